This design comes from an exercise in tuning for small area, a short achievable clock period and few clock cycles on the open sky130 flow, not from production work. Where RTL was checked, it was by simulation tests only, not by an equivalence proof against the original. The runs stand in the order in which they began. Some may have run side by side, so a run need not build on the results above it, and the first need not be the original design. Not every run is shown, and edits may drop behaviour that the tests do not exercise. The RTL of runs 2, 7, 8, 12 and 13 was laid out without a check of its function. Power and IR drop assume default switching activity.

File: flow/design.v
`timescale 1ns / 1ps
module ALU #(
    parameter BUS_WIDTH = 64,
    parameter SELECT_WIDTH = 2
) (
    output [BUS_WIDTH-1:0]result,
    output overflow_flag,
    input [BUS_WIDTH-1:0]num1,
    input [BUS_WIDTH-1:0]num2,
    input [SELECT_WIDTH-1:0]operation
);
wire inverted_selection[SELECT_WIDTH-1:0];  
genvar i;
generate
    for (i = 0; i < SELECT_WIDTH; i = i+1) begin
        not(inverted_selection[i], operation[i]);
    end
endgenerate  
wire and_enable, xor_enable;
and(and_enable, operation[1], inverted_selection[0]);
and(xor_enable, operation[1], operation[0]);
wire [BUS_WIDTH-1:0]add_sub_result;
wire sum_overflow;
wire [BUS_WIDTH-1:0]bitwise_and_result;
wire [BUS_WIDTH-1:0]bitwise_xor_result;
adder_subtractor ADD_SUB1(
    .result(add_sub_result),
    .overflow_flag(sum_overflow),
    .num1(num1),
    .num2(num2),
    .mode(operation[0])
);
bitwise_and BITWISE_AND1(
    .result(bitwise_and_result),
    .num1(num1),
    .num2(num2)
);
bitwise_xor BITWISE_XOR1(
    .result(bitwise_xor_result),
    .num1(num1),
    .num2(num2)
);
wire addsub_effective_result[BUS_WIDTH-1:0];
wire bitwise_and_effective_result[BUS_WIDTH-1:0];
wire bitwise_xor_effective_result[BUS_WIDTH-1:0];
generate
    for (i = 0; i < BUS_WIDTH ; i = i + 1) begin
        and(addsub_effective_result[i], add_sub_result[i], inverted_selection[1]);
        and(bitwise_and_effective_result[i], bitwise_and_result[i], and_enable);
        and(bitwise_xor_effective_result[i], bitwise_xor_result[i], xor_enable);
        or(result[i], addsub_effective_result[i], bitwise_and_effective_result[i], bitwise_xor_effective_result[i]);
    end
endgenerate
and(overflow_flag, sum_overflow, inverted_selection[1]);
endmodule
module half_adder (
    output S, C,
    input A, B
);
    xor(S, A, B);
    and(C, A, B);
endmodule
module full_adder (
    output S, C,
    input A, B, Cin
);
    wire S0, C0;
    half_adder ha1(
        .A(A),
        .B(B),
        .S(S0),
        .C(C0)
    );
    wire C1;
    half_adder ha2(
        .A(S0),
        .B(Cin),
        .S(S),
        .C(C1)
    );
    or(C, C0, C1);
endmodule
module adder_subtractor #(
    parameter BUS_WIDTH = 64
) (
    output [BUS_WIDTH-1:0]result,
    output overflow_flag,
    input [BUS_WIDTH-1:0]num1,
    input [BUS_WIDTH-1:0]num2,
    input mode
);
    wire [BUS_WIDTH:0]carry;
    wire [BUS_WIDTH-1:0] num2_effective;
    assign carry[0] = mode;
    genvar i;
    generate
        for (i = 0; i < BUS_WIDTH; i = i + 1) begin
            xor(num2_effective[i], num2[i], mode);
        end
    endgenerate
    generate
        for (i = 0; i <  BUS_WIDTH; i = i + 1) begin
            full_adder FA1(result[i], carry[i+1], num1[i], num2_effective[i], carry[i]);
        end
    endgenerate
    xor(overflow_flag, carry[BUS_WIDTH], carry[BUS_WIDTH-1]);
endmodule
module bitwise_and #(
    parameter BUS_WIDTH = 64
) (
    output [BUS_WIDTH-1:0]result,
    input [BUS_WIDTH-1:0]num1,
    input [BUS_WIDTH-1:0]num2
);
genvar i;
generate
    for(i = 0; i < BUS_WIDTH; i = i + 1) begin
        and(result[i], num1[i], num2[i]);
    end
endgenerate
endmodule
module bitwise_xor #(
    parameter BUS_WIDTH = 64
) (
    output [BUS_WIDTH-1:0]result,
    input [BUS_WIDTH-1:0]num1,
    input [BUS_WIDTH-1:0]num2
);
genvar i;
generate
    for(i = 0; i < BUS_WIDTH; i = i + 1) begin
        xor(result[i], num1[i], num2[i]);
    end
endgenerate
endmodule
`timescale 1ns / 1ps
module control(
    input [3:0] d_srcA, d_srcB, D_icode,
    input [3:0] E_dstM, E_icode,
    input e_cnd,
    input [3:0] M_icode,
    input [1:0] W_stat, m_stat,
    output reg F_stall,
    output reg D_bubble, D_stall,
    output reg E_bubble,
    output reg set_cc,
    output reg M_bubble,
    output reg W_stall
);
reg load_use, ret_in_pipe, mispredict;
always @(*) begin
    load_use = (E_icode == 4'h5 || E_icode == 4'hB) && (E_dstM == d_srcA || E_dstM == d_srcB);
    ret_in_pipe = (D_icode == 4'h9 || E_icode == 4'h9 || M_icode == 4'h9);
    mispredict = (E_icode == 4'h7 && !e_cnd);
    F_stall = load_use || ret_in_pipe;
    D_stall = load_use;
    D_bubble = mispredict || (!load_use && ret_in_pipe);
    E_bubble = mispredict || load_use;
    M_bubble = (m_stat != 0) || (W_stat != 0);
    W_stall = (W_stat != 0);
    set_cc = (E_icode == 4'h6) && (m_stat == 0) && (W_stat == 0);
end
endmodule
`timescale 1ns / 1ps
module pc_update(
    output reg [63:0] f_pc,
    input [3:0] M_icode,
    input [3:0] W_icode,
    input [63:0] M_valA,
    input [63:0] W_valM,
    input [63:0] F_pc_prelim,
    input M_cnd
);
always @(*) begin
    if (M_icode == 4'h7 && !M_cnd) f_pc = M_valA;
    else if (W_icode == 4'h9) f_pc = W_valM;
    else f_pc = F_pc_prelim;
end
endmodule
module fetch #(
    parameter size = 512  
)(
    output reg [3:0] f_icode,
    output reg [3:0] f_ifun,
    output reg [3:0] f_rA,
    output reg [3:0] f_rB,
    output reg [63:0] f_valC,
    output reg [63:0] f_valP,
    input [63:0] f_pc,
    input [79:0] imem_data,
    output reg [63:0] f_predPC,
    output reg [1:0] f_stat
);
    wire [7:0] byte0 = imem_data[7:0];
    wire [7:0] byte1 = imem_data[15:8];
    reg need_regids, need_valC, bad_ifun, bad_regs;
    reg [63:0] len;
    always @(*) begin
        f_icode = byte0[7:4];
        f_ifun = byte0[3:0];
        case (f_icode)
            4'h2, 4'h3, 4'h4, 4'h5, 4'h6, 4'hA, 4'hB: need_regids = 1'b1;
            default: need_regids = 1'b0;
        endcase
        case (f_icode)
            4'h3, 4'h4, 4'h5, 4'h7, 4'h8: need_valC = 1'b1;
            default: need_valC = 1'b0;
        endcase
        case (f_icode)
            4'h2, 4'h7: bad_ifun = (f_ifun > 4'h6);
            4'h6: bad_ifun = (f_ifun > 4'h3);
            4'hC, 4'hD, 4'hE, 4'hF: bad_ifun = 1'b1;
            default: bad_ifun = (f_ifun != 4'h0);
        endcase
        if (need_regids) begin
            f_rA = byte1[7:4];
            f_rB = byte1[3:0];
            f_valC = imem_data[79:16];
        end else begin
            f_rA = 4'hF;
            f_rB = 4'hF;
            f_valC = imem_data[71:8];
        end
        case (f_icode)
            4'h2, 4'h4, 4'h5, 4'h6: bad_regs = (f_rA == 4'hF) || (f_rB == 4'hF);
            4'h3: bad_regs = (f_rA != 4'hF) || (f_rB == 4'hF);
            4'hA, 4'hB: bad_regs = (f_rA == 4'hF) || (f_rB != 4'hF);
            default: bad_regs = 1'b0;
        endcase
        len = 64'd1 + {63'd0, need_regids} + (need_valC ? 64'd8 : 64'd0);
        f_valP = f_pc + len;
        if (f_pc >= size) f_stat = 2'd2;             
        else if (bad_ifun) f_stat = 2'd3;            
        else if (f_valP > size) f_stat = 2'd2;       
        else if (bad_regs) f_stat = 2'd3;
        else if (f_icode == 4'h0) f_stat = 2'd1;     
        else f_stat = 2'd0;
        case (f_icode)
            4'h7, 4'h8: f_predPC = f_valC;
            default: f_predPC = f_valP;
        endcase
    end
endmodule
`timescale 1ns / 1ps
module f_register (
    input clk,
    input rst,
    input F_stall,
    input [63:0] f_predPC,
    output reg [63:0] F_pc_prelim
);
always @(posedge clk) begin
    if (rst) F_pc_prelim <= 64'd0;
    else if (!F_stall) F_pc_prelim <= f_predPC;
end
endmodule
`timescale 1ns / 1ps
module d_register (
    input clk, rst, D_bubble, D_stall,
    input [1:0] f_stat,
    input [3:0] f_icode,
    input [3:0] f_ifun,
    input [3:0] f_rA,
    input [3:0] f_rB,
    input [63:0] f_valC,
    input [63:0] f_valP,
    output reg [1:0] D_stat,
    output reg [3:0] D_icode,
    output reg [3:0] D_ifun,
    output reg [3:0] D_rA,
    output reg [3:0] D_rB,
    output reg [63:0] D_valC,
    output reg [63:0] D_valP
);
    always @(posedge clk) begin
        if (rst || (!D_stall && D_bubble)) begin
            D_stat <= 0;
            D_icode <= 4'h1;
            D_ifun <= 4'h0;
            D_rA <= 4'hF;
            D_rB <= 4'hF;
            D_valC <= 0;
            D_valP <= 0;
        end
        else if (D_stall) begin
        end
        else if (f_stat != 0) begin
            D_stat <= f_stat;
            D_icode <= 4'h0;
            D_ifun <= 4'h0;
            D_rA <= 4'hF;
            D_rB <= 4'hF;
            D_valC <= 0;
            D_valP <= 0;
        end
        else begin
            D_stat <= f_stat;
            D_icode <= f_icode;
            D_ifun <= f_ifun;
            D_rA <= f_rA;
            D_rB <= f_rB;
            D_valC <= f_valC;
            D_valP <= f_valP;
        end
    end
endmodule
`timescale 1ns / 1ps
module e_register(
    input E_bubble,
    input clk,
    input rst,
    input [1:0] d_stat,
    input [3:0] d_icode,
    input [3:0] d_ifun,
    input [63:0] d_valC,
    input [63:0] d_valB,
    input [63:0] d_valA,
    input [3:0] d_dstE,
    input [3:0] d_dstM,
    output reg [1:0] E_stat,
    output reg [3:0] E_icode,
    output reg [3:0] E_ifun,
    output reg [63:0] E_valC,
    output reg [63:0] E_valB,
    output reg [63:0] E_valA,
    output reg [3:0] E_dstE,
    output reg [3:0] E_dstM
);
always @(posedge clk) begin
    if (rst || E_bubble) begin
        E_stat <= 0;
        E_valC <= 0;
        E_valB <= 0;
        E_valA <= 0;
        E_icode <= 4'h1;
        E_ifun <= 4'h0;
        E_dstE <= 4'hF;
        E_dstM <= 4'hF;
    end
    else begin
        E_stat <= d_stat;
        E_valC <= d_valC;
        E_valB <= d_valB;
        E_valA <= d_valA;
        E_icode <= d_icode;
        E_ifun <= d_ifun;
        E_dstE <= d_dstE;
        E_dstM <= d_dstM;
    end
end
endmodule
`timescale 1ns / 1ps
module m_register(
    input clk,
    input rst,
    input M_bubble,
    input [1:0] e_stat,
    input [3:0] e_icode,
    input e_cnd,
    input [63:0] e_valE,
    input [63:0] e_valA,
    input [3:0] e_dstE,
    input [3:0] e_dstM,
    output reg [1:0] M_stat,
    output reg [3:0] M_icode,
    output reg M_cnd,
    output reg [63:0] M_valE,
    output reg [63:0] M_valA,
    output reg [3:0] M_dstE,
    output reg [3:0] M_dstM
);
always @(posedge clk) begin
    if (rst || M_bubble) begin
        M_stat <= 0;
        M_cnd <= 0;
        M_valE <= 0;
        M_valA <= 0;
        M_icode <= 4'h1;
        M_dstE <= 4'hF;
        M_dstM <= 4'hF;
    end
    else begin
        M_stat <= e_stat;
        M_cnd <= e_cnd;
        M_valE <= e_valE;
        M_valA <= e_valA;
        M_icode <= e_icode;
        M_dstE <= e_dstE;
        M_dstM <= e_dstM;
    end
end
endmodule
`timescale 1ns / 1ps
module w_register (
    input clk, rst, W_stall,
    input [1:0] m_stat,
    input [3:0] m_icode,
    input [63:0] m_valE,
    input [63:0] m_valM,
    input [3:0] m_dstE,
    input [3:0] m_dstM,
    output reg [1:0] W_stat,
    output reg [3:0] W_icode,
    output reg [63:0] W_valE,
    output reg [63:0] W_valM,
    output reg [3:0] W_dstE,
    output reg [3:0] W_dstM
);
always @(posedge clk) begin
    if (rst) begin
        W_stat <= 0;
        W_icode <= 4'h1;
        W_valE <= 0;
        W_valM <= 0;
        W_dstE <= 4'hF;
        W_dstM <= 4'hF;
    end
    else if (!W_stall) begin
        W_stat <= m_stat;
        W_icode <= m_icode;
        W_valE <= m_valE;
        W_valM <= m_valM;
        W_dstE <= m_dstE;
        W_dstM <= m_dstM;
    end
end
endmodule
`timescale 1ns / 1ps
module decode_wb(
    input clk,
    input rst,
    input [1:0] D_stat,
    input [3:0] D_icode,
    input [3:0] D_ifun,
    input [3:0] D_rA,
    input [3:0] D_rB,
    input [63:0] D_valC,
    input [63:0] D_valP,
    input [3:0] e_dstE,
    input [63:0] e_valE,
    input [3:0] M_dstE,
    input [63:0] M_valE,
    input [3:0] M_dstM,
    input [63:0] m_valM,
    input [1:0] W_stat,
    input [63:0] W_valE,
    input [63:0] W_valM,
    input [3:0] W_dstE,
    input [3:0] W_dstM,
    input [3:0] dbg_sel,
    output reg [63:0] dbg_val,
    output reg [1:0] d_stat,
    output reg [3:0] d_icode,
    output reg [3:0] d_ifun,
    output reg [63:0] d_valC,
    output reg [63:0] d_valA,
    output reg [63:0] d_valB,
    output reg [3:0] d_dstE,
    output reg [3:0] d_dstM,
    output reg [3:0] d_srcA,
    output reg [3:0] d_srcB
);
    reg [63:0] registers[0:14];
    integer i;
    always @(*) begin
        d_stat = D_stat;
        d_icode = D_icode;
        d_ifun = D_ifun;
        d_valC = D_valC;
        case (d_icode)
            4'h2: begin  
                d_srcA = D_rA;
                d_srcB = 4'hF;
                d_dstE = D_rB;
                d_dstM = 4'hF;
            end
            4'h3: begin  
                d_srcA = 4'hF;
                d_srcB = 4'hF;
                d_dstE = D_rB;
                d_dstM = 4'hF;
            end
            4'h4: begin  
                d_srcA = D_rA;
                d_srcB = D_rB;
                d_dstE = 4'hF;
                d_dstM = 4'hF;
            end
            4'h5: begin  
                d_srcA = 4'hF;
                d_srcB = D_rB;
                d_dstE = 4'hF;
                d_dstM = D_rA;
            end
            4'h6: begin  
                d_srcA = D_rA;
                d_srcB = D_rB;
                d_dstE = D_rB;
                d_dstM = 4'hF;
            end
            4'h8: begin  
                d_srcA = 4'hF;
                d_srcB = 4;
                d_dstE = 4;
                d_dstM = 4'hF;
            end
            4'h9: begin  
                d_srcA = 4;
                d_srcB = 4;
                d_dstE = 4;
                d_dstM = 4'hF;
            end
            4'hA: begin  
                d_srcA = D_rA;
                d_srcB = 4;
                d_dstE = 4;
                d_dstM = 4'hF;
            end
            4'hB: begin  
                d_srcA = 4;
                d_srcB = 4;
                d_dstE = 4;
                d_dstM = D_rA;
            end
            default: begin  
                d_srcA = 4'hF;
                d_srcB = 4'hF;
                d_dstE = 4'hF;
                d_dstM = 4'hF;
            end
        endcase
        d_valA = (d_srcA == 15 ? 64'd0 : registers[d_srcA]);
        d_valB = (d_srcB == 15 ? 64'd0 : registers[d_srcB]);
        if (D_icode == 4'h8 || D_icode == 4'h7) d_valA = D_valP;
        if (d_srcA != 4'hF) begin
            if (e_dstE == d_srcA) d_valA = e_valE;
            else if (M_dstM == d_srcA) d_valA = m_valM;
            else if (M_dstE == d_srcA) d_valA = M_valE;
            else if (W_dstM == d_srcA) d_valA = W_valM;
            else if (W_dstE == d_srcA) d_valA = W_valE;
        end
        if (d_srcB != 4'hF) begin
            if (e_dstE == d_srcB) d_valB = e_valE;
            else if (M_dstM == d_srcB) d_valB = m_valM;
            else if (M_dstE == d_srcB) d_valB = M_valE;
            else if (W_dstM == d_srcB) d_valB = W_valM;
            else if (W_dstE == d_srcB) d_valB = W_valE;
        end
    end
    always @(posedge clk) begin
        if (rst) begin
            for (i = 0; i < 15; i = i + 1) registers[i] <= 64'd0;
        end
        else if (W_stat == 0) begin
            for (i = 0; i < 15; i = i + 1) begin
                if (W_dstM == i) registers[i] <= W_valM;
                else if (W_dstE == i) registers[i] <= W_valE;
            end
        end
    end
    always @(*) begin
        dbg_val = (dbg_sel == 4'hF) ? 64'd0 : registers[dbg_sel];
    end
endmodule
`timescale 1ns / 1ps
module execute (
    output reg [63:0] e_valE,
    output reg e_cnd,
    output reg [63:0] e_valA,
    output reg [3:0] e_dstE, e_dstM, e_icode,
    output reg [1:0] e_stat,
    input clk,
    input rst,
    input [3:0] E_icode,
    input [3:0] E_ifun,
    input [63:0] E_valA,
    input [63:0] E_valB,
    input [63:0] E_valC,
    input [3:0] E_dstE,
    input [3:0] E_dstM,
    input [1:0] E_stat,
    input set_cc
);
    reg zero_flag, sign_flag, overflow_flag;
    wire [63:0] alu_output;
    reg [63:0] num1;
    reg [63:0] num2;
    reg [1:0] operation;
    wire overflow;
    ALU alu1(
        .result(alu_output),
        .overflow_flag(overflow),
        .num1(num1),
        .num2(num2),
        .operation(operation)
    );
    always @(posedge clk) begin
        if (rst) begin
            zero_flag <= 1'b0;
            sign_flag <= 1'b0;
            overflow_flag <= 1'b0;
        end
        else if (E_icode == 4'h6 && set_cc) begin
            zero_flag <= (alu_output == 64'b0);
            sign_flag <= alu_output[63];
            overflow_flag <= overflow;
        end
    end
    always @(*) begin
        num1 = E_valB;
        num2 = E_valC;
        operation = 2'b00;
        case (E_icode)
            4'h2: begin num1 = E_valA; num2 = E_valB; end       
            4'h6: begin num1 = E_valB; num2 = E_valA; operation = E_ifun[1:0]; end  
            4'h8, 4'hA: begin num1 = E_valB; num2 = -64'd8; end  
            4'h9, 4'hB: begin num1 = E_valB; num2 = 64'd8; end   
            default: begin end                                   
        endcase
        e_valE = (E_icode == 4'h3) ? E_valC : alu_output;
        case (E_ifun)
            4'h0: e_cnd = 1'b1;
            4'h1: e_cnd = (sign_flag ^ overflow_flag) | zero_flag;
            4'h2: e_cnd = sign_flag ^ overflow_flag;
            4'h3: e_cnd = zero_flag;
            4'h4: e_cnd = ~zero_flag;
            4'h5: e_cnd = ~(sign_flag ^ overflow_flag);
            4'h6: e_cnd = ~((sign_flag ^ overflow_flag) | zero_flag);
            default: e_cnd = 1'b0;
        endcase
    end
    always @(*) begin
        e_stat = E_stat;
        e_icode = E_icode;
        e_valA = E_valA;
        e_dstM = E_dstM;
        e_dstE = (E_icode == 4'h2 && !e_cnd) ? 4'hF : E_dstE;
    end
endmodule
`timescale 1ns / 1ps
module memory #(
    parameter mem_size = 512
) (
    input [1:0] M_stat,
    input wire [3:0] M_icode,
    input wire [63:0] M_valA,
    input wire [63:0] M_valE,
    input [3:0] M_dstE,
    input [3:0] M_dstM,
    output reg [8:0] dmem_addr,
    output reg dmem_we,
    output reg [63:0] dmem_wdata,
    input [63:0] dmem_rdata,
    output reg [3:0] m_icode,
    output reg [63:0] m_valM,
    output reg [1:0] m_stat,
    output reg [63:0] m_valE,
    output reg [3:0] m_dstE,
    output reg [3:0] m_dstM
);
    reg error, mem_read, mem_write;
    reg [63:0] addr;
    always @(*) begin
        mem_read = (M_icode == 4'h5 || M_icode == 4'h9 || M_icode == 4'hB);
        mem_write = (M_icode == 4'h4 || M_icode == 4'hA || M_icode == 4'h8);
        addr = (M_icode == 4'h9 || M_icode == 4'hB) ? M_valA : M_valE;
        error = (mem_read || mem_write) && (addr > mem_size - 8);
        dmem_addr = addr[8:0];
        dmem_we = mem_write && !error;
        dmem_wdata = M_valA;
        m_valM = dmem_rdata;
        m_stat = error ? 2'd2 : M_stat;
        m_icode = M_icode;
        m_valE = M_valE;
        m_dstE = M_dstE;
        m_dstM = M_dstM;
    end
endmodule
`timescale 1ns / 1ps
module y86_pipe (
    input clk,
    input rst,
    output [8:0] imem_addr,
    input [79:0] imem_data,
    output [8:0] dmem_addr,
    output dmem_we,
    output [63:0] dmem_wdata,
    input [63:0] dmem_rdata,
    output [1:0] stat,
    input [3:0] dbg_sel,
    output [63:0] dbg_val
);
    wire F_stall, D_bubble, D_stall, E_bubble, M_bubble, W_stall, set_cc;
    wire [63:0] F_pc_prelim;
    wire [63:0] f_predPC;
    wire [1:0] f_stat;
    wire [3:0] f_icode, f_ifun, f_rA, f_rB;
    wire [63:0] f_valC, f_valP, f_pc;
    wire [3:0] M_icode, W_icode;
    wire [63:0] M_valA, W_valM;
    wire M_cnd;
    wire [1:0] D_stat;
    wire [3:0] D_icode, D_ifun, D_rA, D_rB;
    wire [63:0] D_valC, D_valP;
    wire [1:0] d_stat;
    wire [3:0] d_icode, d_ifun;
    wire [63:0] d_valC, d_valB, d_valA;
    wire [3:0] d_dstE, d_dstM, d_srcA, d_srcB;
    wire [1:0] E_stat;
    wire [3:0] E_icode, E_ifun;
    wire [63:0] E_valC, E_valB, E_valA;
    wire [3:0] E_dstE, E_dstM;
    wire [1:0] e_stat;
    wire [3:0] e_icode;
    wire e_cnd;
    wire [63:0] e_valE, e_valA;
    wire [3:0] e_dstE, e_dstM;
    wire [1:0] M_stat;
    wire [63:0] M_valE;
    wire [3:0] M_dstE, M_dstM;
    wire [1:0] m_stat;
    wire [3:0] m_icode;
    wire [63:0] m_valE, m_valM;
    wire [3:0] m_dstE, m_dstM;
    wire [1:0] W_stat;
    wire [63:0] W_valE;
    wire [3:0] W_dstE, W_dstM;
    assign imem_addr = f_pc[8:0];
    assign stat = W_stat;
    control control(
        .d_srcA(d_srcA), .d_srcB(d_srcB), .D_icode(D_icode),
        .E_dstM(E_dstM), .E_icode(E_icode),
        .e_cnd(e_cnd),
        .M_icode(M_icode),
        .W_stat(W_stat), .m_stat(m_stat),
        .F_stall(F_stall),
        .D_bubble(D_bubble), .D_stall(D_stall),
        .E_bubble(E_bubble),
        .set_cc(set_cc),
        .M_bubble(M_bubble),
        .W_stall(W_stall)
    );
    f_register f_register(
        .clk(clk), .rst(rst),
        .F_stall(F_stall),
        .f_predPC(f_predPC),
        .F_pc_prelim(F_pc_prelim)
    );
    pc_update pc_update(
        .f_pc(f_pc),
        .M_icode(M_icode),
        .W_icode(W_icode),
        .M_valA(M_valA),
        .W_valM(W_valM),
        .M_cnd(M_cnd),
        .F_pc_prelim(F_pc_prelim)
    );
    fetch fetch(
        .f_icode(f_icode),
        .f_ifun(f_ifun),
        .f_rA(f_rA),
        .f_rB(f_rB),
        .f_valC(f_valC),
        .f_valP(f_valP),
        .f_pc(f_pc),
        .imem_data(imem_data),
        .f_predPC(f_predPC),
        .f_stat(f_stat)
    );
    d_register d_register(
        .clk(clk), .rst(rst), .D_bubble(D_bubble), .D_stall(D_stall),
        .f_stat(f_stat), .f_icode(f_icode), .f_ifun(f_ifun),
        .f_rA(f_rA), .f_rB(f_rB), .f_valC(f_valC), .f_valP(f_valP),
        .D_stat(D_stat), .D_icode(D_icode), .D_ifun(D_ifun),
        .D_rA(D_rA), .D_rB(D_rB), .D_valC(D_valC), .D_valP(D_valP)
    );
    decode_wb decode_wb(
        .clk(clk), .rst(rst),
        .D_stat(D_stat), .D_icode(D_icode), .D_ifun(D_ifun),
        .D_rA(D_rA), .D_rB(D_rB), .D_valC(D_valC), .D_valP(D_valP),
        .e_dstE(e_dstE), .e_valE(e_valE),
        .M_dstE(M_dstE), .M_valE(M_valE),
        .M_dstM(M_dstM), .m_valM(m_valM),
        .W_stat(W_stat), .W_valE(W_valE), .W_valM(W_valM),
        .W_dstE(W_dstE), .W_dstM(W_dstM),
        .dbg_sel(dbg_sel), .dbg_val(dbg_val),
        .d_stat(d_stat), .d_icode(d_icode), .d_ifun(d_ifun),
        .d_valC(d_valC), .d_valA(d_valA), .d_valB(d_valB),
        .d_dstE(d_dstE), .d_dstM(d_dstM),
        .d_srcA(d_srcA), .d_srcB(d_srcB)
    );
    e_register e_register(
        .E_bubble(E_bubble), .clk(clk), .rst(rst),
        .d_stat(d_stat), .d_icode(d_icode), .d_ifun(d_ifun),
        .d_valC(d_valC), .d_valB(d_valB), .d_valA(d_valA),
        .d_dstE(d_dstE), .d_dstM(d_dstM),
        .E_stat(E_stat), .E_icode(E_icode), .E_ifun(E_ifun),
        .E_valC(E_valC), .E_valB(E_valB), .E_valA(E_valA),
        .E_dstE(E_dstE), .E_dstM(E_dstM)
    );
    execute execute(
        .e_valE(e_valE), .e_cnd(e_cnd),
        .e_valA(e_valA),
        .e_dstE(e_dstE), .e_dstM(e_dstM), .e_icode(e_icode),
        .e_stat(e_stat),
        .clk(clk), .rst(rst),
        .E_icode(E_icode), .E_ifun(E_ifun),
        .E_valA(E_valA), .E_valB(E_valB), .E_valC(E_valC),
        .E_dstE(E_dstE), .E_dstM(E_dstM), .E_stat(E_stat),
        .set_cc(set_cc)
    );
    m_register m_register(
        .clk(clk), .rst(rst), .M_bubble(M_bubble),
        .e_stat(e_stat), .e_icode(e_icode), .e_cnd(e_cnd),
        .e_valE(e_valE), .e_valA(e_valA),
        .e_dstE(e_dstE), .e_dstM(e_dstM),
        .M_stat(M_stat), .M_icode(M_icode), .M_cnd(M_cnd),
        .M_valE(M_valE), .M_valA(M_valA),
        .M_dstE(M_dstE), .M_dstM(M_dstM)
    );
    memory memory(
        .M_stat(M_stat), .M_icode(M_icode),
        .M_valA(M_valA), .M_valE(M_valE),
        .M_dstE(M_dstE), .M_dstM(M_dstM),
        .dmem_addr(dmem_addr), .dmem_we(dmem_we),
        .dmem_wdata(dmem_wdata), .dmem_rdata(dmem_rdata),
        .m_icode(m_icode), .m_valM(m_valM), .m_stat(m_stat),
        .m_valE(m_valE), .m_dstE(m_dstE), .m_dstM(m_dstM)
    );
    w_register w_register(
        .clk(clk), .rst(rst), .W_stall(W_stall),
        .m_stat(m_stat), .m_icode(m_icode),
        .m_valE(m_valE), .m_valM(m_valM),
        .m_dstE(m_dstE), .m_dstM(m_dstM),
        .W_stat(W_stat), .W_icode(W_icode),
        .W_valE(W_valE), .W_valM(W_valM),
        .W_dstE(W_dstE), .W_dstM(W_dstM)
    );
endmodule
File: flow/run.sh
#!/bin/bash
# synth_recipe.tcl (not shown) runs the flow's synth.tcl, then flattens the netlist and writes it again
# the make line also repeats each setting of config.mk as NAME=value (left out here)
make -C /OpenROAD-flow-scripts/flow DESIGN_CONFIG=/design/flow/config.mk WORK_HOME=/design/flow/orfs CLKGATE_MAP_FILE= SYNTH_SCRIPT=/design/flow/synth_recipe.tcl finish
File: flow/config.mk
export PLATFORM = sky130hd
export DESIGN_NAME = y86_pipe
export DESIGN_NICKNAME = y86_pipe
export VERILOG_FILES = /design/flow/design.v
export SDC_FILE = /design/flow/constraint.sdc
export NUM_CORES = 8
export LEC_CHECK = 0
export CAP_MARGIN = 20
export CORE_MARGIN = 2
export CORE_UTILIZATION = 40
export SLEW_MARGIN = 20
File: flow/constraint.sdc
create_clock -name core_clock -period 30.0 [get_ports {clk}]
set_input_delay 6.0000 -clock core_clock [delete_from_list [all_inputs] [get_ports {clk}]]
set_output_delay 6.0000 -clock core_clock [all_outputs]
set_load 0.01 [all_outputs]
==> notes.md, run 1 <==
Mapped Cells 12200; post-synthesis sequential element count 1668; dpl cells 14700; maximum level of the CTS H-tree 4; endpoints failing hold 0; die area 254000 um2; maximum clock frequency 34.2 MHz; number of cells on the worst reg-to-reg path 76; via count of the first global-routing pass 103000; global-route wire length before repair 818000 um; transition time at the pin with the least slew margin 1410 ps; buffer cell driving the clock tree root clkbuf_16; I/O Pins 299; area fraction in compound gates after synthesis 0.285; Min Clock Period, post-route 29270 ps; filler-free cell count of the finished design 15100; Crit path arrival time 30060 ps; number of distinct library cells after synthesis 95; min-delay worst type flip-flop to flip-flop; Wirelength per Cell 39.3 um; Mapped Area 100000 um2; launch instance of the worst min-delay path e_register.E_stat[1]; Largest stage delay, worst path 490 ps; CTS buffer count 187; pin count of the biggest net entering global routing 200; Synth Area in Adders 0.0212; kind of start point of the critical path flip-flop; final routed DRC violation total 0; worst rel slew slack 0.0572; sequential area share after synthesis 0.334; fraction of the cycle the final worst path needs 0.976; xor/xnor share of the synthesized area 0.0155; final worst-path setup slack 731 ps; Post-Synth Simple-Gate Area 0.158; main combinational cell family by area after synthesis compound AO/OA/AOI/OAI gates; result of the run no timing/DRC/antenna violations; DP Worst Slack -1270 ps; endpoint class of the critical path flip-flop; overflow left after global routing 0; final cell area excluding filler cells 112000 um2; TritonCTS clock tree yes; detailed-route via count 113000; Worst R2R Start e_register.E_icode[3]; Final Max Slew Viols 0; unrepaired setup endpoints after global routing no; Yosys warning total 13; leakage 35.6 nW; Clock Pin Slew Worst Setup and Hold Paths 70 ps; antenna violations before repair 60; most common library cell in the layout ignoring fill and taps dfxtp_1; HPWL reported at the end of detailed placement 355000 um; hold-fix buffer count after cts 0; Mapped Avg Cell Area 8.21 um2; Endpoint, Worst Hold m_register.M_stat[1]; number of enable flip-flop cells after synthesis 0; fraction of layout instances using a drive strength above 1 0.0943; highest-delay cell along the critical path fa_1; final-layout fill cell count 24300; Core ar. 249000 um2; floorplan die height 504 um; commonest cells after routing, fill and taps aside dfxtp_1 (1664), nor2_1 (1328), mux2i_1 (1174); Max IR drop VDD 0.0634 mV; post-DR vias/cell 7.50; effective utilization at floorplan 0.402; overall global routing resource usage 0.441; Final Util 0.451; primary flip-flop cell chosen by synthesis mapping dfxtp_1; Power Density 46.9 nW/um2; Die W 504 um; initial DRC count 25300; post-synthesis mux area share 0.128; Synth async-reset ratio 0; final setup violating endpoints 0; post-synthesis to final-layout area growth 12.2%; clock skew 48.9 ps; worst flop-to-flop path endpoint execute.zero_flag; maximum buffer depth of the clock tree 3; quantity of I/O buffers inserted on ports 298; largest fanout on the critical path 4; reg-to-reg setup timing slack 730 ps; critical path class flip-flop to flip-flop; total iterations of the first detailed-routing run 22; number of rows created at floorplan 183; final weighted congestion of routability-driven global placement 1.01; max cap viols 0; Final Hold Slack 422 ps; number of nets in the layout 11800; Post-DRT Antenna Nets 0; insertion delay of the later-clocked pin in the worst-skew pair 910 ps; area after detailed placement 105000 um2; CTS Sinks 1668; Data required, critical path 30790 ps; routed wire length 594000 um; most common cell type on the critical path fa_2; Hold Path Cell Cnt 1
## kinds of logic (layout without fill, tap and decap cells)
kind of cell / Yosys count / count (layout)
compound gates: 3889 / 3889
simple gates: 3541 / 3541
flops: 1668 / 1668
buf+inv: 1504 / 1036
mux: 1270 / 1270
xor+xnor: 177 / 177
fa+ha+maj: 131 / 131
other cells: 0 / 62
## power by group
part | internal (mW) | switching [mW] | leakage, nW
clock network | 1.37 | 1.07 | 3.11
logic | 0.143 | 0.378 | 19.1
registers | 2.25 | 0.0514 | 13.5
total | 3.77 | 1.50 | 35.6
## sequential cells by signal, indices dropped and copies added (netlist names), 64 cells and up
signal                  flops
e_register.E_valA          64
e_register.E_valC          64
w_register.W_valM          64
decode_wb.registers       960
d_register.D_valP          64
w_register.W_valE          64
f_register.F_pc_prelim     64
d_register.D_valC          64
m_register.M_valA          64
m_register.M_valE          64
e_register.E_valB          64
## cells in the mapped netlist, drive strengths merged (26+ instances only)
master  instances  area share
o221ai        123       0.011
nand2        1035       0.039
and2          241       0.015
a221oi         75      0.0066
xnor2         135       0.012
fa             64       0.013
nor3          149      0.0075
mux2i        1176        0.12
a22o           62      0.0054
buf           237       0.010
o211ai        149       0.011
clkbuf       1232       0.046
a31oi          58      0.0036
xor2           42      0.0037
a22oi         740       0.056
o31ai         123      0.0099
and3           36      0.0023
dfxtp        1668        0.33
inv            35      0.0013
nand2b         26      0.0016
o221a          69      0.0078
nand3         322       0.016
a222oi        318       0.032
mux2           94       0.011
o21ai         332       0.017
nor4           82      0.0054
ha             67      0.0084
a21oi         586       0.029
a211oi       1062       0.080
nand4         152      0.0096
nor2         1365       0.051
## final cells by class
class | count | area, um2 | area share
Antenna cell | 62 | 155 | 0.00138
Clock inverter | 77 | 885 | 0.00788
Sequential cell | 1668 | 33400 | 0.298
Multi-Input combinational cell | 9008 | 61900 | 0.552
Timing Repair Buffer | 659 | 6150 | 0.0548
Tap cell | 3330 | 4170 | 0.0371
Inverter | 35 | 131 | 0.00117
Clock buffer | 265 | 5420 | 0.0483
## critical path, delay by kind of cell, from the launching register on
| family | cells | cell delay, ps |
|---|---|---|
| simple gates | 7 | 1530 |
| compound gates | 3 | 410 |
| buf+inv | 2 | 240 |
| fa+ha+maj | 63 | 26440 |
| flops | 1 | 360 |
| xor+xnor | 1 | 210 |
## metal layers
layer  wire [um]  GRT usage
met5        1480     0.0282
met4       56600      0.300
met3      100000      0.218
met2      222000      0.587
met1      213000      0.548
## worst max-delay path by stage
stage	start	end	cells past startpoint	slack, ps
2_1_floorplan	e_register.E_icode[1]	execute.zero_flag	78	30
3_3_place_gp	e_register.E_icode[1]	execute.zero_flag	76	-1350
3_5_place_dp	e_register.E_icode[1]	execute.zero_flag	76	-1270
4_1_cts	e_register.E_icode[1]	execute.zero_flag	76	10
5_1_grt	e_register.E_icode[3]	execute.zero_flag	76	40
6_report	e_register.E_icode[3]	execute.zero_flag	76	730
## repair_timing
action                     in CTS  in global routing
setup buffers                   0                  2
resized for setup              21                 15
cloned                          0                  0
setup endpoints to repair      11                  6
pin swaps                       4                  8
## stage by stage
stage	total power [mW]	setup TNS, ps
final	5.27	0
after global routing	5.34	0
after CTS	5.21	0
after detailed placement	2.83	-5730
after global placement	2.83	-6020
after floorplan	2.59	0
Testbench counts, summed over its fixed seeds: cycles 173,496.
==> inputs of run 2 (changes only) <==
==> flow/design.v (replaced) <==
`timescale 1ns / 1ps
module y86_pipe (
    input clk,
    input rst,
    output [8:0] imem_addr,
    input [79:0] imem_data,
    output [8:0] dmem_addr,
    output dmem_we,
    output [63:0] dmem_wdata,
    input [63:0] dmem_rdata,
    output [1:0] stat,
    input [3:0] dbg_sel,
    output [63:0] dbg_val
);
    reg [8:0] pc;           
    reg pc_hi;              
    reg [63:0] R [0:14];    
    reg zf, sf, of;         
    reg [1:0] st;           
    wire [7:0] b0 = imem_data[7:0];
    wire [3:0] icode = b0[7:4];
    wire [3:0] ifun = b0[3:0];
    wire [3:0] rA = imem_data[15:12];
    wire [3:0] rB = imem_data[11:8];
    wire i_halt  = icode == 4'h0;
    wire i_cmov  = icode == 4'h2;
    wire i_irmov = icode == 4'h3;
    wire i_rmmov = icode == 4'h4;
    wire i_mrmov = icode == 4'h5;
    wire i_op    = icode == 4'h6;
    wire i_jxx   = icode == 4'h7;
    wire i_call  = icode == 4'h8;
    wire i_ret   = icode == 4'h9;
    wire i_push  = icode == 4'hA;
    wire i_pop   = icode == 4'hB;
    reg need_regids, need_valC, bad_ifun, bad_regs;
    always @(*) begin
        case (icode)
            4'h2, 4'h3, 4'h4, 4'h5, 4'h6, 4'hA, 4'hB: need_regids = 1'b1;
            default: need_regids = 1'b0;
        endcase
        case (icode)
            4'h3, 4'h4, 4'h5, 4'h7, 4'h8: need_valC = 1'b1;
            default: need_valC = 1'b0;
        endcase
        case (icode)
            4'h2, 4'h7: bad_ifun = (ifun > 4'h6);
            4'h6: bad_ifun = (ifun > 4'h3);
            4'hC, 4'hD, 4'hE, 4'hF: bad_ifun = 1'b1;
            default: bad_ifun = (ifun != 4'h0);
        endcase
        case (icode)
            4'h2, 4'h4, 4'h5, 4'h6: bad_regs = (rA == 4'hF) || (rB == 4'hF);
            4'h3: bad_regs = (rA != 4'hF) || (rB == 4'hF);
            4'hA, 4'hB: bad_regs = (rA == 4'hF) || (rB != 4'hF);
            default: bad_regs = 1'b0;
        endcase
    end
    wire [63:0] valC = need_regids ? imem_data[79:16] : imem_data[71:8];
    wire [3:0] len = 4'd1 + {3'd0, need_regids} + {need_valC, 3'd0};
    wire [9:0] valP = {1'b0, pc} + {6'd0, len};
    reg [1:0] f_stat;
    always @(*) begin
        if (pc_hi) f_stat = 2'd2;
        else if (bad_ifun) f_stat = 2'd3;
        else if (valP > 10'd512) f_stat = 2'd2;
        else if (bad_regs) f_stat = 2'd3;
        else if (i_halt) f_stat = 2'd1;
        else f_stat = 2'd0;
    end
    wire halt_now = !pc_hi && (b0 == 8'h00);
    wire stopped = (st != 2'd0);
    wire [3:0] idxA = (stopped || halt_now) ? dbg_sel : rA;
    wire [63:0] valA = (idxA == 4'hF) ? 64'd0 : R[idxA];
    wire [63:0] valB = (rB == 4'hF) ? 64'd0 : R[rB];
    wire [63:0] rsp = R[4];
    assign dbg_val = valA;
    reg cnd;
    always @(*) begin
        case (ifun)
            4'h0: cnd = 1'b1;
            4'h1: cnd = (sf ^ of) | zf;
            4'h2: cnd = sf ^ of;
            4'h3: cnd = zf;
            4'h4: cnd = ~zf;
            4'h5: cnd = ~(sf ^ of);
            4'h6: cnd = ~((sf ^ of) | zf);
            default: cnd = 1'b0;
        endcase
    end
    wire sub = ifun[0];
    wire [63:0] opB = valA ^ {64{sub}};
    wire [64:0] sum = {1'b0, valB} + {1'b0, opB} + {64'd0, sub};
    wire [63:0] arith = sum[63:0];
    wire arith_of = (valB[63] == opB[63]) && (arith[63] != valB[63]);
    reg [63:0] alu;
    always @(*) begin
        case (ifun[1:0])
            2'd2: alu = valB & valA;
            2'd3: alu = valB ^ valA;
            default: alu = arith;
        endcase
    end
    wire alu_of = ~ifun[1] & arith_of;
    wire [9:0] am = {1'b0, valB[8:0]} + {1'b0, valC[8:0]};
    wire [63:9] ax = valB[63:9] ^ valC[63:9];
    wire [63:9] ao = valB[63:9] | valC[63:9];
    wire am_hi_zero = (ax[9] == am[9]) && ((ax[63:10] ^ ao[62:9]) == 54'd0);
    wire am_ok = am_hi_zero && !(am[8:3] == 6'h3F && am[2:0] != 3'd0);
    wire [63:0] rsp_dec = rsp - 64'd8;
    wire [63:0] rsp_inc = rsp + 64'd8;
    wire dec_ok = (rsp >= 64'd8) && (rsp <= 64'd512);
    wire inc_ok = (rsp <= 64'd504);
    reg mem_err;
    always @(*) begin
        case (icode)
            4'h4, 4'h5: mem_err = !am_ok;
            4'h8, 4'hA: mem_err = !dec_ok;
            4'h9, 4'hB: mem_err = !inc_ok;
            default: mem_err = 1'b0;
        endcase
    end
    wire go = !stopped && (f_stat == 2'd0);    
    wire exec = go && !mem_err;
    assign imem_addr = pc;
    assign dmem_addr = (i_rmmov | i_mrmov) ? am[8:0] : (i_push | i_call) ? rsp_dec[8:0] : rsp[8:0];
    assign dmem_we = exec && (i_rmmov | i_push | i_call);
    assign dmem_wdata = i_call ? {54'd0, valP} : valA;
    assign stat = stopped ? st : {1'b0, halt_now};
    wire [63:0] valE = i_op ? alu : i_irmov ? valC : valA;
    wire wE = (i_cmov & cnd) | i_irmov | i_op;    
    wire wM = i_mrmov | i_pop;                     
    wire [63:0] wdata = wM ? dmem_rdata : valE;
    integer i;
    always @(posedge clk) begin
        for (i = 0; i < 15; i = i + 1) begin
            if (i != 4) begin
                if (rst) R[i] <= 64'd0;
                else if (exec && ((wE && rB == i) || (wM && rA == i))) R[i] <= wdata;
            end
        end
        if (rst) R[4] <= 64'd0;
        else if (exec) begin
            if (wM && rA == 4'd4) R[4] <= dmem_rdata;
            else if (i_push | i_call) R[4] <= rsp_dec;
            else if (i_pop | i_ret) R[4] <= rsp_inc;
            else if (wE && rB == 4'd4) R[4] <= valE;
        end
    end
    always @(posedge clk) begin
        if (rst) begin
            pc <= 9'd0;
            pc_hi <= 1'b0;
            zf <= 1'b0; sf <= 1'b0; of <= 1'b0;
            st <= 2'd0;
        end else begin
            if (!stopped) begin
                if (f_stat != 2'd0) st <= f_stat;
                else if (mem_err) st <= 2'd2;
            end
            if (exec) begin
                if (i_op) begin
                    zf <= (alu == 64'd0);
                    sf <= alu[63];
                    of <= alu_of;
                end
                if ((i_jxx & cnd) | i_call) begin
                    pc <= valC[8:0];
                    pc_hi <= |valC[63:9];
                end else if (i_ret) begin
                    pc <= dmem_rdata[8:0];
                    pc_hi <= |dmem_rdata[63:9];
                end else begin
                    pc <= valP[8:0];
                    pc_hi <= valP[9];
                end
            end
        end
    end
endmodule
==> run 2 against run 1 <==
Against the previous run:
- clock power is 42% lower
- fmax is 43% higher
- routed wire length fell by 36%
- total power is 31% lower
- area after synthesis decreased by 38%
- register-to-register slack improved by 17000 ps
- clock skew grew 27 ps
- sequential power down 43%
- final area down 37%
- setup slack improved by 8800 ps
==> notes.md, run 2 <==
result of the run no timing/DRC/antenna violations; CTS Sinks 975; final total negative setup slack 0 ps; overflow left after global routing 0; number of rows created at floorplan 144; hold-fix buffer count after cts 0; launch instance of the worst min-delay path of; kind of start point of the critical path input pin; Mapped Avg Cell Area 7.43 um2; commonest cells after routing, fill and taps aside nand2_1 (1555), dfxtp_1 (975), a21oi_1 (900); worst rel slew slack 0.136; crit path cell chain clkdlybuf4s50_1, nand2b_1, nor2_4, buf_4, buf_4, a22oi_1, nand4_1, o221a_2, inv_1, ha_1, xor2_1, nand4_1, nor4_1, nand4_1, o21a_1, a211oi_1, buf_4, and2_2, nor3b_1, clkdlybuf4s50_1; die area 157000 um2; top cell types by occurrence after synthesis nand2_1 (1568), dfxtp_1 (975), a21oi_1 (912); post-synthesis cell type with the largest combined area dfxtp_1; initial DRC count 13900; max cap viols 0; I/O Pins 299; most common library cell in the layout ignoring fill and taps nand2_1; final worst-path setup slack 9530 ps; Die W 397 um; top cell type's share of synthesized area 0.317; post-synthesis to final-layout area growth 14.0%; buffer cell driving the clock tree root clkbuf_16; Post-CTS Setup Bufs 0; critical path class input pin to output port; detailed-route via count 72300; TritonCTS clock tree yes; Max IR drop VDD 0.0486 mV; Wirelength per Cell 36.9 um; Crit path arrival time 14470 ps; CTS buffer count 104; reg-to-reg setup timing slack 17330 ps; overall global routing resource usage 0.460; Post-DRT Antenna Nets 0; largest reg by FF count R; post-synthesis sequential element count 975; Clock Pin Slew Worst Setup and Hold Paths 60 ps; largest registers R x960, pc x9, st x2; Data required, critical path 24000 ps; max FFs per register 960; insertion delay of the later-clocked pin in the worst-skew pair 780 ps; min-delay worst type flip-flop to flip-flop; clock skew 76.1 ps; synth top area cells dfxtp_1 (32%), nand2_1 (9.5%), a21oi_1 (7.4%); floorplan die height 397 um; fraction of layout instances using a drive strength above 1 0.0889; global-route wire length before repair 517000 um; Mapped Cells 8301; number of nets in the layout 8515; fraction of the cycle the final worst path needs 0.682; DP Worst Slack 10060 ps; largest fanout on the critical path 37; Final Util 0.458; via count of the first global-routing pass 65400; Power Density 51.4 nW/um2; leakage 24.2 nW; maximum level of the CTS H-tree 3; unrepaired setup endpoints after global routing no; Min Clock Period, post-route 20470 ps; final-layout fill cell count 15500; total iterations of the first detailed-routing run 13; number of distinct library cells after synthesis 101; Mapped Area 61600 um2; antenna violations before repair 21; cell with the most instances after synthesis nand2_1; final routed DRC violation total 0; highest-delay cell along the critical path clkdlybuf4s50_1; post-DR vias/cell 7.01; number of enable flip-flop cells after synthesis 0; Synth async-reset ratio 0; pin count of the biggest net entering global routing 228; sequential area share after synthesis 0.317; Worst setup startpoint imem_data[8]; Largest stage delay, worst path 1120 ps; Worst R2R Start pc_hi; routed wire length 381000 um; quantity of I/O buffers inserted on ports 298; total power after layout 3.61 mW; endpoints failing hold 0; Core ar. 154000 um2; maximum clock frequency 48.8 MHz; cts repair resizes 0; Final Max Slew Viols 0; Yosys warning total 2; maximum buffer depth of the clock tree 3; HPWL reported at the end of detailed placement 252000 um; effective utilization at floorplan 0.402; primary flip-flop cell chosen by synthesis mapping dfxtp_1; final setup violating endpoints 0; endpoint class of the critical path output port; transition time at the pin with the least slew margin 1300 ps; final weighted congestion of routability-driven global placement 1.06
==> run 2: final cells by class <==
class                   instances  area, um2  area share
diodes                          7       17.5    0.000249
clock buffers                 146       2990      0.0426
clock inverters                48        691     0.00983
inverters                     142        536     0.00762
multi-input cells            6387      38900       0.554
flip-flops and latches        975      19500       0.278
well taps                    2044       2560      0.0364
repair buffers                557       5010      0.0714
==> run 2: path summary, 6_finish.rpt <==
kind | to | cells past startpoint
setup / recovery | dmem_we | 20
hold / removal | of | 2
setup reg to reg | zf | 27
hold reg to reg | of | 2
==> run 2: cells by family after synthesis <==
kind of cell | share of synthesized area
AND/OR/NAND/NOR | 0.215
AO/OA/AOI/OAI | 0.301
XOR/XNOR | 0.0331
buffers and inverters | 0.0611
multiplexers | 0.0326
adder cells (fa/ha/maj) | 0.0406
flip-flops | 0.317
==> run 2: report_power, final <==
group | switching, mW | internal (mW)
combinational | 0.646 | 0.251
sequential | 0.000763 | 1.29
clock | 0.611 | 0.811
==> run 2: critical path: cells and delay by family <==
family	cells	cell delay, ps
buffers and inverters	6	3410
adders and majority gates	1	290
and+or+nand+nor	8	3070
AOI/OAI and AO/OA	4	1050
xor gates and xnor gates	1	520
==> run 2: stage by stage <==
stage / area, um2 / cells / hold slack, ps
floorplan: 61600 / 8301 / 444
global placement: 66500 / 10100 / 453
detailed placement: 66500 / 10100 / 457
CTS: 70200 / 10300 / 465
global route: 70300 / 10300 / 483
finish: 70300 / 10300 / 470
==> run 2: per-layer routing <==
metal  vias to the layer above  global-route usage  routed length [um]
li1                      30000                   -                   -
met1                     33900               0.567              137000
met2                      6444               0.639              149000
met3                      1843               0.196               61000
met4                        24               0.324               33600
met5                         -             0.00739                 418
==> inputs of run 3 (changes only) <==
==> flow/design.v (replaced) <==
`timescale 1ns / 1ps
module rf_read (
    input [1023:0] r,
    input [15:0] sel,
    output [63:0] out
);
    reg [63:0] o;
    integer i;
    always @(*) begin
        o = 64'd0;
        for (i = 0; i < 16; i = i + 1) o = o | (r[64*i +: 64] & {64{sel[i]}});
    end
    assign out = o;
endmodule
module y86_pipe (
    input clk,
    input rst,
    output [8:0] imem_addr,
    input [79:0] imem_data,
    output [8:0] dmem_addr,
    output dmem_we,
    output [63:0] dmem_wdata,
    input [63:0] dmem_rdata,
    output [1:0] stat,
    input [3:0] dbg_sel,
    output [63:0] dbg_val
);
    reg [8:0] fpc;           
    reg fpc_hi;              
    reg [63:0] R [0:14];     
    reg zf, sf, of;          
    reg [1:0] st;            
    reg Dv;                  
    reg [1:0] Dst;           
    reg [3:0] Dic, Dfn, DrA, DrB;
    reg [63:0] DvalC;
    reg [9:0] DvalP;
    reg [9:0] Dpred;         
    reg [9:0] ras;           
    wire stopped = (st != 2'd0);
    function cond(input [3:0] fn, input z, input s, input o);
        case (fn)
            4'h0: cond = 1'b1;
            4'h1: cond = (s ^ o) | z;
            4'h2: cond = s ^ o;
            4'h3: cond = z;
            4'h4: cond = ~z;
            4'h5: cond = ~(s ^ o);
            4'h6: cond = ~((s ^ o) | z);
            default: cond = 1'b0;
        endcase
    endfunction
    wire [3:0] icode = imem_data[7:4];
    wire [3:0] ifun = imem_data[3:0];
    wire [3:0] rA = imem_data[15:12];
    wire [3:0] rB = imem_data[11:8];
    reg need_regids, need_valC, bad_ifun, bad_regs;
    always @(*) begin
        case (icode)
            4'h2, 4'h3, 4'h4, 4'h5, 4'h6, 4'hA, 4'hB: need_regids = 1'b1;
            default: need_regids = 1'b0;
        endcase
        case (icode)
            4'h3, 4'h4, 4'h5, 4'h7, 4'h8: need_valC = 1'b1;
            default: need_valC = 1'b0;
        endcase
        case (icode)
            4'h2, 4'h7: bad_ifun = (ifun > 4'h6);
            4'h6: bad_ifun = (ifun > 4'h3);
            4'hC, 4'hD, 4'hE, 4'hF: bad_ifun = 1'b1;
            default: bad_ifun = (ifun != 4'h0);
        endcase
        case (icode)
            4'h2, 4'h4, 4'h5, 4'h6: bad_regs = (rA == 4'hF) || (rB == 4'hF);
            4'h3: bad_regs = (rA != 4'hF) || (rB == 4'hF);
            4'hA, 4'hB: bad_regs = (rA == 4'hF) || (rB != 4'hF);
            default: bad_regs = 1'b0;
        endcase
    end
    wire [63:0] dest = imem_data[71:8];      
    wire [3:0] len = 4'd1 + {3'd0, need_regids} + {need_valC, 3'd0};
    wire [9:0] valP = {1'b0, fpc} + {6'd0, len};
    reg [1:0] f_stat;
    always @(*) begin
        if (fpc_hi) f_stat = 2'd2;
        else if (bad_ifun) f_stat = 2'd3;
        else if (valP > 10'd512) f_stat = 2'd2;
        else if (bad_regs) f_stat = 2'd3;
        else if (icode == 4'h0) f_stat = 2'd1;
        else f_stat = 2'd0;
    end
    wire x_cmov  = Dic == 4'h2;
    wire x_irmov = Dic == 4'h3;
    wire x_rmmov = Dic == 4'h4;
    wire x_mrmov = Dic == 4'h5;
    wire x_op    = Dic == 4'h6;
    wire x_call  = Dic == 4'h8;
    wire x_ret   = Dic == 4'h9;
    wire x_push  = Dic == 4'hA;
    wire x_pop   = Dic == 4'hB;
    wire x_stack = x_push | x_pop | x_call | x_ret;
    wire x_fault = Dv && (Dst != 2'd0);
    wire halted = stopped || x_fault;
    wire go = Dv && (Dst == 2'd0) && !stopped;
    wire [1023:0] rA_in, rB_in;
    genvar g;
    generate
        for (g = 0; g < 15; g = g + 1) begin : flat
            assign rA_in[64*g +: 64] = R[g];
            assign rB_in[64*g +: 64] = R[g];
        end
    endgenerate
    assign rA_in[1023:960] = {54'd0, DvalP};
    assign rB_in[1023:960] = 64'd0;
    reg [15:0] selA, selB;
    integer k;
    always @(*) begin
        for (k = 0; k < 15; k = k + 1) begin
            selA[k] = halted ? (dbg_sel == k) : (DrA == k) && !x_call;
            selB[k] = x_stack ? (k == 4) : (DrB == k) && !x_cmov && !x_irmov;
        end
        selA[15] = !halted && x_call;
        selB[15] = 1'b0;
    end
    wire [63:0] valA, valB;
    rf_read portA (.r(rA_in), .sel(selA), .out(valA));
    rf_read portB (.r(rB_in), .sel(selB), .out(valB));
    wire [63:0] rsp = R[4];
    assign dbg_val = valA;
    assign dmem_wdata = valA;
    wire sub = x_op & Dfn[0];
    wire dec = x_push | x_call;
    reg [63:0] opB;
    always @(*) begin
        if (x_stack) opB = dec ? -64'd8 : 64'd8;
        else if (x_irmov) opB = DvalC;
        else opB = valA ^ {64{sub}};
    end
    wire [64:0] arith_c = {valB, 1'b1} + {opB, sub};
    wire [63:0] arith = arith_c[64:1];
    wire arith_of = (valB[63] == opB[63]) && (arith[63] != valB[63]);
    reg [63:0] alu;
    always @(*) begin
        case ({x_op, Dfn[1:0]})
            3'b110: alu = valB & valA;
            3'b111: alu = valB ^ valA;
            default: alu = arith;
        endcase
    end
    wire alu_zf = (alu == 64'd0);
    wire alu_sf = alu[63];
    wire alu_of = ~Dfn[1] & arith_of;
    wire [9:0] am = {1'b0, valB[8:0]} + {1'b0, DvalC[8:0]};
    wire [63:9] ax = valB[63:9] ^ DvalC[63:9];
    wire [63:9] ao = valB[63:9] | DvalC[63:9];
    wire am_hi_zero = (ax[9] == am[9]) && ((ax[63:10] ^ ao[62:9]) == 54'd0);
    wire am_ok = am_hi_zero && !(am[8:3] == 6'h3F && am[2:0] != 3'd0);
    wire rsp_hi0 = (rsp[63:10] == 54'd0);
    wire dec_ok = rsp_hi0 && (rsp[9] ? (rsp[8:0] == 9'd0) : (rsp[8:3] != 6'd0));
    wire inc_ok = rsp_hi0 && !rsp[9] && !(rsp[8:3] == 6'h3F && rsp[2:0] != 3'd0);
    wire [8:0] rsp_dec = {rsp[8:3] - 6'd1, rsp[2:0]};
    reg mem_err;
    always @(*) begin
        case (Dic)
            4'h4, 4'h5: mem_err = !am_ok;
            4'h8, 4'hA: mem_err = !dec_ok;
            4'h9, 4'hB: mem_err = !inc_ok;
            default: mem_err = 1'b0;
        endcase
    end
    wire exec = go && !mem_err;
    wire ret_miss = (dmem_rdata != {54'd0, Dpred});
    assign dmem_addr = (x_rmmov | x_mrmov) ? am[8:0] : dec ? rsp_dec : rsp[8:0];
    assign dmem_we = exec && (x_rmmov | x_push | x_call);
    assign stat = stopped ? st : x_fault ? Dst : 2'd0;
    wire x_cnd = cond(Dfn, zf, sf, of);
    wire wE = (x_cmov & x_cnd) | x_irmov | x_op;    
    wire wM = x_mrmov | x_pop;                       
    wire [63:0] wdata = wM ? dmem_rdata : alu;
    wire [63:0] wdata4 = (wM && DrA == 4'd4) ? dmem_rdata : alu;
    wire [63:0] wd = rst ? 64'd0 : wdata;
    wire [63:0] wd4 = rst ? 64'd0 : wdata4;
    reg [14:0] we;
    integer i;
    always @(*) begin
        for (i = 0; i < 15; i = i + 1)
            we[i] = rst || (exec && ((wE && DrB == i) || (wM && DrA == i) || (i == 4 && x_stack)));
    end
    always @(posedge clk) begin
        for (i = 0; i < 15; i = i + 1) begin
            if (we[i]) R[i] <= (i == 4) ? wd4 : wd;
        end
    end
    wire fz = (go && x_op) ? alu_zf : zf;
    wire fs = (go && x_op) ? alu_sf : sf;
    wire fo = (go && x_op) ? alu_of : of;
    wire f_cnd = cond(ifun, fz, fs, fo);
    wire take = (icode == 4'h8) || ((icode == 4'h7) && f_cnd);
    wire f_ret = (icode == 4'h9);
    assign imem_addr = fpc;
    always @(posedge clk) begin
        if (rst) begin
            fpc <= 9'd0;
            fpc_hi <= 1'b0;
            zf <= 1'b0; sf <= 1'b0; of <= 1'b0;
            st <= 2'd0;
            Dv <= 1'b0;
        end else if (!stopped) begin
            if (x_fault) st <= Dst;
            else if (go && mem_err) st <= 2'd2;
            if (exec && x_op) begin
                zf <= alu_zf;
                sf <= alu_sf;
                of <= alu_of;
            end
            if (go && x_ret && ret_miss) begin
                fpc <= dmem_rdata[8:0];
                fpc_hi <= |dmem_rdata[63:9];
                Dv <= 1'b0;
            end else begin
                Dv <= 1'b1;
                if (f_ret) begin
                    fpc <= ras[8:0];
                    fpc_hi <= ras[9];
                end else if (take) begin
                    fpc <= dest[8:0];
                    fpc_hi <= |dest[63:9];
                end else begin
                    fpc <= valP[8:0];
                    fpc_hi <= valP[9];
                end
            end
        end
    end
    always @(posedge clk) begin
        Dst <= f_stat;
        Dic <= icode;
        Dfn <= ifun;
        DrA <= rA;
        DrB <= rB;
        DvalC <= imem_data[79:16];
        DvalP <= valP;
        Dpred <= ras;
        if (rst) ras <= 10'd0;
        else if (icode == 4'h8) ras <= valP;
    end
endmodule
--- a/flow/config.mk
+++ b/flow/config.mk
@@ -9,3 +9,4 @@
 export CORE_MARGIN = 2
 export CORE_UTILIZATION = 40
 export SLEW_MARGIN = 20
+export SYNTH_HIERARCHICAL = 1
==> run 3 against run 2 <==
Against the previous run:
- still clean
- final area is 4.8% lower
- clock skew is 30 ps lower
- sequential cell count is 113 higher
- cell count is 30% lower
- fmax is 27% higher
- die area is 5.2% lower
- largest cell class is now flip-flops and latches
- largest power group is now sequential cells
==> notes.md, run 3 <==
post-synthesis cell type with the largest combined area edfxtp_1; top cell type's share of synthesized area 0.493; post-DR vias/cell 6.87; leakage 24.1 nW; worst flop-to-flop path endpoint fpc[7]; number of nets in the layout 5516; Post-CTS Setup Bufs 0; overflow left after global routing 0; post-synthesis to final-layout area growth 14.5%; TritonCTS clock tree yes; Mapped Avg Cell Area 11.8 um2; largest fanout on the critical path 34; multi-input gate area in the final layout 24600 um2; reg-to-reg setup timing slack 18680 ps; commonest cells after routing, fill and taps aside edfxtp_1 (960), a221oi_1 (519), a22o_1 (512); min-delay worst type flip-flop to flip-flop; final setup violating endpoints 0; hold-fix buffer count after cts 0; synth top area cells edfxtp_1 (49%), a221oi_1 (7.8%), a22o_1 (7.7%); Clock Pin Slew Worst Setup and Hold Paths 60 ps; Post-DRT Antenna Nets 0; Worst R2R Start Dic[2]; final-layout fill cell count 13300; CTS buffer count 116; maximum clock frequency 62.3 MHz; max FFs per register 960; I/O Pins 299; quantity of I/O buffers inserted on ports 298; final weighted congestion of routability-driven global placement 1.08; largest registers R x960, DvalC x64; die area 149000 um2; number of cells on the worst reg-to-reg path 27; total iterations of the first detailed-routing run 6; max cap viols 0; area used by sequential logic in the layout 31400 um2; Yosys warning total 9; number of enable flip-flop cells after synthesis 960; effective utilization at floorplan 0.402; Synth async-reset ratio 0; Mapped Cells 4948; Core ar. 145000 um2; post-synthesis sequential element count 1088; Max IR drop VDD 0.0521 mV; cell with the most instances after synthesis edfxtp_1; via count of the first global-routing pass 46500; sequential area share after synthesis 0.537; initial DRC count 7293; top cell types by occurrence after synthesis edfxtp_1 (960), a221oi_1 (519), a22o_1 (512); final routed DRC violation total 0; fraction of the cycle the final worst path needs 0.535; Data required, critical path 24000 ps; HPWL reported at the end of detailed placement 170000 um; Min Clock Period, post-route 16060 ps; antenna violations before repair 5; launch instance of the worst min-delay path ras[3]; Hold Path Cell Cnt 0; endpoint class of the critical path output port; Die W 386 um; routed wire length 262000 um; most common library cell in the layout ignoring fill and taps edfxtp_1; overall global routing resource usage 0.342; fraction of layout instances using a drive strength above 1 0.0830; maximum buffer depth of the clock tree 3; Wirelength per Cell 36.4 um; Crit path arrival time 10060 ps; pin count of the biggest net entering global routing 90; unrepaired setup endpoints after global routing no; global-route wire length before repair 359000 um; kind of start point of the critical path input pin; insertion delay of the later-clocked pin in the worst-skew pair 790 ps; largest reg by FF count R; transition time at the pin with the least slew margin 1260 ps; result of the run no timing/DRC/antenna violations; worst rel slew slack 0.161; maximum level of the CTS H-tree 3; Mapped Area 58400 um2; final total negative setup slack 0 ps; primary flip-flop cell chosen by synthesis mapping edfxtp_1; CTS Sinks 1088; clock skew 46.2 ps; cts repair resizes 0; number of distinct library cells after synthesis 88; endpoints failing hold 0; number of rows created at floorplan 140; Final Max Slew Viols 0; total power after layout 5.86 mW; floorplan die height 386 um; buffer cell driving the clock tree root clkbuf_16; critical path class input pin to output port; detailed-route via count 49400; Endpoint, Worst Hold Dpred[3]; Power Density 87.6 nW/um2
-- run 3: power breakdown --
| part | switching (mW) | total, mW | internal, mW | leakage (nW) |
|---|---|---|---|---|
| Combinational | 1.32 | 1.98 | 0.661 | 11.4 |
| Sequential | 0.219 | 2.42 | 2.20 | 10.8 |
| Clock | 0.640 | 1.46 | 0.820 | 1.88 |
| Total | 2.18 | 5.86 | 3.68 | 24.1 |
-- run 3: through the flow --
stage | hold slack (ps) | area, um2 | setup slack [ps] | util | std cells
floorplan | 346 | 58900 | 16560 | - | 5066
global placement | 358 | 63000 | 13770 | 0.434 | 6966
detailed placement | 358 | 63100 | 14020 | 0.434 | 6966
CTS | 367 | 66900 | 14010 | 0.460 | 7185
global route | 376 | 66900 | 13960 | 0.460 | 7185
finish | 365 | 66900 | 13940 | 0.460 | 7187
-- run 3: how the worst max path moves through the flow --
| stage | depth (start not counted) | startpoint | end | slack (ps) |
|---|---|---|---|---|
| 3_5_place_dp | 9 | dbg_sel[0] | dmem_wdata[45] | 14020 |
| 5_1_grt | 9 | dbg_sel[0] | dmem_wdata[23] | 13960 |
| 2_1_floorplan | 7 | dbg_sel[1] | dmem_wdata[62] | 16560 |
| 4_1_cts | 9 | dbg_sel[0] | dbg_val[45] | 14010 |
| 3_3_place_gp | 25 | dbg_sel[0] | fpc[7] | 13770 |
| 6_report | 9 | dbg_sel[0] | dbg_val[23] | 13940 |
-- run 3: logic make-up (layout without fill, tap and decap cells) --
kind of cell | Yosys count | after routing | share of synthesized area
other cells | 1 | 121 | 0.0000642
buf+inv | 619 | 821 | 0.0590
fa+ha+maj | 199 | 199 | 0.0430
mux | 77 | 77 | 0.0135
xor+xnor | 195 | 195 | 0.0292
flops | 1088 | 1088 | 0.537
compound gates | 1775 | 1775 | 0.234
simple gates | 994 | 994 | 0.0842
-- run 3: final cells by class --
cell class | count | share of cell area
antenna | 2 | 0.0000748
tap | 1917 | 0.0359
clock buffer | 156 | 0.0484
clock inverter | 63 | 0.00861
multi-input combinational | 3359 | 0.368
sequential | 1088 | 0.469
inverter | 155 | 0.00870
timing repair buffer | 447 | 0.0613
-- run 3: metal layers --
metal	part of all wire	wire [um]	vias to the layer above	GRT usage
met2	0.43	113000	3699	0.518
li1	-	-	20300	-
met5	0.00016	41	-	0.00162
met3	0.13	32700	843	0.0916
met4	0.070	18300	6	0.200
met1	0.37	97500	24500	0.438
-- run 3: per-module statistics from Yosys, one instance, submodules excluded --
module	copies in the design	cell area, um2	flops+latches
y86_pipe	1	46900	1088
rf_read	2	5740	0
-- run 3: critical path, cell delays in order --
cell	delay [ps]
clkdlybuf4s50_1	460
nand3b_1	440
o22ai_4	290
buf_4	620
buf_4	620
a22o_1	240
a221oi_1	50
nand4_1	540
clkdlybuf4s50_1	700
Testbench counts for the RTL of run 3, summed over its fixed seeds: cycles 140,205.
==> inputs of run 4 (changes only) <==
==> flow/flow/run.sh (new file) <==
#!/bin/bash
# The standard ORFS layout (standard.sh), with every port buffered
# with buf_4 instead of the default delay buffer.
set -euo pipefail
bash standard.sh "BUFFER_PORTS_ARGS=-buffer_cell sky130_fd_sc_hd__buf_4" finish > standard_flow.log 2>&1
==> flow/standard.sh (new file) <==
#!/bin/bash
# synth_recipe.tcl (not shown) runs the flow's synth.tcl, then flattens the netlist and writes it again
# the make line also repeats each setting of config.mk as NAME=value (left out here)
make -C /OpenROAD-flow-scripts/flow DESIGN_CONFIG=/design/flow/config.mk WORK_HOME=/design/flow/orfs CLKGATE_MAP_FILE= SYNTH_SCRIPT=/design/flow/synth_recipe.tcl "${@:-finish}"
--- a/flow/config.mk
+++ b/flow/config.mk
@@ -7,6 +7,6 @@
 export LEC_CHECK = 0
 export CAP_MARGIN = 20
 export CORE_MARGIN = 2
-export CORE_UTILIZATION = 40
+export CORE_UTILIZATION = 50
 export SLEW_MARGIN = 20
 export SYNTH_HIERARCHICAL = 1
removed: flow/run.sh
==> run 4 against run 3 <==
Against the previous run:
- register-to-register slack lost 660 ps
- highest routed layer unchanged
- sequential power is essentially flat
- largest cell class unchanged
- via count shrank 0.66%
- setup slack gained 19 ps
- total power shrank 0.41%
==> notes.md, run 4 <==
number of rows created at floorplan 125; CTS buffer count 115; Final Max Slew Viols 0; main combinational cell family by area after synthesis compound AO/OA/AOI/OAI gates; final routed DRC violation total 0; Die W 346 um; number of enable flip-flop cells after synthesis 960; die area 120000 um2; min-delay worst type flip-flop to flip-flop; via count of the first global-routing pass 46100; maximum level of the CTS H-tree 3; endpoints failing hold 0; global-route wire length before repair 346000 um; Yosys warning total 9; CTS Sinks 1088; worst rel slew slack 0.136; maximum buffer depth of the clock tree 3; Final Util 0.566; hold-fix buffer count after cts 0; Post-CTS Setup Bufs 0; Min Clock Period, post-route 16040 ps; number of nets in the layout 5518; final total negative setup slack 0 ps; quantity of I/O buffers inserted on ports 298; leakage 24.5 nW; top cell types by occurrence after synthesis edfxtp_1 (960), a221oi_1 (519), a22o_1 (512); post-synthesis mux area share 0.0135; Mapped Area 58400 um2; I/O Pins 299; Post-Synth Simple-Gate Area 0.0842; total iterations of the first detailed-routing run 7; Power Density 88.8 nW/um2; number of distinct library cells after synthesis 88; max FFs per register 960; maximum clock frequency 62.4 MHz; clock skew 37.8 ps; pin count of the biggest net entering global routing 73; cts repair resizes 0; most common library cell in the layout ignoring fill and taps edfxtp_1; sequential area share after synthesis 0.537; detailed-route via count 49100; Data required, critical path 30600 ps; antenna violations before repair 5; max cap viols 0; largest registers R x960, DvalC x64; TritonCTS clock tree yes; Max IR drop VDD 0.0580 mV; kind of start point of the critical path input pin; HPWL reported at the end of detailed placement 168000 um; post-synthesis sequential element count 1088; Post-DRT Antenna Nets 0; synth top area cells edfxtp_1 (49%), a221oi_1 (7.8%), a22o_1 (7.7%); Clock Pin Slew Worst Setup and Hold Paths 60 ps; endpoint class of the critical path flip-flop; buffer cell driving the clock tree root clkbuf_16; CP delay by family, top simple AND/OR/NAND/NOR gates; routed wire length 250000 um; result of the run no timing/DRC/antenna violations; final weighted congestion of routability-driven global placement 1.07; fraction of the cycle the final worst path needs 0.535; Largest stage delay, worst path 1090 ps; primary flip-flop cell chosen by synthesis mapping edfxtp_1; largest reg by FF count R; commonest cells after routing, fill and taps aside edfxtp_1 (960), a221oi_1 (519), a22o_1 (512); effective utilization at floorplan 0.503; fraction of layout instances using a drive strength above 1 0.140; buffering stage count on the worst path with inverters included 2; Mapped Avg Cell Area 11.8 um2; Synth async-reset ratio 0; Crit path arrival time 16640 ps; Core ar. 116000 um2; Synth Area in Adders 0.0430; critical path class input pin to flip-flop; post-synthesis cell type with the largest combined area edfxtp_1; overflow left after global routing 0; largest fanout on the critical path 21; area fraction in compound gates after synthesis 0.234; floorplan die height 346 um; xor/xnor share of the synthesized area 0.0292; highest-delay cell along the critical path nor4b_1; Mapped Cells 4948; overall global routing resource usage 0.406; post-DR vias/cell 7.22; Wirelength per Cell 36.9 um; final setup violating endpoints 0; unrepaired setup endpoints after global routing no; transition time at the pin with the least slew margin 1280 ps; initial DRC count 6903; post-synthesis to final-layout area growth 12.5%; insertion delay of the later-clocked pin in the worst-skew pair 760 ps; top cell type's share of synthesized area 0.493; cell with the most instances after synthesis edfxtp_1
## run 4: changes by cell type in the layout (fill, tap and decap cells not counted), sizes merged
| cell | previous run | this run |
|---|---|---|
| buf | 150 | 449 |
| clkdlybuf4s50 | 297 | 0 |
| clkbuf | 156 | 159 |
| clkinv | 45 | 42 |
| inv | 162 | 159 |
| bufinv | 7 | 9 |
| diode | 2 | 1 |
## run 4: per-module statistics from Yosys (local to each module, per instance)
module    cell area [um2]  cells inside
y86_pipe            46900          3572
rf_read              5740           688
## run 4: layer usage
metal | track usage | routed length (um) | share of wire
met3 | 0.0785 | 28400 | 0.11
met5 | 0 | 23 | 0.000092
met1 | 0.545 | 95500 | 0.38
met2 | 0.621 | 110000 | 0.44
met4 | 0.224 | 16200 | 0.065
## run 4: report_power, final
group          internal [mW]  total (mW)  switching (mW)
combinational          0.627        1.97            1.34
clock                  0.823        1.45           0.630
sequential              2.20        2.41           0.214
total                   3.65        5.83            2.18
## run 4: kinds of logic after synthesis
logic type | Yosys count
buffers and inverters | 619
other | 1
adders and majority gates | 199
AOI/OAI and AO/OA | 1775
and+or+nand+nor | 994
muxes | 77
DFF | 1088
xor gates and xnor gates | 195
## run 4: worst register-to-register path: cells and delay by family (launching register included)
| kind | cells | cell delay, ps |
|---|---|---|
| AOI/OAI and AO/OA | 12 | 4270 |
| xor gates and xnor gates | 2 | 420 |
| adders and majority gates | 1 | 430 |
| buffers and inverters | 1 | 610 |
| DFF | 1 | 560 |
| and+or+nand+nor | 13 | 5560 |
## run 4: worst paths after layout
path                   start  endpoint  slack (ps)  cells after the start
setup / recovery  dbg_sel[0]    fpc[0]       13960                     27
hold / removal        ras[4]  Dpred[4]         370                      0
setup reg to reg      Dic[2]    fpc[0]       18020                     29
hold reg to reg       ras[4]  Dpred[4]         370                      0
## run 4: final cells by class
cell class	count	area (um2)
fillers	9889	50300
flip-flops and latches	1088	31400
multi-input cells	3359	24600
repair buffers	450	3410
clock buffers	158	3190
well taps	1524	1910
clock inverters	59	608
inverters	155	582
diodes	1	2.50
## run 4: metrics by stage
step	cell area (um2)	power (mW)	hold slack [ps]	cells	setup WS, ps
5_1_grt	65700	6.03	376	6793	14040
4_1_cts	65700	5.76	371	6792	14390
3_3_place_gp	61900	4.30	361	6575	13800
2_1_floorplan	58900	3.48	346	5066	16560
3_5_place_dp	61900	4.32	363	6575	13830
6_report	65700	5.83	372	6794	13960
==> inputs of run 5 (changes only) <==
==> flow/flow/run.sh (replaced) <==
#!/bin/bash
# The standard ORFS layout (standard.sh), with:
#  - every port buffered with buf_4 instead of the default delay buffer,
#  - repair_timing asked to keep a large setup margin (the SDC is unchanged).
set -euo pipefail
bash standard.sh "BUFFER_PORTS_ARGS=-buffer_cell sky130_fd_sc_hd__buf_4" SETUP_SLACK_MARGIN=16.5 finish > standard_flow.log 2>&1
==> run 5 against run 4 <==
Against the previous run:
- register-to-register slack improved by 2400 ps
- final area increased by 6.0%
- combinational power increased by about 10%
- via count increased by 3.0%
- first-iteration DRC count increased by 7.9%
- routed wire length increased by 6.8%
- hold slack got worse by 1.1 ps
- critical path type is now input pin to output port
- critical endpoint is now dbg_val[35]
==> notes.md, run 5 <==
most common library cell in the layout ignoring fill and taps edfxtp_1; top cell types by occurrence after synthesis edfxtp_1 (960), a221oi_1 (519), a22o_1 (512); HPWL reported at the end of detailed placement 168000 um; post-synthesis cell type with the largest combined area edfxtp_1; critical path class input pin to output port; Mapped Area 58400 um2; largest reg by FF count R; kind of start point of the critical path input pin; endpoint class of the critical path output port; synth top area cells edfxtp_1 (49%), a221oi_1 (7.8%), a22o_1 (7.7%); highest-delay cell along the critical path a221oi_1; die area 120000 um2; Largest stage delay, worst path 300 ps; fraction of the cycle the final worst path needs 0.466; most common cell type on the critical path buf_12; maximum level of the CTS H-tree 3; routed wire length 267000 um; Crit path arrival time 7990 ps; overflow left after global routing 0; Clock Pin Slew Worst Setup and Hold Paths 60 ps; final worst-path setup slack 16010 ps; commonest cells after routing, fill and taps aside edfxtp_1 (960), a22o_1 (511), buf_4 (483); post-DR vias/cell 7.24; endpoints failing hold 0; pin count of the biggest net entering global routing 73; number of distinct library cells after synthesis 88; effective utilization at floorplan 0.503; top cell type's share of synthesized area 0.493; number of enable flip-flop cells after synthesis 960; initial DRC count 7450; min-delay worst type flip-flop to flip-flop; global-route wire length before repair 361000 um; CP delay by family, top buffers and inverters; max FFs per register 960; detailed-route via count 50600; max cap viols 0; insertion delay of the later-clocked pin in the worst-skew pair 760 ps; I/O Pins 299; post-synthesis to final-layout area growth 19.3%; buffering stage count on the worst path with inverters included 5; CTS Sinks 1088; floorplan die height 346 um; unrepaired setup endpoints after global routing yes; crit path cell chain buf_8, nand3b_1, buf_6, o22ai_4, buf_12, buf_12, a22o_1, a221oi_1, nand4_1, buf_4; multi-input gate area in the final layout 25800 um2; sequential area share after synthesis 0.537; transition time at the pin with the least slew margin 1210 ps; Post-DRT Antenna Nets 0; number of rows created at floorplan 125; final total negative setup slack 0 ps; number of cells on the worst reg-to-reg path 31; Mapped Avg Cell Area 11.8 um2; critical path endpoint dbg_val[35]; largest fanout on the critical path 14; Data required, critical path 24000 ps; area after detailed placement 61900 um2; Mapped Cells 4948; maximum clock frequency 71.5 MHz; cell with the most instances after synthesis edfxtp_1; number of nets in the layout 5703; post-synthesis sequential element count 1088; final weighted congestion of routability-driven global placement 1.07; final routed DRC violation total 0; quantity of I/O buffers inserted on ports 298; result of the run no timing/DRC/antenna violations; Worst R2R Start Dic[2]; leakage 26.3 nW; Yosys warning total 9; DP Worst Slack 13830 ps; antenna violations before repair 13; Final Max Slew Viols 0; Min Clock Period, post-route 13990 ps; Worst setup startpoint dbg_sel[0]; fraction of layout instances using a drive strength above 1 0.202; Wirelength per Cell 38.3 um; Power Density 87.1 nW/um2; maximum buffer depth of the clock tree 3; area used by sequential logic in the layout 31400 um2; buffer cell driving the clock tree root clkbuf_16; reg-to-reg setup timing slack 20450 ps; TritonCTS clock tree yes; final cell area excluding filler cells 69700 um2; worst rel slew slack 0.188; clock skew 44.2 ps; worst flop-to-flop path endpoint fpc[1]; final setup violating endpoints 0; CTS buffer count 115; largest registers R x960, DvalC x64; Synth async-reset ratio 0; overall global routing resource usage 0.427; via count of the first global-routing pass 47300; Critical Path Stages 10; final-layout fill cell count 9478; Max IR drop VDD 0.0588 mV; hold-fix buffer count after cts 0; total iterations of the first detailed-routing run 6; Die W 346 um; Core ar. 116000 um2; primary flip-flop cell chosen by synthesis mapping edfxtp_1
run 5: how the worst min path moves through the flow:
stage	startpoint	end	cells after the start
global route	ras[2]	Dpred[2]	0
floorplan	ras[2]	Dpred[2]	0
global placement	ras[2]	Dpred[2]	0
CTS	ras[2]	Dpred[2]	0
detailed placement	ras[2]	Dpred[2]	0
finish	ras[4]	Dpred[4]	0
run 5: power by group:
part           internal, mW  total, mW  switching [mW]
clock                 0.823       1.46           0.634
sequential             2.20       2.44           0.239
combinational         0.763       2.17            1.41
run 5: kinds of logic (layout without fill, tap and decap cells):
group | after synthesis | in the layout | synth area share
flip-flops | 1088 | 1088 | 0.537
AO/OA/AOI/OAI | 1775 | 1775 | 0.234
buffers and inverters | 619 | 1007 | 0.0590
AND/OR/NAND/NOR | 994 | 994 | 0.0842
other | 1 | 122 | 0.0000642
XOR/XNOR | 195 | 195 | 0.0292
adder cells (fa/ha/maj) | 199 | 199 | 0.0430
multiplexers | 77 | 77 | 0.0135
run 5: per-module statistics from Yosys (local to each module, per instance):
module / copies in the design / flops+latches
rf_read: 2 / 0
y86_pipe: 1 / 1088
run 5: area by class of cell:
type	instances	area share
well taps	1524	0.0274
multi-input cells	3359	0.371
inverters	155	0.00835
diodes	3	0.000108
clock buffers	158	0.0458
clock inverters	59	0.00873
repair buffers	635	0.0885
flip-flops and latches	1088	0.450
run 5: layer usage:
layer / track usage / vias up / routed length, um
li1: - / 20800 / -
met1: 0.557 / 25000 / 98800
met2: 0.639 / 3825 / 114000
met3: 0.0971 / 920 / 32300
met4: 0.282 / 14 / 21900
met5: 0 / - / 80
run 5: what timing repair did:
action / CTS / global route
pin swaps: 86 / 68
gates resized for setup: 244 / 154
buffers inserted: 131 / 26
endpoints found under the hold margin: 0 / 0
setup endpoints to repair: 140 / 139
cloned: 17 / 11
run 5: through the flow:
step	instances	total power, mW	hold slack, ps	util
final	6981	6.07	371	0.600
after global routing	6979	6.25	376	0.600
after CTS	6940	5.91	371	0.590
after detailed placement	6575	4.32	363	0.533
after global placement	6575	4.30	361	0.533
after floorplan	5066	3.48	346	-
==> inputs of run 6 (changes only) <==
==> flow/flow/run.sh (replaced) <==
#!/bin/bash
# The standard ORFS layout (standard.sh), with:
#  - every port buffered with buf_2 instead of the default delay buffer,
#  - repair_timing asked to keep a large setup margin (the SDC is unchanged),
#  - a clock tree of clkbuf_8 with larger sink clusters and no dummy loads.
set -euo pipefail
bash standard.sh "BUFFER_PORTS_ARGS=-buffer_cell sky130_fd_sc_hd__buf_2" SETUP_SLACK_MARGIN=16.5 \
  "CTS_ARGS=-sink_clustering_enable -repair_clock_nets -buf_list sky130_fd_sc_hd__clkbuf_8 -sink_clustering_size 20 -dont_use_dummy_load" \
  finish > standard_flow.log 2>&1
--- a/flow/config.mk
+++ b/flow/config.mk
@@ -7,6 +7,6 @@
 export LEC_CHECK = 0
 export CAP_MARGIN = 20
 export CORE_MARGIN = 2
-export CORE_UTILIZATION = 50
+export CORE_UTILIZATION = 60
 export SLEW_MARGIN = 20
 export SYNTH_HIERARCHICAL = 1
==> run 6 against run 5 <==
Against the previous run:
- clock skew rose by 71 ps
- core utilization rose by 11 points
- count of clock-buffer cells in the layout rose by 17
- routed wire length rose by 1.2%
- total power fell by 6.7%
- critical path depth did not move
- die area fell by 16%
- non-clock buffer count rose by 28
- clock power fell by 27%
- sequential cell count did not move
- setup slack improved by 25 ps
- largest cell class unchanged
==> notes.md, run 6 <==
endpoints failing hold 0; Min Clock Period, post-route 13960 ps; largest registers R x960, DvalC x64; top cell types by occurrence after synthesis edfxtp_1 (960), a221oi_1 (519), a22o_1 (512); total iterations of the first detailed-routing run 7; filler-free cell count of the finished design 6729; effective utilization at floorplan 0.605; cell with the most instances after synthesis edfxtp_1; crit path cell chain buf_6, or2_4, o22ai_4, buf_12, buf_12, buf_16, a22o_1, a221oi_1, nand4_1, buf_2; unrepaired setup endpoints after global routing yes; Post-DRT Antenna Nets 0; Synth async-reset ratio 0; buffer cell driving the clock tree root clkbuf_8; insertion delay of the later-clocked pin in the worst-skew pair 910 ps; die area 99900 um2; CTS buffer count 175; Largest stage delay, worst path 280 ps; critical path class input pin to output port; dpl cells 6306; Hold Path Cell Cnt 0; Power Density 82.8 nW/um2; detailed-route via count 53100; endpoint class of the critical path output port; Crit path arrival time 7960 ps; final weighted congestion of routability-driven global placement 1.11; Worst R2R Start Dic[2]; leakage 25.9 nW; Data required, critical path 24000 ps; largest reg by FF count R; overflow left after global routing 0; Core ar. 96600 um2; Mapped Avg Cell Area 11.8 um2; launch instance of the worst min-delay path ras[0]; transition time at the pin with the least slew margin 1260 ps; primary flip-flop cell chosen by synthesis mapping edfxtp_1; kind of start point of the critical path input pin; final routed DRC violation total 0; Mapped Area 58400 um2; quantity of I/O buffers inserted on ports 298; floorplan die height 316 um; final setup violating endpoints 0; number of distinct library cells after synthesis 88; antenna violations before repair 12; min-delay worst type flip-flop to flip-flop; Final Hold Slack 362 ps; fraction of layout instances using a drive strength above 1 0.215; number of cells on the worst reg-to-reg path 32; maximum level of the CTS H-tree 4; TritonCTS clock tree yes; global-route wire length before repair 358000 um; Die W 316 um; maximum clock frequency 71.6 MHz; Yosys warning total 9; Endpoint, Worst Hold Dpred[0]; most common library cell in the layout ignoring fill and taps edfxtp_1; fraction of the cycle the final worst path needs 0.465; initial DRC count 10300; sequential area share after synthesis 0.537; worst flop-to-flop path endpoint fpc[1]; post-synthesis cell type with the largest combined area edfxtp_1; HPWL reported at the end of detailed placement 159000 um; post-synthesis to final-layout area growth 17.1%; pin count of the biggest net entering global routing 118; synth top area cells edfxtp_1 (49%), a221oi_1 (7.8%), a22o_1 (7.7%); Final Max Slew Viols 0; via count of the first global-routing pass 48700; Mapped Cells 4948; overall global routing resource usage 0.515; worst rel slew slack 0.153; most common cell type on the critical path buf_12; post-synthesis sequential element count 1088; max FFs per register 960; number of rows created at floorplan 114; CTS Sinks 1088; reg-to-reg setup timing slack 20020 ps; number of enable flip-flop cells after synthesis 960; Max IR drop VDD 0.0678 mV; commonest cells after routing, fill and taps aside edfxtp_1 (960), a22o_1 (508), a221oi_1 (332); max cap viols 0; largest fanout on the critical path 8; maximum buffer depth of the clock tree 3; result of the run no timing/DRC/antenna violations; top cell type's share of synthesized area 0.493; final total negative setup slack 0 ps; number of nets in the layout 5791; Clock Pin Slew Worst Setup and Hold Paths 60 ps; post-DR vias/cell 7.90; Wirelength per Cell 40.2 um; clock skew 115 ps; I/O Pins 299; Final Util 0.708; routed wire length 271000 um; highest-delay cell along the critical path a221oi_1
## run 6: cell counts after synthesis
No cell type changed its count.
## run 6: Yosys stat by module, one instance, submodules excluded
module | cells inside | flip-flops and latches | cell area [um2]
y86_pipe | 3572 | 1088 | 46900
rf_read | 688 | 0 | 5740
## run 6: kinds of logic after synthesis
logic type / Yosys count / share of synthesized area
buffers and inverters: 619 / 0.0590
xor gates and xnor gates: 195 / 0.0292
AOI/OAI and AO/OA: 1775 / 0.234
muxes: 77 / 0.0135
and+or+nand+nor: 994 / 0.0842
adders and majority gates: 199 / 0.0430
other: 1 / 0.0000642
DFF: 1088 / 0.537
## run 6: power breakdown
| group | total (mW) | leakage, nW | switching [mW] | internal (mW) |
|---|---|---|---|---|
| clock network | 1.06 | 1.26 | 0.549 | 0.511 |
| logic | 2.14 | 13.8 | 1.41 | 0.732 |
| registers | 2.47 | 10.8 | 0.258 | 2.21 |
## run 6: how the worst max path moves through the flow
stage                     startpoint        endpoint  slack, ps  cells after the start
after floorplan           dbg_sel[1]  dmem_wdata[62]      16560                      7
after global placement    dbg_sel[1]          fpc[7]      14020                     26
after detailed placement  dbg_sel[1]          fpc[1]      14260                     26
after CTS                 dbg_sel[3]  dmem_wdata[62]      16160                     10
after global routing      dbg_sel[3]     dbg_val[62]      16010                     11
final                     dbg_sel[3]     dbg_val[23]      16040                     10
## run 6: repair_timing
action	in CTS	in global routing
hold buffers	0	0
buffers inserted	128	56
gates cloned	34	17
pin swaps	100	93
endpoints found under the setup margin	139	139
gates resized for setup	261	165
## run 6: layout make-up
type	instances	area, um2
clock buffer	175	2410
tap	1276	1600
sequential	1088	31400
multi-input combinational	3359	26200
timing repair buffer	663	6240
inverter	155	582
antenna	13	32.5
fill	6745	28100
## run 6: worst max-delay path, delay by kind of cell
kind                   cells  cell delay, ps
AOI/OAI and AO/OA          3             630
buffers and inverters      5             830
and+or+nand+nor            2             470
## run 6: through the flow
step	cell area, um2	worst slack, ps	total power, mW
floorplan	58900	16560	3.48
global placement	60800	14020	4.21
detailed placement	60800	14260	4.24
CTS	66600	16160	5.43
global route	68400	16010	5.81
finish	68400	16040	5.67
## run 6: per-layer routing
metal	vias up	global-route usage	wire, um
met5	-	0.00521	311
met4	21	0.370	27400
met3	1491	0.200	45800
met2	5499	0.722	108000
met1	25300	0.652	89300
li1	20800	-	-
==> inputs of run 7 (changes only) <==
--- a/flow/design.v
+++ b/flow/design.v
@@ -12,6 +12,329 @@
     end
     assign out = o;
 endmodule
+module add64 (
+    input [63:0] a,
+    input [63:0] b,
+    input cin,
+    output [63:0] sum,
+    output cout,
+    output [63:0] p,         
+    output [63:0] ab         
+);
+    assign p = a ^ b;
+    assign ab = a & b;
+    wire [63:0] g;
+    assign g[0] = ab[0] | (p[0] & cin);
+    assign g[63:1] = ab[63:1];
+    wire n1_g = g[1] | (p[1] & g[0]);
+    wire n1_p = p[1] & p[0];
+    wire n2_g = g[3] | (p[3] & g[2]);
+    wire n2_p = p[3] & p[2];
+    wire n3_g = g[5] | (p[5] & g[4]);
+    wire n3_p = p[5] & p[4];
+    wire n4_g = g[7] | (p[7] & g[6]);
+    wire n4_p = p[7] & p[6];
+    wire n5_g = g[9] | (p[9] & g[8]);
+    wire n5_p = p[9] & p[8];
+    wire n6_g = g[11] | (p[11] & g[10]);
+    wire n6_p = p[11] & p[10];
+    wire n7_g = g[13] | (p[13] & g[12]);
+    wire n7_p = p[13] & p[12];
+    wire n8_g = g[15] | (p[15] & g[14]);
+    wire n8_p = p[15] & p[14];
+    wire n9_g = g[17] | (p[17] & g[16]);
+    wire n9_p = p[17] & p[16];
+    wire n10_g = g[19] | (p[19] & g[18]);
+    wire n10_p = p[19] & p[18];
+    wire n11_g = g[21] | (p[21] & g[20]);
+    wire n11_p = p[21] & p[20];
+    wire n12_g = g[23] | (p[23] & g[22]);
+    wire n12_p = p[23] & p[22];
+    wire n13_g = g[25] | (p[25] & g[24]);
+    wire n13_p = p[25] & p[24];
+    wire n14_g = g[27] | (p[27] & g[26]);
+    wire n14_p = p[27] & p[26];
+    wire n15_g = g[29] | (p[29] & g[28]);
+    wire n15_p = p[29] & p[28];
+    wire n16_g = g[31] | (p[31] & g[30]);
+    wire n16_p = p[31] & p[30];
+    wire n17_g = g[33] | (p[33] & g[32]);
+    wire n17_p = p[33] & p[32];
+    wire n18_g = g[35] | (p[35] & g[34]);
+    wire n18_p = p[35] & p[34];
+    wire n19_g = g[37] | (p[37] & g[36]);
+    wire n19_p = p[37] & p[36];
+    wire n20_g = g[39] | (p[39] & g[38]);
+    wire n20_p = p[39] & p[38];
+    wire n21_g = g[41] | (p[41] & g[40]);
+    wire n21_p = p[41] & p[40];
+    wire n22_g = g[43] | (p[43] & g[42]);
+    wire n22_p = p[43] & p[42];
+    wire n23_g = g[45] | (p[45] & g[44]);
+    wire n23_p = p[45] & p[44];
+    wire n24_g = g[47] | (p[47] & g[46]);
+    wire n24_p = p[47] & p[46];
+    wire n25_g = g[49] | (p[49] & g[48]);
+    wire n25_p = p[49] & p[48];
+    wire n26_g = g[51] | (p[51] & g[50]);
+    wire n26_p = p[51] & p[50];
+    wire n27_g = g[53] | (p[53] & g[52]);
+    wire n27_p = p[53] & p[52];
+    wire n28_g = g[55] | (p[55] & g[54]);
+    wire n28_p = p[55] & p[54];
+    wire n29_g = g[57] | (p[57] & g[56]);
+    wire n29_p = p[57] & p[56];
+    wire n30_g = g[59] | (p[59] & g[58]);
+    wire n30_p = p[59] & p[58];
+    wire n31_g = g[61] | (p[61] & g[60]);
+    wire n31_p = p[61] & p[60];
+    wire n32_g = g[63] | (p[63] & g[62]);
+    wire n32_p = p[63] & p[62];
+    wire n33_g = n2_g | (n2_p & n1_g);
+    wire n33_p = n2_p & n1_p;
+    wire n34_g = n4_g | (n4_p & n3_g);
+    wire n34_p = n4_p & n3_p;
+    wire n35_g = n6_g | (n6_p & n5_g);
+    wire n35_p = n6_p & n5_p;
+    wire n36_g = n8_g | (n8_p & n7_g);
+    wire n36_p = n8_p & n7_p;
+    wire n37_g = n10_g | (n10_p & n9_g);
+    wire n37_p = n10_p & n9_p;
+    wire n38_g = n12_g | (n12_p & n11_g);
+    wire n38_p = n12_p & n11_p;
+    wire n39_g = n14_g | (n14_p & n13_g);
+    wire n39_p = n14_p & n13_p;
+    wire n40_g = n16_g | (n16_p & n15_g);
+    wire n40_p = n16_p & n15_p;
+    wire n41_g = n18_g | (n18_p & n17_g);
+    wire n41_p = n18_p & n17_p;
+    wire n42_g = n20_g | (n20_p & n19_g);
+    wire n42_p = n20_p & n19_p;
+    wire n43_g = n22_g | (n22_p & n21_g);
+    wire n43_p = n22_p & n21_p;
+    wire n44_g = n24_g | (n24_p & n23_g);
+    wire n44_p = n24_p & n23_p;
+    wire n45_g = n26_g | (n26_p & n25_g);
+    wire n45_p = n26_p & n25_p;
+    wire n46_g = n28_g | (n28_p & n27_g);
+    wire n46_p = n28_p & n27_p;
+    wire n47_g = n30_g | (n30_p & n29_g);
+    wire n47_p = n30_p & n29_p;
+    wire n48_g = n32_g | (n32_p & n31_g);
+    wire n48_p = n32_p & n31_p;
+    wire n49_g = n34_g | (n34_p & n33_g);
+    wire n49_p = n34_p & n33_p;
+    wire n50_g = n36_g | (n36_p & n35_g);
+    wire n50_p = n36_p & n35_p;
+    wire n51_g = n38_g | (n38_p & n37_g);
+    wire n51_p = n38_p & n37_p;
+    wire n52_g = n40_g | (n40_p & n39_g);
+    wire n52_p = n40_p & n39_p;
+    wire n53_g = n42_g | (n42_p & n41_g);
+    wire n53_p = n42_p & n41_p;
+    wire n54_g = n44_g | (n44_p & n43_g);
+    wire n54_p = n44_p & n43_p;
+    wire n55_g = n46_g | (n46_p & n45_g);
+    wire n55_p = n46_p & n45_p;
+    wire n56_g = n48_g | (n48_p & n47_g);
+    wire n56_p = n48_p & n47_p;
+    wire n57_g = n50_g | (n50_p & n49_g);
+    wire n57_p = n50_p & n49_p;
+    wire n58_g = n52_g | (n52_p & n51_g);
+    wire n58_p = n52_p & n51_p;
+    wire n59_g = n54_g | (n54_p & n53_g);
+    wire n59_p = n54_p & n53_p;
+    wire n60_g = n56_g | (n56_p & n55_g);
+    wire n60_p = n56_p & n55_p;
+    wire n61_g = n58_g | (n58_p & n57_g);
+    wire n61_p = n58_p & n57_p;
+    wire n62_g = n60_g | (n60_p & n59_g);
+    wire n62_p = n60_p & n59_p;
+    wire n63_g = n62_g | (n62_p & n61_g);
+    wire n63_p = n62_p & n61_p;
+    wire n64_g = n59_g | (n59_p & n61_g);
+    wire n64_p = n59_p & n61_p;
+    wire n65_g = n51_g | (n51_p & n57_g);
+    wire n65_p = n51_p & n57_p;
+    wire n66_g = n53_g | (n53_p & n61_g);
+    wire n66_p = n53_p & n61_p;
+    wire n67_g = n55_g | (n55_p & n64_g);
+    wire n67_p = n55_p & n64_p;
+    wire n68_g = n35_g | (n35_p & n49_g);
+    wire n68_p = n35_p & n49_p;
+    wire n69_g = n37_g | (n37_p & n57_g);
+    wire n69_p = n37_p & n57_p;
+    wire n70_g = n39_g | (n39_p & n65_g);
+    wire n70_p = n39_p & n65_p;
+    wire n71_g = n41_g | (n41_p & n61_g);
+    wire n71_p = n41_p & n61_p;
+    wire n72_g = n43_g | (n43_p & n66_g);
+    wire n72_p = n43_p & n66_p;
+    wire n73_g = n45_g | (n45_p & n64_g);
+    wire n73_p = n45_p & n64_p;
+    wire n74_g = n47_g | (n47_p & n67_g);
+    wire n74_p = n47_p & n67_p;
+    wire n75_g = n3_g | (n3_p & n33_g);
+    wire n75_p = n3_p & n33_p;
+    wire n76_g = n5_g | (n5_p & n49_g);
+    wire n76_p = n5_p & n49_p;
+    wire n77_g = n7_g | (n7_p & n68_g);
+    wire n77_p = n7_p & n68_p;
+    wire n78_g = n9_g | (n9_p & n57_g);
+    wire n78_p = n9_p & n57_p;
+    wire n79_g = n11_g | (n11_p & n69_g);
+    wire n79_p = n11_p & n69_p;
+    wire n80_g = n13_g | (n13_p & n65_g);
+    wire n80_p = n13_p & n65_p;
+    wire n81_g = n15_g | (n15_p & n70_g);
+    wire n81_p = n15_p & n70_p;
+    wire n82_g = n17_g | (n17_p & n61_g);
+    wire n82_p = n17_p & n61_p;
+    wire n83_g = n19_g | (n19_p & n71_g);
+    wire n83_p = n19_p & n71_p;
+    wire n84_g = n21_g | (n21_p & n66_g);
+    wire n84_p = n21_p & n66_p;
+    wire n85_g = n23_g | (n23_p & n72_g);
+    wire n85_p = n23_p & n72_p;
+    wire n86_g = n25_g | (n25_p & n64_g);
+    wire n86_p = n25_p & n64_p;
+    wire n87_g = n27_g | (n27_p & n73_g);
+    wire n87_p = n27_p & n73_p;
+    wire n88_g = n29_g | (n29_p & n67_g);
+    wire n88_p = n29_p & n67_p;
+    wire n89_g = n31_g | (n31_p & n74_g);
+    wire n89_p = n31_p & n74_p;
+    wire n90_g = g[2] | (p[2] & n1_g);
+    wire n90_p = p[2] & n1_p;
+    wire n91_g = g[4] | (p[4] & n33_g);
+    wire n91_p = p[4] & n33_p;
+    wire n92_g = g[6] | (p[6] & n75_g);
+    wire n92_p = p[6] & n75_p;
+    wire n93_g = g[8] | (p[8] & n49_g);
+    wire n93_p = p[8] & n49_p;
+    wire n94_g = g[10] | (p[10] & n76_g);
+    wire n94_p = p[10] & n76_p;
+    wire n95_g = g[12] | (p[12] & n68_g);
+    wire n95_p = p[12] & n68_p;
+    wire n96_g = g[14] | (p[14] & n77_g);
+    wire n96_p = p[14] & n77_p;
+    wire n97_g = g[16] | (p[16] & n57_g);
+    wire n97_p = p[16] & n57_p;
+    wire n98_g = g[18] | (p[18] & n78_g);
+    wire n98_p = p[18] & n78_p;
+    wire n99_g = g[20] | (p[20] & n69_g);
+    wire n99_p = p[20] & n69_p;
+    wire n100_g = g[22] | (p[22] & n79_g);
+    wire n100_p = p[22] & n79_p;
+    wire n101_g = g[24] | (p[24] & n65_g);
+    wire n101_p = p[24] & n65_p;
+    wire n102_g = g[26] | (p[26] & n80_g);
+    wire n102_p = p[26] & n80_p;
+    wire n103_g = g[28] | (p[28] & n70_g);
+    wire n103_p = p[28] & n70_p;
+    wire n104_g = g[30] | (p[30] & n81_g);
+    wire n104_p = p[30] & n81_p;
+    wire n105_g = g[32] | (p[32] & n61_g);
+    wire n105_p = p[32] & n61_p;
+    wire n106_g = g[34] | (p[34] & n82_g);
+    wire n106_p = p[34] & n82_p;
+    wire n107_g = g[36] | (p[36] & n71_g);
+    wire n107_p = p[36] & n71_p;
+    wire n108_g = g[38] | (p[38] & n83_g);
+    wire n108_p = p[38] & n83_p;
+    wire n109_g = g[40] | (p[40] & n66_g);
+    wire n109_p = p[40] & n66_p;
+    wire n110_g = g[42] | (p[42] & n84_g);
+    wire n110_p = p[42] & n84_p;
+    wire n111_g = g[44] | (p[44] & n72_g);
+    wire n111_p = p[44] & n72_p;
+    wire n112_g = g[46] | (p[46] & n85_g);
+    wire n112_p = p[46] & n85_p;
+    wire n113_g = g[48] | (p[48] & n64_g);
+    wire n113_p = p[48] & n64_p;
+    wire n114_g = g[50] | (p[50] & n86_g);
+    wire n114_p = p[50] & n86_p;
+    wire n115_g = g[52] | (p[52] & n73_g);
+    wire n115_p = p[52] & n73_p;
+    wire n116_g = g[54] | (p[54] & n87_g);
+    wire n116_p = p[54] & n87_p;
+    wire n117_g = g[56] | (p[56] & n67_g);
+    wire n117_p = p[56] & n67_p;
+    wire n118_g = g[58] | (p[58] & n88_g);
+    wire n118_p = p[58] & n88_p;
+    wire n119_g = g[60] | (p[60] & n74_g);
+    wire n119_p = p[60] & n74_p;
+    wire n120_g = g[62] | (p[62] & n89_g);
+    wire n120_p = p[62] & n89_p;
+    wire [64:0] c;
+    assign c[0] = cin;
+    assign c[1] = g[0];
+    assign c[2] = n1_g;
+    assign c[3] = n90_g;
+    assign c[4] = n33_g;
+    assign c[5] = n91_g;
+    assign c[6] = n75_g;
+    assign c[7] = n92_g;
+    assign c[8] = n49_g;
+    assign c[9] = n93_g;
+    assign c[10] = n76_g;
+    assign c[11] = n94_g;
+    assign c[12] = n68_g;
+    assign c[13] = n95_g;
+    assign c[14] = n77_g;
+    assign c[15] = n96_g;
+    assign c[16] = n57_g;
+    assign c[17] = n97_g;
+    assign c[18] = n78_g;
+    assign c[19] = n98_g;
+    assign c[20] = n69_g;
+    assign c[21] = n99_g;
+    assign c[22] = n79_g;
+    assign c[23] = n100_g;
+    assign c[24] = n65_g;
+    assign c[25] = n101_g;
+    assign c[26] = n80_g;
+    assign c[27] = n102_g;
+    assign c[28] = n70_g;
+    assign c[29] = n103_g;
+    assign c[30] = n81_g;
+    assign c[31] = n104_g;
+    assign c[32] = n61_g;
+    assign c[33] = n105_g;
+    assign c[34] = n82_g;
+    assign c[35] = n106_g;
+    assign c[36] = n71_g;
+    assign c[37] = n107_g;
+    assign c[38] = n83_g;
+    assign c[39] = n108_g;
+    assign c[40] = n66_g;
+    assign c[41] = n109_g;
+    assign c[42] = n84_g;
+    assign c[43] = n110_g;
+    assign c[44] = n72_g;
+    assign c[45] = n111_g;
+    assign c[46] = n85_g;
+    assign c[47] = n112_g;
+    assign c[48] = n64_g;
+    assign c[49] = n113_g;
+    assign c[50] = n86_g;
+    assign c[51] = n114_g;
+    assign c[52] = n73_g;
+    assign c[53] = n115_g;
+    assign c[54] = n87_g;
+    assign c[55] = n116_g;
+    assign c[56] = n67_g;
+    assign c[57] = n117_g;
+    assign c[58] = n88_g;
+    assign c[59] = n118_g;
+    assign c[60] = n74_g;
+    assign c[61] = n119_g;
+    assign c[62] = n89_g;
+    assign c[63] = n120_g;
+    assign c[64] = n63_g;
+    assign sum = p ^ c[63:0];
+    assign cout = c[64];
+endmodule
 module y86_pipe (
     input clk,
     input rst,
@@ -33,10 +356,9 @@
     reg Dv;                  
     reg [1:0] Dst;           
     reg [3:0] Dic, Dfn, DrA, DrB;
+    reg [14:0] DselB;        
     reg [63:0] DvalC;
-    reg [9:0] DvalP;
-    reg [9:0] Dpred;         
-    reg [9:0] ras;           
+    reg [9:0] ras;
     wire stopped = (st != 2'd0);
     function cond(input [3:0] fn, input z, input s, input o);
         case (fn)
@@ -110,17 +432,16 @@
             assign rB_in[64*g +: 64] = R[g];
         end
     endgenerate
-    assign rA_in[1023:960] = {54'd0, DvalP};
+    assign rA_in[1023:960] = {54'd0, ras};
     assign rB_in[1023:960] = 64'd0;
     reg [15:0] selA, selB;
     integer k;
     always @(*) begin
         for (k = 0; k < 15; k = k + 1) begin
             selA[k] = halted ? (dbg_sel == k) : (DrA == k) && !x_call;
-            selB[k] = x_stack ? (k == 4) : (DrB == k) && !x_cmov && !x_irmov;
         end
         selA[15] = !halted && x_call;
-        selB[15] = 1'b0;
+        selB = {1'b0, DselB};
     end
     wire [63:0] valA, valB;
     rf_read portA (.r(rA_in), .sel(selA), .out(valA));
@@ -128,7 +449,7 @@
     wire [63:0] rsp = R[4];
     assign dbg_val = valA;
     assign dmem_wdata = valA;
-    wire sub = x_op & Dfn[0];
+    wire sub = x_op && (Dfn[1:0] == 2'd1);
     wire dec = x_push | x_call;
     reg [63:0] opB;
     always @(*) begin
@@ -136,14 +457,15 @@
         else if (x_irmov) opB = DvalC;
         else opB = valA ^ {64{sub}};
     end
-    wire [64:0] arith_c = {valB, 1'b1} + {opB, sub};
-    wire [63:0] arith = arith_c[64:1];
+    wire [63:0] arith, a_xor, a_and;
+    wire arith_co;
+    add64 adder (.a(valB), .b(opB), .cin(sub), .sum(arith), .cout(arith_co), .p(a_xor), .ab(a_and));
     wire arith_of = (valB[63] == opB[63]) && (arith[63] != valB[63]);
     reg [63:0] alu;
     always @(*) begin
         case ({x_op, Dfn[1:0]})
-            3'b110: alu = valB & valA;
-            3'b111: alu = valB ^ valA;
+            3'b110: alu = a_and;     
+            3'b111: alu = a_xor;
             default: alu = arith;
         endcase
     end
@@ -169,7 +491,7 @@
         endcase
     end
     wire exec = go && !mem_err;
-    wire ret_miss = (dmem_rdata != {54'd0, Dpred});
+    wire ret_miss = (dmem_rdata != {54'd0, ras});
     assign dmem_addr = (x_rmmov | x_mrmov) ? am[8:0] : dec ? rsp_dec : rsp[8:0];
     assign dmem_we = exec && (x_rmmov | x_push | x_call);
     assign stat = stopped ? st : x_fault ? Dst : 2'd0;
@@ -197,6 +519,7 @@
     wire f_cnd = cond(ifun, fz, fs, fo);
     wire take = (icode == 4'h8) || ((icode == 4'h7) && f_cnd);
     wire f_ret = (icode == 4'h9);
+    wire f_stack = (icode == 4'h8) || (icode == 4'h9) || (icode == 4'hA) || (icode == 4'hB);
     assign imem_addr = fpc;
     always @(posedge clk) begin
         if (rst) begin
@@ -238,9 +561,9 @@
         Dfn <= ifun;
         DrA <= rA;
         DrB <= rB;
+        for (k = 0; k < 15; k = k + 1)
+            DselB[k] <= (f_stack ? (k == 4) : (rB == k)) && (icode != 4'h2) && (icode != 4'h3);
         DvalC <= imem_data[79:16];
-        DvalP <= valP;
-        Dpred <= ras;
         if (rst) ras <= 10'd0;
         else if (icode == 4'h8) ras <= valP;
     end
==> flow/flow/run.sh (replaced) <==
#!/bin/bash
# The standard ORFS layout (standard.sh), with:
#  - every port buffered with buf_2 instead of the default delay buffer,
#  - repair_timing asked to keep a large setup margin (the SDC is unchanged),
#  - a clock tree of clkbuf_16 with larger sink clusters and no dummy loads.
set -euo pipefail
bash standard.sh "BUFFER_PORTS_ARGS=-buffer_cell sky130_fd_sc_hd__buf_2" SETUP_SLACK_MARGIN=17.5 \
  "CTS_ARGS=-sink_clustering_enable -repair_clock_nets -buf_list sky130_fd_sc_hd__clkbuf_16 -sink_clustering_size 24 -sink_clustering_max_diameter 80 -dont_use_dummy_load" \
  finish > standard_flow.log 2>&1
==> run 7 against run 6 <==
Against the previous run:
- count of clock-buffer cells in the layout is 119 lower
- fmax is 0.80% lower
- non-clock buffer count is 8 lower
- sequential share of layout area is 2.1 points higher
- critical path type unchanged
- die area is 3.4% lower
- largest power group unchanged
- sequential cell count is 5 lower
- highest routed layer unchanged
- critical endpoint is now dbg_val[53]
- still clean
==> notes.md, run 7 <==
transition time at the pin with the least slew margin 1320 ps; Die W 311 um; final cell area excluding filler cells 65300 um2; Final Max Slew Viols 0; Yosys warning total 9; global-route wire length before repair 337000 um; largest registers R x960, DvalC x64, DselB x15; Mapped Area 56400 um2; CTS Sinks 1083; Power Density 79.5 nW/um2; largest reg by FF count R; die area 96500 um2; total iterations of the first detailed-routing run 7; result of the run no timing/DRC/antenna violations; worst flop-to-flop path endpoint fpc[4]; final routed DRC violation total 0; final worst-path setup slack 15930 ps; Mapped Avg Cell Area 12.1 um2; post-DR vias/cell 7.73; max cap viols 0; Post-DRT Antenna Nets 0; number of cells on the worst reg-to-reg path 38; routed wire length 246000 um; max FFs per register 960; Crit path arrival time 8070 ps; floorplan die height 311 um; fraction of the cycle the final worst path needs 0.469; min-delay worst type flip-flop to flip-flop; final weighted congestion of routability-driven global placement 1.06; TritonCTS clock tree yes; Mapped Cells 4663; kind of start point of the critical path input pin; maximum level of the CTS H-tree 2; number of nets in the layout 5395; via count of the first global-routing pass 45700; hold-fix buffer count after cts 0; commonest cells after routing, fill and taps aside edfxtp_1 (960), a22o_1 (512), nand2_1 (400); buffer cell driving the clock tree root clkbuf_16; antenna violations before repair 10; critical path endpoint dbg_val[53]; largest fanout on the critical path 6; unrepaired setup endpoints after global routing yes; worst rel slew slack 0.112; insertion delay of the later-clocked pin in the worst-skew pair 750 ps; Min Clock Period, post-route 14070 ps; HPWL reported at the end of detailed placement 144000 um; Worst setup startpoint dbg_sel[0]; final setup violating endpoints 0; critical path class input pin to output port; Max IR drop VDD 0.0592 mV; pin count of the biggest net entering global routing 89; maximum buffer depth of the clock tree 3; reg-to-reg setup timing slack 20250 ps; area after detailed placement 58500 um2; detailed-route via count 49000; CTS buffer count 56; fraction of layout instances using a drive strength above 1 0.210; overall global routing resource usage 0.492; overflow left after global routing 0; effective utilization at floorplan 0.605; clock skew 95.6 ps; endpoint class of the critical path output port; DP Worst Slack 14680 ps; Wirelength per Cell 38.8 um; Core ar. 93200 um2; quantity of I/O buffers inserted on ports 298; I/O Pins 299; initial DRC count 9027; post-synthesis to final-layout area growth 15.8%; most common library cell in the layout ignoring fill and taps edfxtp_1; Data required, critical path 24000 ps; endpoints failing hold 0; Worst R2R Start Dic[0]; number of rows created at floorplan 112; Clock Pin Slew Worst Setup and Hold Paths 100 ps; maximum clock frequency 71.1 MHz; leakage 24.8 nW; final total negative setup slack 0 ps
run 7: worst min-delay path by stage:
stage	start	endpoint	slack (ps)	cells past startpoint
6_report	sf	sf	480	2
5_1_grt	sf	sf	510	2
4_1_cts	sf	sf	480	2
3_5_place_dp	sf	sf	470	2
3_3_place_gp	sf	sf	460	2
2_1_floorplan	fpc_hi	Dst[0]	410	1
run 7: what timing repair did:
item                                    CTS  global route
gates resized for setup                 303           170
cloned                                   33             4
pin swaps                                84            66
endpoints found under the setup margin  794           593
setup buffers                           204            33
run 7: layout make-up:
cell class	count	area, um2
multi-input cells	3104	24200
diodes	8	20.0
flip-flops and latches	1083	31400
inverters	177	667
clock buffers	56	1400
fillers	6586	27900
well taps	1254	1570
repair buffers	655	6060
run 7: worst max-delay path: stages:
cell and delay [ps]:
buf_8 100, nand3b_1 200, buf_6 160, buf_6 100, o22ai_4 80, buf_12 230, buf_12 170, buf_12 150
a22o_1 250, a221oi_2 180, nand4_1 230, buf_2 220
run 7: power breakdown:
group / switching (mW) / internal (mW)
registers: 0.250 / 2.20
clock network: 0.485 / 0.331
logic: 1.22 / 0.703
run 7: per-stage QoR:
step	hold WS, ps	total power [mW]	util	cells
floorplan	406	3.38	-	4781
global placement	457	3.95	0.628	5997
detailed placement	467	3.99	0.628	5998
CTS	480	4.96	0.687	6291
global route	506	5.34	0.701	6329
finish	481	5.19	0.701	6337
run 7: metal layers:
layer  vias up  track usage  wire length (um)
li1      19300            -                 -
met1     23800        0.648             83800
met2      4724        0.677             98100
met3      1086        0.190             43300
met4        12        0.322             20600
met5         -            0               164
==> inputs of run 8 (changes only) <==
==> flow/flow/run.sh (replaced) <==
#!/bin/bash
# The standard ORFS layout (standard.sh), with:
#  - synthesis mapped by ABC for area (delay relaxed) instead of ORFS's speed
#    script; everything else in synthesis is ORFS's (synth_recipe.tcl),
#  - every port buffered with buf_2 instead of the default delay buffer,
#  - repair_timing asked to keep a large setup margin (the SDC is unchanged),
#  - a clock tree of clkbuf_16 with larger sink clusters and no dummy loads.
set -euo pipefail
rm -rf orfs_scripts
cp -r "$FLOW_HOME/scripts" orfs_scripts
printf '&get -n\n&st\n&dch\n&nf -R 1000\n&put\n' > orfs_scripts/abc_speed.script
bash standard.sh "SCRIPTS_DIR=$PWD/orfs_scripts" synth > synth.log 2>&1
bash standard.sh "BUFFER_PORTS_ARGS=-buffer_cell sky130_fd_sc_hd__buf_2" SETUP_SLACK_MARGIN=17.5 \
  "CTS_ARGS=-sink_clustering_enable -repair_clock_nets -buf_list sky130_fd_sc_hd__clkbuf_16 -sink_clustering_size 24 -sink_clustering_max_diameter 80 -dont_use_dummy_load" \
  finish > standard_flow.log 2>&1
==> run 8 against run 7 <==
Against the previous run:
- still clean on timing, DRC and antenna
- via count down 4.3%
- clock skew down 47 ps
- hold slack worse by 20 ps
==> notes.md, run 8 <==
max FFs per register 960; pin count of the biggest net entering global routing 72; global-route wire length before repair 306000 um; buffer cell driving the clock tree root clkbuf_16; unrepaired setup endpoints after global routing yes; quantity of I/O buffers inserted on ports 298; number of cells on the worst reg-to-reg path 56; HPWL reported at the end of detailed placement 133000 um; Power Density 86.3 nW/um2; floorplan die height 301 um; Mapped Avg Cell Area 12.8 um2; total iterations of the first detailed-routing run 10; combinational power share 0.397; CP delay by family, top compound AO/OA/AOI/OAI gates; final cell area excluding filler cells 63100 um2; crit path cell chain buf_8, nand3b_1, o32ai_4, buf_12, buf_12, buf_4, a222oi_1, nand4_1, a221o_1, a221o_1, a221o_1, a221o_1, a221o_2, buf_6; Clock Pin Slew Worst Setup and Hold Paths 70 ps; P_sw 1.96 mW; number of nets in the layout 5288; transition time at the pin with the least slew margin 1260 ps; die area 90700 um2; kind of start point of the critical path input pin; post-synthesis to final-layout area growth 19.1%; Post-DRT Antenna Nets 0; Core ar. 87200 um2; initial DRC count 8496; number of rows created at floorplan 108; most common library cell in the layout ignoring fill and taps edfxtp_1; largest reg by FF count R; Mapped Area 53000 um2; most common cell type on the critical path a221o_1; fraction of the cycle the final worst path needs 0.507; area after detailed placement 58100 um2; via count of the first global-routing pass 43900; internal power contribution 3.49 mW; clock skew 48.6 ps; buffering stage count on the worst path with inverters included 5; Crit path arrival time 9200 ps; routed wire length 223000 um; largest fanout on the critical path 4; part of the power in the clock network 0.147; CTS buffer count 55; worst rel slew slack 0.160; endpoints failing hold 0; final setup violating endpoints 0; maximum level of the CTS H-tree 2; effective utilization at floorplan 0.608; Mapped Cells 4151; commonest cells after routing, fill and taps aside edfxtp_1 (960), a221o_1 (631), nand2_1 (458); Max IR drop VDD 0.0771 mV; Final Max Slew Viols 0; sw frac 0.359; Worst R2R Start st[1]; min-delay worst type flip-flop to flip-flop; antenna violations before repair 6; final total negative setup slack 0 ps; leakage 23.2 nW; final-layout fill cell count 6020; result of the run no timing/DRC/antenna violations; post-DR vias/cell 7.65; I/O Pins 299; detailed-route via count 46900; CTS Sinks 1083; Die W 301 um; fraction of layout instances using a drive strength above 1 0.186; highest-delay cell along the critical path a221o_2; overflow left after global routing 0; overall global routing resource usage 0.476; maximum clock frequency 65.8 MHz; reg-to-reg setup timing slack 18780 ps; Data required, critical path 24000 ps; Endpoint, Worst Hold Dst[0]; Wirelength per Cell 36.3 um; final routed DRC violation total 0; launch instance of the worst min-delay path fpc_hi; sequential fraction of design power 0.456; Min Clock Period, post-route 15200 ps; Hold Path Cell Cnt 1; area used by sequential logic in the layout 31300 um2; critical path class input pin to output port; worst flop-to-flop path endpoint fpc[5]; multi-input gate area in the final layout 22900 um2; insertion delay of the later-clocked pin in the worst-skew pair 700 ps; max cap viols 0; maximum buffer depth of the clock tree 3; final weighted congestion of routability-driven global placement 0.999; endpoint class of the critical path output port; Largest stage delay, worst path 410 ps; largest registers R x960, DvalC x64, DselB x15; hold-fix buffer count after cts 0; TritonCTS clock tree yes; Yosys warning total 9
==> run 8: timing repair <==
action,4_1_cts,5_1_grt
pin swaps,146,89
buffers inserted,97,72
gates resized for setup,252,114
setup endpoints to repair,852,737
cloned,16,9
==> run 8: worst max path at each step <==
stage / start / slack, ps / end / cells after the start
2_1_floorplan: dbg_sel[1] / 14400 / dmem_wdata[10] / 7
3_3_place_gp: dbg_sel[2] / 12500 / fpc[8] / 48
3_5_place_dp: dbg_sel[2] / 12370 / fpc[8] / 45
4_1_cts: dbg_sel[0] / 15010 / dmem_wdata[48] / 12
5_1_grt: dbg_sel[0] / 14650 / fpc[5] / 57
6_report: dbg_sel[0] / 14800 / dmem_wdata[48] / 14
==> run 8: metal layers <==
metal | vias up | wire (um) | share of wire | GRT usage
li1 | 18800 | - | - | -
met1 | 22500 | 72000 | 0.32 | 0.592
met2 | 4459 | 93500 | 0.42 | 0.696
met3 | 1202 | 35600 | 0.16 | 0.149
met4 | 6 | 21600 | 0.097 | 0.366
met5 | - | 34 | 0.00015 | 0
==> run 8: worst reg2reg max path, delay by kind of cell, from the launching register on <==
| kind | cells | cell delay [ps] |
|---|---|---|
| xor+xnor | 2 | 190 |
| mux | 1 | 110 |
| buf+inv | 13 | 2170 |
| compound gates | 21 | 4220 |
| fa+ha+maj | 2 | 650 |
| flops | 1 | 330 |
| simple gates | 17 | 3460 |
==> run 8: power by group through the flow <==
| stage | sequential (mW) | combinational, mW | clock, mW |
|---|---|---|---|
| after global routing | 2.53 | 2.27 | 0.840 |
| after CTS | 2.47 | 1.97 | 0.792 |
| after detailed placement | 2.51 | 1.76 | 0 |
| final | 2.48 | 2.16 | 0.801 |
| after global placement | 2.49 | 1.73 | 0 |
| after floorplan | 2.46 | 1.20 | 0 |
==> run 8: cell type report <==
class,count,area share
Tap cell,1155,0.0229
Timing Repair Buffer,645,0.0865
Antenna cell,6,0.000238
Clock buffer,55,0.0218
Multi-Input combinational cell,3019,0.362
Inverter,166,0.00991
Sequential cell,1083,0.497
==> run 8: stage by stage <==
| stage | instances | hold WS (ps) | utilization | setup WS (ps) | power (mW) |
|---|---|---|---|---|---|
| finish | 6129 | 461 | 0.724 | 14800 | 5.45 |
| global route | 6123 | 478 | 0.724 | 14650 | 5.64 |
| global placement | 5873 | 464 | 0.666 | 12500 | 4.22 |
| CTS | 6042 | 463 | 0.710 | 15010 | 5.23 |
| detailed placement | 5874 | 458 | 0.667 | 12370 | 4.27 |
| floorplan | 4332 | 412 | - | 14400 | 3.65 |
==> inputs of run 9 (changes only) <==
--- a/flow/design.v
+++ b/flow/design.v
@@ -356,7 +356,6 @@
     reg Dv;                  
     reg [1:0] Dst;           
     reg [3:0] Dic, Dfn, DrA, DrB;
-    reg [14:0] DselB;        
     reg [63:0] DvalC;
     reg [9:0] ras;
     wire stopped = (st != 2'd0);
@@ -439,9 +438,10 @@
     always @(*) begin
         for (k = 0; k < 15; k = k + 1) begin
             selA[k] = halted ? (dbg_sel == k) : (DrA == k) && !x_call;
+            selB[k] = x_stack ? (k == 4) : (DrB == k) && !x_cmov && !x_irmov;
         end
         selA[15] = !halted && x_call;
-        selB = {1'b0, DselB};
+        selB[15] = 1'b0;
     end
     wire [63:0] valA, valB;
     rf_read portA (.r(rA_in), .sel(selA), .out(valA));
@@ -519,7 +519,6 @@
     wire f_cnd = cond(ifun, fz, fs, fo);
     wire take = (icode == 4'h8) || ((icode == 4'h7) && f_cnd);
     wire f_ret = (icode == 4'h9);
-    wire f_stack = (icode == 4'h8) || (icode == 4'h9) || (icode == 4'hA) || (icode == 4'hB);
     assign imem_addr = fpc;
     always @(posedge clk) begin
         if (rst) begin
@@ -561,8 +560,6 @@
         Dfn <= ifun;
         DrA <= rA;
         DrB <= rB;
-        for (k = 0; k < 15; k = k + 1)
-            DselB[k] <= (f_stack ? (k == 4) : (rB == k)) && (icode != 4'h2) && (icode != 4'h3);
         DvalC <= imem_data[79:16];
         if (rst) ras <= 10'd0;
         else if (icode == 4'h8) ras <= valP;
==> flow/flow/run.sh (replaced) <==
#!/bin/bash
# The standard ORFS layout (standard.sh), with:
#  - every port buffered with buf_2 instead of the default delay buffer,
#  - repair_timing asked to keep a large setup margin (the SDC is unchanged),
#  - a clock tree of clkbuf_8 with larger sink clusters and no dummy loads.
set -euo pipefail
bash standard.sh "BUFFER_PORTS_ARGS=-buffer_cell sky130_fd_sc_hd__buf_2" SETUP_SLACK_MARGIN=16.5 \
  "CTS_ARGS=-sink_clustering_enable -repair_clock_nets -buf_list sky130_fd_sc_hd__clkbuf_8 -sink_clustering_size 20 -dont_use_dummy_load" \
  finish > standard_flow.log 2>&1
==> run 9 against run 8 <==
Against the previous run:
- still clean on timing, DRC and antenna
- cell count is 4.1% higher
- sequential power about the same
- routed wire length increased by 17%
- final area is 3.5% higher
- area after synthesis increased by 5.6%
- register-to-register slack better by 610 ps
- core utilization down 2.1 points
- clock power grew 31%
- non-clock buffer count is 29 lower
- die area grew 5.5%
- critical path type unchanged
- critical endpoint is now dbg_val[41]
- largest cell class unchanged
- highest routed layer unchanged
==> notes.md, run 9 <==
result of the run no timing/DRC/antenna violations; Clock Pin Slew Worst Setup and Hold Paths 50 ps; kind of start point of the critical path input pin; final routed DRC violation total 0; DP Worst Slack 14720 ps; buffer cell driving the clock tree root clkbuf_8; Final Max Slew Viols 0; CTS buffer count 171; endpoints failing hold 0; Data required, critical path 24000 ps; maximum clock frequency 71.7 MHz; TritonCTS clock tree yes; final total negative setup slack 0 ps; detailed-route via count 50300; effective utilization at floorplan 0.602; Worst R2R Start Dic[2]; hold-fix buffer count after cts 0; Max IR drop VDD 0.0493 mV; Crit path arrival time 7940 ps; Largest stage delay, worst path 320 ps; Post-DRT Antenna Nets 0; crit path cell chain buf_8, nand2b_4, o22ai_4, buf_12, buf_16, a22o_1, a221oi_1, nand4_1, buf_2; global-route wire length before repair 345000 um; antenna violations before repair 16; floorplan die height 309 um; largest fanout on the critical path 9; most common library cell in the layout ignoring fill and taps edfxtp_1; commonest cells after routing, fill and taps aside edfxtp_1 (960), a22o_1 (511), nand2_1 (438); fraction of layout instances using a drive strength above 1 0.204; endpoint class of the critical path output port; HPWL reported at the end of detailed placement 148000 um; final worst-path setup slack 16060 ps; routed length on met3 50200 um; pin count of the biggest net entering global routing 102; Power Density 81.8 nW/um2; largest registers R x960, DvalC x64, ras x10; CTS Sinks 1068; Endpoint, Worst Hold Dst[0]; Yosys warning total 9; Final Hold Slack 487 ps; dpl cells 5978; leakage 24.8 nW; fraction of the cycle the final worst path needs 0.465; number of cells on the worst reg-to-reg path 39; DR WL met2 102000 um; reg-to-reg setup timing slack 19390 ps; max cap viols 0; launch instance of the worst min-delay path fpc_hi; highest metal used met5; total iterations of the first detailed-routing run 12; number of rows created at floorplan 112; Die W 309 um; overall global routing resource usage 0.524; via count of the first global-routing pass 45900; Core ar. 92900 um2; worst rel slew slack 0.127; Hold Path Cell Cnt 1; I/O Pins 299; Mapped Area 56000 um2; maximum buffer depth of the clock tree 3; filler-free cell count of the finished design 6381; Mapped Avg Cell Area 12.1 um2; Min Clock Period, post-route 13940 ps; final weighted congestion of routability-driven global placement 1.11; die area 95700 um2; initial DRC count 10800; largest reg by FF count R; critical path class input pin to output port; min-delay worst type flip-flop to flip-flop; maximum level of the CTS H-tree 4; transition time at the pin with the least slew margin 1300 ps; insertion delay of the later-clocked pin in the worst-skew pair 950 ps; max FFs per register 960; final setup violating endpoints 0; unrepaired setup endpoints after global routing yes; post-synthesis to final-layout area growth 16.7%; quantity of I/O buffers inserted on ports 298; routed wire length 261000 um; overflow left after global routing 0; Met1 Routed Length 84200 um; post-DR vias/cell 7.88; clock skew 121 ps; Mapped Cells 4620; number of nets in the layout 5434; Wirelength per Cell 40.9 um; worst flop-to-flop path endpoint fpc_hi; highest-delay cell along the critical path nand4_1
-- run 9: layer usage --
metal | track usage | vias up
li1 | - | 19400
met1 | 0.647 | 23900
met2 | 0.708 | 5500
met3 | 0.271 | 1507
met4 | 0.358 | 14
met5 | 0.0187 | -
-- run 9: critical path, delay by kind of cell --
| family | cells | cell delay, ps |
|---|---|---|
| simple gates | 2 | 510 |
| buf+inv | 4 | 740 |
| compound gates | 3 | 660 |
-- run 9: final cells by class --
class | count | area [um2]
Sequential cell | 1068 | 31000
Fill cell | 6592 | 27600
Multi-Input combinational cell | 3096 | 23700
Timing Repair Buffer | 616 | 6020
Clock buffer | 171 | 2350
Tap cell | 1254 | 1570
Inverter | 163 | 612
Antenna cell | 13 | 32.5
-- run 9: power breakdown --
part | leakage [nW] | switching [mW] | internal (mW)
clock network | 1.23 | 0.549 | 0.500
logic | 12.9 | 1.23 | 0.625
registers | 10.7 | 0.252 | 2.19
total | 24.8 | 2.03 | 3.32
-- run 9: what timing repair did --
item                       4_1_cts  5_1_grt
resized for setup              281      117
pin swaps                       86       52
cloned                          36       11
setup endpoints to repair      138      139
setup buffers                  140       31
-- run 9: worst max-delay path by stage --
stage,start,end,cells past startpoint
after floorplan,dbg_sel[1],dmem_wdata[62],7
after global placement,dbg_sel[1],fpc_hi,31
after detailed placement,dbg_sel[1],fpc_hi,31
after CTS,dbg_sel[1],dmem_wdata[52],10
after global routing,dbg_sel[1],dbg_val[30],10
final,dbg_sel[3],dbg_val[41],9
-- run 9: metrics by stage --
stage	instance area (um2)	utilization	total power, mW
3_5_place_dp	58000	0.625	3.98
6_report	65300	0.703	5.34
5_1_grt	65300	0.703	5.48
4_1_cts	64100	0.690	5.13
3_3_place_gp	58000	0.625	3.96
2_1_floorplan	56400	-	3.35
Testbench counts for the RTL of run 9, summed over its fixed seeds: cycles 140,205.
==> inputs of run 10 (changes only) <==
==> flow/flow/run.sh (replaced) <==
#!/bin/bash
# The standard ORFS layout (standard.sh), with:
#  - every port buffered with buf_1 instead of the default delay buffer,
#  - repair_timing asked to keep a large setup margin (the SDC is unchanged),
#  - a clock tree of clkbuf_16 with larger sink clusters and no dummy loads.
set -euo pipefail
bash standard.sh "BUFFER_PORTS_ARGS=-buffer_cell sky130_fd_sc_hd__buf_1" SETUP_SLACK_MARGIN=17.5 \
  "CTS_ARGS=-sink_clustering_enable -repair_clock_nets -buf_list sky130_fd_sc_hd__clkbuf_16 -sink_clustering_size 24 -sink_clustering_max_diameter 80 -dont_use_dummy_load" \
  finish > standard_flow.log 2>&1
--- a/flow/config.mk
+++ b/flow/config.mk
@@ -7,6 +7,6 @@
 export LEC_CHECK = 0
 export CAP_MARGIN = 20
 export CORE_MARGIN = 2
-export CORE_UTILIZATION = 60
+export CORE_UTILIZATION = 55
 export SLEW_MARGIN = 20
 export SYNTH_HIERARCHICAL = 1
==> run 10 against run 9 <==
Against the previous run:
- global-route usage down 2.9 points
- routed wire length up 2.0%
- highest routed layer unchanged
- still clean on timing, DRC and antenna
- setup slack worse by 10 ps
- largest power group unchanged
==> notes.md, run 10 <==
CTS buffer count 54; number of nets in the layout 5339; CTS Sinks 1068; largest fanout on the critical path 19; Post-DRT Antenna Nets 0; Wirelength per Cell 41.6 um; buffer cell driving the clock tree root clkbuf_16; Power Density 79.7 nW/um2; Crit path arrival time 7950 ps; Max IR drop VDD 0.0718 mV; min-delay worst type flip-flop to flip-flop; routed wire length 266000 um; Mapped Cells 4620; final routed DRC violation total 0; Mapped Avg Cell Area 12.1 um2; global-route wire length before repair 355000 um; Data required, critical path 24000 ps; final weighted congestion of routability-driven global placement 1.09; via count of the first global-routing pass 45200; quantity of I/O buffers inserted on ports 298; endpoint class of the critical path output port; final total negative setup slack 0 ps; die area 104000 um2; maximum level of the CTS H-tree 2; worst rel slew slack 0.114; commonest cells after routing, fill and taps aside edfxtp_1 (960), a22o_1 (512), nand2_1 (436); critical path class input pin to output port; most common library cell in the layout ignoring fill and taps edfxtp_1; max FFs per register 960; max cap viols 0; Final Max Slew Viols 0; Final Hold Slack 523 ps; pin count of the biggest net entering global routing 91; Clock Pin Slew Worst Setup and Hold Paths 80 ps; leakage 23.7 nW; dpl cells 6090; post-synthesis to final-layout area growth 15.5%; overflow left after global routing 0; fraction of layout instances using a drive strength above 1 0.165; insertion delay of the later-clocked pin in the worst-skew pair 740 ps; Yosys warning total 9; kind of start point of the critical path input pin; maximum clock frequency 71.7 MHz; Hold Path Cell Cnt 1; overall global routing resource usage 0.496; Core ar. 101000 um2; Die W 323 um; largest reg by FF count R; detailed-route via count 49200; result of the run no timing/DRC/antenna violations; hold-fix buffer count after cts 0; effective utilization at floorplan 0.552; filler-free cell count of the finished design 6410; initial DRC count 8499; Min Clock Period, post-route 13950 ps; DP Worst Slack 14960 ps; unrepaired setup endpoints after global routing yes; fraction of the cycle the final worst path needs 0.465; Mapped Area 56000 um2; final setup violating endpoints 0; final worst-path setup slack 16050 ps; antenna violations before repair 24; endpoints failing hold 0; total iterations of the first detailed-routing run 6; I/O Pins 299; number of rows created at floorplan 117; post-DR vias/cell 7.68; maximum buffer depth of the clock tree 3; TritonCTS clock tree yes; HPWL reported at the end of detailed placement 149000 um; largest registers R x960, DvalC x64, ras x10; floorplan die height 323 um; clock skew 67.4 ps; transition time at the pin with the least slew margin 1310 ps; number of cells on the worst reg-to-reg path 43
## run 10: power breakdown
part	switching, mW	internal [mW]	total, mW
Clock	0.481	0.320	0.801
Combinational	1.28	0.652	1.93
Sequential	0.241	2.18	2.43
Total	2.00	3.16	5.16
## run 10: metrics by stage
stage,utilization,area [um2],power (mW)
CTS,0.627,63500,4.93
finish,0.638,64700,5.16
floorplan,-,56500,3.35
detailed placement,0.572,57900,3.96
global route,0.638,64600,5.30
global placement,0.572,57900,3.93
## run 10: timing repair
action | in CTS | in global routing
setup buffers | 165 | 23
pin swaps | 90 | 75
setup endpoints to repair | 676 | 742
gates resized for setup | 393 | 166
cloned | 44 | 9
## run 10: path summary, 6_finish.rpt
path / start / to / slack, ps
worst max register to register: Dic[2] / fpc_hi / 20080
worst max-delay path: dbg_sel[1] / dbg_val[63] / 16050
worst min-delay path: fpc_hi / Dst[0] / 520
worst min register to register: fpc_hi / Dst[0] / 520
## run 10: worst max-delay path: stages
cell and delay [ps]:
buf_12 110, or3_4 440, buf_4 170, o22ai_4 170, buf_12 210, buf_16 240, a221oi_1 120, nand4_1 110
buf_4 150, buf_1 160
## run 10: final cells by class
class,count,area [um2]
clock buffers,54,1350
flip-flops and latches,1068,31000
fillers,8014,36700
multi-input cells,3098,24100
inverters,163,612
well taps,1368,1710
repair buffers,636,5770
diodes,23,57.6
## run 10: layer usage
layer | vias to the layer above | global-route usage | routed length [um]
met4 | 30 | 0.356 | 23800
met5 | - | 0.0134 | 530
met1 | 24300 | 0.603 | 90100
met3 | 1219 | 0.213 | 42600
met2 | 4498 | 0.703 | 109000
li1 | 19200 | - | -
==> inputs of run 11 (changes only) <==
==> flow/flow/run.sh (replaced) <==
#!/bin/bash
# The standard ORFS layout (standard.sh), with:
#  - every port buffered with buf_1 instead of the default delay buffer,
#  - repair_timing asked to keep a large setup margin (the SDC is unchanged),
#  - a clock tree of clkbuf_8 with larger sink clusters and no dummy loads.
set -euo pipefail
bash standard.sh "BUFFER_PORTS_ARGS=-buffer_cell sky130_fd_sc_hd__buf_1" SETUP_SLACK_MARGIN=17.5 \
  "CTS_ARGS=-sink_clustering_enable -repair_clock_nets -buf_list sky130_fd_sc_hd__clkbuf_8 -sink_clustering_size 16 -sink_clustering_max_diameter 50 -dont_use_dummy_load" \
  finish > standard_flow.log 2>&1
==> run 11 against run 10 <==
Against the previous run:
- critical path depth down 2
- area after synthesis unchanged
- clock power up 6.1%
- critical path type unchanged
- largest cell class unchanged
==> notes.md, run 11 <==
initial DRC count 8386; dpl cells 6090; overall global routing resource usage 0.491; Final Util 0.640; largest registers R x960, DvalC x64, ras x10; crit path cell chain buf_8, nand2b_4, o22ai_4, buf_6, a221oi_1, nand4_1, buf_4, buf_1; TritonCTS clock tree yes; effective utilization at floorplan 0.552; Mapped Cells 4620; largest reg by FF count R; pin count of the biggest net entering global routing 91; insertion delay of the later-clocked pin in the worst-skew pair 870 ps; final total negative setup slack 0 ps; Final Max Slew Viols 0; Die W 323 um; Crit path arrival time 7940 ps; final setup violating endpoints 0; final-layout fill cell count 8008; buffer cell driving the clock tree root clkbuf_8; final weighted congestion of routability-driven global placement 1.09; P_sw 2.02 mW; clock skew 118 ps; overflow left after global routing 0; Wirelength per Cell 40.9 um; Mapped Avg Cell Area 12.1 um2; endpoints failing hold 0; post-synthesis to final-layout area growth 15.8%; Yosys warning total 9; Min Clock Period, post-route 13940 ps; maximum buffer depth of the clock tree 3; Post-DRT Antenna Nets 0; Max IR drop VDD 0.0473 mV; min-delay worst type flip-flop to flip-flop; post-DR vias/cell 7.59; maximum level of the CTS H-tree 3; total power after layout 5.20 mW; endpoint class of the critical path output port; number of rows created at floorplan 117; fraction of layout instances using a drive strength above 1 0.171; commonest cells after routing, fill and taps aside edfxtp_1 (960), a22o_1 (510), nand2_1 (437); part of the power in the clock network 0.164; area used by sequential logic in the layout 31000 um2; antenna violations before repair 15; fraction of the cycle the final worst path needs 0.465; transition time at the pin with the least slew margin 1270 ps; CTS buffer count 117; filler-free cell count of the finished design 6464; detailed-route via count 49000; I/O Pins 299; max FFs per register 960; via count of the first global-routing pass 45500; multi-input gate area in the final layout 24100 um2; highest-delay cell along the critical path buf_6; sw frac 0.388; worst rel slew slack 0.144; die area 104000 um2; total iterations of the first detailed-routing run 7; CTS Sinks 1068; HPWL reported at the end of detailed placement 149000 um; floorplan die height 323 um; number of nets in the layout 5407; Power Density 80.2 nW/um2; hold-fix buffer count after cts 0; Final Hold Slack 508 ps; most common library cell in the layout ignoring fill and taps edfxtp_1; sequential fraction of design power 0.467; largest fanout on the critical path 43; Mapped Area 56000 um2; Largest stage delay, worst path 540 ps; leakage 23.8 nW; unrepaired setup endpoints after global routing yes; Clock Pin Slew Worst Setup and Hold Paths 50 ps; max cap viols 0; maximum clock frequency 71.7 MHz; quantity of I/O buffers inserted on ports 298; kind of start point of the critical path input pin; combinational power share 0.370; global-route wire length before repair 353000 um; final routed DRC violation total 0; routed wire length 264000 um; result of the run no timing/DRC/antenna violations; Data required, critical path 24000 ps; internal power contribution 3.18 mW; Core ar. 101000 um2; critical path class input pin to output port
[run 11: changes by cell type in the layout (fill, tap and decap cells not counted), sizes merged]
cell    previous run  this run
bufbuf             8         6
clkbuf            75       141
diode             23         9
buf              607       611
[run 11: power by group through the flow]
stage	clock (mW)	combinational (mW)	sequential [mW]
after floorplan	0	1.00	2.35
after global placement	0	1.52	2.41
after detailed placement	0	1.53	2.43
after CTS	0.838	1.72	2.41
after global routing	0.887	2.00	2.46
final	0.850	1.92	2.43
[run 11: final timing paths]
path               from  slack (ps)  cells after the start          to
max          dbg_sel[3]       16060                      8  dbg_val[6]
min              fpc_hi         510                      1      Dst[0]
max reg2reg      Dic[2]       19750                     44      fpc_hi
min reg2reg      fpc_hi         510                      1      Dst[0]
[run 11: area by class of cell]
| type | instances | area share |
|---|---|---|
| Antenna cell | 9 | 0.000348 |
| Clock buffer | 117 | 0.0249 |
| Inverter | 163 | 0.00944 |
| Multi-Input combinational cell | 3098 | 0.372 |
| Sequential cell | 1068 | 0.478 |
| Tap cell | 1368 | 0.0264 |
| Timing Repair Buffer | 641 | 0.0882 |
[run 11: stage by stage]
stage | cell area [um2] | setup slack [ps]
CTS | 63200 | 16130
global route | 64800 | 15990
global placement | 57900 | 15000
finish | 64800 | 16060
detailed placement | 57900 | 14960
floorplan | 56500 | 16660
[run 11: routing by layer]
metal | GRT usage | up-vias | share of wire
li1 | - | 19300 | -
met2 | 0.698 | 4435 | 0.41
met5 | 0 | - | 0.00037
met3 | 0.190 | 1146 | 0.16
met1 | 0.609 | 24100 | 0.34
met4 | 0.359 | 14 | 0.089
[run 11: timing repair]
| item | CTS | global route |
|---|---|---|
| resized for setup | 301 | 238 |
| gates cloned | 38 | 8 |
| pin swaps | 89 | 81 |
| setup endpoints to repair | 536 | 640 |
| endpoints found under the hold margin | 0 | 0 |
| buffers inserted | 162 | 37 |
[run 11: critical path: cells and delay by family]
kind,cells,cell delay (ps)
simple gates,2,350
compound gates,2,390
buf+inv,4,950
==> inputs of run 12 (changes only) <==
--- a/flow/design.v
+++ b/flow/design.v
@@ -357,6 +357,7 @@
     reg [1:0] Dst;           
     reg [3:0] Dic, Dfn, DrA, DrB;
     reg [63:0] DvalC;
+    reg [63:0] DvalA;        
     reg [9:0] ras;
     wire stopped = (st != 2'd0);
     function cond(input [3:0] fn, input z, input s, input o);
@@ -431,23 +432,26 @@
             assign rB_in[64*g +: 64] = R[g];
         end
     endgenerate
-    assign rA_in[1023:960] = {54'd0, ras};
+    assign rA_in[1023:960] = 64'd0;
     assign rB_in[1023:960] = 64'd0;
-    reg [15:0] selA, selB;
+    reg [15:0] selA_f, selA, selB;
     integer k;
     always @(*) begin
         for (k = 0; k < 15; k = k + 1) begin
-            selA[k] = halted ? (dbg_sel == k) : (DrA == k) && !x_call;
+            selA_f[k] = (rA == k);
+            selA[k] = halted ? (dbg_sel == k) : selA_f[k];
             selB[k] = x_stack ? (k == 4) : (DrB == k) && !x_cmov && !x_irmov;
         end
-        selA[15] = !halted && x_call;
+        selA_f[15] = 1'b0;
+        selA[15] = 1'b0;
         selB[15] = 1'b0;
     end
-    wire [63:0] valA, valB;
-    rf_read portA (.r(rA_in), .sel(selA), .out(valA));
+    wire [63:0] portA_out, valB;
+    rf_read portA (.r(rA_in), .sel(selA), .out(portA_out));
     rf_read portB (.r(rB_in), .sel(selB), .out(valB));
     wire [63:0] rsp = R[4];
-    assign dbg_val = valA;
+    wire [63:0] valA = DvalA;
+    assign dbg_val = portA_out;
     assign dmem_wdata = valA;
     wire sub = x_op && (Dfn[1:0] == 2'd1);
     wire dec = x_push | x_call;
@@ -502,17 +506,25 @@
     wire [63:0] wdata4 = (wM && DrA == 4'd4) ? dmem_rdata : alu;
     wire [63:0] wd = rst ? 64'd0 : wdata;
     wire [63:0] wd4 = rst ? 64'd0 : wdata4;
-    reg [14:0] we;
+    reg [14:0] we, we_x;
     integer i;
     always @(*) begin
-        for (i = 0; i < 15; i = i + 1)
-            we[i] = rst || (exec && ((wE && DrB == i) || (wM && DrA == i) || (i == 4 && x_stack)));
+        for (i = 0; i < 15; i = i + 1) begin
+            we_x[i] = exec && ((wE && DrB == i) || (wM && DrA == i) || (i == 4 && x_stack));
+            we[i] = rst || we_x[i];
+        end
     end
     always @(posedge clk) begin
         for (i = 0; i < 15; i = i + 1) begin
             if (we[i]) R[i] <= (i == 4) ? wd4 : wd;
         end
     end
+    wire fwdA = |(we_x & selA_f[14:0]);
+    always @(posedge clk) begin
+        if (icode == 4'h8) DvalA <= {54'd0, valP};    
+        else if (fwdA) DvalA <= selA_f[4] ? wdata4 : wdata;
+        else DvalA <= portA_out;
+    end
     wire fz = (go && x_op) ? alu_zf : zf;
     wire fs = (go && x_op) ? alu_sf : sf;
     wire fo = (go && x_op) ? alu_of : of;
==> flow/flow/run.sh (replaced) <==
#!/bin/bash
# The standard ORFS layout (standard.sh), with:
#  - every port buffered with buf_1 instead of the default delay buffer,
#  - repair_timing asked to keep a large setup margin (the SDC is unchanged),
#  - a clock tree of clkbuf_16 with larger sink clusters and no dummy loads.
set -euo pipefail
bash standard.sh "BUFFER_PORTS_ARGS=-buffer_cell sky130_fd_sc_hd__buf_1" SETUP_SLACK_MARGIN=17.5 \
  "CTS_ARGS=-sink_clustering_enable -repair_clock_nets -buf_list sky130_fd_sc_hd__clkbuf_16 -sink_clustering_size 24 -sink_clustering_max_diameter 80 -dont_use_dummy_load" \
  finish > standard_flow.log 2>&1
==> run 12 against run 11 <==
Against the previous run:
- sequential power increased by 7%
- highest routed layer unchanged
- global-route usage is 0.33 points higher
- sequential cell count is 64 higher
- largest cell class unchanged
==> notes.md, run 12 <==
post-synthesis to final-layout area growth 15.3%; HPWL reported at the end of detailed placement 168000 um; Yosys warning total 9; worst flop-to-flop path endpoint fpc[4]; overflow left after global routing 0; maximum level of the CTS H-tree 2; CTS Sinks 1132; final setup violating endpoints 0; max cap viols 0; quantity of I/O buffers inserted on ports 298; Mapped Avg Cell Area 11.8 um2; effective utilization at floorplan 0.555; overall global routing resource usage 0.494; floorplan die height 333 um; detailed-route via count 52200; largest registers R x960, DvalA x64, DvalC x64; maximum buffer depth of the clock tree 3; Clock Pin Slew Worst Setup and Hold Paths 70 ps; total iterations of the first detailed-routing run 8; internal power contribution 3.29 mW; final total negative setup slack 0 ps; Worst R2R Start Dic[2]; commonest cells after routing, fill and taps aside edfxtp_1 (960), a22o_1 (515), nand2_1 (509); number of cells on the worst reg-to-reg path 28; dpl cells 6603; critical path class input pin to output port; largest reg by FF count R; TritonCTS clock tree yes; Final Max Slew Viols 0; post-DR vias/cell 7.60; Crit path arrival time 7960 ps; Max IR drop VDD 0.0556 mV; via count of the first global-routing pass 48300; kind of start point of the critical path input pin; combinational power share 0.360; Min Clock Period, post-route 13970 ps; buffer cell driving the clock tree root clkbuf_16; transition time at the pin with the least slew margin 1240 ps; Data required, critical path 24000 ps; Power Density 78.3 nW/um2; insertion delay of the later-clocked pin in the worst-skew pair 750 ps; I/O Pins 299; Core ar. 107000 um2; min-delay worst type flip-flop to flip-flop; Mapped Cells 5046; routed wire length 282000 um; CTS buffer count 59; leakage 25.9 nW; endpoint class of the critical path output port; Mapped Area 59600 um2; number of nets in the layout 5776; P_sw 2.10 mW; Die W 333 um; critical path endpoint dbg_val[47]; part of the power in the clock network 0.159; most common library cell in the layout ignoring fill and taps edfxtp_1; antenna violations before repair 23; fraction of layout instances using a drive strength above 1 0.156; endpoints failing hold 0; fraction of the cycle the final worst path needs 0.465; initial DRC count 9126; unrepaired setup endpoints after global routing yes; worst rel slew slack 0.173; reg-to-reg setup timing slack 21130 ps; Worst setup startpoint dbg_sel[2]; max FFs per register 960; maximum clock frequency 71.6 MHz; final-layout fill cell count 8451; number of rows created at floorplan 120; sequential fraction of design power 0.481; Wirelength per Cell 41.1 um; filler-free cell count of the finished design 6871; largest fanout on the critical path 8; final cell area excluding filler cells 68800 um2; global-route wire length before repair 382000 um; die area 111000 um2; area after detailed placement 63100 um2; pin count of the biggest net entering global routing 84; clock skew 82.7 ps; final weighted congestion of routability-driven global placement 1.05; sw frac 0.389; final routed DRC violation total 0; result of the run no timing/DRC/antenna violations; Post-DRT Antenna Nets 0
==> run 12: worst min path at each step <==
| stage | startpoint | endpoint | slack [ps] | cells after the start |
|---|---|---|---|---|
| 2_1_floorplan | fpc_hi | Dst[0] | 420 | 1 |
| 3_3_place_gp | fpc_hi | Dst[0] | 450 | 1 |
| 5_1_grt | fpc_hi | Dst[0] | 500 | 1 |
| 4_1_cts | fpc_hi | Dst[0] | 480 | 1 |
| 3_5_place_dp | fpc_hi | Dst[0] | 460 | 1 |
| 6_report | fpc_hi | Dst[0] | 480 | 1 |
==> run 12: routing by layer <==
metal | routed length, um | share of wire | GRT usage | up-vias
met5 | 522 | 0.0018 | 0.00521 | -
met4 | 22100 | 0.078 | 0.311 | 38
met3 | 49000 | 0.17 | 0.215 | 1112
met2 | 113000 | 0.40 | 0.683 | 4769
met1 | 97800 | 0.35 | 0.633 | 25500
li1 | - | - | - | 20800
==> run 12: layout make-up <==
cell class	count	area, um2	area share
Sequential cell	1132	32300	0.469
Multi-Input combinational cell	3472	26800	0.390
Antenna cell	12	30.0	0.000437
Clock buffer	59	1480	0.0215
Tap cell	1403	1760	0.0255
Inverter	178	668	0.00971
Timing Repair Buffer	615	5720	0.0832
==> run 12: critical path, cell delays in order <==
cell and delay [ps]:
buf_12 90, nand2b_4 130, nor3_2 40, o21bai_4 190, buf_12 190, buf_12 160, buf_16 170, a22o_1 220
a221oi_2 200, nand4_1 290, buf_2 240
==> run 12: what timing repair did <==
item | 4_1_cts | 5_1_grt
hold buffers | 0 | 0
resized for setup | 323 | 76
gates cloned | 48 | 6
endpoints found under the setup margin | 65 | 65
buffers inserted | 110 | 30
pin swaps | 88 | 68
==> run 12: power groups by stage <==
| stage | Combinational [mW] | Clock [mW] | Sequential [mW] |
|---|---|---|---|
| 5_1_grt | 2.03 | 0.894 | 2.63 |
| 4_1_cts | 1.82 | 0.845 | 2.57 |
| 2_1_floorplan | 1.08 | 0 | 2.51 |
| 6_report | 1.94 | 0.857 | 2.59 |
| 3_3_place_gp | 1.69 | 0 | 2.59 |
| 3_5_place_dp | 1.71 | 0 | 2.60 |
==> run 12: metrics by stage <==
stage | utilization | power (mW) | setup WS (ps) | hold slack [ps]
2_1_floorplan | - | 3.59 | 16720 | 421
3_3_place_gp | 0.588 | 4.28 | 14580 | 450
3_5_place_dp | 0.588 | 4.31 | 14580 | 458
4_1_cts | 0.634 | 5.24 | 16100 | 475
5_1_grt | 0.641 | 5.55 | 16020 | 499
6_report | 0.641 | 5.39 | 16040 | 484
==> inputs of run 13 (changes only) <==
--- a/flow/design.v
+++ b/flow/design.v
@@ -1,17 +1,32 @@
 `timescale 1ns / 1ps
-module rf_read (
-    input [1023:0] r,
+module rf_read #(
+    parameter W = 64
+) (
+    input [16*W-1:0] r,
     input [15:0] sel,
-    output [63:0] out
+    output [W-1:0] out
 );
-    reg [63:0] o;
+    reg [W-1:0] o;
     integer i;
     always @(*) begin
-        o = 64'd0;
-        for (i = 0; i < 16; i = i + 1) o = o | (r[64*i +: 64] & {64{sel[i]}});
+        o = {W{1'b0}};
+        for (i = 0; i < 16; i = i + 1) o = o | (r[W*i +: W] & {W{sel[i]}});
     end
     assign out = o;
 endmodule
+module selA_dec (
+    input [3:0] dbg_sel,
+    input halted,
+    input [15:0] sel_run,
+    output reg [15:0] sel
+);
+    integer k;
+    always @(*) begin
+        for (k = 0; k < 15; k = k + 1)
+            sel[k] = halted ? (dbg_sel == k) : sel_run[k];
+        sel[15] = !halted && sel_run[15];
+    end
+endmodule
 module add64 (
     input [63:0] a,
     input [63:0] b,
@@ -356,8 +371,8 @@
     reg Dv;                  
     reg [1:0] Dst;           
     reg [3:0] Dic, Dfn, DrA, DrB;
+    reg [14:0] DselB;        
     reg [63:0] DvalC;
-    reg [63:0] DvalA;        
     reg [9:0] ras;
     wire stopped = (st != 2'd0);
     function cond(input [3:0] fn, input z, input s, input o);
@@ -424,34 +439,42 @@
     wire x_fault = Dv && (Dst != 2'd0);
     wire halted = stopped || x_fault;
     wire go = Dv && (Dst == 2'd0) && !stopped;
-    wire [1023:0] rA_in, rB_in;
+    wire [1023:0] rB_in;
     genvar g;
     generate
         for (g = 0; g < 15; g = g + 1) begin : flat
-            assign rA_in[64*g +: 64] = R[g];
             assign rB_in[64*g +: 64] = R[g];
         end
     endgenerate
-    assign rA_in[1023:960] = 64'd0;
     assign rB_in[1023:960] = 64'd0;
-    reg [15:0] selA_f, selA, selB;
+    reg [15:0] selA_run;
+    wire [15:0] selB = {1'b0, DselB};
     integer k;
     always @(*) begin
-        for (k = 0; k < 15; k = k + 1) begin
-            selA_f[k] = (rA == k);
-            selA[k] = halted ? (dbg_sel == k) : selA_f[k];
-            selB[k] = x_stack ? (k == 4) : (DrB == k) && !x_cmov && !x_irmov;
-        end
-        selA_f[15] = 1'b0;
-        selA[15] = 1'b0;
-        selB[15] = 1'b0;
+        for (k = 0; k < 15; k = k + 1) selA_run[k] = (DrA == k) && !x_call;
+        selA_run[15] = x_call;
     end
-    wire [63:0] portA_out, valB;
-    rf_read portA (.r(rA_in), .sel(selA), .out(portA_out));
+    wire [63:0] valA, valB;
+    generate
+        for (g = 0; g < 4; g = g + 1) begin : pa
+            wire [255:0] rin;
+            genvar h;
+            for (h = 0; h < 15; h = h + 1) begin : rr
+                assign rin[16*h +: 16] = R[h][16*g +: 16];
+            end
+            if (g == 0) begin : lo
+                assign rin[255:240] = {6'd0, ras};
+            end else begin : hi
+                assign rin[255:240] = 16'd0;
+            end
+            wire [15:0] sel;
+            selA_dec dec (.dbg_sel(dbg_sel), .halted(halted), .sel_run(selA_run), .sel(sel));
+            rf_read #(.W(16)) port (.r(rin), .sel(sel), .out(valA[16*g +: 16]));
+        end
+    endgenerate
     rf_read portB (.r(rB_in), .sel(selB), .out(valB));
     wire [63:0] rsp = R[4];
-    wire [63:0] valA = DvalA;
-    assign dbg_val = portA_out;
+    assign dbg_val = valA;
     assign dmem_wdata = valA;
     wire sub = x_op && (Dfn[1:0] == 2'd1);
     wire dec = x_push | x_call;
@@ -506,31 +529,24 @@
     wire [63:0] wdata4 = (wM && DrA == 4'd4) ? dmem_rdata : alu;
     wire [63:0] wd = rst ? 64'd0 : wdata;
     wire [63:0] wd4 = rst ? 64'd0 : wdata4;
-    reg [14:0] we, we_x;
+    reg [14:0] we;
     integer i;
     always @(*) begin
-        for (i = 0; i < 15; i = i + 1) begin
-            we_x[i] = exec && ((wE && DrB == i) || (wM && DrA == i) || (i == 4 && x_stack));
-            we[i] = rst || we_x[i];
-        end
+        for (i = 0; i < 15; i = i + 1)
+            we[i] = rst || (exec && ((wE && DrB == i) || (wM && DrA == i) || (i == 4 && x_stack)));
     end
     always @(posedge clk) begin
         for (i = 0; i < 15; i = i + 1) begin
             if (we[i]) R[i] <= (i == 4) ? wd4 : wd;
         end
     end
-    wire fwdA = |(we_x & selA_f[14:0]);
-    always @(posedge clk) begin
-        if (icode == 4'h8) DvalA <= {54'd0, valP};    
-        else if (fwdA) DvalA <= selA_f[4] ? wdata4 : wdata;
-        else DvalA <= portA_out;
-    end
     wire fz = (go && x_op) ? alu_zf : zf;
     wire fs = (go && x_op) ? alu_sf : sf;
     wire fo = (go && x_op) ? alu_of : of;
     wire f_cnd = cond(ifun, fz, fs, fo);
     wire take = (icode == 4'h8) || ((icode == 4'h7) && f_cnd);
     wire f_ret = (icode == 4'h9);
+    wire f_stack = (icode == 4'h8) || (icode == 4'h9) || (icode == 4'hA) || (icode == 4'hB);
     assign imem_addr = fpc;
     always @(posedge clk) begin
         if (rst) begin
@@ -572,6 +588,8 @@
         Dfn <= ifun;
         DrA <= rA;
         DrB <= rB;
+        for (k = 0; k < 15; k = k + 1)
+            DselB[k] <= (f_stack ? (k == 4) : (rB == k)) && (icode != 4'h2) && (icode != 4'h3);
         DvalC <= imem_data[79:16];
         if (rst) ras <= 10'd0;
         else if (icode == 4'h8) ras <= valP;
==> run 13 against run 12 <==
Against the previous run:
- sequential cell count shrank 49
- fmax shrank 0.15%
- synthesized cell count shrank 4.6%
- total power shrank 4.0%
==> notes.md, run 13 <==
endpoint class of the critical path output port; I/O Pins 299; Final Max Slew Viols 0; filler-free cell count of the finished design 6560; Post-DRT Antenna Nets 0; floorplan die height 328 um; Core ar. 104000 um2; insertion delay of the later-clocked pin in the worst-skew pair 740 ps; detailed-route via count 49000; highest-delay cell along the critical path a221oi_1; final weighted congestion of routability-driven global placement 1.03; final routed DRC violation total 0; Mapped Avg Cell Area 12.0 um2; worst flop-to-flop path endpoint fpc[8]; Wirelength per Cell 38.1 um; Endpoint, Worst Hold Dst[0]; Final Util 0.640; Max IR drop VDD 0.0668 mV; worst rel slew slack 0.0878; Die W 328 um; routed wire length 250000 um; largest registers R x960, DvalC x64, DselB x15; most common cell type on the critical path buf_12; CP delay by family, top compound AO/OA/AOI/OAI gates; Yosys warning total 11; multi-input gate area in the final layout 26400 um2; final-layout fill cell count 8108; largest fanout on the critical path 8; fraction of layout instances using a drive strength above 1 0.178; reg-to-reg setup timing slack 19310 ps; commonest cells after routing, fill and taps aside edfxtp_1 (960), a22o_1 (513), nand2_1 (396); final cell area excluding filler cells 66400 um2; sequential fraction of design power 0.474; total iterations of the first detailed-routing run 6; area used by sequential logic in the layout 31400 um2; quantity of I/O buffers inserted on ports 298; max cap viols 0; internal power contribution 3.19 mW; buffer cell driving the clock tree root clkbuf_16; CTS Sinks 1083; die area 107000 um2; Crit path arrival time 7990 ps; post-synthesis to final-layout area growth 15.2%; leakage 24.5 nW; P_sw 1.99 mW; number of rows created at floorplan 118; crit path cell chain buf_12, buf_12, buf_16, buf_12, nor2b_4, buf_6, a31o_4, a221oi_1, nand4_1, buf_1; dpl cells 6247; Data required, critical path 24000 ps; endpoints failing hold 0; pin count of the biggest net entering global routing 83; overflow left after global routing 0; Clock Pin Slew Worst Setup and Hold Paths 80 ps; launch instance of the worst min-delay path fpc_hi; final total negative setup slack 0 ps; combinational power share 0.368; Min Clock Period, post-route 13990 ps; maximum level of the CTS H-tree 2; result of the run no timing/DRC/antenna violations; effective utilization at floorplan 0.556; unrepaired setup endpoints after global routing yes; CTS buffer count 56; initial DRC count 8496; Power Density 77.9 nW/um2; Worst R2R Start Dv; Mapped Cells 4813; HPWL reported at the end of detailed placement 152000 um; most common library cell in the layout ignoring fill and taps edfxtp_1; hold-fix buffer count after cts 0; sw frac 0.384; critical path class input pin to output port; maximum buffer depth of the clock tree 3; final setup violating endpoints 0; global-route wire length before repair 339000 um; part of the power in the clock network 0.158; max FFs per register 960; clock skew 63.0 ps; kind of start point of the critical path input pin; TritonCTS clock tree yes; number of cells on the worst reg-to-reg path 45; Largest stage delay, worst path 540 ps; fraction of the cycle the final worst path needs 0.466; largest reg by FF count R; transition time at the pin with the least slew margin 1360 ps; antenna violations before repair 7; post-DR vias/cell 7.47; min-delay worst type flip-flop to flip-flop; Mapped Area 57700 um2; maximum clock frequency 71.5 MHz; overall global routing resource usage 0.448; Hold Path Cell Cnt 1; area after detailed placement 59900 um2; buffering stage count on the worst path with inverters included 6; number of nets in the layout 5492; via count of the first global-routing pass 44700
## run 13: power by group through the flow
| stage | clock network (mW) | logic, mW | registers [mW] |
|---|---|---|---|
| 6_report | 0.817 | 1.90 | 2.45 |
| 3_5_place_dp | 0 | 1.55 | 2.47 |
| 3_3_place_gp | 0 | 1.54 | 2.46 |
| 4_1_cts | 0.812 | 1.72 | 2.44 |
| 2_1_floorplan | 0 | 1.02 | 2.38 |
| 5_1_grt | 0.858 | 1.99 | 2.49 |
## run 13: how the worst max path moves through the flow
stage               startpoint  depth (start not counted)             to
finish              dbg_sel[2]                         10    dbg_val[11]
global placement    dbg_sel[2]                         27         fpc[7]
CTS                 dbg_sel[2]                          9    dbg_val[41]
detailed placement  dbg_sel[3]                         28         fpc[8]
global route        dbg_sel[2]                         10    dbg_val[11]
floorplan           dbg_sel[3]                          8  dmem_wdata[9]
## run 13: per-stage QoR
| stage | power, mW | setup WS, ps | hold WS (ps) |
|---|---|---|---|
| floorplan | 3.41 | 16600 | 433 |
| global placement | 3.99 | 14830 | 492 |
| detailed placement | 4.02 | 14710 | 482 |
| CTS | 4.97 | 16160 | 532 |
| global route | 5.34 | 16030 | 562 |
| finish | 5.17 | 16010 | 527 |
## run 13: layer usage
metal | track usage | part of all wire | wire length, um
met4 | 0.226 | 0.064 | 16000
met2 | 0.644 | 0.41 | 103000
met1 | 0.614 | 0.37 | 92700
met3 | 0.139 | 0.15 | 37500
met5 | 0.000887 | 0.00014 | 34
## run 13: repair_timing
action / CTS / global route
setup buffers: 162 / 54
cloned: 26 / 5
pin swaps: 97 / 105
hold endpoints to repair: 0 / 0
endpoints found under the setup margin: 336 / 770
resized for setup: 341 / 181
## run 13: layout make-up
class | count | area share
Sequential cell | 1083 | 0.472
Multi-Input combinational cell | 3249 | 0.398
Tap cell | 1380 | 0.0260
Inverter | 172 | 0.00972
Antenna cell | 8 | 0.000301
Clock buffer | 56 | 0.0211
Timing Repair Buffer | 612 | 0.0733
==> inputs of run 14 (changes only) <==
==> flow/design.v: back to that of run 9 <==
==> flow/flow/run.sh (replaced) <==
#!/bin/bash
# The standard ORFS layout (standard.sh), with:
#  - every port buffered with buf_1 instead of the default delay buffer,
#  - repair_timing asked to keep a large setup margin (the SDC is unchanged),
#  - a clock tree of clkbuf_16 with larger sink clusters and no dummy loads.
set -euo pipefail
bash standard.sh "BUFFER_PORTS_ARGS=-buffer_cell sky130_fd_sc_hd__buf_1" SETUP_SLACK_MARGIN=16 \
  "CTS_ARGS=-sink_clustering_enable -repair_clock_nets -buf_list sky130_fd_sc_hd__clkbuf_16 -sink_clustering_size 24 -sink_clustering_max_diameter 80 -dont_use_dummy_load" \
  finish > standard_flow.log 2>&1
==> run 14 against run 13 <==
Against the previous run:
- core utilization shrank 3.4 points
- die area down 2.9%
- sequential cell count shrank 15
- cell count fell by 4.3%
- total power is 4.4% lower
- combinational power shrank about 10%
- count of clock-buffer cells in the layout unchanged
- sequential share of layout area rose by 3.3 points
- clock skew up 13 ps
- via count decreased by 4.1%
- global-route usage shrank 0.22 points
- critical path type unchanged
- critical endpoint is now dmem_wdata[41]
- largest power group unchanged
==> notes.md, run 14 <==
result of the run no timing/DRC/antenna violations; Yosys warning total 9; Final Util 0.606; Clock Pin Slew Worst Setup and Hold Paths 90 ps; launch instance of the worst min-delay path fpc_hi; Final Max Slew Viols 0; number of rows created at floorplan 117; effective utilization at floorplan 0.552; reg-to-reg setup timing slack 20000 ps; Power Density 80.5 nW/um2; area after detailed placement 57900 um2; HPWL reported at the end of detailed placement 150000 um; final cell area excluding filler cells 61400 um2; endpoints failing hold 0; die area 104000 um2; fraction of the cycle the final worst path needs 0.467; Min Clock Period, post-route 14000 ps; maximum buffer depth of the clock tree 3; largest fanout on the critical path 38; kind of start point of the critical path input pin; Worst setup startpoint dbg_sel[0]; leakage 22.2 nW; insertion delay of the later-clocked pin in the worst-skew pair 750 ps; CTS buffer count 56; unrepaired setup endpoints after global routing yes; commonest cells after routing, fill and taps aside edfxtp_1 (960), a22o_1 (512), a221oi_1 (463); buffer cell driving the clock tree root clkbuf_16; hold-fix buffer count after cts 0; TritonCTS clock tree yes; initial DRC count 8277; DR WL met2 105000 um; largest registers R x960, DvalC x64, ras x10; detailed-route via count 47000; Core ar. 101000 um2; Die W 323 um; quantity of I/O buffers inserted on ports 298; floorplan die height 323 um; Max IR drop VDD 0.0553 mV; Mapped Avg Cell Area 12.1 um2; via count of the first global-routing pass 42800; DP Worst Slack 15080 ps; Mapped Cells 4620; min-delay worst type flip-flop to flip-flop; maximum level of the CTS H-tree 2; worst rel slew slack 0.126; global-route wire length before repair 324000 um; Post-DRT Antenna Nets 0; total iterations of the first detailed-routing run 5; transition time at the pin with the least slew margin 1310 ps; post-DR vias/cell 7.48; Crit path arrival time 8000 ps; routed wire length 246000 um; Data required, critical path 24000 ps; antenna violations before repair 12; overall global routing resource usage 0.446; final setup violating endpoints 0; Mapped Area 56000 um2; Final Hold Slack 444 ps; max cap viols 0; number of nets in the layout 5223; total power after layout 4.95 mW; critical path class input pin to output port; Wirelength per Cell 39.2 um; dpl cells 6093; CTS Sinks 1068; endpoint class of the critical path output port; fraction of layout instances using a drive strength above 1 0.0948; routed length on met3 33400 um; clock skew 76.0 ps; filler-free cell count of the finished design 6278; final worst-path setup slack 16000 ps; largest reg by FF count R; max FFs per register 960; overflow left after global routing 0; highest metal used met5; I/O Pins 299; final total negative setup slack 0 ps; final weighted congestion of routability-driven global placement 1.06; pin count of the biggest net entering global routing 89; maximum clock frequency 71.4 MHz; most common library cell in the layout ignoring fill and taps edfxtp_1; post-synthesis to final-layout area growth 9.72%; final routed DRC violation total 0; Worst R2R Start Dic[2]; Met1 Routed Length 88900 um
-- run 14: changes by cell type in the layout (fill, tap and decap cells not counted), sizes merged, moves of 33 or more --
| cell | change |
|---|---|
| nor2 | -97 |
| a41o | -33 |
| o21ai | +48 |
| a21oi | -52 |
| a31o | -58 |
| nor2b | -64 |
| buf | -98 |
| nand2 | +41 |
-- run 14: where the power goes --
part / internal, mW / switching, mW / total, mW / leakage (nW)
Sequential: 2.18 / 0.229 / 2.41 / 10.7
Combinational: 0.547 / 1.17 / 1.71 / 10.9
Clock: 0.331 / 0.486 / 0.817 / 0.690
Total: 3.06 / 1.88 / 4.95 / 22.2
-- run 14: worst paths after layout --
kind	end	cells past startpoint
hold / removal	Dst[0]	1
hold reg to reg	Dst[0]	1
setup reg to reg	fpc_hi	37
setup / recovery	dmem_wdata[41]	10
-- run 14: what timing repair did --
item / 4_1_cts / 5_1_grt
pin swaps: 47 / 34
resized for setup: 103 / 100
setup buffers: 74 / 27
gates cloned: 5 / 14
endpoints found under the setup margin: 138 / 135
-- run 14: worst max-delay path: stages --
cell and delay [ps]:
clkbuf_2 130, nor2_1 70, nand2_2 170, o22ai_4 90, buf_12 190, buf_16 210, a22o_1 310, a221oi_1 210
nand4_1 280, buf_1 210
-- run 14: layout make-up --
class / count / area, um2
antenna: 7 / 17.5
multi-input combinational: 3096 / 23000
timing repair buffer: 520 / 3620
clock buffer: 56 / 1400
sequential: 1068 / 31000
fill: 8396 / 39900
inverter: 163 / 612
tap: 1368 / 1710
-- run 14: metal layers --
| metal | up-vias | global-route usage |
|---|---|---|
| met5 | - | 0 |
| met4 | 16 | 0.262 |
| met3 | 881 | 0.111 |
| met2 | 3853 | 0.663 |
| met1 | 23300 | 0.595 |
| li1 | 18900 | - |
Testbench counts for the RTL of run 14, summed over its fixed seeds: cycles 140,205.
==> inputs of run 15 (changes only) <==
==> flow/flow/run.sh (replaced) <==
#!/bin/bash
# The standard ORFS layout (standard.sh), with:
#  - every port buffered with buf_1 instead of the default delay buffer,
#  - repair_timing asked to keep a large setup margin (the SDC is unchanged),
#  - a clock tree of clkbuf_16 with larger sink clusters and no dummy loads.
set -euo pipefail
bash standard.sh "BUFFER_PORTS_ARGS=-buffer_cell sky130_fd_sc_hd__buf_1" SETUP_SLACK_MARGIN=15.5 \
  "CTS_ARGS=-sink_clustering_enable -repair_clock_nets -buf_list sky130_fd_sc_hd__clkbuf_16 -sink_clustering_size 24 -sink_clustering_max_diameter 80 -dont_use_dummy_load" \
  finish > standard_flow.log 2>&1
==> run 15 against run 14 <==
Against the previous run:
- still clean on timing, DRC and antenna
- clock skew grew 5.9 ps
- core utilization is 1.8 points lower
- global-route usage is 0.62 points lower
- die area unchanged
- largest power group unchanged
==> notes.md, run 15 <==
result of the run no timing/DRC/antenna violations; total iterations of the first detailed-routing run 8; CTS buffer count 56; fraction of layout instances using a drive strength above 1 0.0572; unrepaired setup endpoints after global routing no; area after detailed placement 57900 um2; leakage 21.3 nW; final setup violating endpoints 0; maximum buffer depth of the clock tree 3; hold-fix buffer count after cts 0; fraction of the cycle the final worst path needs 0.484; die area 104000 um2; pin count of the biggest net entering global routing 89; Core ar. 101000 um2; final-layout fill cell count 8592; initial DRC count 7428; detailed-route via count 45800; worst rel slew slack 0.158; most common library cell in the layout ignoring fill and taps edfxtp_1; Post-DRT Antenna Nets 0; area used by sequential logic in the layout 31000 um2; Final Hold Slack 469 ps; clock skew 81.9 ps; CTS Sinks 1068; floorplan die height 323 um; final weighted congestion of routability-driven global placement 1.06; Largest stage delay, worst path 550 ps; number of rows created at floorplan 117; via count of the first global-routing pass 42500; final worst-path setup slack 15470 ps; highest-delay cell along the critical path or3_1; kind of start point of the critical path input pin; final cell area excluding filler cells 59500 um2; Min Clock Period, post-route 14530 ps; antenna violations before repair 6; multi-input gate area in the final layout 22700 um2; TritonCTS clock tree yes; endpoint class of the critical path output port; Power Density 81.2 nW/um2; maximum clock frequency 68.8 MHz; number of cells on the worst reg-to-reg path 36; Clock Pin Slew Worst Setup and Hold Paths 80 ps; critical path class input pin to output port; I/O Pins 299; min-delay worst type flip-flop to flip-flop; post-synthesis to final-layout area growth 6.40%; quantity of I/O buffers inserted on ports 298; Final Max Slew Viols 0; overflow left after global routing 0; number of nets in the layout 5113; Mapped Area 56000 um2; global-route wire length before repair 320000 um; largest fanout on the critical path 38; largest reg by FF count R; filler-free cell count of the finished design 6165; Data required, critical path 24000 ps; Hold Path Cell Cnt 1; max cap viols 0; Wirelength per Cell 38.0 um; transition time at the pin with the least slew margin 1260 ps; CP delay by family, top buffers and inverters; final routed DRC violation total 0; Max IR drop VDD 0.0546 mV; post-DR vias/cell 7.43; buffer cell driving the clock tree root clkbuf_16; most common cell type on the critical path buf_1; overall global routing resource usage 0.440; dpl cells 6093; DP Worst Slack 15080 ps; endpoints failing hold 0; insertion delay of the later-clocked pin in the worst-skew pair 750 ps; largest registers R x960, DvalC x64, ras x10; Yosys warning total 9; crit path cell chain buf_1, or3_1, o22ai_4, buf_4, buf_12, a221oi_1, nand4_1, buf_1; max FFs per register 960; Mapped Avg Cell Area 12.1 um2; Mapped Cells 4620; Die W 323 um; effective utilization at floorplan 0.552; Crit path arrival time 8530 ps; Critical Path Stages 8; HPWL reported at the end of detailed placement 150000 um; buffering stage count on the worst path with inverters included 4; maximum level of the CTS H-tree 2; final total negative setup slack 0 ps; routed wire length 234000 um; commonest cells after routing, fill and taps aside edfxtp_1 (960), a221oi_1 (512), a22o_1 (512)
-- run 15: worst paths after layout --
check,from,endpoint,slack (ps)
worst max-delay path,dbg_sel[1],dmem_wdata[6],15470
worst min-delay path,fpc_hi,Dst[0],470
worst max register to register,Dic[2],fpc_hi,19500
worst min register to register,fpc_hi,Dst[0],470
-- run 15: power breakdown --
| part | switching (mW) | internal [mW] | total (mW) | leakage, nW |
|---|---|---|---|---|
| Sequential | 0.221 | 2.18 | 2.40 | 10.7 |
| Combinational | 1.13 | 0.483 | 1.62 | 9.87 |
| Clock | 0.482 | 0.331 | 0.814 | 0.690 |
-- run 15: timing repair --
item,in CTS,in global routing
buffers inserted,4,4
resized for setup,19,17
pin swaps,3,2
setup endpoints to repair,128,47
-- run 15: per-stage QoR --
stage               power [mW]   util
finish                    4.83  0.588
global route              5.01  0.588
CTS                       4.75  0.586
detailed placement        3.96  0.571
global placement          3.94  0.571
floorplan                 3.35      -
-- run 15: layout make-up --
cell class                 count  area share
multi-input combinational   3096       0.381
antenna                        4    0.000168
inverter                     163      0.0103
tap                         1368      0.0287
sequential                  1068       0.521
clock buffer                  56      0.0235
timing repair buffer         410      0.0356
-- run 15: metal layers --
layer | GRT usage | up-vias | part of all wire
li1 | - | 18700 | -
met1 | 0.587 | 22800 | 0.37
met2 | 0.660 | 3531 | 0.44
met3 | 0.106 | 749 | 0.13
met4 | 0.248 | 8 | 0.064
met5 | 0 | - | 0.00023
==> inputs of run 16 (changes only) <==
==> flow/flow/run.sh (replaced) <==
#!/bin/bash
# The standard ORFS layout (standard.sh), with:
#  - every port buffered with buf_1 instead of the default delay buffer,
#  - repair_timing asked to keep a large setup margin (the SDC is unchanged),
#  - a clock tree of clkbuf_16 with larger sink clusters and no dummy loads.
set -euo pipefail
bash standard.sh "BUFFER_PORTS_ARGS=-buffer_cell sky130_fd_sc_hd__buf_1" SETUP_SLACK_MARGIN=15 \
  "CTS_ARGS=-sink_clustering_enable -repair_clock_nets -buf_list sky130_fd_sc_hd__clkbuf_16 -sink_clustering_size 24 -sink_clustering_max_diameter 80 -dont_use_dummy_load" \
  finish > standard_flow.log 2>&1
==> run 16 against run 15 <==
Against the previous run:
- still clean on timing, DRC and antenna
- via count is 0.24% lower
- sequential share of layout area up 0.17 points
- count of clock-buffer cells in the layout stayed put
- final area is 0.32% lower
- non-clock buffer count decreased by 8
- sequential cell count unchanged
- register-to-register slack lost 290 ps
- routed wire length increased by 0.14%
- clock power about the same
- critical endpoint is now dbg_val[21]
- largest power group unchanged
- highest routed layer unchanged
==> notes.md, run 16 <==
result of the run no timing/DRC/antenna violations; met3 demand-to-capacity share in global routing 0.110; largest fanout on the critical path 38; HPWL reported at the end of detailed placement 150000 um; Crit path arrival time 8990 ps; commonest cells after routing, fill and taps aside edfxtp_1 (960), a221oi_1 (512), a22o_1 (512); pin count of the biggest net entering global routing 89; Yosys warning total 9; floorplan die height 323 um; final-layout fill cell count 8610; initial DRC count 7305; total iterations of the first detailed-routing run 6; overall global routing resource usage 0.440; GR met2 Demand/Resource 0.663; die area 104000 um2; min-delay worst type flip-flop to flip-flop; CTS Sinks 1068; final setup violating endpoints 0; Final Util 0.586; Mapped Cells 4620; maximum level of the CTS H-tree 2; CTS buffer count 56; highest-delay cell along the critical path buf_4; worst rel slew slack 0.182; largest reg by FF count R; crit path cell chain buf_1, or3_1, o22ai_4, buf_4, buf_4, a221oi_1, nand4_1, buf_1; Data required, critical path 24000 ps; final total negative setup slack 0 ps; global-route track usage on met1 0.584; Clock Pin Slew Worst Setup and Hold Paths 90 ps; I/O Pins 299; effective utilization at floorplan 0.552; maximum buffer depth of the clock tree 3; antenna violations before repair 7; detailed-route via count 45700; area used by sequential logic in the layout 31000 um2; max FFs per register 960; global-route wire length before repair 321000 um; Worst setup startpoint dbg_sel[1]; Post-DRT Antenna Nets 0; maximum clock frequency 66.7 MHz; Max IR drop VDD 0.0551 mV; busiest metal layer after global routing met2; Largest stage delay, worst path 760 ps; unrepaired setup endpoints after global routing no; post-DR vias/cell 7.42; Die W 323 um; launch instance of the worst min-delay path fpc_hi; area after detailed placement 57900 um2; multi-input gate area in the final layout 22700 um2; most common library cell in the layout ignoring fill and taps edfxtp_1; final routed DRC violation total 0; post-synthesis to final-layout area growth 6.06%; Final Max Slew Viols 0; leakage 21.2 nW; kind of start point of the critical path input pin; number of nets in the layout 5105; quantity of I/O buffers inserted on ports 298; buffering stage count on the worst path with inverters included 4; clock skew 76.2 ps; largest registers R x960, DvalC x64, ras x10; Post-CTS Setup Bufs 0; buffer cell driving the clock tree root clkbuf_16; TritonCTS clock tree yes; via count of the first global-routing pass 42500; Core ar. 101000 um2; Wirelength per Cell 38.1 um; Mapped Avg Cell Area 12.1 um2; final weighted congestion of routability-driven global placement 1.06; routed wire length 235000 um; fraction of layout instances using a drive strength above 1 0.0550; overflow left after global routing 0; cts repair resizes 0; dpl cells 6093; filler-free cell count of the finished design 6157; Worst R2R Start Dic[2]; hold-fix buffer count after cts 0; transition time at the pin with the least slew margin 1230 ps; max cap viols 0; fraction of the cycle the final worst path needs 0.500; endpoints failing hold 0; Min Clock Period, post-route 14990 ps; critical path class input pin to output port; endpoint class of the critical path output port; Mapped Area 56000 um2; CP delay by family, top buffers and inverters; number of rows created at floorplan 117; insertion delay of the later-clocked pin in the worst-skew pair 740 ps; final cell area excluding filler cells 59400 um2; Power Density 81.3 nW/um2
run 16: cell type report:
class                      count  area share
antenna                        4    0.000169
clock buffer                  56      0.0236
inverter                     163      0.0103
multi-input combinational   3096       0.382
sequential                  1068       0.522
tap                         1368      0.0288
timing repair buffer         402      0.0327
run 16: worst paths after layout:
path	to	slack (ps)	cells past startpoint
worst min register to register	Dst[0]	480	1
worst min-delay path	Dst[0]	480	1
worst max-delay path	dbg_val[21]	15010	8
worst max register to register	fpc_hi	19210	36
run 16: through the flow:
| stage | setup WS [ps] | total power [mW] | hold WS [ps] |
|---|---|---|---|
| after floorplan | 16520 | 3.35 | 411 |
| after global placement | 15070 | 3.94 | 482 |
| after detailed placement | 15080 | 3.96 | 475 |
| after CTS | 15130 | 4.75 | 451 |
| after global routing | 15040 | 5.00 | 484 |
| final | 15010 | 4.83 | 476 |
run 16: worst reg2reg max path: cells and delay by family (launching register included):
kind / cells / cell delay (ps)
simple gates: 15 / 4390
compound gates: 11 / 2410
buf+inv: 4 / 1460
fa+ha+maj: 3 / 1000
flops: 1 / 710
xor+xnor: 2 / 380
mux: 1 / 350
run 16: where the power goes:
part	internal [mW]	switching, mW	total, mW
Combinational	0.477	1.13	1.61
Clock	0.331	0.484	0.815
Sequential	2.18	0.221	2.40
Total	2.99	1.84	4.83
run 16: metal layers:
| layer | wire [um] | vias to the layer above |
|---|---|---|
| li1 | - | 18700 |
| met4 | 15400 | 10 |
| met3 | 31100 | 792 |
| met2 | 102000 | 3533 |
| met1 | 85700 | 22700 |
| met5 | 68 | - |

## re-timing with driven ports
In the flow no input, the clock included, has a driving cell. The finished layouts below were timed again as built, in two steps. Step 1, drivers: a clkbuf_16 drives clk and a buf_2 each remaining input, both assumed. Step 2, shift: input delay + t, output delay - t, t = (earliest + latest rising clock arrival at the registers) / 2. This alone moves slack from input paths to output paths. Three values: ideal, step 1, step 2; two values: the first two.
run | shift t [ns] | setup slack, ns | hold WS [ns] | slew at the worst register clock pin (ns) | worst data-port slew with drivers (ns)
run 1 | 0.985 | 0.731 / 0.731 / 0.731 | 0.422 / 0.422 / 0.422 | 0.07 / 0.07 | 0.15
run 2 | 0.819 | 9.529 / 9.507 / 9.507 | 0.470 / 0.470 / 0.470 | 0.07 / 0.07 | 0.10
run 3 | 0.848 | 13.944 / 13.911 / 13.601 | 0.365 / 0.365 / 0.365 | 0.08 / 0.08 | 0.06
run 4 | 0.821 | 13.963 / 14.019 / 13.198 | 0.372 / 0.372 / 0.372 | 0.08 / 0.08 | 0.05
run 5 | 0.825 | 16.014 / 15.961 / 15.833 | 0.371 / 0.371 / 0.371 | 0.08 / 0.08 | 0.06
run 6 | 0.935 | 16.039 / 15.966 / 15.547 | 0.362 / 0.362 / 0.362 | 0.07 / 0.07 | 0.10
run 7 | 0.779 | 15.927 / 15.869 / 15.725 | 0.481 / 0.481 / 0.481 | 0.11 / 0.11 | 0.08
run 8 | 0.749 | 14.801 / 14.735 / 14.197 | 0.461 / 0.461 / 0.461 | 0.10 / 0.10 | 0.10
run 9 | 0.964 | 16.057 / 15.984 / 15.532 | 0.487 / 0.487 / 0.487 | 0.07 / 0.07 | 0.07
run 10 | 0.788 | 16.047 / 15.984 / 15.827 | 0.523 / 0.523 / 0.523 | 0.10 / 0.10 | 0.10
run 11 | 0.889 | 16.056 / 16.015 / 15.568 | 0.508 / 0.508 / 0.508 | 0.10 / 0.10 | 0.10
run 12 | 0.787 | 16.035 / 15.963 / 15.963 | 0.484 / 0.484 / 0.484 | 0.11 / 0.11 | 0.15
run 13 | 0.788 | 16.014 / 15.913 / 15.501 | 0.527 / 0.527 / 0.527 | 0.10 / 0.10 | 0.10
run 14 | 0.793 | 15.997 / 15.963 / 15.655 | 0.444 / 0.444 / 0.444 | 0.10 / 0.10 | 0.12
run 15 | 0.788 | 15.469 / 15.441 / 14.994 | 0.469 / 0.469 / 0.469 | 0.11 / 0.11 | 0.13
run 16 | 0.786 | 15.006 / 14.977 / 14.726 | 0.476 / 0.476 / 0.476 | 0.11 / 0.11 | 0.12
After both steps setup and hold are still met in every run listed. For run 4, which loses most, drivers alone change the setup slack by +0.056 ns; drivers and shift together by -0.765 ns.
